Context: an optimization exercise on an open-source flow, tuned for small area, a short achievable clock period and few clock cycles. The choices shown serve that exercise and are no tape-out recipe.
Where RTL was checked, it was by simulation tests only, not by an equivalence proof against the original.
Order is by start time. A run may have started before the one above it ended, and the first run may already hold edits.
Not every run is shown, and edits may drop behaviour that the tests do not exercise.
Only the layout flow was run in runs 10 and 11; the RTL was not checked for function there.

**flow/config.mk**
```make
export PLATFORM = sky130hd
export DESIGN_NAME = reuleaux
export DESIGN_NICKNAME = reuleaux
export VERILOG_FILES = /design/flow/design.v
export SDC_FILE = /design/flow/constraint.sdc
export NUM_CORES = 4
export LEC_CHECK = 0
export CAP_MARGIN = 20
export CORE_MARGIN = 2
export CORE_UTILIZATION = 40
export SLEW_MARGIN = 20
```
**flow/constraint.sdc**
```tcl
create_clock -name core_clock -period 34.0 [get_ports {clk}]
set_input_delay 6.8000 -clock core_clock [delete_from_list [all_inputs] [get_ports {clk}]]
set_output_delay 6.8000 -clock core_clock [all_outputs]
set_load 0.01 [all_outputs]
```
**flow/design.v**
```verilog
module circle(input logic clk, input logic rst_n, input logic [2:0] colour,
              input logic [7:0] centre_x, input logic [6:0] centre_y, input logic [7:0] radius,
              input logic start, output logic done,
              output logic [7:0] vga_x, output logic [6:0] vga_y,
              output logic [2:0] vga_colour, output logic vga_plot);
logic y_increment, x_increment, crit1_increment, crit2_increment, loop_start, plot;
logic [9:0] offset_x, next_vgax, offset_y, next_vgay, crit;
logic [3:0] state, next_state, which_octant; 
assign vga_colour = colour; 
localparam x_dimension = 159; 
localparam y_dimension = 119;  
localparam RESET = 4'b0000;
localparam START_DRAWING = 4'b0001;
localparam BIG_LOOP = 4'b0010;
localparam OCTANT_1 = 4'b0011;
localparam OCTANT_2 = 4'b0100;
localparam OCTANT_3 = 4'b0101;
localparam OCTANT_4 = 4'b0110;
localparam OCTANT_5 = 4'b0111;
localparam OCTANT_6 = 4'b1000;
localparam OCTANT_7 = 4'b1001;
localparam OCTANT_8 = 4'b1010;
localparam INCREMENT_Y = 4'b1011;
localparam INCREMENT_CRIT1 = 4'b1100;
localparam INCREMENT_CRIT2 = 4'b1101;
localparam DONE_ALL = 4'b1110;
always_ff @(posedge clk or negedge rst_n) begin 
	if(!rst_n) state = RESET; 
	else state = next_state; 
end  
always_comb begin 
	if (plot ==1 && $signed(next_vgax) >= 0 && $signed(next_vgax) <= x_dimension && $signed(next_vgay) >= 0 && $signed(next_vgay) <= y_dimension)
		vga_plot = 1;
	else vga_plot = 0;
end
always_ff @(posedge clk) begin
	if(loop_start == 1) offset_y <= 10'd0; 
	else if (y_increment) offset_y <= offset_y + 10'd1;
	else offset_y <= offset_y;
end
always_ff @ (posedge clk) begin
	if(loop_start == 1) offset_x <= radius;
	else if (x_increment) offset_x <= offset_x - 10'd1;
	else offset_x <= offset_x;
end
always_ff @ (posedge clk) begin
	if(loop_start == 1) crit <= 10'd1 - radius;
	else if (crit1_increment) crit <= crit + (10'd2 * offset_y) + 10'd1; 
	else if (crit2_increment) crit <= crit + (10'd2 * (offset_y - offset_x)) + 10'd1;
	else crit <= crit;
end  
always_ff @(posedge clk) begin 
	if (loop_start == 1) begin
		next_vgax = centre_x + radius;
		next_vgay = centre_y; end
	else
	case(which_octant) 
	4'd1: begin
		next_vgax = centre_x + offset_x;
		next_vgay = centre_y + offset_y; end
	4'd2: begin
		next_vgax = centre_x + offset_y;
		next_vgay = centre_y + offset_x; end
	4'd3: begin
		next_vgax = centre_x - offset_x;
		next_vgay = centre_y + offset_y; end
	4'd4: begin
		next_vgax = centre_x - offset_y;
		next_vgay = centre_y + offset_x; end
	4'd5: begin
		next_vgax = centre_x - offset_x;
		next_vgay = centre_y - offset_y; end
	4'd6: begin
		next_vgax = centre_x - offset_y;
		next_vgay = centre_y - offset_x; end
	4'd7: begin
		next_vgax = centre_x + offset_x;
		next_vgay = centre_y - offset_y; end
	4'd8: begin
		next_vgax = centre_x + offset_y;
		next_vgay = centre_y - offset_x; end
	default:  begin
		next_vgax = next_vgax;
		next_vgay = next_vgay; end
	endcase
end  
assign vga_x = next_vgax[7:0];
assign vga_y = next_vgay[6:0];
always_comb begin
	case(state)
	RESET: begin
		if (start) begin
			next_state = START_DRAWING; 
			end
		else next_state = RESET;
		end
	START_DRAWING: begin 
			next_state = BIG_LOOP; end 
	BIG_LOOP: begin  
			if ($signed(offset_y) <= $signed(offset_x)) next_state = OCTANT_1;  
			else next_state = DONE_ALL; 
		end
	OCTANT_1: next_state = OCTANT_2; 
	OCTANT_2: next_state = OCTANT_3;  
	OCTANT_3: next_state = OCTANT_4; 
	OCTANT_4: next_state = OCTANT_5; 
	OCTANT_5: next_state = OCTANT_6; 
	OCTANT_6: next_state = OCTANT_7;  
	OCTANT_7: next_state = OCTANT_8; 
	OCTANT_8: next_state = INCREMENT_Y; 
	INCREMENT_Y: next_state = INCREMENT_CRIT1; 
	INCREMENT_CRIT1: begin 
		if($signed(crit) <= 0) next_state = BIG_LOOP; 
		else next_state = INCREMENT_CRIT2;  
		end
	INCREMENT_CRIT2: next_state = BIG_LOOP; 
	DONE_ALL: next_state = DONE_ALL;  
	default: next_state = RESET;  
	endcase
end  
always_comb begin
	case(state) 
	RESET: begin
		loop_start = 0;
		which_octant = 0;
		plot = 0;
		x_increment = 0;
		y_increment = 0;
		crit1_increment = 0;
		crit2_increment  = 0;
		done = 0;
		end
	START_DRAWING: begin
		loop_start = 1;
		which_octant = 0;
		plot = 0;
		x_increment = 0;
		y_increment = 0;
		crit1_increment = 0;
		crit2_increment  = 0;
		done = 0;
		end
	BIG_LOOP: begin
		loop_start = 0;
		which_octant = 0;
		plot = 0;
		x_increment = 0;
		y_increment = 0;
		crit1_increment = 0;
		crit2_increment  = 0;
		done = 0;
		end
	OCTANT_1: begin
		loop_start = 0;
		which_octant = 4'd1;
		plot = 1;
		x_increment = 0;
		y_increment = 0;
		crit1_increment = 0;
		crit2_increment  = 0;
		done = 0;
		end
	OCTANT_2: begin
		loop_start = 0;
		which_octant = 4'd2;
		plot = 1;
		x_increment = 0;
		y_increment = 0;
		crit1_increment = 0;
		crit2_increment  = 0;
		done = 0;
		end
	OCTANT_3: begin
		loop_start = 0;
		which_octant = 4'd3;
		plot = 1;
		x_increment = 0;
		y_increment = 0;
		crit1_increment = 0;
		crit2_increment  = 0;
		done = 0;
		end
	OCTANT_4: begin
		loop_start = 0;
		which_octant = 4'd4;
		plot = 1;
		x_increment = 0;
		y_increment = 0;
		crit1_increment = 0;
		crit2_increment  = 0;
		done = 0;
		end
	OCTANT_5: begin
		loop_start = 0;
		which_octant = 4'd5;
		plot = 1;
		x_increment = 0;
		y_increment = 0;
		crit1_increment = 0;
		crit2_increment  = 0;
		done = 0;
		end
	OCTANT_6: begin
		loop_start = 0;
		which_octant = 4'd6;
		plot = 1;
		x_increment = 0;
		y_increment = 0;
		crit1_increment = 0;
		crit2_increment  = 0;
		done = 0;
		end
	OCTANT_7: begin
		loop_start = 0;
		which_octant = 4'd7;
		plot = 1;
		x_increment = 0;
		y_increment = 0;
		crit1_increment = 0;
		crit2_increment  = 0;
		done = 0;
		end
	OCTANT_8: begin
		loop_start = 0;
		which_octant = 4'd8;
		plot = 1;
		x_increment = 0;
		y_increment = 0;
		crit1_increment = 0;
		crit2_increment  = 0;
		done = 0;
		end
	INCREMENT_Y: begin
		loop_start = 0;
		which_octant = 4'd8;
		plot = 1;
		x_increment = 0;
		y_increment = 1;
		crit1_increment = 0;
		crit2_increment  = 0;
		done = 0;
		end
	INCREMENT_CRIT1: begin
		if($signed(crit) <= 0) begin crit1_increment = 1; x_increment = 0; end 
		else begin x_increment = 1; crit1_increment = 0; end  
		loop_start = 0;
		which_octant = 0;
		plot = 0;
		y_increment = 0;
		crit2_increment  = 0;
		done = 0;
		end
	INCREMENT_CRIT2: begin
		loop_start = 0;
		which_octant = 0;
		plot = 0;
		x_increment = 0;
		y_increment = 0;
		crit1_increment = 0;
		crit2_increment  = 1;
		done = 0;
		end
	DONE_ALL: begin
		loop_start = 0;
		which_octant = 0;
		plot = 0;
		x_increment = 0;
		y_increment = 0;
		crit1_increment = 0;
		crit2_increment  = 0;
		done = 1;
		end
	default:  begin
		loop_start = 0;
		which_octant = 0;
		plot = 0;
		x_increment = 0;
		y_increment = 0;
		crit1_increment = 0;
		crit2_increment  = 0;
		done = 0;
		end
	endcase
end  
endmodule
module reuleaux(input logic clk, input logic rst_n, input logic [2:0] colour,
                input logic [7:0] centre_x, input logic [6:0] centre_y, input logic [7:0] diameter,
                input logic start, output logic done,
                output logic [7:0] vga_x, output logic [6:0] vga_y,
                output logic [2:0] vga_colour, output logic vga_plot);
localparam RESET = 4'b0000;
localparam CIRCLE_1 = 4'b0001;
localparam CIRCLE_2 = 4'b0010;
localparam CIRCLE_3 = 4'b0011;
localparam DONE = 4'b0100;
logic [7:0] corner_x1, corner_y1, corner_x2, corner_y2, corner_x3, corner_y3;
logic circle_1_start, circle_2_start, circle_3_start, circle_1_done, circle_2_done, circle_3_done, circle_1_plot, circle_2_plot, circle_3_plot; 
logic [7:0] circle_1_x, circle_2_x, circle_3_x;
logic [6:0] circle_1_y, circle_2_y, circle_3_y;
logic [3:0] state, next_state;
logic [2:0] circle_1_colour_out, circle_2_colour_out, circle_3_colour_out;
assign vga_colour = colour; 
assign corner_x1 = centre_x + (diameter / 2); 
assign corner_y1 = centre_y + (((diameter * 978122)/564719)/6);
assign corner_x2 = centre_x - (diameter / 2);
assign corner_y2 = centre_y + (((diameter * 978122)/564719)/6);
assign corner_x3 = centre_x;
assign corner_y3 = centre_y - (((diameter * 978122)/564719)/3);
circle circle_1(.clk(clk), .rst_n(rst_n),  .colour(colour),
	.centre_x(corner_x1), .centre_y(corner_y1), .radius(diameter),
	 .start(circle_1_start), .done(circle_1_done), .vga_x(circle_1_x), .vga_y(circle_1_y), 
	.vga_colour(circle_1_colour_out), .vga_plot(circle_1_plot) );
circle circle_2(.clk(clk), .rst_n(rst_n),  .colour(colour),
	.centre_x(corner_x2), .centre_y(corner_y2), .radius(diameter),
	 .start(circle_2_start), .done(circle_2_done), .vga_x(circle_2_x), .vga_y(circle_2_y), 
	.vga_colour(circle_2_colour_out), .vga_plot(circle_2_plot) );
circle circle_3(.clk(clk), .rst_n(rst_n),  .colour(colour),
	.centre_x(corner_x3), .centre_y(corner_y3), .radius(diameter),
	 .start(circle_3_start), .done(circle_3_done), .vga_x(circle_3_x), .vga_y(circle_3_y), 
	.vga_colour(circle_3_colour_out), .vga_plot(circle_3_plot) );
always_comb begin 
	if (circle_1_plot ==1 
			&& $signed(circle_1_x) >= $signed(0) 
			&& $signed(circle_1_x) <= $signed(corner_x3) 
			&& (circle_1_y) >= (corner_y3) 
			&& (circle_1_y) <= (corner_y2) 
		) begin
		vga_x = circle_1_x;
		vga_y = circle_1_y;
		vga_plot = circle_1_plot;
		end
	else if (circle_2_plot == 1 
			&& $signed(circle_2_x) >= $signed(corner_x3)
			&& $signed(circle_2_x) <= $signed(corner_x1) 
			&& (circle_2_y) >= (corner_y3) 
			&& (circle_2_y) <= (corner_y1) 
		) begin
		vga_x = circle_2_x;
		vga_y = circle_2_y;
		vga_plot = circle_2_plot;
		end
	else if (circle_3_plot == 1
			&& $signed(circle_3_x) >= $signed(corner_x2)
			&& $signed(circle_3_x) <= $signed(corner_x1)
			&& (circle_3_y) >= (corner_y3) 
			&& (circle_3_y) <= (corner_y1 + diameter) 
			) begin
		vga_x = circle_3_x;
		vga_y = circle_3_y;
		vga_plot = circle_3_plot;
		end
	else begin 
		vga_x = 0;
		vga_y = 0;
		vga_plot = 0;
		end
end
always_ff @(posedge clk or negedge rst_n) begin 
	if(!rst_n) state = RESET; 
	else state = next_state; 
end  
always_comb begin
	case(state)
	RESET: begin
		if (start) next_state = CIRCLE_1;
		else next_state = RESET;
		end
	CIRCLE_1: begin
		if (circle_1_done) next_state = CIRCLE_2;
		else next_state = CIRCLE_1;
		end
	CIRCLE_2: begin
		if (circle_2_done) next_state = CIRCLE_3;
		else next_state = CIRCLE_2;
		end
	CIRCLE_3: begin
		if (circle_3_done) next_state = DONE;
		else next_state = CIRCLE_3;
		end
	DONE: next_state = DONE;
	default: next_state = RESET;
	endcase
end
always_comb begin  
	case(state)
	RESET: begin
		circle_1_start = 0;
		circle_2_start = 0;
		circle_3_start = 0;
		done = 0; end
	CIRCLE_1:  begin
		circle_1_start = 1;
		circle_2_start = 0;
		circle_3_start = 0;
		done = 0; end
	CIRCLE_2: begin
		circle_1_start = 0;
		circle_2_start = 1;
		circle_3_start = 0;
		done = 0; end
	CIRCLE_3: begin
		circle_1_start = 0;
		circle_2_start = 0;
		circle_3_start = 1;
		done = 0; end
	DONE: begin
		circle_1_start = 0;
		circle_2_start = 0;
		circle_3_start = 0;
		done = 1; end
	default:  begin
		circle_1_start = 0;
		circle_2_start = 0;
		circle_3_start = 0;
		done = 0; end
	endcase
end  
endmodule
```
**flow/run.sh**
```bash
#!/bin/bash
# synth_recipe.tcl (not shown) runs the flow's synth.tcl, then flattens the netlist and writes it again
# the make line also repeats each setting of config.mk as NAME=value (left out here)
make -C /OpenROAD-flow-scripts/flow DESIGN_CONFIG=/design/flow/config.mk WORK_HOME=/design/flow/orfs CLKGATE_MAP_FILE= SYNTH_SCRIPT=/design/flow/synth_recipe.tcl finish
```
==> results of run 1 <==
==> flip-flops by register name (all words and copies together) (netlist names) <==
name	flops
circle_1.crit	10
circle_1.next_vgax	10
circle_1.next_vgay	10
circle_1.offset_x	10
circle_1.offset_y	10
circle_1.state	4
circle_2.crit	10
circle_2.next_vgax	10
circle_2.next_vgay	10
circle_2.offset_x	10
circle_2.offset_y	10
circle_2.state	4
circle_3.crit	10
circle_3.next_vgax	10
circle_3.next_vgay	10
circle_3.offset_x	10
circle_3.offset_y	10
circle_3.state	4
state	3
==> stage by stage <==
stage / cell area (um2) / cells
2_1_floorplan: 29300 / 3871
3_3_place_gp: 31200 / 4843
3_5_place_dp: 31200 / 4845
4_1_cts: 31900 / 4878
5_1_grt: 32600 / 4899
6_report: 32600 / 4901
==> cell type report <==
cell class	count	area (um2)	area share, %
antenna	2	5.00	0.0154
clock buffer	18	450	1.38
clock inverter	14	168	0.515
inverter	294	1100	3.39
multi-input combinational	3268	23700	72.8
sequential	165	4430	13.6
tap	959	1200	3.69
timing repair buffer	181	1500	4.60
==> logic make-up after synthesis <==
| kind of cell | after synthesis | synth area share [%] |
|---|---|---|
| buf+inv | 439 | 5.88 |
| mux | 43 | 1.55 |
| xor+xnor | 332 | 9.97 |
| simple gates | 1270 | 20.9 |
| fa+ha+maj | 412 | 19.1 |
| flops | 165 | 15.1 |
| compound gates | 1210 | 27.4 |
==> critical path: cells and delay by family <==
family,cells,cell delay (ps)
multiplexers,2,570
buffers and inverters,12,3040
adder cells (fa/ha/maj),9,3730
AND/OR/NAND/NOR,14,3050
AO/OA/AOI/OAI,38,9030
==> per-layer routing <==
| metal | track usage, % | up-vias | part of all wire (%) |
|---|---|---|---|
| li1 | - | 14092 | - |
| met1 | 35.6 | 13527 | 45 |
| met2 | 42.1 | 1013 | 46 |
| met3 | 2.37 | 146 | 6.3 |
| met4 | 8.98 | 4 | 3.4 |
| met5 | 0 | - | 0.026 |
==> worst max path at each step <==
stage                          end  cells past startpoint
after floorplan           vga_x[0]                     75
after global placement    vga_x[5]                     75
after detailed placement  vga_x[4]                     76
after CTS                 vga_y[2]                     74
after global routing      vga_x[4]                     80
final                     vga_y[2]                     75
==> placed cells by master, fill, tap and decap left out, drive strengths merged, types with 62 or more instances in the layout <==
cell / netlist / final
o21ai: 286 / 286
xor2: 102 / 102
nor3: 87 / 87
nand2b: 67 / 67
edfxtp: 105 / 105
inv: 293 / 302
nand2: 310 / 310
ha: 347 / 347
and2: 62 / 62
xnor2: 230 / 230
nand3: 96 / 96
buf: 31 / 140
a21o: 81 / 81
a21oi: 372 / 372
nor2: 398 / 398
==> timing repair <==
item                                    4_1_cts  5_1_grt
resized for setup                            12       95
setup buffers                                 1       20
hold endpoints to repair                      0        0
pin swaps                                     1       18
cloned                                        0        1
endpoints found under the setup margin       16       16
==> summary.md, run 1 <==
| Metric | Value |
|---|---|
| Worst flop-to-flop path endpoint | `circle_2.next_vgax[9]$_SDFFCE_PP0P_` |
| Slew Viols, Final | `0` |
| R2R depth | `18` |
| Chip height | `275 um` |
| Setup TNS | `0 ps` |
| H-tree lvl count | `4` |
| Fmax | `30.2 MHz` |
| Top-count cell post-synth | `nor2_1` |
| Netlist cell types | `126` |
| Post-Synthesis Cells | `3,871` |
| Final GP Congestion | `0.950` |
| Share of cells above drive strength 1 | `9.11%` |
| Synth Register Bits | `165` |
| Cell area after synthesis | `0.0293 mm2` |
| Row cnt | `99` |
| Worst-Skew Late Latency | `490 ps` |
| 1st-iter DRT viols | `2,894` |
| Final antenna-violating net count | `0` |
| Worst Max-Slew Pin Slew | `1170 ps` |
| Crit path launch | `diameter[3]` |
| Synth cell count leaders | `396 x nor2_1, 367 x a21oi_1, 347 x ha_1, 310 x nand2_1, 292 x inv_1` |
| Num ports | `49` |
| Final setup violating endpoints | `0` |
| Hold path depth | `2` |
| Max-slew headroom | `21.6%` |
| Core ar. | `0.0727 mm2` |
| WHS Endpoint | `circle_1.next_vgay[9]$_SDFFE_PP0P_` |
| Initial Util | `40.3%` |
| Post-route DRC | `0` |
| Die W | `275 um` |
| First-pass GRT wire length | `155,000 um` |
| Synth top area share | `between 10% and 20%` |
| Mapped Nets | `4,308` |
| Syn Area/Cell | `7.57 um2` |
| Worst path required time | `27,200 ps` |
| CTS Buf Count | `17` |
| Area grow syn2layout | `11.1%` |
| Detailed Place HPWL | `a little under 80,000 um` |
| Via density | `5.87` |
| Largest net degree at the start of global routing | `37` |
| Port buffer count | `42` |
| Drt pass-1 iters | `6` |
| Hold Fails Final Rpt | `0` |
| Hold-fix buffers, CTS | `0` |
| Status | `timing/DRC/antenna clean` |
| Routed wire per std cell | `20.2 um` |
| Final worst path period need | `33,090 ps` |
| Die footprint | `about 0.075 mm2` |
| Worst min path class | `flop to flop` |
| R2R Setup Slk | `29,040 ps` |
| Clk_skew | `24.8 ps` |
| Final net count | `4,364` |
| Crit start category | `input pin` |
| Slowest-stage cell, CP | `fa_1` |
| Hold slack | `466 ps` |
| Ys async rst share | `9.09%` |
| Total routed wirelength | `99,200 um` |
| Overall routing resource usage | `25.8%` |
| Tcrit/Tclk final | `97.3%` |
| Initial antenna violation count | `4` |
| CP endpoint kind | `output port` |
| Clk sinks | `between 150 and 200` |
| Final core utilization | `44.8%` |
| Warnings, synthesis | `5` |
| EDFF count, synth | `105` |
| CTS tree | `yes` |
| Top_reg_cell synth | `edfxtp_1` |
| Worst EP arrival | `26,290 ps` |
| Seq/Total Area, Yosys | `about 15%` |
| Hold Crit Start | `circle_1.next_vgay[9]$_SDFFE_PP0P_` |
| Critical path class | `input pin to output port` |
| Root Driver | `clkbuf_16` |
| Dpl ws | `-817 ps` |
| Max-cap violations | `0` |
| Vias in the first global route | `27,050` |
| Slowest stage delay, CP | `600 ps` |
| Reg2reg start | `circle_2.state[2]$_DFF_PN0_` |
| Setup WS post-layout | `approximately 910 ps` |
| Yosys top cell by area | `ha_1` |
| Fillers | `between 7,000 and 8,000` |
| Vias | `approximately 29,000` |
| Register clock-pin slew on the reported worst setup and hold paths | `70 ps` |
| GRT Residual Overflow | `0` |
| Worst-path fanout max | `30` |
| Maximum clock path buffer count | `2` |
| Area contributors post-synth | `ha_1 15%, edfxtp_1 11%, xnor2_1 6.9%, a21oi_1 6.3%, nor2_1 5.1%` |
Testbench counts, summed over its fixed seeds: cycles 415,028.
Power of run 1 is left out: the tool's default activity adds up to more than one toggle a clock period on the data nets, which glitch-free logic cannot reach.
==> run 2: changes to the inputs <==
==> flow/design.v (replaced) <==
module circle_xtest(input logic [7:0] xc, input logic [7:0] off, input logic sub,
                    input logic [7:0] lo, input logic [7:0] hi,
                    output logic [7:0] x, output logic pass);
  logic [9:0] X;
  assign X = sub ? ({2'b00, xc} - {2'b00, off}) : ({2'b00, xc} + {2'b00, off});
  assign x = X[7:0];
  assign pass = ($signed(X) >= 0) && ($signed(X) <= 159) &&
                ($signed(X[7:0]) >= $signed(lo)) && ($signed(X[7:0]) <= $signed(hi));
endmodule
module circle_ytest(input logic [6:0] yc, input logic [7:0] off, input logic sub,
                    input logic [7:0] lo, input logic [7:0] hi,
                    output logic [6:0] y, output logic pass);
  logic [9:0] Y;
  assign Y = sub ? ({3'b000, yc} - {2'b00, off}) : ({3'b000, yc} + {2'b00, off});
  assign y = Y[6:0];
  assign pass = ($signed(Y) >= 0) && ($signed(Y) <= 119) &&
                ({1'b0, Y[6:0]} >= lo) && ({1'b0, Y[6:0]} <= hi);
endmodule
module reuleaux(input logic clk, input logic rst_n, input logic [2:0] colour,
                input logic [7:0] centre_x, input logic [6:0] centre_y, input logic [7:0] diameter,
                input logic start, output logic done,
                output logic [7:0] vga_x, output logic [6:0] vga_y,
                output logic [2:0] vga_colour, output logic vga_plot);
localparam IDLE = 2'd0;
localparam RUN  = 2'd1;
localparam FIN  = 2'd2;
localparam DONE = 2'd3;
logic [1:0] state;
logic [1:0] ci;                  
logic [7:0] cx, d;
logic [6:0] cy;
logic [2:0] col;
logic [7:0] ox, oy;              
logic [9:0] crit;                
logic [2:0] ptr;                 
logic [7:0] px;
logic [6:0] py;
logic plot_r, done_r;
assign vga_x = px;
assign vga_y = py;
assign vga_colour = col;
assign vga_plot = plot_r;
assign done = done_r;
logic [21:0] prod;
logic [7:0] h3, h6;
assign prod = {14'd0, d} * 22'd9459;
assign h3 = prod[21:14];
assign h6 = {1'b0, h3[7:1]};
logic [7:0] x1, x2, x3, y1, y3, y1d;
logic [8:0] x1w, x2w;
assign x1w = {1'b0, cx} + {2'b00, d[7:1]};
assign x2w = {1'b0, cx} - {2'b00, d[7:1]};
assign x1 = x1w[7:0];
assign x2 = x2w[7:0];
assign x3 = cx;
assign y1 = {1'b0, cy} + h6;
assign y3 = {1'b0, cy} - h3;
assign y1d = y1 + d;
logic e1, e2, e3;
assign e1 = x3[7] || (y3 > y1) || (y3 > 8'd119);
assign e2 = ($signed(x3) > $signed(x1)) || (y3 > y1) || (y3 > 8'd119);
assign e3 = ($signed(x2) > $signed(x1)) || (y3 > y1d) || (y3 > 8'd119);
logic nowrap;
assign nowrap = !x1w[8] && !x2w[8];
logic [7:0] xc, xlo, xhi, yhi;
logic [6:0] yc;
always_comb begin
  case (ci)
    2'd0: begin xc = x1; yc = y1[6:0]; xlo = 8'd0; xhi = x3; yhi = y1; end
    2'd1: begin xc = x2; yc = y1[6:0]; xlo = x3;   xhi = x1; yhi = y1; end
    default: begin xc = x3; yc = y3[6:0]; xlo = x2; xhi = x1; yhi = y1d; end
  endcase
end
logic [7:0] xa, xb, xcc, xd;
logic [6:0] ya, yb, ycc, yd;
logic pxa, pxb, pxc, pxd, pya, pyb, pyc, pyd;
circle_xtest tx_a(.xc(xc), .off(ox), .sub(1'b0), .lo(xlo), .hi(xhi), .x(xa),  .pass(pxa));
circle_xtest tx_b(.xc(xc), .off(ox), .sub(1'b1), .lo(xlo), .hi(xhi), .x(xb),  .pass(pxb));
circle_xtest tx_c(.xc(xc), .off(oy), .sub(1'b0), .lo(xlo), .hi(xhi), .x(xcc), .pass(pxc));
circle_xtest tx_d(.xc(xc), .off(oy), .sub(1'b1), .lo(xlo), .hi(xhi), .x(xd),  .pass(pxd));
circle_ytest ty_a(.yc(yc), .off(oy), .sub(1'b0), .lo(y3), .hi(yhi), .y(ya),  .pass(pya));
circle_ytest ty_b(.yc(yc), .off(oy), .sub(1'b1), .lo(y3), .hi(yhi), .y(yb),  .pass(pyb));
circle_ytest ty_c(.yc(yc), .off(ox), .sub(1'b0), .lo(y3), .hi(yhi), .y(ycc), .pass(pyc));
circle_ytest ty_d(.yc(yc), .off(ox), .sub(1'b1), .lo(y3), .hi(yhi), .y(yd),  .pass(pyd));
logic [7:0] mask, avail;
assign mask = {pxc & pyd, pxa & pyb, pxd & pyd, pxb & pyb,
               pxd & pyc, pxb & pya, pxc & pyc, pxa & pya};
assign avail = mask & (8'hFF << ptr);
logic [2:0] sel;
logic any, last;
always_comb begin
  sel = 3'd0;
  for (int i = 7; i >= 0; i--) if (avail[i]) sel = 3'(i);
end
assign any = |avail;
assign last = (avail & ~(8'd1 << sel)) == 8'd0;
logic [7:0] sx;
logic [6:0] sy;
always_comb begin
  case (sel)
    3'd0: begin sx = xa;  sy = ya;  end
    3'd1: begin sx = xcc; sy = ycc; end
    3'd2: begin sx = xb;  sy = ya;  end
    3'd3: begin sx = xd;  sy = ycc; end
    3'd4: begin sx = xb;  sy = yb;  end
    3'd5: begin sx = xd;  sy = yd;  end
    3'd6: begin sx = xa;  sy = yb;  end
    default: begin sx = xcc; sy = yd; end
  endcase
end
logic dec, cont, skip;
logic [8:0] oy_n;
logic [8:0] ox_n;
logic [9:0] crit_n;
assign dec = !crit[9] || (&crit);
assign oy_n = {1'b0, oy} + 9'd1;
assign ox_n = {1'b0, ox} - {8'd0, dec};
assign crit_n = dec ? crit + {oy_n, 1'b0} - {ox_n, 1'b0} + 10'd1
                    : crit + {oy_n, 1'b0} + 10'd1;
always_comb begin
  case (ci)
    2'd0: skip = e1;
    2'd1: skip = e2;
    default: skip = e3;
  endcase
end
assign cont = !skip && ($signed({1'b0, oy_n}) <= $signed({ox_n[8], ox_n})) &&
              !(ci == 2'd2 && nowrap && oy_n > {1'b0, d[7:1]});
logic [1:0] ci_nx;
logic fin_nx;
always_comb begin
  fin_nx = 1'b0;
  ci_nx = 2'd2;
  if (ci == 2'd0 && !e2) ci_nx = 2'd1;
  else if (ci != 2'd2 && !e3) ci_nx = 2'd2;
  else fin_nx = 1'b1;
end
logic adv;
assign adv = skip || !any || last;
always_ff @(posedge clk or negedge rst_n) begin
  if (!rst_n) begin
    state <= IDLE;
    plot_r <= 1'b0;
    done_r <= 1'b0;
  end else begin
    case (state)
      IDLE: if (start) state <= RUN;
      RUN: begin
        plot_r <= any && !skip;
        if (adv && !cont && fin_nx) begin
          if (any && !skip) state <= FIN;
          else begin state <= DONE; done_r <= 1'b1; end
        end
      end
      FIN: begin state <= DONE; plot_r <= 1'b0; done_r <= 1'b1; end
      default: ;
    endcase
  end
end
always_ff @(posedge clk) begin
  if (state == IDLE) begin
    cx <= centre_x;
    cy <= centre_y;
    d <= diameter;
    col <= colour;
    ci <= 2'd0;
    ox <= diameter;
    oy <= 8'd0;
    crit <= {2'b11, ~diameter};
    ptr <= 3'd0;
  end else if (state == RUN) begin
    px <= sx;
    py <= sy;
    if (adv) begin
      ptr <= 3'd0;
      if (cont) begin
        ox <= ox_n[7:0];
        oy <= oy_n[7:0];
        crit <= crit_n;
      end else begin
        ci <= ci_nx;
        ox <= d;
        oy <= 8'd0;
        crit <= {2'b11, ~d};
      end
    end else begin
      ptr <= sel + 3'd1;
    end
  end
end
endmodule
==> run 2 against run 1 <==
Register-to-register slack worse by 7900 ps. Non-clock buffer count is 123 lower. Final cell count is 52% lower. Clock-buffer cell count is 8 lower. First-iteration DRC count is 67% lower. Die area is 47% lower. Via count is 52% lower. Highest routed layer is now met4. Maximum frequency grew to 2.6 times the previous value.
==> summary.md, run 2 <==
| Metric | Value |
|---|---|
| Worst Max-Slew Pin Slew | `1030 ps (-143 ps)` |
| Hold-fix buffers, CTS | `0 (unchanged)` |
| Detailed Place HPWL | `41,300 um (-48%)` |
| CP top delay family | `adder cells` |
| Total routed wirelength | `50,000 um (-50%)` |
| Fillers | `3,765 (-48%)` |
| Setup TNS | `0 ps (unchanged)` |
| Ys async rst share | `5.26% (-3.8 points)` |
| Crit start category | `flop` |
| Synth Register Bits | `76 (-54%)` |
| Initial Util | `40.7% (+0.36 points)` |
| Post-Layout Inst Area | `0.0167 mm2 (-49%)` |
| Max-slew headroom | `31.2% (+9.6 points)` |
| Setup Fix Bufs, Post-CTS | `0 (-1)` |
| Port buffer count | `48 (+14%)` |
| Seq/Total Area, Yosys | `13.8% (-1.4 points)` |
| Hold slack | `533 ps (+67.2 ps)` |
| Post-route DRC | `0 (unchanged)` |
| Worst min path class | `flop to flop` |
| Post-CTS sizing | `0 (-12)` |
| Final antenna-violating net count | `0 (unchanged)` |
| Num ports | `49 (unchanged)` |
| Final GP Congestion | `0.952 (+0.18%)` |
| Yosys top cell by area | `ha_1` |
| Final core utilization | `44.2% (-0.57 points)` |
| Tcrit/Tclk final | `37.9% (-59 points)` |
| Die W | `200 um (-27%)` |
| Warnings, synthesis | `1 (-4)` |
| Vias in the first global route | `13,676 (-49%)` |
| Row cnt | `71 (-28%)` |
| Largest net degree at the start of global routing | `72 (+95%)` |
| Ant. Diodes | `0 (-2)` |
| Hold Fails Final Rpt | `0 (unchanged)` |
| Maximum clock path buffer count | `2 (unchanged)` |
| GRT Residual Overflow | `0 (unchanged)` |
| CTS Buf Count | `9 (-8)` |
| Clk_skew | `14.0 ps (-10.8 ps)` |
| 1st-iter DRT viols | `958 (-67%)` |
| CP dominant cell by count | `a21oi_1` |
| First-pass GRT wire length | `78,900 um (-49%)` |
| Final worst path period need | `12,890 ps (-20,200 ps)` |
| Area contributors post-synth | `ha_1 29%, edfxtp_1 11%, fa_1 4.7%, inv_1 4.3%, a21oi_1 3.9%` |
| Top_reg_cell synth | `edfxtp_1` |
| Most common cell after layout, fill and taps aside | `ha_1` |
| Syn Area/Cell | `8.40 um2 (+11%)` |
| Share of cells above drive strength 1 | `3.29% (-5.8 points)` |
| Slowest stage delay, CP | `800 ps (+200 ps)` |
| EDFF count, synth | `57 (-46%)` |
| Final setup violating endpoints | `0 (unchanged)` |
| Cell area after synthesis | `0.0154 mm2 (-48%)` |
| Die footprint | `0.0400 mm2 (-47%)` |
| Worst-Skew Late Latency | `380 ps (-110 ps)` |
| Core ar. | `0.0378 mm2 (-48%)` |
| Critical path class | `flop to flop` |
| RSZ-0062 raised after global routing | `false` |
| Top-count cell post-synth | `ha_1` |
| Routed wire per std cell | `21.1 um (+4.4%)` |
| Initial antenna violation count | `0 (-4)` |
| Vias | `13,923 (-52%)` |
| Fmax | `77.6 MHz (+160%)` |
| Max-cap violations | `0 (unchanged)` |
| Drt pass-1 iters | `5 (-1)` |
| Area grow syn2layout | `8.67%` |
| Netlist cell types | `92 (-27%)` |
| Overall routing resource usage | `25.9% (+0.13 points)` |
| Worst-path fanout max | `24 (-20%)` |
| Clk sinks | `76 (-54%)` |
| CP bufs+invs | `5 (-7)` |
| Synth cell count leaders | `353 x ha_1, 175 x inv_1, 132 x nor2_1, 120 x a21oi_1, 97 x nand2_1` |
| Via density | `5.88 (+0.16%)` |
| CP endpoint kind | `flop` |
| Most frequent cells in the layout | `352 x ha_1, 175 x inv_1, 132 x nor2_1` |
| Slew Viols, Final | `0 (unchanged)` |
| CTS tree | `yes` |
| Root Driver | `clkbuf_16` |
| Post-Synthesis Cells | `1,829 (-53%)` |
| Number of flip-flops in the largest register | `10` |
| Final net count | `2,269 (-48%)` |
| Worst path required time | `33,960 ps (+6760 ps)` |
| Status | `timing/DRC/antenna clean` |
| Largest Register | `crit` |
| Synth top area share | `28.8% (+14 points)` |
| Mapped Nets | `2,247 (-48%)` |
| Worst EP arrival | `12,850 ps (-13,440 ps)` |
| Register clock-pin slew on the reported worst setup and hold paths | `70 ps (about the same)` |
| Chip height | `200 um (-27%)` |
| H-tree lvl count | `3 (-1)` |
| Slowest-stage cell, CP | `nor4b_1` |
| Cell Area, Placed | `0.0163 mm2 (-48%)` |
run 2: worst paths after layout:
kind,from,endpoint,slack (ps),depth (start not counted)
hold reg to reg,ptr[2]$_SDFFE_PP0P_,ptr[2]$_SDFFE_PP0P_,530,2
max in group asynchronous,rst_n,done_r$_DFFE_PN0P_,27200,1
min in group asynchronous,rst_n,plot_r$_DFFE_PN0P_,6630,1
setup reg to reg,d[5]$_DFFE_PP_,ox[0]$_DFFE_PP_,21110,47
hold / removal,ptr[2]$_SDFFE_PP0P_,ptr[2]$_SDFFE_PP0P_,530,2
setup / recovery,d[5]$_DFFE_PP_,ox[0]$_DFFE_PP_,21110,47
run 2: final cells by class:
class                      count  area [um2]  area share, %
clock inverter                 6        95.1          0.570
clock buffer                  10         229           1.37
multi-input combinational   1528       12400           74.1
tap                          511         639           3.83
sequential                    76        2110           12.7
inverter                     178         668           4.00
timing repair buffer          58         571           3.42
run 2: cells by family after synthesis:
family / Yosys count / synth area share (%)
muxes: 30 / 2.08
DFF: 76 / 13.8
adders and majority gates: 389 / 33.5
xor gates and xnor gates: 109 / 6.27
buffers and inverters: 225 / 5.69
and+or+nand+nor: 486 / 15.9
AOI/OAI and AO/OA: 514 / 22.9
run 2: worst register-to-register path: cells and delay by family, from the launching register on:
kind | cells | cell delay [ps]
buf+inv | 5 | 790
simple gates | 13 | 3500
fa+ha+maj | 9 | 3720
xor+xnor | 3 | 610
compound gates | 17 | 3200
flops | 1 | 670
run 2: through the flow:
step	cells	setup WS, ps
final	2367	21110
after detailed placement	2349	21050
after CTS	2365	20990
after global placement	2349	21560
after global routing	2367	19990
after floorplan	1829	23650
run 2: layer usage:
layer	share of wire, %	GRT usage (%)	wire [um]
met5	0	0	0
met4	2.2	6.34	1110
met3	5.8	3.46	2880
met2	46	43.4	22900
met1	46	35.4	23100
Testbench counts for the RTL of run 2, summed over its fixed seeds: cycles 35,328.
Power of run 2 is not shown: the default activity estimate is doubtful for this run.
==> run 3: changes to the inputs <==
==> flow/design.v (replaced) <==
module radd #(parameter W = 8) (input logic [W-1:0] a, input logic [W-1:0] b, input logic ci,
                               output logic [W-1:0] s, output logic co);
  logic [W:0] c;
  assign c[0] = ci;
  for (genvar i = 0; i < W; i++) begin : g
    assign s[i] = a[i] ^ b[i] ^ c[i];
    assign c[i+1] = (a[i] & b[i]) | (a[i] & c[i]) | (b[i] & c[i]);
  end
  assign co = c[W];
endmodule
module rge #(parameter W = 8) (input logic [W-1:0] a, input logic [W-1:0] b, output logic ge);
  logic [W:0] c;
  assign c[0] = 1'b1;
  for (genvar i = 0; i < W; i++) begin : g
    assign c[i+1] = (a[i] & ~b[i]) | (a[i] & c[i]) | (~b[i] & c[i]);
  end
  assign ge = c[W];
endmodule
module circle_cand(input logic [7:0] xc, input logic [6:0] yc,
                   input logic [7:0] a, input logic [7:0] b, input logic sx, input logic sy,
                   input logic [7:0] xlo, input logic [7:0] xhi,
                   input logic [7:0] ylo, input logic [7:0] yhi,
                   output logic [7:0] x, output logic [6:0] y, output logic pass);
  logic [9:0] X, Y;
  logic cx_, cy_;
  radd #(10) ax(.a({2'b00, xc}), .b({2'b00, a} ^ {10{sx}}), .ci(sx), .s(X), .co(cx_));
  radd #(10) ay(.a({3'b000, yc}), .b({2'b00, b} ^ {10{sy}}), .ci(sy), .s(Y), .co(cy_));
  assign x = X[7:0];
  assign y = Y[6:0];
  logic xge, xle, yge, yle;
  rge #(8) c1(.a({~X[7], X[6:0]}), .b({~xlo[7], xlo[6:0]}), .ge(xge));
  rge #(8) c2(.a({~xhi[7], xhi[6:0]}), .b({~X[7], X[6:0]}), .ge(xle));
  rge #(8) c3(.a(Y[7:0]), .b(ylo), .ge(yge));
  rge #(8) c4(.a(yhi), .b(Y[7:0]), .ge(yle));
  logic xin, yin;
  assign xin = (X[9:8] == 2'b00) && !(X[7] && (X[6:5] != 2'b00)) && !(X[7:5] == 3'b100 && X[4:0] > 5'd31);
  assign yin = (Y[9:7] == 3'b000) && !(Y[6:3] == 4'b1111);
  assign pass = xin && yin && xge && xle && yge && yle;
endmodule
module reuleaux(input logic clk, input logic rst_n, input logic [2:0] colour,
                input logic [7:0] centre_x, input logic [6:0] centre_y, input logic [7:0] diameter,
                input logic start, output logic done,
                output logic [7:0] vga_x, output logic [6:0] vga_y,
                output logic [2:0] vga_colour, output logic vga_plot);
localparam IDLE  = 3'd0;
localparam SETUP = 3'd1;
localparam RUN   = 3'd2;
localparam FIN   = 3'd3;
localparam DONE  = 3'd4;
logic [2:0] state;
logic [2:0] col;
logic [7:0] x3, d, y1, y3;
logic [1:0] ci;                  
logic [1:0] ph;                  
logic qonly;                     
logic [7:0] ox, oy;
logic [9:0] crit;                
logic [7:0] px;
logic [6:0] py;
logic plot_r, done_r;
assign vga_x = px;
assign vga_y = py;
assign vga_colour = col;
assign vga_plot = plot_r;
assign done = done_r;
logic [7:0] t5; logic c5;
radd #(8) m1(.a({2'b00, d[7:2]}), .b(d), .ci(1'b0), .s(t5), .co(c5));
logic [10:0] d5;
assign d5 = {c5, t5, d[1:0]};
logic [8:0] u37; logic c37;
radd #(9) m2(.a({3'b000, d5[10:5]}), .b({1'b0, d}), .ci(1'b0), .s(u37), .co(c37));
logic [13:0] d37;
assign d37 = {u37, d5[4:0]};
logic [8:0] d3s; logic c3s;
radd #(9) m3(.a({1'b0, d}), .b({d, 1'b0}), .ci(1'b0), .s(d3s), .co(c3s));
logic [12:0] d29; logic c29;
radd #(13) m4(.a({d, 5'd0}), .b(~{3'b000, c3s, d3s}), .ci(1'b1), .s(d29), .co(c29));
logic [13:0] r37; logic cr;
radd #(14) m5(.a(d37), .b(~{10'd0, d29[12:9]}), .ci(1'b1), .s(r37), .co(cr));
logic [7:0] h3;
assign h3 = r37[13:6];
logic [7:0] y1s, y3s; logic cy1, cy3;
radd #(8) m6(.a(y1), .b({1'b0, h3[7:1]}), .ci(1'b0), .s(y1s), .co(cy1));
radd #(8) m7(.a(y3), .b(~h3), .ci(1'b1), .s(y3s), .co(cy3));
logic [7:0] x1, x2, y1d; logic cx1, cx2, cyd;
radd #(8) m8(.a(x3), .b({1'b0, d[7:1]}), .ci(1'b0), .s(x1), .co(cx1));
radd #(8) m9(.a(x3), .b(~{1'b0, d[7:1]}), .ci(1'b1), .s(x2), .co(cx2));
radd #(8) m10(.a(y1), .b(d), .ci(1'b0), .s(y1d), .co(cyd));
logic nowrap;
assign nowrap = !cx1 && cx2;
logic ov1, ov2, e1, e2, e3;
assign ov1 = !x3[7] && x1[7];
assign ov2 = x3[7] && !x2[7];
assign e1 = x3[7];
assign e2 = ov1;
assign e3 = ov1 || ov2;
logic norm, norm_s;
assign norm = nowrap && !y1[7] && (d[7:1] != 7'd0);
assign norm_s = nowrap && !y1s[7] && (d[7:1] != 7'd0);
logic [7:0] xc, xlo, xhi, yhi;
logic [6:0] yc;
always_comb begin
  case (ci)
    2'd0: begin xc = x1; yc = y1[6:0]; xlo = 8'd0; xhi = x3; yhi = y1; end
    2'd1: begin xc = x2; yc = y1[6:0]; xlo = x3;   xhi = x1; yhi = y1; end
    default: begin xc = x3; yc = y3[6:0]; xlo = x2; xhi = x1; yhi = y1d; end
  endcase
end
function automatic [1:0] ph_first(input logic [1:0] c, input logic n);
  if (!n) ph_first = 2'd0;
  else case (c)
    2'd0: ph_first = 2'd2;
    2'd1: ph_first = 2'd3;
    default: ph_first = 2'd0;
  endcase
endfunction
logic [1:0] ph_last;
always_comb begin
  if (!norm) ph_last = 2'd3;
  else case (ci)
    2'd0: ph_last = 2'd2;
    2'd1: ph_last = 2'd3;
    default: ph_last = 2'd1;
  endcase
end
logic sx, sy;
assign sx = ph[0] ^ ph[1];
assign sy = ph[1];
logic [7:0] xp, xq;
logic [6:0] yp, yq;
logic okp, okq;
circle_cand cp(.xc(xc), .yc(yc), .a(ox), .b(oy), .sx(sx), .sy(sy), .xlo(xlo), .xhi(xhi),
               .ylo(y3), .yhi(yhi), .x(xp), .y(yp), .pass(okp));
circle_cand cq(.xc(xc), .yc(yc), .a(oy), .b(ox), .sx(sx), .sy(sy), .xlo(xlo), .xhi(xhi),
               .ylo(y3), .yhi(yhi), .x(xq), .y(yq), .pass(okq));
logic oy0;
assign oy0 = (oy == 8'd0);
logic wp, wq;
assign wp = okp && !qonly;
assign wq = okq && !(oy0 && ph == 2'd1);
logic ph_done, it_done;
assign ph_done = !(wp && wq);
assign it_done = ph_done && (ph == ph_last);
logic dec;
assign dec = !crit[9] || (&crit);
logic [7:0] oy_n; logic coy;
radd #(8) m11(.a(oy), .b(8'd0), .ci(1'b1), .s(oy_n), .co(coy));
logic [7:0] ox_n; logic cox;
radd #(8) m12(.a(ox), .b({8{dec}}), .ci(1'b0), .s(ox_n), .co(cox));
logic [9:0] k1, crit_n; logic ck1, ckn;
radd #(10) m13(.a(crit), .b({1'b0, oy_n, 1'b1}), .ci(1'b0), .s(k1), .co(ck1));
radd #(10) m14(.a(k1), .b(dec ? ~{1'b0, ox_n, 1'b0} : 10'd0), .ci(dec), .s(crit_n), .co(ckn));
logic le_n;
rge #(9) m15(.a({1'b0, ox_n}), .b({coy, oy_n}), .ge(le_n));
logic past3;
rge #(8) m16(.a(oy), .b({1'b0, d[7:1]}), .ge(past3));
logic cont;
assign cont = le_n && !(dec && !cox) && !(ci == 2'd2 && nowrap && past3);
logic [1:0] ci_nx;
logic fin_nx;
always_comb begin
  fin_nx = 1'b0;
  ci_nx = 2'd2;
  if (ci == 2'd0 && !e2) ci_nx = 2'd1;
  else if (ci != 2'd2 && !e3) ci_nx = 2'd2;
  else fin_nx = 1'b1;
end
logic [1:0] ci_0;
logic none;
always_comb begin
  none = 1'b0;
  ci_0 = 2'd2;
  if (!e1) ci_0 = 2'd0;
  else if (!e2) ci_0 = 2'd1;
  else if (!e3) ci_0 = 2'd2;
  else none = 1'b1;
end
always_ff @(posedge clk or negedge rst_n) begin
  if (!rst_n) begin
    state <= IDLE;
    plot_r <= 1'b0;
    done_r <= 1'b0;
  end else begin
    case (state)
      IDLE: if (start) state <= SETUP;
      SETUP: if (none) begin state <= DONE; done_r <= 1'b1; end
             else state <= RUN;
      RUN: begin
        plot_r <= wp || wq;
        if (it_done && !cont && fin_nx) begin
          if (wp || wq) state <= FIN;
          else begin state <= DONE; done_r <= 1'b1; end
        end
      end
      FIN: begin state <= DONE; plot_r <= 1'b0; done_r <= 1'b1; end
      default: ;
    endcase
  end
end
always_ff @(posedge clk) begin
  case (state)
    IDLE: begin
      x3 <= centre_x;
      y1 <= {1'b0, centre_y};
      y3 <= {1'b0, centre_y};
      d <= diameter;
      col <= colour;
    end
    SETUP: begin
      y1 <= y1s;
      y3 <= y3s;
      ci <= ci_0;
      ph <= ph_first(ci_0, norm_s);
      qonly <= 1'b0;
      ox <= d;
      oy <= 8'd0;
      crit <= {2'b11, ~d};
    end
    RUN: begin
      px <= wp ? xp : xq;
      py <= wp ? yp : yq;
      qonly <= !ph_done;
      if (ph_done) begin
        if (!it_done) ph <= ph + 2'd1;
        else if (cont) begin
          ph <= ph_first(ci, norm);
          ox <= ox_n;
          oy <= oy_n;
          crit <= crit_n;
        end else begin
          ci <= ci_nx;
          ph <= ph_first(ci_nx, norm);
          ox <= d;
          oy <= 8'd0;
          crit <= {2'b11, ~d};
        end
      end
    end
    default: ;
  endcase
end
endmodule
==> run 3 against run 2 <==
Critical path depth is 12 lower. Highest routed layer unchanged. Synthesized cell count shrank 53%. Clock skew fell by 1.9 ps. Setup slack gained 3600 ps. Sequential share of layout area grew 13 points. Still clean on timing, DRC and antenna. Routed wire length is 53% lower. Hold slack got worse by 47 ps.
==> summary.md, run 3 <==
| Metric | Value |
|---|---|
| Initial antenna violation count | `0 (unchanged)` |
| Hold path depth | `2 (unchanged)` |
| Top_reg_cell synth | `edfxtp_1` |
| CP bufs+invs | `3 (-2)` |
| Top-count cell post-synth | `inv_1` |
| Fmax | `108 MHz (+39%)` |
| Most frequent cells in the layout | `103 x inv_1, 90 x fa_1, 81 x edfxtp_1` |
| Yosys top cell by area | `edfxtp_1` |
| Synth top area share | `27.5% (-1.3 points)` |
| Die W | `153 um (-24%)` |
| CTS tree | `yes` |
| Netlist cell types | `82 (-11%)` |
| Via density | `5.62 (-4.4%)` |
| Final GP Congestion | `0.920 (-3.3%)` |
| Post-route DRC | `0 (unchanged)` |
| Slew Viols, Final | `0 (unchanged)` |
| Ant. Diodes | `0 (unchanged)` |
| Vias | `6,690 (-52%)` |
| Register clock-pin slew on the reported worst setup and hold paths | `70 ps (about the same)` |
| Detailed Place HPWL | `18,100 um (-56%)` |
| Critical path class | `flop to flop` |
| WHS Endpoint | `done_r$_DFFE_PN0P_` |
| Most common cell after layout, fill and taps aside | `inv_1` |
| Root Driver | `clkbuf_16` |
| Max-slew headroom | `39.4% (+8.2 points)` |
| Hold Crit Start | `done_r$_DFFE_PN0P_` |
| Core ar. | `0.0218 mm2 (-42%)` |
| Worst Max-Slew Pin Slew | `909 ps (-117 ps)` |
| 1st-iter DRT viols | `474 (-51%)` |
| Vias in the first global route | `6,741 (-51%)` |
| Clk_skew | `12.1 ps (-1.90 ps)` |
| Routed wire per std cell | `19.6 um (-7.1%)` |
| CTS Buf Count | `9 (unchanged)` |
| Synth Register Bits | `86 (+13%)` |
| R2R depth | `35 (-26%)` |
| Num ports | `49 (unchanged)` |
| Area contributors post-synth | `edfxtp_1 27%, fa_1 20%, ha_1 6.4%, inv_1 4.4%, xnor2_1 3.6%` |
| RSZ-0062 raised after global routing | `false` |
| Final worst path period need | `9260 ps (-3620 ps)` |
| Number of flip-flops in the largest register | `10 (unchanged)` |
| Row cnt | `54 (-24%)` |
| Largest net degree at the start of global routing | `75 (+4.2%)` |
| CP endpoint kind | `flop` |
| Setup TNS | `0 ps (unchanged)` |
| Drt pass-1 iters | `5 (unchanged)` |
| Worst-path fanout max | `13 (-46%)` |
| Area grow syn2layout | `12.2%` |
| Slowest-stage cell, CP | `edfxtp_1` |
| Ys async rst share | `5.81% (+0.55 points)` |
| Maximum clock path buffer count | `2 (unchanged)` |
| Tcrit/Tclk final | `27.2% (-11 points)` |
| Syn Area/Cell | `10.2 um2 (+21%)` |
| Hold-fix buffers, CTS | `0 (unchanged)` |
| Initial Util | `40.7% (about the same)` |
| Synth cell count leaders | `103 x inv_1, 90 x fa_1, 81 x edfxtp_1, 68 x nand2_1, 48 x o21ai_0` |
| Crit start category | `flop` |
| R2R Setup Slk | `24,740 ps (+3620 ps)` |
| Post-CTS sizing | `0 (unchanged)` |
| Cell area after synthesis | `0.00885 mm2 (-42%)` |
| Mapped Nets | `1,032 (-54%)` |
| Worst flop-to-flop path endpoint | `ph[0]$_DFFE_PP_` |
| Worst EP arrival | `9480 ps (-3370 ps)` |
| EDFF count, synth | `81 (+42%)` |
| Chip height | `153 um (-24%)` |
| Final antenna-violating net count | `0 (unchanged)` |
| Final setup violating endpoints | `0 (unchanged)` |
| Post-Synthesis Cells | `868 (-53%)` |
| Worst-Skew Late Latency | `360 ps (-20 ps)` |
| Port buffer count | `48 (unchanged)` |
| Status | `timing/DRC/antenna clean` |
| Fillers | `2,084 (-45%)` |
| CP dominant cell by count | `fa_1` |
| Reg2reg start | `d[1]$_DFFE_PP_` |
| Clk sinks | `86 (+13%)` |
| Max-cap violations | `0 (unchanged)` |
| Die footprint | `0.0233 mm2 (-42%)` |
| Final net count | `1,069 (-53%)` |
| Worst min path class | `flop to flop` |
| Largest Register | `crit` |
| Slowest stage delay, CP | `710 ps (-90 ps)` |
| Hold Fails Final Rpt | `0 (unchanged)` |
| Warnings, synthesis | `1 (unchanged)` |
| Share of cells above drive strength 1 | `6.26% (+3.0 points)` |
| GRT Residual Overflow | `0 (unchanged)` |
| First-pass GRT wire length | `37,400 um (-53%)` |
| Seq/Total Area, Yosys | `28.9% (+15 points)` |
| Overall routing resource usage | `20.5% (-5.4 points)` |
| CP top delay family | `adder cells` |
| H-tree lvl count | `3 (unchanged)` |
| Total routed wirelength | `23,400 um (-53%)` |
| Setup Fix Bufs, Post-CTS | `0 (unchanged)` |
| Worst path required time | `34,210 ps (+250 ps)` |
==> run 3: cell count changes in the layout (fill, tap and decap cells not counted), sizes merged, moves of 31 or more <==
cell	before	now
nand3	40	7
inv	179	107
o21ai	101	55
nor2	133	47
a21oi	120	46
o21a	38	4
xor2	44	13
fa	36	90
ha	353	45
a21o	44	1
nand2b	45	7
==> run 3: layout make-up <==
cell class,count,area [um2],area share (%)
sequential,86,2560,25.8
clock buffer,9,225,2.27
inverter,105,394,3.97
tap,280,350,3.53
multi-input combinational,644,5730,57.7
timing repair buffer,59,571,5.75
clock inverter,7,96.3,0.971
==> run 3: logic make-up after synthesis <==
family                   count (synthesis)  share of synthesized area [%]
AO/OA/AOI/OAI                          187                           14.0
XOR/XNOR                                49                           4.85
adder cells (fa/ha/maj)                152                           28.7
buffers and inverters                  138                           6.39
flip-flops                              86                           28.9
multiplexers                            38                           4.44
AND/OR/NAND/NOR                        218                           12.7
==> run 3: worst max path at each step <==
| stage | cells after the start | endpoint | start | slack [ps] |
|---|---|---|---|---|
| finish | 35 | ph[0]$_DFFE_PP_ | d[1]$_DFFE_PP_ | 24740 |
| global placement | 34 | ph[0]$_DFFE_PP_ | d[3]$_DFFE_PP_ | 24940 |
| detailed placement | 35 | ph[0]$_DFFE_PP_ | d[1]$_DFFE_PP_ | 24740 |
| CTS | 35 | ph[0]$_DFFE_PP_ | d[1]$_DFFE_PP_ | 24720 |
| floorplan | 35 | ph[0]$_DFFE_PP_ | d[1]$_DFFE_PP_ | 25580 |
| global route | 34 | ph[0]$_DFFE_PP_ | d[3]$_DFFE_PP_ | 24050 |
==> run 3: metal layers <==
metal / up-vias / track usage, % / share of wire [%]
li1: 3141 / - / -
met1: 3259 / 28.4 / 45
met2: 247 / 32.5 / 46
met3: 43 / 3.64 / 6.2
met4: 0 / 7.23 / 3.1
met5: - / 0 / 0
==> run 3: worst register-to-register path, delay by kind of cell, from the launching register on <==
| family | cells | cell delay [ps] |
|---|---|---|
| compound gates | 9 | 1130 |
| xor+xnor | 1 | 160 |
| fa+ha+maj | 19 | 6260 |
| buf+inv | 3 | 190 |
| flops | 1 | 710 |
| simple gates | 3 | 650 |
==> run 3: stage by stage <==
step | setup WS [ps] | hold slack, ps | instance area (um2) | instances | utilization [%]
after floorplan | 25580 | 503 | 8850 | 868 | -
after global placement | 24940 | 469 | 9590 | 1173 | 44.1
after detailed placement | 24740 | 485 | 9600 | 1174 | 44.1
after CTS | 24720 | 501 | 9920 | 1190 | 45.6
after global routing | 24050 | 520 | 9920 | 1190 | 45.6
final | 24740 | 486 | 9920 | 1190 | 45.6
Testbench counts for the RTL of run 3, summed over its fixed seeds: cycles 35,214.
Power of run 3 is not shown: the default activity estimate is doubtful for this run.
==> run 4: changes to the inputs <==
--- a/flow/design.v
+++ b/flow/design.v
@@ -43,15 +43,17 @@
                 output logic [7:0] vga_x, output logic [6:0] vga_y,
                 output logic [2:0] vga_colour, output logic vga_plot);
 localparam IDLE  = 3'd0;
-localparam SETUP = 3'd1;
-localparam RUN   = 3'd2;
-localparam FIN   = 3'd3;
-localparam DONE  = 3'd4;
+localparam SET1  = 3'd1;
+localparam SET2  = 3'd2;
+localparam RUN   = 3'd3;
+localparam FIN   = 3'd4;
+localparam DONE  = 3'd5;
 logic [2:0] state;
 logic [2:0] col;
 logic [7:0] x3, d, y1, y3;
 logic [1:0] ci;                  
-logic [1:0] ph;                  
+logic [1:0] pr;                  
+logic [7:0] xc;                  
 logic qonly;                     
 logic [7:0] ox, oy;
 logic [9:0] crit;                
@@ -80,8 +82,8 @@
 logic [7:0] h3;
 assign h3 = r37[13:6];
 logic [7:0] y1s, y3s; logic cy1, cy3;
-radd #(8) m6(.a(y1), .b({1'b0, h3[7:1]}), .ci(1'b0), .s(y1s), .co(cy1));
-radd #(8) m7(.a(y3), .b(~h3), .ci(1'b1), .s(y3s), .co(cy3));
+radd #(8) m6(.a(y1), .b({1'b0, oy[7:1]}), .ci(1'b0), .s(y1s), .co(cy1));
+radd #(8) m7(.a(y3), .b(~oy), .ci(1'b1), .s(y3s), .co(cy3));
 logic [7:0] x1, x2, y1d; logic cx1, cx2, cyd;
 radd #(8) m8(.a(x3), .b({1'b0, d[7:1]}), .ci(1'b0), .s(x1), .co(cx1));
 radd #(8) m9(.a(x3), .b(~{1'b0, d[7:1]}), .ci(1'b1), .s(x2), .co(cx2));
@@ -94,33 +96,35 @@
 assign e1 = x3[7];
 assign e2 = ov1;
 assign e3 = ov1 || ov2;
-logic norm, norm_s;
+logic norm;
 assign norm = nowrap && !y1[7] && (d[7:1] != 7'd0);
-assign norm_s = nowrap && !y1s[7] && (d[7:1] != 7'd0);
-logic [7:0] xc, xlo, xhi, yhi;
+logic [7:0] xlo, xhi, yhi;
 logic [6:0] yc;
 always_comb begin
   case (ci)
-    2'd0: begin xc = x1; yc = y1[6:0]; xlo = 8'd0; xhi = x3; yhi = y1; end
-    2'd1: begin xc = x2; yc = y1[6:0]; xlo = x3;   xhi = x1; yhi = y1; end
-    default: begin xc = x3; yc = y3[6:0]; xlo = x2; xhi = x1; yhi = y1d; end
-  endcase
-end
-function automatic [1:0] ph_first(input logic [1:0] c, input logic n);
-  if (!n) ph_first = 2'd0;
-  else case (c)
-    2'd0: ph_first = 2'd2;
-    2'd1: ph_first = 2'd3;
-    default: ph_first = 2'd0;
+    2'd0: begin yc = y1[6:0]; xlo = 8'd0; xhi = x3; yhi = y1; end
+    2'd1: begin yc = y1[6:0]; xlo = x3;   xhi = x1; yhi = y1; end
+    default: begin yc = y3[6:0]; xlo = x2; xhi = x1; yhi = y1d; end
+  endcase
+end
+function automatic [7:0] centre(input logic [1:0] c, input logic [7:0] a1, input logic [7:0] a2,
+                                input logic [7:0] a3);
+  case (c)
+    2'd0: centre = a1;
+    2'd1: centre = a2;
+    default: centre = a3;
   endcase
 endfunction
-logic [1:0] ph_last;
-always_comb begin
-  if (!norm) ph_last = 2'd3;
-  else case (ci)
-    2'd0: ph_last = 2'd2;
-    2'd1: ph_last = 2'd3;
-    default: ph_last = 2'd1;
+logic [1:0] ph;
+logic pr_last;
+always_comb begin
+  if (!norm) begin
+    ph = pr;
+    pr_last = (pr == 2'd3);
+  end else case (ci)
+    2'd0: begin ph = 2'd2; pr_last = 1'b1; end
+    2'd1: begin ph = 2'd3; pr_last = 1'b1; end
+    default: begin ph = pr; pr_last = pr[0]; end
   endcase
 end
 logic sx, sy;
@@ -140,7 +144,7 @@
 assign wq = okq && !(oy0 && ph == 2'd1);
 logic ph_done, it_done;
 assign ph_done = !(wp && wq);
-assign it_done = ph_done && (ph == ph_last);
+assign it_done = ph_done && pr_last;
 logic dec;
 assign dec = !crit[9] || (&crit);
 logic [7:0] oy_n; logic coy;
@@ -182,9 +186,10 @@
     done_r <= 1'b0;
   end else begin
     case (state)
-      IDLE: if (start) state <= SETUP;
-      SETUP: if (none) begin state <= DONE; done_r <= 1'b1; end
-             else state <= RUN;
+      IDLE: if (start) state <= SET1;
+      SET1: state <= SET2;
+      SET2: if (none) begin state <= DONE; done_r <= 1'b1; end
+            else state <= RUN;
       RUN: begin
         plot_r <= wp || wq;
         if (it_done && !cont && fin_nx) begin
@@ -198,6 +203,8 @@
   end
 end
 always_ff @(posedge clk) begin
+  px <= wp ? xp : xq;
+  py <= wp ? yp : yq;
   case (state)
     IDLE: begin
       x3 <= centre_x;
@@ -206,30 +213,31 @@
       d <= diameter;
       col <= colour;
     end
-    SETUP: begin
+    SET1: oy <= h3;
+    SET2: begin
       y1 <= y1s;
       y3 <= y3s;
       ci <= ci_0;
-      ph <= ph_first(ci_0, norm_s);
+      xc <= centre(ci_0, x1, x2, x3);
+      pr <= 2'd0;
       qonly <= 1'b0;
       ox <= d;
       oy <= 8'd0;
       crit <= {2'b11, ~d};
     end
     RUN: begin
-      px <= wp ? xp : xq;
-      py <= wp ? yp : yq;
       qonly <= !ph_done;
       if (ph_done) begin
-        if (!it_done) ph <= ph + 2'd1;
+        if (!it_done) pr <= pr + 2'd1;
         else if (cont) begin
-          ph <= ph_first(ci, norm);
+          pr <= 2'd0;
           ox <= ox_n;
           oy <= oy_n;
           crit <= crit_n;
         end else begin
           ci <= ci_nx;
-          ph <= ph_first(ci_nx, norm);
+          xc <= centre(ci_nx, x1, x2, x3);
+          pr <= 2'd0;
           ox <= d;
           oy <= 8'd0;
           crit <= {2'b11, ~d};
==> run 4 against run 3 <==
Routed wire length rose by 8.0%. Global-route usage rose by 1.5 points. Synthesized cell count rose by 4.1%. Sequential share of layout area rose by 0.62 points. Sequential cell count rose by 8. Synthesized area rose by 1.9%. Utilization rose by 0.075 points. First-iteration DRC count rose by 25%. Still clean. Critical endpoint is now oy[2]$_DFFE_PP_. Highest routed layer unchanged. Largest cell class unchanged.
==> summary.md, run 4 <==
| Metric | Value |
|---|---|
| Status | `timing/DRC/antenna clean` |
| Share of cells above drive strength 1 | `5.83% (-0.44 points)` |
| H-tree lvl count | `3 (unchanged)` |
| Slowest-stage cell, CP | `ha_1` |
| Ant. Diodes | `0 (unchanged)` |
| Setup WS post-layout | `22,660 ps (-2070 ps)` |
| Worst-Skew Late Latency | `370 ps (about the same)` |
| Initial Util | `41.1% (+0.40 points)` |
| Worst Max-Slew Pin Slew | `924 ps (+15.4 ps)` |
| Tcrit/Tclk final | `33.3% (+6.1 points)` |
| Largest Register | `crit` |
| M1 WL | `11,100 um (+5.9%)` |
| Row cnt | `54 (unchanged)` |
| Warnings, synthesis | `1 (unchanged)` |
| WL met3 | `1660 um (+15%)` |
| Ys async rst share | `5.32% (-0.49 points)` |
| Core ar. | `0.0220 mm2 (+0.93%)` |
| Drt pass-1 iters | `5 (unchanged)` |
| Synth top area share | `24.6% (-2.8 points)` |
| Area contributors post-synth | `edfxtp_1 25%, fa_1 20%, ha_1 6.4%, inv_1 4.0%, nand2_1 3.5%` |
| Seq/Total Area, Yosys | `29.4% (+0.45 points)` |
| CTS Buf Count | `9 (unchanged)` |
| Worst min path class | `flop to flop` |
| Maximum clock path buffer count | `2 (unchanged)` |
| Hold Crit Start | `done_r$_DFFE_PN0P_` |
| Setup Fix Bufs, Post-CTS | `0 (unchanged)` |
| Synth Register Bits | `94 (+9.3%)` |
| Crit start category | `flop` |
| Routed wire per std cell | `20.6 um (+5.0%)` |
| Chip height | `154 um (+0.93%)` |
| Port buffer count | `48 (unchanged)` |
| RSZ-0062 raised after global routing | `false` |
| Top layer in use | `met4` |
| Num ports | `49 (unchanged)` |
| Number of flip-flops in the largest register | `10 (unchanged)` |
| Most frequent cells in the layout | `97 x inv_1, 90 x fa_1, 85 x nand2_1` |
| Clk_skew | `11.3 ps (-0.771 ps)` |
| Met2 wire length | `11,800 um (+9.9%)` |
| Mapped Nets | `1,069 (+3.6%)` |
| Max-slew headroom | `36.8% (-2.6 points)` |
| Slowest stage delay, CP | `880 ps (+170 ps)` |
| Total routed wirelength | `25,200 um (+8.0%)` |
| Vias in the first global route | `7,019 (+4.1%)` |
| Critical path class | `flop to flop` |
| Die footprint | `0.0238 mm2 (+1.9%)` |
| R2R depth | `30 (-14%)` |
| Most common cell after layout, fill and taps aside | `inv_1` |
| Final antenna-violating net count | `0 (unchanged)` |
| CTS tree | `yes` |
| Syn Area/Cell | `9.97 um2 (-2.1%)` |
| Fmax | `88.2 MHz (-18%)` |
| Final net count | `1,104 (+3.3%)` |
| Hold Fails Final Rpt | `0 (unchanged)` |
| Root Driver | `clkbuf_16` |
| Synth cell count leaders | `97 x inv_1, 90 x fa_1, 85 x nand2_1, 74 x edfxtp_1, 57 x nor2_1` |
| Post-Synthesis Cells | `904 (+4.1%)` |
| Register clock-pin slew on the reported worst setup and hold paths | `70 ps (about the same)` |
| 1st-iter DRT viols | `594 (+25%)` |
| Worst flop-to-flop path endpoint | `oy[2]$_DFFE_PP_` |
| EDFF count, synth | `74 (-8.6%)` |
| Max-cap violations | `0 (unchanged)` |
| Final setup violating endpoints | `0 (unchanged)` |
| Hold-fix buffers, CTS | `0 (unchanged)` |
| Top_reg_cell synth | `edfxtp_1` |
| R2R Setup Slk | `22,660 ps (-2070 ps)` |
| Detailed Place HPWL | `19,700 um (+8.3%)` |
| Largest net degree at the start of global routing | `43 (-43%)` |
| Die W | `154 um (+0.93%)` |
| CP dominant cell by count | `fa_1` |
| Clk sinks | `94 (+9.3%)` |
| GRT Residual Overflow | `0 (unchanged)` |
| Slew Viols, Final | `0 (unchanged)` |
| Reg2reg start | `d[1]$_DFFE_PP_` |
| Top-count cell post-synth | `inv_1` |
| First-pass GRT wire length | `40,100 um (+7.4%)` |
| WHS Endpoint | `done_r$_DFFE_PN0P_` |
| Vias | `7,054 (+5.4%)` |
| Fillers | `2,074 (-0.48%)` |
| Netlist cell types | `88 (+7.3%)` |
| Final GP Congestion | `0.956 (+3.9%)` |
| Cell area after synthesis | `0.00902 mm2 (+1.9%)` |
| Yosys top cell by area | `edfxtp_1` |
| Hold path depth | `1 (-1)` |
| Overall routing resource usage | `22.0% (+1.5 points)` |
| Final worst path period need | `11,340 ps (+2070 ps)` |
| Area grow syn2layout | `11.3%` |
| Worst-path fanout max | `27 (+14)` |
| Setup TNS | `0 ps (unchanged)` |
| CP bufs+invs | `3 (unchanged)` |
| Post-route DRC | `0 (unchanged)` |
| Worst path required time | `34,000 ps (-210 ps)` |
| Initial antenna violation count | `0 (unchanged)` |
| Worst EP arrival | `11,340 ps (+1860 ps)` |
| Via density | `5.76 (+2.5%)` |
| Post-CTS sizing | `0 (unchanged)` |
| Dpl ws | `22,340 ps (-2400 ps)` |
| CP endpoint kind | `flop` |
| CP top delay family | `adder cells` |
[run 4: cell count changes after synthesis, sizes merged, moves of 8 or more]
| cell | previous run | this run |
|---|---|---|
| a22oi | 6 | 18 |
| and3 | 10 | 2 |
| dfxtp | 0 | 15 |
| mux2i | 28 | 11 |
| nand2 | 68 | 86 |
| nor2 | 47 | 59 |
[run 4: stage by stage]
stage | std cells | cell area [um2] | util, % | hold WS [ps]
floorplan | 904 | 9020 | - | 506
global placement | 1208 | 9750 | 44.4 | 471
detailed placement | 1208 | 9750 | 44.4 | 500
CTS | 1224 | 10000 | 45.7 | 530
global route | 1224 | 10000 | 45.7 | 536
finish | 1224 | 10000 | 45.7 | 526
[run 4: cell families after synthesis]
logic type / share of synthesized area, %
DFF: 29.4
buffers and inverters: 5.79
muxes: 1.89
adders and majority gates: 27.5
and+or+nand+nor: 13.1
xor gates and xnor gates: 4.57
AOI/OAI and AO/OA: 17.8
[run 4: metal layers]
metal | up-vias | track usage (%)
met5 | - | 0
met4 | 0 | 6.81
met3 | 42 | 4.51
met2 | 289 | 35.3
met1 | 3462 | 30.2
li1 | 3261 | -
[run 4: layout make-up]
cell class,instances,area (um2),area share [%]
clock buffers,10,229,2.28
clock inverters,6,46.3,0.461
inverters,98,368,3.67
multi-input cells,681,5860,58.4
flip-flops and latches,94,2650,26.4
well taps,280,350,3.49
repair buffers,55,533,5.31
[run 4: worst max-delay path by stage]
stage | endpoint | cells past startpoint | slack, ps | startpoint
after floorplan | crit[0]$_DFFE_PP_ | 33 | 23300 | d[1]$_DFFE_PP_
after global placement | oy[4]$_DFFE_PP_ | 30 | 22590 | d[1]$_DFFE_PP_
after detailed placement | oy[7]$_DFFE_PP_ | 30 | 22340 | d[1]$_DFFE_PP_
after CTS | oy[2]$_DFFE_PP_ | 30 | 22320 | d[1]$_DFFE_PP_
after global routing | oy[2]$_DFFE_PP_ | 30 | 22060 | d[1]$_DFFE_PP_
final | oy[2]$_DFFE_PP_ | 30 | 22660 | d[1]$_DFFE_PP_
Testbench counts for the RTL of run 4, summed over its fixed seeds: cycles 35,534.
Power of run 4 is not shown: the default activity estimate is doubtful for this run.
==> run 5: changes to the inputs <==
--- a/flow/design.v
+++ b/flow/design.v
@@ -21,20 +21,20 @@
                    input logic [7:0] xlo, input logic [7:0] xhi,
                    input logic [7:0] ylo, input logic [7:0] yhi,
                    output logic [7:0] x, output logic [6:0] y, output logic pass);
-  logic [9:0] X, Y;
+  logic [7:0] X, Y;
   logic cx_, cy_;
-  radd #(10) ax(.a({2'b00, xc}), .b({2'b00, a} ^ {10{sx}}), .ci(sx), .s(X), .co(cx_));
-  radd #(10) ay(.a({3'b000, yc}), .b({2'b00, b} ^ {10{sy}}), .ci(sy), .s(Y), .co(cy_));
-  assign x = X[7:0];
+  radd #(8) ax(.a(xc), .b(a ^ {8{sx}}), .ci(sx), .s(X), .co(cx_));
+  radd #(8) ay(.a({1'b0, yc}), .b(b ^ {8{sy}}), .ci(sy), .s(Y), .co(cy_));
+  assign x = X;
   assign y = Y[6:0];
   logic xge, xle, yge, yle;
   rge #(8) c1(.a({~X[7], X[6:0]}), .b({~xlo[7], xlo[6:0]}), .ge(xge));
   rge #(8) c2(.a({~xhi[7], xhi[6:0]}), .b({~X[7], X[6:0]}), .ge(xle));
-  rge #(8) c3(.a(Y[7:0]), .b(ylo), .ge(yge));
-  rge #(8) c4(.a(yhi), .b(Y[7:0]), .ge(yle));
+  rge #(8) c3(.a(Y), .b(ylo), .ge(yge));
+  rge #(8) c4(.a(yhi), .b(Y), .ge(yle));
   logic xin, yin;
-  assign xin = (X[9:8] == 2'b00) && !(X[7] && (X[6:5] != 2'b00)) && !(X[7:5] == 3'b100 && X[4:0] > 5'd31);
-  assign yin = (Y[9:7] == 3'b000) && !(Y[6:3] == 4'b1111);
+  assign xin = (cx_ == sx) && !(X[7] && (X[6:5] != 2'b00));
+  assign yin = (cy_ == sy) && !Y[7] && !(Y[6:3] == 4'b1111);
   assign pass = xin && yin && xge && xle && yge && yle;
 endmodule
 module reuleaux(input logic clk, input logic rst_n, input logic [2:0] colour,
@@ -52,7 +52,7 @@
 logic [2:0] col;
 logic [7:0] x3, d, y1, y3;
 logic [1:0] ci;                  
-logic [1:0] pr;                  
+logic sx, sy;                    
 logic [7:0] xc;                  
 logic qonly;                     
 logic [7:0] ox, oy;
@@ -96,8 +96,9 @@
 assign e1 = x3[7];
 assign e2 = ov1;
 assign e3 = ov1 || ov2;
-logic norm;
-assign norm = nowrap && !y1[7] && (d[7:1] != 7'd0);
+logic norm;                      
+logic norm_s;
+assign norm_s = nowrap && !y1s[7] && (d[7:1] != 7'd0);
 logic [7:0] xlo, xhi, yhi;
 logic [6:0] yc;
 always_comb begin
@@ -115,21 +116,23 @@
     default: centre = a3;
   endcase
 endfunction
-logic [1:0] ph;
-logic pr_last;
-always_comb begin
-  if (!norm) begin
-    ph = pr;
-    pr_last = (pr == 2'd3);
-  end else case (ci)
-    2'd0: begin ph = 2'd2; pr_last = 1'b1; end
-    2'd1: begin ph = 2'd3; pr_last = 1'b1; end
-    default: begin ph = pr; pr_last = pr[0]; end
-  endcase
-end
-logic sx, sy;
-assign sx = ph[0] ^ ph[1];
-assign sy = ph[1];
+function automatic [1:0] ph_first(input logic [1:0] c, input logic n);
+  if (!n) ph_first = 2'b00;
+  else case (c)
+    2'd0: ph_first = 2'b11;
+    2'd1: ph_first = 2'b01;
+    default: ph_first = 2'b00;
+  endcase
+endfunction
+logic ph_last;
+always_comb begin
+  if (!norm) ph_last = !sx && sy;
+  else case (ci)
+    2'd0: ph_last = 1'b1;
+    2'd1: ph_last = 1'b1;
+    default: ph_last = sx;
+  endcase
+end
 logic [7:0] xp, xq;
 logic [6:0] yp, yq;
 logic okp, okq;
@@ -141,10 +144,10 @@
 assign oy0 = (oy == 8'd0);
 logic wp, wq;
 assign wp = okp && !qonly;
-assign wq = okq && !(oy0 && ph == 2'd1);
+assign wq = okq && !(oy0 && sx && !sy);
 logic ph_done, it_done;
 assign ph_done = !(wp && wq);
-assign it_done = ph_done && pr_last;
+assign it_done = ph_done && ph_last;
 logic dec;
 assign dec = !crit[9] || (&crit);
 logic [7:0] oy_n; logic coy;
@@ -219,7 +222,8 @@
       y3 <= y3s;
       ci <= ci_0;
       xc <= centre(ci_0, x1, x2, x3);
-      pr <= 2'd0;
+      norm <= norm_s;
+      {sx, sy} <= ph_first(ci_0, norm_s);
       qonly <= 1'b0;
       ox <= d;
       oy <= 8'd0;
@@ -228,16 +232,16 @@
     RUN: begin
       qonly <= !ph_done;
       if (ph_done) begin
-        if (!it_done) pr <= pr + 2'd1;
+        if (!it_done) {sx, sy} <= {!sy, sx};
         else if (cont) begin
-          pr <= 2'd0;
+          {sx, sy} <= ph_first(ci, norm);
           ox <= ox_n;
           oy <= oy_n;
           crit <= crit_n;
         end else begin
           ci <= ci_nx;
           xc <= centre(ci_nx, x1, x2, x3);
-          pr <= 2'd0;
+          {sx, sy} <= ph_first(ci_nx, norm);
           ox <= d;
           oy <= 8'd0;
           crit <= {2'b11, ~d};
==> run 5 against run 4 <==
Setup slack improved by 3300 ps. Cell area is 3.4% lower. Sequential cell count grew 1. Final cell count down 5.8%. Die area decreased by 3.8%. Critical path depth is 29 lower. Routed wire length fell by 9.2%. Synthesized area is 3.9% lower. Utilization is 0.12 points higher. Critical endpoint is now done.
==> summary.md, run 5 <==
| Metric | Value |
|---|---|
| Critical path class | `flop to output port` |
| CP endpoint kind | `output port` |
| Worst flop-to-flop path endpoint | `oy[2]$_DFFE_PP_` |
| Worst path cell trace | `clkdlybuf4s50_1` |
| Setup Fix Bufs, Post-CTS | `0 (unchanged)` |
| Most frequent cells in the layout | `92 x fa_1, 83 x inv_1, 78 x nand2_1` |
| Worst-Skew Late Latency | `370 ps (about the same)` |
| Seq/Total Area, Yosys | `30.9% (+1.5 points)` |
| Detailed Place HPWL | `17,400 um (-11%)` |
| Worst Max-Slew Pin Slew | `879 ps (-45.6 ps)` |
| Largest Register | `crit` |
| Clk sinks | `95 (+1.1%)` |
| Hold Crit Start | `done_r$_DFFE_PN0P_` |
| Ys async rst share | `5.26% (-0.056 points)` |
| DP Cell Count | `1,137 (-5.9%)` |
| Total routed wirelength | `22,900 um (-9.2%)` |
| Post-Layout Inst Area | `0.00969 mm2 (-3.4%)` |
| Final antenna-violating net count | `0 (unchanged)` |
| GRT Residual Overflow | `0 (unchanged)` |
| Max-slew headroom | `41.4% (+4.6 points)` |
| Final core utilization | `45.8% (+0.12 points)` |
| Chip height | `151 um (-1.9%)` |
| Top_reg_cell synth | `edfxtp_1` |
| Port buffer count | `48 (unchanged)` |
| CP bufs+invs | `1 (-2)` |
| CP top delay family | `buffers and inverters` |
| Final net count | `1,034 (-6.3%)` |
| EDFF count, synth | `75 (+1.4%)` |
| Synth cell count leaders | `92 x fa_1, 83 x inv_1, 78 x nand2_1, 75 x edfxtp_1, 58 x o21ai_0` |
| Die W | `151 um (-1.9%)` |
| 1st-iter DRT viols | `497 (-16%)` |
| R2R Setup Slk | `26,940 ps (+4280 ps)` |
| Final GP Congestion | `0.877 (-8.2%)` |
| Share of cells above drive strength 1 | `5.81% (-0.018 points)` |
| Ant. Diodes | `0 (unchanged)` |
| Cell Area, Placed | `0.00941 mm2 (-3.5%)` |
| Hold Fails Final Rpt | `0 (unchanged)` |
| Hold path depth | `2 (+1)` |
| Non-Filler Instances | `1,153 (-5.8%)` |
| Synth Register Bits | `95 (+1.1%)` |
| Worst-path fanout max | `2 (-93%)` |
| Vias in the first global route | `6,525 (-7.0%)` |
| Top-count cell post-synth | `fa_1` |
| H-tree lvl count | `3 (unchanged)` |
| Worst path required time | `27,200 ps (-6800 ps)` |
| WHS Endpoint | `done_r$_DFFE_PN0P_` |
| Most common cell after layout, fill and taps aside | `fa_1` |
| Tcrit/Tclk final | `23.7% (-9.6 points)` |
| Row cnt | `53 (-1.9%)` |
| Cell area after synthesis | `0.00867 mm2 (-3.9%)` |
| Worst EP arrival | `1270 ps (-10,070 ps)` |
| CTS tree | `yes` |
| Area contributors post-synth | `edfxtp_1 26%, fa_1 21%, ha_1 5.8%, xor2_1 3.6%, inv_1 3.6%` |
| Num ports | `49 (unchanged)` |
| Setup TNS | `0 ps (unchanged)` |
| Worst min path class | `flop to flop` |
| Largest net degree at the start of global routing | `53 (+23%)` |
| Reg2reg start | `sx$_DFFE_PP_` |
| Via density | `5.66 (-1.8%)` |
| Crit start category | `flop` |
| Initial antenna violation count | `0 (unchanged)` |
| Final setup violating endpoints | `0 (unchanged)` |
| Post-route DRC | `0 (unchanged)` |
| Final worst path period need | `8070 ps (-3270 ps)` |
| Status | `timing/DRC/antenna clean` |
| Initial Util | `41.0% (-0.082 points)` |
| Syn Area/Cell | `10.4 um2 (+4.2%)` |
| Yosys top cell by area | `edfxtp_1` |
| Netlist cell types | `78 (-11%)` |
| Die footprint | `0.0229 mm2 (-3.8%)` |
| Fmax | `124 MHz (+40%)` |
| Warnings, synthesis | `1 (unchanged)` |
| Vias | `6,528 (-7.5%)` |
| Slew Viols, Final | `0 (unchanged)` |
| Post-CTS sizing | `0 (unchanged)` |
| Area grow syn2layout | `11.8%` |
| Overall routing resource usage | `21.3% (-0.71 points)` |
| Number of flip-flops in the largest register | `10 (unchanged)` |
| Maximum clock path buffer count | `2 (unchanged)` |
| Slowest stage delay, CP | `550 ps (-330 ps)` |
| Register clock-pin slew on the reported worst setup and hold paths | `70 ps (about the same)` |
| Mapped Nets | `995 (-6.9%)` |
| Routed wire per std cell | `19.9 um (-3.6%)` |
| Slowest-stage cell, CP | `clkdlybuf4s50_1` |
| Core ar. | `0.0212 mm2 (-3.7%)` |
| Root Driver | `clkbuf_16` |
| RSZ-0062 raised after global routing | `false` |
| CTS Buf Count | `9 (unchanged)` |
| First-pass GRT wire length | `36,400 um (-9.2%)` |
| Post-Synthesis Cells | `834 (-7.7%)` |
| Max-cap violations | `0 (unchanged)` |
| Synth top area share | `26.0% (+1.3 points)` |
| R2R depth | `17 (-43%)` |
| Clk_skew | `9.69 ps (-1.60 ps)` |
| Hold-fix buffers, CTS | `0 (unchanged)` |
| Drt pass-1 iters | `5 (unchanged)` |
-- run 5: worst max-delay path by stage --
stage	to	slack (ps)	start	depth (start not counted)
6_report	done	25930	done_r$_DFFE_PN0P_	1
3_3_place_gp	state[0]$_DFFE_PN0P_	26290	start	4
3_5_place_dp	state[0]$_DFFE_PN0P_	26280	start	4
5_1_grt	done	25890	done_r$_DFFE_PN0P_	1
4_1_cts	done	25890	done_r$_DFFE_PN0P_	1
2_1_floorplan	state[0]$_DFFE_PN0P_	26750	start	3
-- run 5: cells by family after synthesis --
family / after synthesis / synth area share (%)
muxes: 22 / 2.84
DFF: 95 / 30.9
xor gates and xnor gates: 54 / 5.46
and+or+nand+nor: 190 / 10.2
buffers and inverters: 116 / 5.72
AOI/OAI and AO/OA: 209 / 16.0
adders and majority gates: 148 / 28.9
-- run 5: area by class of cell --
class                           instances  area, um2
Clock buffer                            9        225
Clock inverter                          7       47.5
Fill cell                            1980      11500
Inverter                               85        319
Multi-Input combinational cell        623       5510
Sequential cell                        95       2680
Tap cell                              275        344
Timing Repair Buffer                   59        563
-- run 5: routing by layer --
metal	part of all wire [%]	global-route usage [%]
met1	44	29.4
met4	2.4	7.48
met5	0	0
met2	48	34.0
met3	6.3	3.73
-- run 5: per-stage QoR --
step / setup slack, ps / hold slack (ps)
after global routing: 25890 / 532
after floorplan: 26750 / 507
after detailed placement: 26280 / 500
final: 25930 / 503
after global placement: 26290 / 510
after CTS: 25890 / 518
Testbench counts for the RTL of run 5, summed over its fixed seeds: cycles 35,534.
Power of run 5 is not shown: the default activity estimate is doubtful for this run.
==> run 6: changes to the inputs <==
--- a/flow/design.v
+++ b/flow/design.v
@@ -20,13 +20,13 @@
                    input logic [7:0] a, input logic [7:0] b, input logic sx, input logic sy,
                    input logic [7:0] xlo, input logic [7:0] xhi,
                    input logic [7:0] ylo, input logic [7:0] yhi,
-                   output logic [7:0] x, output logic [6:0] y, output logic pass);
+                   output logic [7:0] x, output logic [7:0] y, output logic pass);
   logic [7:0] X, Y;
   logic cx_, cy_;
   radd #(8) ax(.a(xc), .b(a ^ {8{sx}}), .ci(sx), .s(X), .co(cx_));
   radd #(8) ay(.a({1'b0, yc}), .b(b ^ {8{sy}}), .ci(sy), .s(Y), .co(cy_));
   assign x = X;
-  assign y = Y[6:0];
+  assign y = Y;
   logic xge, xle, yge, yle;
   rge #(8) c1(.a({~X[7], X[6:0]}), .b({~xlo[7], xlo[6:0]}), .ge(xge));
   rge #(8) c2(.a({~xhi[7], xhi[6:0]}), .b({~X[7], X[6:0]}), .ge(xle));
@@ -52,9 +52,8 @@
 logic [2:0] col;
 logic [7:0] x3, d, y1, y3;
 logic [1:0] ci;                  
-logic sx, sy;                    
+logic sx, sy, sw;                
 logic [7:0] xc;                  
-logic qonly;                     
 logic [7:0] ox, oy;
 logic [9:0] crit;                
 logic [7:0] px;
@@ -73,17 +72,24 @@
 radd #(9) m2(.a({3'b000, d5[10:5]}), .b({1'b0, d}), .ci(1'b0), .s(u37), .co(c37));
 logic [13:0] d37;
 assign d37 = {u37, d5[4:0]};
-logic [8:0] d3s; logic c3s;
-radd #(9) m3(.a({1'b0, d}), .b({d, 1'b0}), .ci(1'b0), .s(d3s), .co(c3s));
-logic [12:0] d29; logic c29;
-radd #(13) m4(.a({d, 5'd0}), .b(~{3'b000, c3s, d3s}), .ci(1'b1), .s(d29), .co(c29));
+logic [3:0] cc;
+always_comb begin
+  case (d[7:5])
+    3'd0: cc = 4'd0;
+    3'd1: cc = 4'd2;
+    3'd2: cc = 4'd4;
+    3'd3: cc = 4'd5;
+    3'd4: cc = 4'd7;
+    3'd5: cc = 4'd9;
+    3'd6: cc = 4'd10;
+    default: cc = 4'd12;
+  endcase
+end
 logic [13:0] r37; logic cr;
-radd #(14) m5(.a(d37), .b(~{10'd0, d29[12:9]}), .ci(1'b1), .s(r37), .co(cr));
+radd #(14) m5(.a(d37), .b(~{10'd0, cc}), .ci(1'b1), .s(r37), .co(cr));
 logic [7:0] h3;
 assign h3 = r37[13:6];
-logic [7:0] y1s, y3s; logic cy1, cy3;
-radd #(8) m6(.a(y1), .b({1'b0, oy[7:1]}), .ci(1'b0), .s(y1s), .co(cy1));
-radd #(8) m7(.a(y3), .b(~oy), .ci(1'b1), .s(y3s), .co(cy3));
+logic [7:0] y1s, y3s;
 logic [7:0] x1, x2, y1d; logic cx1, cx2, cyd;
 radd #(8) m8(.a(x3), .b({1'b0, d[7:1]}), .ci(1'b0), .s(x1), .co(cx1));
 radd #(8) m9(.a(x3), .b(~{1'b0, d[7:1]}), .ci(1'b1), .s(x2), .co(cx2));
@@ -96,8 +102,8 @@
 assign e1 = x3[7];
 assign e2 = ov1;
 assign e3 = ov1 || ov2;
-logic norm;                      
-logic norm_s;
+logic norm, norm_s;              
+assign norm = nowrap && !y1[7] && (d[7:1] != 7'd0);
 assign norm_s = nowrap && !y1s[7] && (d[7:1] != 7'd0);
 logic [7:0] xlo, xhi, yhi;
 logic [6:0] yc;
@@ -116,38 +122,37 @@
     default: centre = a3;
   endcase
 endfunction
-function automatic [1:0] ph_first(input logic [1:0] c, input logic n);
-  if (!n) ph_first = 2'b00;
+function automatic [2:0] oct_first(input logic [1:0] c, input logic n);
+  if (!n) oct_first = 3'b000;
   else case (c)
-    2'd0: ph_first = 2'b11;
-    2'd1: ph_first = 2'b01;
-    default: ph_first = 2'b00;
+    2'd0: oct_first = 3'b110;
+    2'd1: oct_first = 3'b010;
+    default: oct_first = 3'b001;
   endcase
 endfunction
-logic ph_last;
-always_comb begin
-  if (!norm) ph_last = !sx && sy;
-  else case (ci)
-    2'd0: ph_last = 1'b1;
-    2'd1: ph_last = 1'b1;
-    default: ph_last = sx;
-  endcase
-end
-logic [7:0] xp, xq;
-logic [6:0] yp, yq;
-logic okp, okq;
-circle_cand cp(.xc(xc), .yc(yc), .a(ox), .b(oy), .sx(sx), .sy(sy), .xlo(xlo), .xhi(xhi),
-               .ylo(y3), .yhi(yhi), .x(xp), .y(yp), .pass(okp));
-circle_cand cq(.xc(xc), .yc(yc), .a(oy), .b(ox), .sx(sx), .sy(sy), .xlo(xlo), .xhi(xhi),
-               .ylo(y3), .yhi(yhi), .x(xq), .y(yq), .pass(okq));
+logic past3;                     
 logic oy0;
 assign oy0 = (oy == 8'd0);
-logic wp, wq;
-assign wp = okp && !qonly;
-assign wq = okq && !(oy0 && sx && !sy);
-logic ph_done, it_done;
-assign ph_done = !(wp && wq);
-assign it_done = ph_done && ph_last;
+logic it_done;
+logic [2:0] oct_nx;
+always_comb begin
+  if (!norm) begin
+    it_done = !sx && sy && sw;
+    oct_nx = sw ? {!sy, sx, 1'b0} : {sx, sy, 1'b1};
+  end else if (ci != 2'd2) begin
+    it_done = sw || !past3;
+    oct_nx = {sx, sy, 1'b1};
+  end else begin
+    it_done = sx || oy0;
+    oct_nx = {1'b1, sy, sw};
+  end
+end
+logic [7:0] xv, yv;
+logic ok;
+circle_cand cand(.xc(xc), .yc(yc), .a(sw ? oy : ox), .b(sw ? ox : oy), .sx(sx), .sy(sy),
+                 .xlo(xlo), .xhi(xhi), .ylo(y3), .yhi(yhi), .x(xv), .y(yv), .pass(ok));
+assign y3s = xv;
+assign y1s = yv;
 logic dec;
 assign dec = !crit[9] || (&crit);
 logic [7:0] oy_n; logic coy;
@@ -159,7 +164,6 @@
 radd #(10) m14(.a(k1), .b(dec ? ~{1'b0, ox_n, 1'b0} : 10'd0), .ci(dec), .s(crit_n), .co(ckn));
 logic le_n;
 rge #(9) m15(.a({1'b0, ox_n}), .b({coy, oy_n}), .ge(le_n));
-logic past3;
 rge #(8) m16(.a(oy), .b({1'b0, d[7:1]}), .ge(past3));
 logic cont;
 assign cont = le_n && !(dec && !cox) && !(ci == 2'd2 && nowrap && past3);
@@ -182,66 +186,67 @@
   else if (!e3) ci_0 = 2'd2;
   else none = 1'b1;
 end
+logic [2:0] state_nx;
+always_comb begin
+  state_nx = state;
+  case (state)
+    IDLE: if (start) state_nx = SET1;
+    SET1: state_nx = SET2;
+    SET2: state_nx = none ? DONE : RUN;
+    RUN: if (it_done && !cont && fin_nx) state_nx = ok ? FIN : DONE;
+    FIN: state_nx = DONE;
+    default: ;
+  endcase
+end
 always_ff @(posedge clk or negedge rst_n) begin
   if (!rst_n) begin
     state <= IDLE;
-    plot_r <= 1'b0;
     done_r <= 1'b0;
   end else begin
-    case (state)
-      IDLE: if (start) state <= SET1;
-      SET1: state <= SET2;
-      SET2: if (none) begin state <= DONE; done_r <= 1'b1; end
-            else state <= RUN;
-      RUN: begin
-        plot_r <= wp || wq;
-        if (it_done && !cont && fin_nx) begin
-          if (wp || wq) state <= FIN;
-          else begin state <= DONE; done_r <= 1'b1; end
-        end
-      end
-      FIN: begin state <= DONE; plot_r <= 1'b0; done_r <= 1'b1; end
-      default: ;
-    endcase
+    state <= state_nx;
+    done_r <= (state_nx == DONE);
   end
 end
 always_ff @(posedge clk) begin
-  px <= wp ? xp : xq;
-  py <= wp ? yp : yq;
+  x3 <= centre_x;
+  d <= diameter;
+  col <= colour;
+  px <= xv;
+  py <= yv[6:0];
+  plot_r <= (state == RUN) && ok;
   case (state)
     IDLE: begin
-      x3 <= centre_x;
+      xc <= {1'b0, centre_y};
       y1 <= {1'b0, centre_y};
       y3 <= {1'b0, centre_y};
-      d <= diameter;
-      col <= colour;
-    end
-    SET1: oy <= h3;
+    end
+    SET1: begin
+      oy <= h3;
+      ox <= {1'b0, h3[7:1]};
+      {sx, sy, sw} <= 3'b101;
+    end
     SET2: begin
       y1 <= y1s;
       y3 <= y3s;
       ci <= ci_0;
       xc <= centre(ci_0, x1, x2, x3);
-      norm <= norm_s;
-      {sx, sy} <= ph_first(ci_0, norm_s);
-      qonly <= 1'b0;
+      {sx, sy, sw} <= oct_first(ci_0, norm_s);
       ox <= d;
       oy <= 8'd0;
       crit <= {2'b11, ~d};
     end
     RUN: begin
-      qonly <= !ph_done;
-      if (ph_done) begin
-        if (!it_done) {sx, sy} <= {!sy, sx};
+      begin
+        if (!it_done) {sx, sy, sw} <= oct_nx;
         else if (cont) begin
-          {sx, sy} <= ph_first(ci, norm);
+          {sx, sy, sw} <= oct_first(ci, norm);
           ox <= ox_n;
           oy <= oy_n;
           crit <= crit_n;
         end else begin
           ci <= ci_nx;
           xc <= centre(ci_nx, x1, x2, x3);
-          {sx, sy} <= ph_first(ci_nx, norm);
+          {sx, sy, sw} <= oct_first(ci_nx, norm);
           ox <= d;
           oy <= 8'd0;
           crit <= {2'b11, ~d};
==> flow/flow/run.sh (new file) <==
#!/bin/bash
# Layout: the standard flow (standard.sh, ORFS synthesis to finish), with
# the port buffers that ORFS inserts on every input and output made
# sky130_fd_sc_hd__buf_2 instead of the default delay-buffer cell, which is
# slow on the port paths. The whole make output goes to standard.log in this
# folder; ORFS also keeps a log of each step under orfs/logs.
set -euo pipefail
export BUFFER_PORTS_ARGS="-buffer_cell sky130_fd_sc_hd__buf_2"
bash standard.sh > standard.log 2>&1
==> flow/standard.sh (new file) <==
#!/bin/bash
# synth_recipe.tcl (not shown) runs the flow's synth.tcl, then flattens the netlist and writes it again
# the make line also repeats each setting of config.mk as NAME=value (left out here)
make -C /OpenROAD-flow-scripts/flow DESIGN_CONFIG=/design/flow/config.mk WORK_HOME=/design/flow/orfs CLKGATE_MAP_FILE= SYNTH_SCRIPT=/design/flow/synth_recipe.tcl "${@:-finish}"
--- a/flow/config.mk
+++ b/flow/config.mk
@@ -7,5 +7,5 @@
 export LEC_CHECK = 0
 export CAP_MARGIN = 20
 export CORE_MARGIN = 2
-export CORE_UTILIZATION = 40
+export CORE_UTILIZATION = 70
 export SLEW_MARGIN = 20
removed: flow/run.sh
==> run 6 against run 5 <==
Synthesized area decreased by 17%. Final cell count decreased by 22%. Sequential share of layout area increased by 4.0 points. Highest routed layer unchanged.
==> summary.md, run 6 <==
| Metric | Value |
|---|---|
| Overall routing resource usage | `35.2% (+14 points)` |
| Worst min path class | `flop to flop` |
| Netlist cell types | `70 (-10%)` |
| Worst-path fanout max | `1 (-1)` |
| Port buffer count | `48 (unchanged)` |
| Number of flip-flops in the largest register | `10 (unchanged)` |
| Detailed Place HPWL | `14,200 um (-19%)` |
| Most common cell after layout, fill and taps aside | `nand2_1` |
| CP bufs+invs | `1 (unchanged)` |
| Initial antenna violation count | `0 (unchanged)` |
| Hold Fails Final Rpt | `0 (unchanged)` |
| Hold-fix buffers, CTS | `0 (unchanged)` |
| Tcrit/Tclk final | `22.6% (-1.2 points)` |
| Worst-Skew Late Latency | `380 ps (about the same)` |
| Final worst path period need | `7680 ps (-395 ps)` |
| Yosys top cell by area | `edfxtp_1` |
| Post-Synthesis Cells | `730 (-12%)` |
| Area grow syn2layout | `7.25%` |
| RSZ-0062 raised after global routing | `false` |
| Initial Util | `71.0% (+30 points)` |
| Clk_skew | `8.83 ps (-0.852 ps)` |
| Top_reg_cell synth | `edfxtp_1` |
| Worst path required time | `27,200 ps (about the same)` |
| Top-count cell post-synth | `nand2_1` |
| CTS tree | `yes` |
| Maximum clock path buffer count | `2 (unchanged)` |
| Root Driver | `clkbuf_8` |
| Final antenna-violating net count | `0 (unchanged)` |
| Status | `timing/DRC/antenna clean` |
| Syn Area/Cell | `9.90 um2 (-4.8%)` |
| DP Cell Count | `889 (-22%)` |
| Via density | `6.40 (+13%)` |
| Core ar. | `0.0102 mm2 (-52%)` |
| Post-CTS sizing | `0 (unchanged)` |
| Cell area after synthesis | `0.00723 mm2 (-17%)` |
| Num ports | `49 (unchanged)` |
| CTS Buf Count | `9 (unchanged)` |
| Area contributors post-synth | `edfxtp_1 23%, fa_1 17%, dfxtp_1 9.7%, ha_1 5.4%, nand2_1 4.2%` |
| Max-cap violations | `0 (unchanged)` |
| Share of cells above drive strength 1 | `11.7% (+5.9 points)` |
| H-tree lvl count | `3 (unchanged)` |
| Largest Register | `crit` |
| CP endpoint kind | `output port` |
| Most frequent cells in the layout | `80 x nand2_1, 77 x inv_1, 62 x fa_1` |
| Row cnt | `37 (-30%)` |
| Synth cell count leaders | `80 x nand2_1, 77 x inv_1, 62 x fa_1, 55 x edfxtp_1, 54 x a21oi_1` |
| Setup TNS | `0 ps (unchanged)` |
| Total routed wirelength | `18,700 um (-18%)` |
| Worst path cell trace | `buf_2` |
| Mapped Nets | `852 (-14%)` |
| Cell Area, Placed | `0.00754 mm2 (-20%)` |
| Slowest-stage cell, CP | `dfrtp_1` |
| Fmax | `130 MHz (+5.1%)` |
| Critical path class | `flop to output port` |
| Non-Filler Instances | `905 (-22%)` |
| Die footprint | `0.0112 mm2 (-51%)` |
| Seq/Total Area, Yosys | `33.9% (+3.0 points)` |
| Synth Register Bits | `94 (-1.1%)` |
| Worst Max-Slew Pin Slew | `970 ps (+91.6 ps)` |
| Register clock-pin slew on the reported worst setup and hold paths | `100 ps (+30 ps)` |
| Final GP Congestion | `0.979 (+12%)` |
| 1st-iter DRT viols | `659 (+33%)` |
| Warnings, synthesis | `1 (unchanged)` |
| Slew Viols, Final | `0 (unchanged)` |
| Ys async rst share | `4.26% (-1.0 points)` |
| Final setup violating endpoints | `0 (unchanged)` |
| Vias in the first global route | `5,717 (-12%)` |
| Vias | `5,788 (-11%)` |
| Dpl ws | `26,470 ps (+192 ps)` |
| Setup Fix Bufs, Post-CTS | `0 (unchanged)` |
| Crit start category | `flop` |
| Max-slew headroom | `35.3% (-6.2 points)` |
| EDFF count, synth | `55 (-27%)` |
| Slowest stage delay, CP | `370 ps (-180 ps)` |
| CP top delay family | `flip-flops` |
| Die W | `106 um (-30%)` |
| GRT Residual Overflow | `0 (unchanged)` |
| Ant. Diodes | `0 (unchanged)` |
| Chip height | `106 um (-30%)` |
| Final net count | `886 (-14%)` |
| Synth top area share | `22.9% (-3.1 points)` |
| Worst EP arrival | `880 ps (-390 ps)` |
| Drt pass-1 iters | `7 (+2)` |
| Post-route DRC | `0 (unchanged)` |
| Post-Layout Inst Area | `0.00775 mm2 (-20%)` |
| First-pass GRT wire length | `29,700 um (-19%)` |
| Setup WS post-layout | `26,320 ps (+395 ps)` |
| Routed wire per std cell | `20.7 um (+4.2%)` |
| Largest net degree at the start of global routing | `42 (-21%)` |
| Clk sinks | `94 (-1.1%)` |
-- run 6: cell count changes in the layout (fill, tap and decap cells not counted), sizes merged, moves of 20 or more --
cell / previous run / this run
buf: 11 / 52
clkdlybuf4s50: 48 / 0
dfxtp: 15 / 35
edfxtp: 75 / 55
a21oi: 31 / 54
fa: 92 / 62
xor2: 36 / 7
-- run 6: cell type report --
class,count,area (um2)
Inverter,81,304
Sequential cell,94,2450
Tap cell,136,170
Timing Repair Buffer,52,270
Multi-Input combinational cell,526,4340
Clock buffer,11,153
Clock inverter,5,62.6
Fill cell,712,2430
-- run 6: path summary, 6_finish.rpt --
kind	start	endpoint	slack, ps	cells after the start
max in group asynchronous	rst_n	state[1]$_DFF_PN0_	27670	1
hold / removal	crit[9]$_SDFFCE_PN1P_	crit[9]$_SDFFCE_PN1P_	690	3
setup / recovery	done_r$_DFF_PN0_	done	26320	1
hold reg to reg	crit[9]$_SDFFCE_PN1P_	crit[9]$_SDFFCE_PN1P_	690	3
min in group asynchronous	rst_n	state[0]$_DFF_PN0_	6210	1
setup reg to reg	crit[7]$_DFFE_PP_	xc[1]$_DFFE_PP_	27550	18
-- run 6: cell families (layout without fill, tap and decap cells) --
kind of cell | count (synthesis) | in the layout | share of synthesized area, %
adder cells (fa/ha/maj) | 105 | 105 | 24.3
AO/OA/AOI/OAI | 185 | 185 | 16.1
XOR/XNOR | 28 | 28 | 3.39
AND/OR/NAND/NOR | 178 | 178 | 12.0
multiplexers | 30 | 30 | 4.24
buffers and inverters | 110 | 149 | 6.02
flip-flops | 94 | 94 | 33.9
-- run 6: through the flow --
stage / hold WS [ps] / utilization (%)
6_report: 694 / 76.1
5_1_grt: 746 / 76.1
4_1_cts: 700 / 76.1
3_5_place_dp: 671 / 74.0
3_3_place_gp: 669 / 74.0
2_1_floorplan: 508 / -
-- run 6: per-layer routing --
layer  track usage, %  part of all wire (%)  vias to the layer above
li1                 -                     -                     2616
met1             47.9                    40                     2771
met2             54.3                    46                      341
met3             5.19                   8.4                       60
met4             20.2                   5.9                        0
met5                0                     0                        -
Testbench counts for the RTL of run 6, summed over its fixed seeds: cycles 36,137.
Power of run 6 is not shown: the default activity estimate is doubtful for this run.
==> run 7: changes to the inputs <==
--- a/flow/config.mk
+++ b/flow/config.mk
@@ -7,5 +7,5 @@
 export LEC_CHECK = 0
 export CAP_MARGIN = 20
 export CORE_MARGIN = 2
-export CORE_UTILIZATION = 70
+export CORE_UTILIZATION = 78
 export SLEW_MARGIN = 20
==> run 7 against run 6 <==
Global-route usage grew 4.0 points. Via count grew 2.4%. Register-to-register slack is essentially flat. Sequential share of layout area grew 0.24 points. Synthesized cell count is the same. Clock-buffer cell count shrank 2. Critical path type unchanged. Highest routed layer unchanged.
==> summary.md, run 7 <==
| Metric | Value |
|---|---|
| Crit start category | `flop` |
| Synth Register Bits | `94 (unchanged)` |
| Worst-path fanout max | `1 (unchanged)` |
| CP endpoint kind | `output port` |
| Slowest stage delay, CP | `370 ps (about the same)` |
| Row cnt | `35 (-5.4%)` |
| Hold Fails Final Rpt | `0 (unchanged)` |
| GRT Residual Overflow | `0 (unchanged)` |
| Clk sinks | `94 (unchanged)` |
| Final worst path period need | `7670 ps (-9.10 ps)` |
| Number of flip-flops in the largest register | `10 (unchanged)` |
| Cell area after synthesis | `0.00723 mm2 (unchanged)` |
| Worst min path class | `flop to flop` |
| Top_reg_cell synth | `edfxtp_1` |
| Area contributors post-synth | `edfxtp_1 23%, fa_1 17%, dfxtp_1 9.7%, ha_1 5.4%, nand2_1 4.2%` |
| Warnings, synthesis | `1 (unchanged)` |
| 1st-iter DRT viols | `568 (-14%)` |
| Ant. Diodes | `0 (unchanged)` |
| Synth cell count leaders | `80 x nand2_1, 77 x inv_1, 62 x fa_1, 55 x edfxtp_1, 54 x a21oi_1` |
| Hold Crit Start | `d[5]$_DFF_P_` |
| Initial antenna violation count | `0 (unchanged)` |
| Slowest-stage cell, CP | `dfrtp_1` |
| Worst path required time | `27,200 ps (about the same)` |
| Max-slew headroom | `32.1% (-3.1 points)` |
| Total routed wirelength | `18,600 um (-0.50%)` |
| R2R depth | `17 (-1)` |
| Setup TNS | `0 ps (unchanged)` |
| CP bufs+invs | `1 (unchanged)` |
| Mapped Nets | `852 (unchanged)` |
| Root Driver | `clkbuf_8` |
| Hold path depth | `1 (-2)` |
| Post-Synthesis Cells | `730 (unchanged)` |
| CP top delay family | `flip-flops` |
| Top-count cell post-synth | `nand2_1` |
| Fmax | `130 MHz (+0.12%)` |
| Register clock-pin slew on the reported worst setup and hold paths | `110 ps (about the same)` |
| Largest net degree at the start of global routing | `42 (unchanged)` |
| Hold-fix buffers, CTS | `0 (unchanged)` |
| Area grow syn2layout | `6.46%` |
| Core ar. | `0.00911 mm2 (-11%)` |
| Final setup violating endpoints | `0 (unchanged)` |
| Post-CTS sizing | `0 (unchanged)` |
| EDFF count, synth | `55 (unchanged)` |
| Yosys top cell by area | `edfxtp_1` |
| Setup Fix Bufs, Post-CTS | `0 (unchanged)` |
| Worst EP arrival | `870 ps (about the same)` |
| Worst flop-to-flop path endpoint | `xc[2]$_DFFE_PP_` |
| Status | `timing/DRC/antenna clean` |
| Clk_skew | `20.7 ps (+11.9 ps)` |
| H-tree lvl count | `3 (unchanged)` |
| Most frequent cells in the layout | `80 x nand2_1, 77 x inv_1, 62 x fa_1` |
| Maximum clock path buffer count | `2 (unchanged)` |
| Die footprint | `0.0101 mm2 (-9.9%)` |
| Chip height | `100 um (-5.1%)` |
| Num ports | `49 (unchanged)` |
| Netlist cell types | `70 (unchanged)` |
| First-pass GRT wire length | `29,700 um (+0.14%)` |
| Syn Area/Cell | `9.90 um2 (unchanged)` |
| Seq/Total Area, Yosys | `33.9% (unchanged)` |
| Critical path class | `flop to output port` |
| Synth top area share | `22.9% (unchanged)` |
| CTS tree | `yes` |
| Post-route DRC | `0 (unchanged)` |
| Max-cap violations | `0 (unchanged)` |
| Detailed Place HPWL | `13,800 um (-2.7%)` |
| CTS Buf Count | `9 (unchanged)` |
| Tcrit/Tclk final | `22.6% (-0.027 points)` |
| Port buffer count | `48 (unchanged)` |
| Drt pass-1 iters | `5 (-2)` |
| Worst Max-Slew Pin Slew | `1020 ps (+46.5 ps)` |
| Final antenna-violating net count | `0 (unchanged)` |
| Slew Viols, Final | `0 (unchanged)` |
| Final net count | `886 (unchanged)` |
| Final GP Congestion | `1.01 (+3.3%)` |
| Ys async rst share | `4.26% (unchanged)` |
| Die W | `100 um (-5.1%)` |
| Vias in the first global route | `5,764 (+0.82%)` |
| Routed wire per std cell | `21.2 um (+2.3%)` |
| Most common cell after layout, fill and taps aside | `nand2_1` |
| Worst path cell trace | `buf_2` |
| WHS Endpoint | `ox[5]$_DFFE_PP_` |
| Vias | `5,925 (+2.4%)` |
| Worst-Skew Late Latency | `380 ps (about the same)` |
| RSZ-0062 raised after global routing | `false` |
| Via density | `6.73 (+5.3%)` |
| Largest Register | `crit` |
| Overall routing resource usage | `39.2% (+4.0 points)` |
| Initial Util | `79.3% (+8.4 points)` |
| R2R Setup Slk | `27,560 ps (about the same)` |
| Share of cells above drive strength 1 | `11.8% (+0.13 points)` |
| Reg2reg start | `crit[8]$_SDFFCE_PN1P_` |
[run 7: layer usage]
layer  share of wire (%)  global-route usage, %  vias up
met3                  11                   10.3       82
li1                    -                      -     2622
met5                   0                      0        -
met4                 4.4                   17.5        0
met2                  48                   62.4      390
met1                  37                   51.0     2831
[run 7: layout make-up]
type | count | area, um2
Tap cell | 111 | 139
Clock buffer | 9 | 124
Sequential cell | 94 | 2450
Timing Repair Buffer | 52 | 270
Clock inverter | 7 | 65.1
Inverter | 81 | 304
Fill cell | 532 | 1420
Multi-Input combinational cell | 526 | 4340
[run 7: stage by stage]
| step | worst slack, ps | hold WS, ps | utilization, % | area [um2] | cells |
|---|---|---|---|---|---|
| 6_report | 26330 | 687 | 84.5 | 7690 | 880 |
| 2_1_floorplan | 26660 | 508 | - | 7230 | 730 |
| 3_5_place_dp | 26470 | 657 | 82.4 | 7500 | 864 |
| 5_1_grt | 26310 | 696 | 84.5 | 7690 | 880 |
| 3_3_place_gp | 26520 | 645 | 82.4 | 7500 | 864 |
| 4_1_cts | 26330 | 679 | 84.5 | 7690 | 880 |
[run 7: cell families (layout without fill, tap and decap cells)]
logic type	after synthesis	count (layout)	share of synthesized area, %
buffers and inverters	110	149	6.02
and+or+nand+nor	178	178	12.0
muxes	30	30	4.24
xor gates and xnor gates	28	28	3.39
adders and majority gates	105	105	24.3
DFF	94	94	33.9
AOI/OAI and AO/OA	185	185	16.1
[run 7: worst max path at each step]
stage	to	depth (start not counted)	from	slack, ps
4_1_cts	done	1	done_r$_DFF_PN0_	26330
2_1_floorplan	xc[0]$_DFFE_PP_	1	centre_y[0]	26660
6_report	done	1	done_r$_DFF_PN0_	26330
3_3_place_gp	state[0]$_DFF_PN0_	5	start	26520
3_5_place_dp	state[0]$_DFF_PN0_	5	start	26470
5_1_grt	done	1	done_r$_DFF_PN0_	26310
Power of run 7 is not shown: the default activity estimate is doubtful for this run.
==> run 8: changes to the inputs <==
==> flow/flow/run.sh (replaced) <==
#!/bin/bash
# Layout: the standard flow (standard.sh, ORFS synthesis to finish), with
# two changes: the port buffers that ORFS inserts on every input and output
# are sky130_fd_sc_hd__buf_2 instead of the default delay-buffer cell, which
# is slow on the port paths, and clock tree synthesis adds no dummy loads.
# The whole make output goes to standard.log in this folder; ORFS also keeps
# a log of each step under orfs/logs.
set -euo pipefail
export BUFFER_PORTS_ARGS="-buffer_cell sky130_fd_sc_hd__buf_2"
export CTS_ARGS="-sink_clustering_enable -repair_clock_nets -dont_use_dummy_load"
bash standard.sh > standard.log 2>&1
--- a/flow/config.mk
+++ b/flow/config.mk
@@ -7,5 +7,5 @@
 export LEC_CHECK = 0
 export CAP_MARGIN = 20
 export CORE_MARGIN = 2
-export CORE_UTILIZATION = 78
+export CORE_UTILIZATION = 70
 export SLEW_MARGIN = 20
==> run 8 against run 7 <==
Largest cell class unchanged. Critical path type unchanged. Sequential share of layout area rose by 0.14 points. Cell area shrank 0.44%. Via count down 2.9%. Critical endpoint unchanged. Maximum frequency hardly changed. Hold slack gained 4.4 ps. Setup slack about the same.
==> summary.md, run 8 <==
| Metric | Value |
|---|---|
| Core ar. | `0.0102 mm2 (+12%)` |
| Largest net degree at the start of global routing | `42 (unchanged)` |
| Status | `timing/DRC/antenna clean` |
| Maximum clock path buffer count | `2 (unchanged)` |
| Largest Register | `crit` |
| Post-Synthesis Cells | `730 (unchanged)` |
| Setup Fix Bufs, Post-CTS | `0 (unchanged)` |
| Fmax | `130 MHz (about the same)` |
| Worst path required time | `27,200 ps (about the same)` |
| Netlist cell types | `70 (unchanged)` |
| Via density | `6.41 (-4.8%)` |
| Num ports | `49 (unchanged)` |
| Routed wire per std cell | `20.8 um (-2.0%)` |
| Vias in the first global route | `5,619 (-2.5%)` |
| Die footprint | `0.0112 mm2 (+11%)` |
| Worst EP arrival | `870 ps (about the same)` |
| Area grow syn2layout | `5.99%` |
| H-tree lvl count | `3 (unchanged)` |
| Vias | `5,754 (-2.9%)` |
| Final setup violating endpoints | `0 (unchanged)` |
| Synth cell count leaders | `80 x nand2_1, 77 x inv_1, 62 x fa_1, 55 x edfxtp_1, 54 x a21oi_1` |
| Final antenna-violating net count | `0 (unchanged)` |
| Yosys top cell by area | `edfxtp_1` |
| Most common cell after layout, fill and taps aside | `nand2_1` |
| RSZ-0062 raised after global routing | `false` |
| Dpl ws | `26,470 ps (+3.20 ps)` |
| Register clock-pin slew on the reported worst setup and hold paths | `80 ps (-30 ps)` |
| Clk sinks | `94 (unchanged)` |
| Synth top area share | `22.9% (unchanged)` |
| First-pass GRT wire length | `29,500 um (-0.86%)` |
| Top_reg_cell synth | `edfxtp_1` |
| Post-route DRC | `0 (unchanged)` |
| Crit start category | `flop` |
| Final GP Congestion | `0.979 (-3.2%)` |
| Hold slack | `692 ps (+4.38 ps)` |
| Worst min path class | `flop to flop` |
| CP top delay family | `flip-flops` |
| 1st-iter DRT viols | `642 (+13%)` |
| Non-Filler Instances | `898 (+2.0%)` |
| Clk_skew | `24.7 ps (+4.00 ps)` |
| Row cnt | `37 (+5.7%)` |
| Detailed Place HPWL | `14,200 um (+2.8%)` |
| DP Cell Count | `889 (+2.9%)` |
| Total routed wirelength | `18,600 um (about the same)` |
| Critical path class | `flop to output port` |
| Fillers | `727 (+37%)` |
| Final worst path period need | `7670 ps (+0.100 ps)` |
| CP bufs+invs | `1 (unchanged)` |
| Hold Fails Final Rpt | `0 (unchanged)` |
| Port buffer count | `48 (unchanged)` |
| Worst Max-Slew Pin Slew | `952 ps (-64.5 ps)` |
| Chip height | `106 um (+5.3%)` |
| Mapped Nets | `852 (unchanged)` |
| Root Driver | `clkbuf_8` |
| Seq/Total Area, Yosys | `33.9% (unchanged)` |
| Share of cells above drive strength 1 | `11.0% (-0.81 points)` |
| Drt pass-1 iters | `5 (unchanged)` |
| Slew Viols, Final | `0 (unchanged)` |
| Tcrit/Tclk final | `22.6% (about the same)` |
| Max-slew headroom | `36.5% (+4.3 points)` |
| Post-CTS sizing | `0 (unchanged)` |
| Hold-fix buffers, CTS | `0 (unchanged)` |
| Most frequent cells in the layout | `80 x nand2_1, 77 x inv_1, 62 x fa_1` |
| CTS Buf Count | `9 (unchanged)` |
| Area contributors post-synth | `edfxtp_1 23%, fa_1 17%, dfxtp_1 9.7%, ha_1 5.4%, nand2_1 4.2%` |
| Worst path cell trace | `buf_2` |
| CP endpoint kind | `output port` |
| Syn Area/Cell | `9.90 um2 (unchanged)` |
| CTS tree | `yes` |
| Warnings, synthesis | `1 (unchanged)` |
| Worst-Skew Late Latency | `380 ps (about the same)` |
| Cell area after synthesis | `0.00723 mm2 (unchanged)` |
| Max-cap violations | `0 (unchanged)` |
| Synth Register Bits | `94 (unchanged)` |
| Setup TNS | `0 ps (unchanged)` |
| Worst-path fanout max | `1 (unchanged)` |
| Slowest stage delay, CP | `370 ps (about the same)` |
| Top-count cell post-synth | `nand2_1` |
| Initial antenna violation count | `0 (unchanged)` |
| GRT Residual Overflow | `0 (unchanged)` |
| Number of flip-flops in the largest register | `10 (unchanged)` |
| Initial Util | `71.0% (-8.4 points)` |
| Die W | `106 um (+5.3%)` |
| Overall routing resource usage | `35.0% (-4.2 points)` |
| Slowest-stage cell, CP | `dfrtp_1` |
| EDFF count, synth | `55 (unchanged)` |
| Setup WS post-layout | `26,330 ps (-0.100 ps)` |
| Ys async rst share | `4.26% (unchanged)` |
| Final net count | `886 (unchanged)` |
| Ant. Diodes | `0 (unchanged)` |
==> run 8: cell type report <==
class	instances	area (um2)	area share, %
Timing Repair Buffer	52	270	3.53
Clock buffer	9	124	1.62
Multi-Input combinational cell	526	4340	56.6
Tap cell	136	170	2.22
Inverter	81	304	3.97
Sequential cell	94	2450	32.0
==> run 8: worst paths after layout <==
kind / from / endpoint / slack (ps) / cells past startpoint
worst max-delay path: done_r$_DFF_PN0_ / done / 26330 / 1
worst min-delay path: crit[9]$_SDFFCE_PN1P_ / crit[9]$_SDFFCE_PN1P_ / 690 / 3
worst max register to register: crit[6]$_DFFE_PP_ / xc[1]$_DFFE_PP_ / 27610 / 18
worst min register to register: crit[9]$_SDFFCE_PN1P_ / crit[9]$_SDFFCE_PN1P_ / 690 / 3
max in group asynchronous: rst_n / state[1]$_DFF_PN0_ / 27670 / 1
min in group asynchronous: rst_n / state[0]$_DFF_PN0_ / 6220 / 1
==> run 8: stage by stage <==
| step | cell area, um2 | util, % |
|---|---|---|
| 6_report | 7660 | 75.2 |
| 5_1_grt | 7660 | 75.2 |
| 4_1_cts | 7660 | 75.2 |
| 3_5_place_dp | 7540 | 74.0 |
| 3_3_place_gp | 7540 | 74.0 |
| 2_1_floorplan | 7230 | - |
==> run 8: metal layers <==
| metal | GRT usage [%] | vias to the layer above | share of wire [%] |
|---|---|---|---|
| met1 | 47.5 | 2737 | 40 |
| met5 | 0 | - | 0 |
| met2 | 54.7 | 357 | 47 |
| met3 | 5.19 | 56 | 8.8 |
| li1 | - | 2604 | - |
| met4 | 19.0 | 0 | 4.9 |
==> run 8: cell families (layout without fill, tap and decap cells) <==
group,after synthesis,after routing,synth area share [%]
multiplexers,30,30,4.24
AO/OA/AOI/OAI,185,185,16.1
adder cells (fa/ha/maj),105,105,24.3
AND/OR/NAND/NOR,178,178,12.0
XOR/XNOR,28,28,3.39
buffers and inverters,110,142,6.02
flip-flops,94,94,33.9
Power of run 8 is not shown: the default activity estimate is doubtful for this run.
==> run 9: changes to the inputs <==
--- a/flow/config.mk
+++ b/flow/config.mk
@@ -7,5 +7,5 @@
 export LEC_CHECK = 0
 export CAP_MARGIN = 20
 export CORE_MARGIN = 2
-export CORE_UTILIZATION = 70
+export CORE_UTILIZATION = 78
 export SLEW_MARGIN = 20
==> run 9 against run 8 <==
Die area shrank 9.9%. Non-clock buffer count is the same. Maximum frequency grew 0.25%. Final cell count shrank 2.8%. Global-route usage grew 3.8 points.
==> summary.md, run 9 <==
| Metric | Value |
|---|---|
| Seq/Total Area, Yosys | `33.9% (unchanged)` |
| Hold-fix buffers, CTS | `0 (unchanged)` |
| Largest Register | `crit` |
| H-tree lvl count | `3 (unchanged)` |
| 1st-iter DRT viols | `537 (-16%)` |
| Ys async rst share | `4.26% (unchanged)` |
| Setup TNS | `0 ps (unchanged)` |
| Top_reg_cell synth | `edfxtp_1` |
| Area grow syn2layout | `5.56%` |
| Post-Synth Simple-Gate Area | `12.0% (unchanged)` |
| Slowest-stage cell, CP | `dfrtp_1` |
| Vias | `5,879 (+2.2%)` |
| Final setup violating endpoints | `0 (unchanged)` |
| Largest net degree at the start of global routing | `42 (unchanged)` |
| Register clock-pin slew on the reported worst setup and hold paths | `90 ps (about the same)` |
| Initial antenna violation count | `0 (unchanged)` |
| Synth Register Bits | `94 (unchanged)` |
| R2R Setup Slk | `27,550 ps (-60 ps)` |
| First-pass GRT wire length | `29,400 um (-0.28%)` |
| Die footprint | `0.0101 mm2 (-9.9%)` |
| WHS Endpoint | `ox[5]$_DFFE_PP_` |
| Yosys top cell by area | `edfxtp_1` |
| Worst flop-to-flop path endpoint | `xc[7]$_DFFE_PP_` |
| Critical path class | `flop to output port` |
| Initial Util | `79.3% (+8.4 points)` |
| Vias in the first global route | `5,726 (+1.9%)` |
| Post-Synthesis Cells | `730 (unchanged)` |
| Post-CTS sizing | `0 (unchanged)` |
| CP endpoint kind | `output port` |
| Final antenna-violating net count | `0 (unchanged)` |
| Top-count cell post-synth | `nand2_1` |
| Core ar. | `0.00911 mm2 (-11%)` |
| Clk sinks | `94 (unchanged)` |
| Status | `timing/DRC/antenna clean` |
| Worst min path class | `flop to flop` |
| Final worst path period need | `7650 ps (-18.9 ps)` |
| Setup Fix Bufs, Post-CTS | `0 (unchanged)` |
| Fmax | `131 MHz (+0.25%)` |
| R2R depth | `17 (-1)` |
| CP bufs+invs | `1 (unchanged)` |
| Tcrit/Tclk final | `22.5% (-0.056 points)` |
| GRT Residual Overflow | `0 (unchanged)` |
| Worst-Skew Late Latency | `370 ps (about the same)` |
| Area contributors post-synth | `edfxtp_1 23%, fa_1 17%, dfxtp_1 9.7%, ha_1 5.4%, nand2_1 4.2%` |
| Final net count | `886 (unchanged)` |
| Post-synthesis compound-gate area fraction | `16.1% (unchanged)` |
| Worst path required time | `27,200 ps (about the same)` |
| Chip height | `100 um (-5.1%)` |
| Hold Crit Start | `d[5]$_DFF_P_` |
| CP top delay family | `flip-flops` |
| Slew Viols, Final | `0 (unchanged)` |
| CTS tree | `yes` |
| Reg2reg start | `crit[8]$_SDFFCE_PN1P_` |
| Num ports | `49 (unchanged)` |
| Synth cell count leaders | `80 x nand2_1, 77 x inv_1, 62 x fa_1, 55 x edfxtp_1, 54 x a21oi_1` |
| Cell area after synthesis | `0.00723 mm2 (unchanged)` |
| Worst path cell trace | `buf_2` |
| Total routed wirelength | `18,400 um (-1.5%)` |
| Slowest stage delay, CP | `360 ps (about the same)` |
| Warnings, synthesis | `1 (unchanged)` |
| Port buffer count | `48 (unchanged)` |
| Maximum clock path buffer count | `2 (unchanged)` |
| Final GP Congestion | `1.01 (+3.3%)` |
| Ant. Diodes | `0 (unchanged)` |
| CTS Buf Count | `9 (unchanged)` |
| Number of flip-flops in the largest register | `10 (unchanged)` |
| Most common cell after layout, fill and taps aside | `nand2_1` |
| Post-route DRC | `0 (unchanged)` |
| Worst-path fanout max | `1 (unchanged)` |
| Largest family of logic cells by synthesized area | `adder cells` |
| Share of cells above drive strength 1 | `11.0% (unchanged)` |
| XOR/XNOR share of the synthesized area | `3.39% (unchanged)` |
| Crit start category | `flop` |
| Worst EP arrival | `850 ps (-20 ps)` |
| Max-slew headroom | `33.4% (-3.1 points)` |
| Syn Area/Cell | `9.90 um2 (unchanged)` |
| Worst Max-Slew Pin Slew | `998 ps (+46.1 ps)` |
| Hold Fails Final Rpt | `0 (unchanged)` |
| Synth top area share | `22.9% (unchanged)` |
| Netlist cell types | `70 (unchanged)` |
| Mapped Nets | `852 (unchanged)` |
| Drt pass-1 iters | `7 (+2)` |
| Detailed Place HPWL | `13,800 um (-2.7%)` |
| Die W | `100 um (-5.1%)` |
| Post-synthesis mux area share | `4.24% (unchanged)` |
| Overall routing resource usage | `38.8% (+3.8 points)` |
| Most frequent cells in the layout | `80 x nand2_1, 77 x inv_1, 62 x fa_1` |
| EDFF count, synth | `55 (unchanged)` |
| Max-cap violations | `0 (unchanged)` |
| RSZ-0062 raised after global routing | `false` |
| Adder-Cell Fraction of Synth Area | `24.3% (unchanged)` |
| Clk_skew | `37.3 ps (+12.6 ps)` |
| Row cnt | `35 (-5.4%)` |
| Hold path depth | `1 (-2)` |
| Routed wire per std cell | `21.0 um (+1.3%)` |
| Root Driver | `clkbuf_8` |
| Via density | `6.73 (+5.1%)` |
## run 9: per-layer routing
| metal | up-vias | part of all wire [%] | track usage (%) |
|---|---|---|---|
| met1 | 2803 | 37 | 51.1 |
| met5 | - | 0 | 0 |
| li1 | 2608 | - | - |
| met4 | 0 | 4.4 | 17.4 |
| met3 | 82 | 11 | 9.26 |
| met2 | 386 | 48 | 61.5 |
## run 9: cells by family after synthesis
family,after synthesis
compound gates,185
simple gates,178
buf+inv,110
fa+ha+maj,105
flops,94
mux,30
xor+xnor,28
## run 9: how the worst max path moves through the flow
stage | from | endpoint | slack (ps) | cells past startpoint
2_1_floorplan | centre_y[0] | xc[0]$_DFFE_PP_ | 26660 | 1
3_3_place_gp | start | state[0]$_DFF_PN0_ | 26520 | 5
3_5_place_dp | start | state[0]$_DFF_PN0_ | 26470 | 5
4_1_cts | done_r$_DFF_PN0_ | done | 26350 | 1
5_1_grt | done_r$_DFF_PN0_ | done | 26330 | 1
6_report | done_r$_DFF_PN0_ | done | 26350 | 1
## run 9: per-stage QoR
step	util (%)	area (um2)	instances	hold WS [ps]	setup slack, ps
after CTS	83.8	7630	873	655	26350
final	83.8	7630	873	683	26350
after detailed placement	82.4	7500	864	657	26470
after floorplan	-	7230	730	508	26660
after global routing	83.8	7630	873	686	26330
after global placement	82.4	7500	864	645	26520
## run 9: area by class of cell
| cell class | instances | area, um2 |
|---|---|---|
| Clock buffer | 9 | 124 |
| Fill cell | 544 | 1480 |
| Tap cell | 111 | 139 |
| Timing Repair Buffer | 52 | 270 |
| Multi-Input combinational cell | 526 | 4340 |
| Sequential cell | 94 | 2450 |
| Inverter | 81 | 304 |
Power of run 9 is not shown: the default activity estimate is doubtful for this run.
==> run 10: changes to the inputs <==
--- a/flow/design.v
+++ b/flow/design.v
@@ -51,7 +51,7 @@
 logic [2:0] state;
 logic [2:0] col;
 logic [7:0] x3, d, y1, y3;
-logic [1:0] ci;                  
+logic [2:0] ci;                  
 logic sx, sy, sw;                
 logic [7:0] xc;                  
 logic [7:0] ox, oy;
@@ -108,27 +108,18 @@
 logic [7:0] xlo, xhi, yhi;
 logic [6:0] yc;
 always_comb begin
-  case (ci)
-    2'd0: begin yc = y1[6:0]; xlo = 8'd0; xhi = x3; yhi = y1; end
-    2'd1: begin yc = y1[6:0]; xlo = x3;   xhi = x1; yhi = y1; end
-    default: begin yc = y3[6:0]; xlo = x2; xhi = x1; yhi = y1d; end
-  endcase
-end
-function automatic [7:0] centre(input logic [1:0] c, input logic [7:0] a1, input logic [7:0] a2,
+  yc = ({7{!ci[2]}} & y1[6:0]) | ({7{ci[2]}} & y3[6:0]);
+  xlo = ({8{ci[1]}} & x3) | ({8{ci[2]}} & x2);
+  xhi = ({8{ci[0]}} & x3) | ({8{!ci[0]}} & x1);
+  yhi = ({8{!ci[2]}} & y1) | ({8{ci[2]}} & y1d);
+end
+function automatic [7:0] centre(input logic [2:0] c, input logic [7:0] a1, input logic [7:0] a2,
                                 input logic [7:0] a3);
-  case (c)
-    2'd0: centre = a1;
-    2'd1: centre = a2;
-    default: centre = a3;
-  endcase
+  centre = ({8{c[0]}} & a1) | ({8{c[1]}} & a2) | ({8{c[2]}} & a3);
 endfunction
-function automatic [2:0] oct_first(input logic [1:0] c, input logic n);
+function automatic [2:0] oct_first(input logic [2:0] c, input logic n);
   if (!n) oct_first = 3'b000;
-  else case (c)
-    2'd0: oct_first = 3'b110;
-    2'd1: oct_first = 3'b010;
-    default: oct_first = 3'b001;
-  endcase
+  else oct_first = {c[0], !c[2], c[2]};
 endfunction
 logic past3;                     
 logic oy0;
@@ -139,7 +130,7 @@
   if (!norm) begin
     it_done = !sx && sy && sw;
     oct_nx = sw ? {!sy, sx, 1'b0} : {sx, sy, 1'b1};
-  end else if (ci != 2'd2) begin
+  end else if (!ci[2]) begin
     it_done = sw || !past3;
     oct_nx = {sx, sy, 1'b1};
   end else begin
@@ -166,24 +157,24 @@
 rge #(9) m15(.a({1'b0, ox_n}), .b({coy, oy_n}), .ge(le_n));
 rge #(8) m16(.a(oy), .b({1'b0, d[7:1]}), .ge(past3));
 logic cont;
-assign cont = le_n && !(dec && !cox) && !(ci == 2'd2 && nowrap && past3);
-logic [1:0] ci_nx;
+assign cont = le_n && !(dec && !cox) && !(ci[2] && nowrap && past3);
+logic [2:0] ci_nx;
 logic fin_nx;
 always_comb begin
   fin_nx = 1'b0;
-  ci_nx = 2'd2;
-  if (ci == 2'd0 && !e2) ci_nx = 2'd1;
-  else if (ci != 2'd2 && !e3) ci_nx = 2'd2;
+  ci_nx = 3'b100;
+  if (ci[0] && !e2) ci_nx = 3'b010;
+  else if (!ci[2] && !e3) ci_nx = 3'b100;
   else fin_nx = 1'b1;
 end
-logic [1:0] ci_0;
+logic [2:0] ci_0;
 logic none;
 always_comb begin
   none = 1'b0;
-  ci_0 = 2'd2;
-  if (!e1) ci_0 = 2'd0;
-  else if (!e2) ci_0 = 2'd1;
-  else if (!e3) ci_0 = 2'd2;
+  ci_0 = 3'b100;
+  if (!e1) ci_0 = 3'b001;
+  else if (!e2) ci_0 = 3'b010;
+  else if (!e3) ci_0 = 3'b100;
   else none = 1'b1;
 end
 logic [2:0] state_nx;
--- a/flow/config.mk
+++ b/flow/config.mk
@@ -7,5 +7,5 @@
 export LEC_CHECK = 0
 export CAP_MARGIN = 20
 export CORE_MARGIN = 2
-export CORE_UTILIZATION = 78
+export CORE_UTILIZATION = 70
 export SLEW_MARGIN = 20
==> run 10 against run 9 <==
Still clean. Synthesized area fell by 0.90%. Via count is 4.8% lower. Clock skew hardly changed. Register-to-register slack worse by 970 ps. Sequential cell count grew 1. Global-route usage decreased by 5.0 points. Cell area shrank 0.33%. Synthesized cell count down 5.6%. Critical path depth unchanged. Critical endpoint unchanged. Highest routed layer unchanged.
==> summary.md, run 10 <==
| Metric | Value |
|---|---|
| Status | `timing/DRC/antenna clean` |
| Largest Register | `crit` |
| Area contributors post-synth | `edfxtp_1 23%, fa_1 17%, dfxtp_1 9.8%, ha_1 5.4%, mux2i_1 5.0%` |
| Die footprint | `0.0111 mm2 (+10%)` |
| Initial antenna violation count | `0 (unchanged)` |
| Top_reg_cell synth | `edfxtp_1` |
| Final setup violating endpoints | `0 (unchanged)` |
| Ys async rst share | `4.21% (-0.045 points)` |
| GRT Residual Overflow | `0 (unchanged)` |
| Total routed wirelength | `17,800 um (-3.1%)` |
| First-pass GRT wire length | `28,400 um (-3.5%)` |
| Final GP Congestion | `0.983 (-2.8%)` |
| Post-Synthesis Cells | `689 (-5.6%)` |
| CTS tree | `yes` |
| Final antenna-violating net count | `0 (unchanged)` |
| Synth top area share | `23.5% (+0.63 points)` |
| Slowest-stage cell, CP | `dfrtp_1` |
| Initial Util | `72.6% (-6.7 points)` |
| Via density | `6.52 (-3.1%)` |
| Worst EP arrival | `880 ps (+30 ps)` |
| Maximum clock path buffer count | `2 (unchanged)` |
| Largest net degree at the start of global routing | `29 (-31%)` |
| Die W | `105 um (+4.9%)` |
| Post-route DRC | `0 (unchanged)` |
| EDFF count, synth | `56 (+1.8%)` |
| Number of flip-flops in the largest register | `10 (unchanged)` |
| Routed wire per std cell | `20.7 um (-1.4%)` |
| Fmax | `130 MHz (-0.36%)` |
| Slowest stage delay, CP | `370 ps (about the same)` |
| CP bufs+invs | `1 (unchanged)` |
| Tcrit/Tclk final | `22.6% (+0.081 points)` |
| H-tree lvl count | `3 (unchanged)` |
| Vias | `5,598 (-4.8%)` |
| Worst-path fanout max | `1 (unchanged)` |
| Netlist cell types | `75 (+7.1%)` |
| Most common cell after layout, fill and taps aside | `inv_1` |
| Hold Fails Final Rpt | `0 (unchanged)` |
| Synth cell count leaders | `88 x inv_1, 62 x fa_1, 56 x edfxtp_1, 54 x nand2_1, 40 x nor2_1` |
| CP endpoint kind | `output port` |
| Port buffer count | `48 (unchanged)` |
| Drt pass-1 iters | `7 (unchanged)` |
| Slew Viols, Final | `0 (unchanged)` |
| Final worst path period need | `7680 ps (+27.4 ps)` |
| Fillers | `684 (+26%)` |
| Hold-fix buffers, CTS | `0 (unchanged)` |
| Clk_skew | `37.8 ps (+0.476 ps)` |
| CP top delay family | `flip-flops` |
| Setup Fix Bufs, Post-CTS | `0 (unchanged)` |
| Row cnt | `36 (+2.9%)` |
| Detailed Place HPWL | `13,700 um (-0.35%)` |
| Register clock-pin slew on the reported worst setup and hold paths | `100 ps (about the same)` |
| Overall routing resource usage | `33.8% (-5.0 points)` |
| RSZ-0062 raised after global routing | `false` |
| Seq/Total Area, Yosys | `34.7% (+0.73 points)` |
| Top-count cell post-synth | `inv_1` |
| Worst path cell trace | `buf_2` |
| Max-cap violations | `0 (unchanged)` |
| Synth Register Bits | `95 (+1.1%)` |
| Cell area after synthesis | `0.00716 mm2 (-0.90%)` |
| Root Driver | `clkbuf_8` |
| Vias in the first global route | `5,572 (-2.7%)` |
| Final net count | `849 (-4.2%)` |
| Syn Area/Cell | `10.4 um2 (+5.0%)` |
| Worst Max-Slew Pin Slew | `1160 ps (+158 ps)` |
| Area grow syn2layout | `6.17%` |
| Max-slew headroom | `22.9% (-10 points)` |
| Share of cells above drive strength 1 | `10.9% (-0.13 points)` |
| Worst-Skew Late Latency | `380 ps (about the same)` |
| Crit start category | `flop` |
| Post-CTS sizing | `0 (unchanged)` |
| Yosys top cell by area | `edfxtp_1` |
| CTS Buf Count | `9 (unchanged)` |
| Critical path class | `flop to output port` |
| 1st-iter DRT viols | `603 (+12%)` |
| Chip height | `105 um (+4.9%)` |
| Mapped Nets | `811 (-4.8%)` |
| Num ports | `49 (unchanged)` |
| Setup TNS | `0 ps (unchanged)` |
| Core ar. | `0.00986 mm2 (+8.3%)` |
| Most frequent cells in the layout | `88 x inv_1, 62 x fa_1, 56 x edfxtp_1` |
| Warnings, synthesis | `1 (unchanged)` |
| Worst path required time | `27,200 ps (about the same)` |
| Ant. Diodes | `0 (unchanged)` |
| Clk sinks | `95 (+1.1%)` |
| Worst min path class | `flop to flop` |
==> run 10: final timing paths <==
path	startpoint	endpoint	slack (ps)	depth (start not counted)
setup reg to reg	crit[5]$_DFFE_PP_	xc[4]$_DFFE_PP_	26580	19
hold / removal	xc[0]$_DFFE_PP_	px[0]$_DFF_P_	610	1
min in group asynchronous	rst_n	done_r$_DFF_PN0_	6210	1
setup / recovery	done_r$_DFF_PN0_	done	26320	1
hold reg to reg	xc[0]$_DFFE_PP_	px[0]$_DFF_P_	610	1
max in group asynchronous	rst_n	state[2]$_DFF_PN0_	27650	1
==> run 10: per-stage QoR <==
step                      cells  utilization (%)  hold WS, ps  cell area, um2  worst slack, ps
after global routing        858             77.1          635            7600            26120
after detailed placement    849             75.8          598            7480            26490
after global placement      849             75.8          587            7480            26520
after CTS                   858             77.1          610            7600            26320
after floorplan             689                -          524            7160            26660
final                       858             77.1          613            7600            26320
==> run 10: cell families (layout without fill, tap and decap cells) <==
kind of cell	after synthesis	in the layout	share of synthesized area [%]
xor+xnor	26	26	3.28
simple gates	147	147	9.52
buf+inv	116	152	6.59
mux	40	40	5.70
fa+ha+maj	105	105	24.4
compound gates	160	160	15.8
flops	95	95	34.7
==> run 10: metal layers <==
layer / GRT usage (%) / share of wire (%) / up-vias
li1: - / - / 2507
met1: 47.8 / 40 / 2680
met2: 51.7 / 46 / 371
met3: 7.24 / 11 / 40
met4: 12.2 / 2.6 / 0
met5: 0 / 0 / -
==> run 10: layout make-up <==
cell class | count | area, um2 | share of cell area (%)
Sequential cell | 95 | 2480 | 32.6
Tap cell | 133 | 166 | 2.19
Clock buffer | 9 | 124 | 1.63
Multi-Input combinational cell | 478 | 4220 | 55.4
Timing Repair Buffer | 53 | 278 | 3.65
Inverter | 90 | 338 | 4.44
Power of run 10 is not shown: the default activity estimate is doubtful for this run.
==> run 11: changes to the inputs <==
--- a/flow/config.mk
+++ b/flow/config.mk
@@ -7,5 +7,5 @@
 export LEC_CHECK = 0
 export CAP_MARGIN = 20
 export CORE_MARGIN = 2
-export CORE_UTILIZATION = 70
+export CORE_UTILIZATION = 78
 export SLEW_MARGIN = 20
==> run 11 against run 10 <==
Via count grew 4.3%. Hold slack gained 27 ps. Setup slack is essentially flat. Critical path type unchanged. Synthesized cell count is the same. Die area shrank 9.9%. Critical endpoint is now vga_x[2]. Largest cell class unchanged. Utilization grew 8.9 points. Clock skew shrank 3.2 ps. Non-clock buffer count shrank 1. Sequential cell count is the same.
==> summary.md, run 11 <==
| Metric | Value |
|---|---|
| Status | `timing/DRC/antenna clean` |
| Slowest stage delay, CP | `350 ps (-20 ps)` |
| Cell area after synthesis | `0.00716 mm2 (unchanged)` |
| Syn Area/Cell | `10.4 um2 (unchanged)` |
| CTS Buf Count | `9 (unchanged)` |
| Maximum clock path buffer count | `2 (unchanged)` |
| Initial antenna violation count | `0 (unchanged)` |
| Hold Fails Final Rpt | `0 (unchanged)` |
| Dpl ws | `26,490 ps (-2.20 ps)` |
| Detailed Place HPWL | `14,800 um (+7.7%)` |
| Worst-Skew Late Latency | `380 ps (about the same)` |
| Post-CTS sizing | `0 (unchanged)` |
| Most frequent cells in the layout | `88 x inv_1, 62 x fa_1, 56 x edfxtp_1` |
| Die W | `99.8 um (-5.1%)` |
| First-pass GRT wire length | `30,100 um (+6.1%)` |
| Mapped Nets | `811 (unchanged)` |
| Top-count cell post-synth | `inv_1` |
| R2R depth | `19 (unchanged)` |
| Overall routing resource usage | `40.1% (+6.4 points)` |
| RSZ-0062 raised after global routing | `false` |
| Most common cell after layout, fill and taps aside | `inv_1` |
| Chip height | `99.8 um (-5.1%)` |
| Number of flip-flops in the largest register | `10 (unchanged)` |
| Worst path required time | `27,200 ps (about the same)` |
| Worst path cell trace | `buf_2` |
| Synth cell count leaders | `88 x inv_1, 62 x fa_1, 56 x edfxtp_1, 54 x nand2_1, 40 x nor2_1` |
| Critical path class | `flop to output port` |
| Ys async rst share | `4.21% (unchanged)` |
| Vias in the first global route | `5,791 (+3.9%)` |
| CTS tree | `yes` |
| Final GP Congestion | `0.971 (-1.2%)` |
| 1st-iter DRT viols | `745 (+24%)` |
| Max-cap violations | `0 (unchanged)` |
| H-tree lvl count | `3 (unchanged)` |
| Fmax | `130 MHz (about the same)` |
| Total routed wirelength | `19,300 um (+8.3%)` |
| Routed wire per std cell | `23.2 um (+12%)` |
| Ant. Diodes | `0 (unchanged)` |
| Final core utilization | `85.9% (+8.9 points)` |
| Post-Layout Inst Area | `0.00757 mm2 (-0.46%)` |
| Slowest-stage cell, CP | `dfxtp_1` |
| Top_reg_cell synth | `edfxtp_1` |
| Final worst path period need | `7680 ps (-0.400 ps)` |
| Slew Viols, Final | `0 (unchanged)` |
| Cell depth of the worst setup path | `1 (unchanged)` |
| Row cnt | `34 (-5.6%)` |
| CP endpoint kind | `output port` |
| GRT Residual Overflow | `0 (unchanged)` |
| Port buffer count | `48 (unchanged)` |
| Largest Register | `crit` |
| Yosys top cell by area | `edfxtp_1` |
| Max-slew headroom | `32.3% (+9.4 points)` |
| Final antenna-violating net count | `0 (unchanged)` |
| Hold-fix buffers, CTS | `0 (unchanged)` |
| Area contributors post-synth | `edfxtp_1 23%, fa_1 17%, dfxtp_1 9.8%, ha_1 5.4%, mux2i_1 5.0%` |
| Setup TNS | `0 ps (unchanged)` |
| Post-Synthesis Cells | `689 (unchanged)` |
| Final setup violating endpoints | `0 (unchanged)` |
| CP bufs+invs | `1 (unchanged)` |
| Synth Register Bits | `95 (unchanged)` |
| Worst EP arrival | `880 ps (about the same)` |
| Root Driver | `clkbuf_8` |
| Vias | `5,838 (+4.3%)` |
| Initial Util | `81.3% (+8.7 points)` |
| Share of cells above drive strength 1 | `11.0% (+0.15 points)` |
| Cell Area, Placed | `0.00744 mm2 (-0.49%)` |
| Setup WS post-layout | `26,320 ps (+0.400 ps)` |
| Hold path depth | `1 (unchanged)` |
| CP top delay family | `flip-flops` |
| Drt pass-1 iters | `8 (+1)` |
| Netlist cell types | `75 (unchanged)` |
| Via density | `7.02 (+7.5%)` |
| Post-route DRC | `0 (unchanged)` |
| Setup Fix Bufs, Post-CTS | `0 (unchanged)` |
| Synth top area share | `23.5% (unchanged)` |
| Clk_skew | `34.6 ps (-3.17 ps)` |
| Worst min path class | `flop to flop` |
| Crit start category | `flop` |
| Final net count | `848 (-0.12%)` |
| Area grow syn2layout | `5.68%` |
| Worst Max-Slew Pin Slew | `1020 ps (-141 ps)` |
| Core ar. | `0.00881 mm2 (-11%)` |
| Warnings, synthesis | `1 (unchanged)` |
| Seq/Total Area, Yosys | `34.7% (unchanged)` |
| Die footprint | `0.00996 mm2 (-9.9%)` |
| Num ports | `49 (unchanged)` |
| Register clock-pin slew on the reported worst setup and hold paths | `110 ps (about the same)` |
| Fillers | `468 (-32%)` |
| Worst-path fanout max | `1 (unchanged)` |
| EDFF count, synth | `56 (unchanged)` |
| Tcrit/Tclk final | `22.6% (about the same)` |
| Clk sinks | `95 (unchanged)` |
| Largest net degree at the start of global routing | `32 (+10%)` |
## run 11: cells by family after synthesis
kind of cell / count (synthesis) / share of synthesized area, %
compound gates: 160 / 15.8
xor+xnor: 26 / 3.28
simple gates: 147 / 9.52
mux: 40 / 5.70
flops: 95 / 34.7
buf+inv: 116 / 6.59
fa+ha+maj: 105 / 24.4
## run 11: worst register-to-register path: cells and delay by family, from the launching register on
| kind | cells | cell delay (ps) |
|---|---|---|
| flip-flops | 1 | 410 |
| AND/OR/NAND/NOR | 2 | 560 |
| AO/OA/AOI/OAI | 7 | 2290 |
| buffers and inverters | 3 | 500 |
| adder cells (fa/ha/maj) | 7 | 2840 |
## run 11: final cells by class
cell class	count	area [um2]	area share, %
Clock buffer	9	124	1.64
Inverter	90	338	4.46
Multi-Input combinational cell	478	4220	55.7
Sequential cell	95	2480	32.8
Tap cell	108	135	1.79
Timing Repair Buffer	52	270	3.57
## run 11: final timing paths
| path | startpoint | slack (ps) | to |
|---|---|---|---|
| setup / recovery | px[2]$_DFF_P_ | 26320 | vga_x[2] |
| hold / removal | xc[0]$_DFFE_PP_ | 640 | px[0]$_DFF_P_ |
| setup reg to reg | crit[4]$_DFFE_PP_ | 27030 | xc[7]$_DFFE_PP_ |
| hold reg to reg | xc[0]$_DFFE_PP_ | 640 | px[0]$_DFF_P_ |
| max in group asynchronous | rst_n | 27650 | state[0]$_DFF_PN0_ |
| min in group asynchronous | rst_n | 6240 | done_r$_DFF_PN0_ |
## run 11: metrics by stage
step / std cells / hold slack (ps)
finish: 832 / 639
CTS: 832 / 625
global placement: 823 / 578
detailed placement: 823 / 593
global route: 832 / 655
floorplan: 689 / 524
## run 11: layer usage
metal	track usage (%)	share of wire, %	up-vias
met2	62.9	46	490
met5	0	0	-
met1	52.1	36	2747
met3	11.2	13	100
met4	19.8	5.2	0
li1	-	-	2501
Power of run 11 is not shown: the default activity estimate is doubtful for this run.
==> run 12: changes to the inputs <==
--- a/flow/design.v
+++ b/flow/design.v
@@ -227,21 +227,19 @@
       crit <= {2'b11, ~d};
     end
     RUN: begin
-      begin
-        if (!it_done) {sx, sy, sw} <= oct_nx;
-        else if (cont) begin
-          {sx, sy, sw} <= oct_first(ci, norm);
-          ox <= ox_n;
-          oy <= oy_n;
-          crit <= crit_n;
-        end else begin
-          ci <= ci_nx;
-          xc <= centre(ci_nx, x1, x2, x3);
-          {sx, sy, sw} <= oct_first(ci_nx, norm);
-          ox <= d;
-          oy <= 8'd0;
-          crit <= {2'b11, ~d};
-        end
+      if (!it_done) {sx, sy, sw} <= oct_nx;
+      else if (cont) begin
+        {sx, sy, sw} <= oct_first(ci, norm);
+        ox <= ox_n;
+        oy <= oy_n;
+        crit <= crit_n;
+      end else begin
+        ci <= ci_nx;
+        xc <= centre(ci_nx, x1, x2, x3);
+        {sx, sy, sw} <= oct_first(ci_nx, norm);
+        ox <= d;
+        oy <= 8'd0;
+        crit <= {2'b11, ~d};
       end
     end
     default: ;
--- a/flow/config.mk
+++ b/flow/config.mk
@@ -7,5 +7,5 @@
 export LEC_CHECK = 0
 export CAP_MARGIN = 20
 export CORE_MARGIN = 2
-export CORE_UTILIZATION = 78
+export CORE_UTILIZATION = 70
 export SLEW_MARGIN = 20
==> run 12 against run 11 <==
Clock-buffer cell count did not move. Sequential share of layout area fell by 0.15 points. Synthesized area did not move. First-iteration DRC count fell by 19%. Global-route usage fell by 6.4 points. Highest routed layer unchanged. Synthesized cell count did not move. Cell area rose by 0.46%. Setup slack barely moved. Sequential cell count did not move. Clock skew rose by 3.2 ps. Largest cell class unchanged.
==> summary.md, run 12 <==
| Metric | Value |
|---|---|
| Status | `timing/DRC/antenna clean` |
| Final setup violating endpoints | `0 (unchanged)` |
| Worst path required time | `27,200 ps (about the same)` |
| Multi-input logic area | `0.00422 mm2 (about the same)` |
| Worst Max-Slew Pin Slew | `1160 ps (+141 ps)` |
| Setup Fix Bufs, Post-CTS | `0 (unchanged)` |
| Maximum clock path buffer count | `2 (unchanged)` |
| Core ar. | `0.00986 mm2 (+12%)` |
| Vias in the first global route | `5,572 (-3.8%)` |
| Hold Fails Final Rpt | `0 (unchanged)` |
| CTS tree | `yes` |
| Vias | `5,598 (-4.1%)` |
| Worst path cell trace | `buf_2` |
| Synth Register Bits | `95 (unchanged)` |
| CP endpoint kind | `output port` |
| Syn Area/Cell | `10.4 um2 (unchanged)` |
| Root Driver | `clkbuf_8` |
| 1st-iter DRT viols | `603 (-19%)` |
| Post-Layout Inst Area | `0.00760 mm2 (+0.46%)` |
| Top-count cell post-synth | `inv_1` |
| Cell Area, Placed | `0.00748 mm2 (+0.49%)` |
| Cell area after synthesis | `0.00716 mm2 (unchanged)` |
| RSZ-0062 raised after global routing | `false` |
| Top_reg_cell synth | `edfxtp_1` |
| Total routed wirelength | `17,800 um (-7.7%)` |
| Final net count | `849 (+0.12%)` |
| H-tree lvl count | `3 (unchanged)` |
| GRT Residual Overflow | `0 (unchanged)` |
| Largest Register | `crit` |
| Die footprint | `0.0111 mm2 (+11%)` |
| Most common cell after layout, fill and taps aside | `inv_1` |
| Fmax | `130 MHz (about the same)` |
| Via density | `6.52 (-7.0%)` |
| Die W | `105 um (+5.3%)` |
| Storage cell area | `0.00248 mm2 (unchanged)` |
| Seq/Total Area, Yosys | `34.7% (unchanged)` |
| Final antenna-violating net count | `0 (unchanged)` |
| Initial antenna violation count | `0 (unchanged)` |
| Routed wire per std cell | `20.7 um (-10%)` |
| Area grow syn2layout | `6.17%` |
| Share of cells above drive strength 1 | `10.9% (-0.15 points)` |
| Register clock-pin slew on the reported worst setup and hold paths | `100 ps (about the same)` |
| Final worst path period need | `7680 ps (+0.400 ps)` |
| Chip height | `105 um (+5.3%)` |
| Yosys top cell by area | `edfxtp_1` |
| Clk_skew | `37.8 ps (+3.17 ps)` |
| Port buffer count | `48 (unchanged)` |
| Mapped Nets | `811 (unchanged)` |
| Ys async rst share | `4.21% (unchanged)` |
| CTS Buf Count | `9 (unchanged)` |
| Worst-path fanout max | `1 (unchanged)` |
| Max-slew headroom | `22.9% (-9.4 points)` |
| Row cnt | `36 (+5.9%)` |
| Worst-Skew Late Latency | `380 ps (about the same)` |
| Netlist cell types | `75 (unchanged)` |
| Clk sinks | `95 (unchanged)` |
| Warnings, synthesis | `1 (unchanged)` |
| CP top delay family | `flip-flops` |
| Non-Filler Instances | `858 (+3.1%)` |
| Number of flip-flops in the largest register | `10 (unchanged)` |
| Initial Util | `72.6% (-8.7 points)` |
| Hold-fix buffers, CTS | `0 (unchanged)` |
| Post-Synthesis Cells | `689 (unchanged)` |
| Final GP Congestion | `0.983 (+1.2%)` |
| Slowest-stage cell, CP | `dfrtp_1` |
| Drt pass-1 iters | `7 (-1)` |
| Detailed Place HPWL | `13,700 um (-7.1%)` |
| Ant. Diodes | `0 (unchanged)` |
| Critical path class | `flop to output port` |
| Fillers | `684 (+46%)` |
| Most frequent cells in the layout | `88 x inv_1, 62 x fa_1, 56 x edfxtp_1` |
| Worst EP arrival | `880 ps (about the same)` |
| Largest net degree at the start of global routing | `29 (-9.4%)` |
| Post-CTS sizing | `0 (unchanged)` |
| Worst min path class | `flop to flop` |
| EDFF count, synth | `56 (unchanged)` |
| Crit start category | `flop` |
| CP bufs+invs | `1 (unchanged)` |
| Synth cell count leaders | `88 x inv_1, 62 x fa_1, 56 x edfxtp_1, 54 x nand2_1, 40 x nor2_1` |
| Post-route DRC | `0 (unchanged)` |
| Setup TNS | `0 ps (unchanged)` |
| Area contributors post-synth | `edfxtp_1 23%, fa_1 17%, dfxtp_1 9.8%, ha_1 5.4%, mux2i_1 5.0%` |
| Max-cap violations | `0 (unchanged)` |
| Tcrit/Tclk final | `22.6% (about the same)` |
| Synth top area share | `23.5% (unchanged)` |
| First-pass GRT wire length | `28,400 um (-5.8%)` |
| Overall routing resource usage | `33.8% (-6.4 points)` |
| Slew Viols, Final | `0 (unchanged)` |
| DP Cell Count | `849 (+3.2%)` |
| Slowest stage delay, CP | `370 ps (+20 ps)` |
| Num ports | `49 (unchanged)` |
| Hold slack | `613 ps (-26.8 ps)` |
-- run 12: layout make-up --
cell class	count	area share [%]
multi-input cells	478	55.4
inverters	90	4.44
flip-flops and latches	95	32.6
repair buffers	53	3.65
well taps	133	2.19
clock buffers	9	1.63
-- run 12: per-stage QoR --
stage | setup WS [ps] | utilization (%)
2_1_floorplan | 26660 | -
3_3_place_gp | 26520 | 75.8
3_5_place_dp | 26490 | 75.8
4_1_cts | 26320 | 77.1
5_1_grt | 26120 | 77.1
6_report | 26320 | 77.1
-- run 12: worst paths after layout --
| kind | slack [ps] | depth (start not counted) | startpoint | to |
|---|---|---|---|---|
| max | 26320 | 1 | done_r$_DFF_PN0_ | done |
| min reg2reg | 610 | 1 | xc[0]$_DFFE_PP_ | px[0]$_DFF_P_ |
| max reg2reg | 26580 | 19 | crit[5]$_DFFE_PP_ | xc[4]$_DFFE_PP_ |
| min | 610 | 1 | xc[0]$_DFFE_PP_ | px[0]$_DFF_P_ |
| max in group asynchronous | 27650 | 1 | rst_n | state[2]$_DFF_PN0_ |
| min in group asynchronous | 6210 | 1 | rst_n | done_r$_DFF_PN0_ |
-- run 12: per-layer routing --
layer  GRT usage [%]  share of wire [%]
met1            47.8                 40
met2            51.7                 46
met3            7.24                 11
met4            12.2                2.6
met5               0                  0
-- run 12: logic make-up after synthesis --
logic type / Yosys count / share of synthesized area [%]
AO/OA/AOI/OAI: 160 / 15.8
AND/OR/NAND/NOR: 147 / 9.52
buffers and inverters: 116 / 6.59
adder cells (fa/ha/maj): 105 / 24.4
flip-flops: 95 / 34.7
multiplexers: 40 / 5.70
XOR/XNOR: 26 / 3.28
Testbench counts for the RTL of run 12, summed over its fixed seeds: cycles 36,137.
Power of run 12 is not shown: the default activity estimate is doubtful for this run.
==> run 13: changes to the inputs <==
==> flow/flow/run.sh (replaced) <==
#!/bin/bash
# Layout: the standard flow (standard.sh, ORFS synthesis to finish), with
# two changes: the buffers that ORFS puts on every port are
# sky130_fd_sc_hd__buf_1 on the inputs and sky130_fd_sc_hd__buf_2 on the
# outputs (flow/ports.tcl) instead of the default delay-buffer cell, which is
# slow on the port paths, and clock tree synthesis adds no dummy loads.
# The whole make output goes to standard.log in this folder; ORFS also keeps
# a log of each step under orfs/logs.
set -euo pipefail
export PRE_GLOBAL_PLACE_TCL="$(pwd)/flow/ports.tcl"
export CTS_ARGS="-sink_clustering_enable -repair_clock_nets -dont_use_dummy_load"
bash standard.sh > standard.log 2>&1
==> flow/flow/ports.tcl (new file) <==
# Sourced before global placement (PRE_GLOBAL_PLACE_TCL): make ORFS's port
# buffering put sky130_fd_sc_hd__buf_1 on the inputs and
# sky130_fd_sc_hd__buf_2 on the outputs.
rename buffer_ports orfs_buffer_ports
proc buffer_ports { args } {
  orfs_buffer_ports -inputs -buffer_cell sky130_fd_sc_hd__buf_1
  orfs_buffer_ports -outputs -buffer_cell sky130_fd_sc_hd__buf_2
}
==> run 13 against run 12 <==
Sequential share of layout area rose by 0.13 points. Sequential cell count did not move. First-iteration DRC count rose by 31%. Largest cell class unchanged. Still clean on timing, DRC and antenna. Global-route usage rose by 1.3 points.
==> summary.md, run 13 <==
| Metric | Value |
|---|---|
| Clk sinks | `95 (unchanged)` |
| R2R Setup Slk | `26,880 ps (+300 ps)` |
| CTS Buf Count | `9 (unchanged)` |
| Setup WS post-layout | `26,340 ps (+13.9 ps)` |
| XOR/XNOR share of the synthesized area | `3.28% (unchanged)` |
| Synth cell count leaders | `88 x inv_1, 62 x fa_1, 56 x edfxtp_1, 54 x nand2_1, 40 x nor2_1` |
| Final net count | `849 (unchanged)` |
| Worst path cell trace | `buf_2` |
| Worst EP arrival | `860 ps (-20 ps)` |
| Register clock-pin slew on the reported worst setup and hold paths | `80 ps (-20 ps)` |
| RSZ-0062 raised after global routing | `false` |
| Port buffer count | `48 (unchanged)` |
| GRT Residual Overflow | `0 (unchanged)` |
| Area grow syn2layout | `5.73%` |
| Tcrit/Tclk final | `22.5% (-0.041 points)` |
| Routed wire per std cell | `21.2 um (+2.2%)` |
| 1st-iter DRT viols | `787 (+31%)` |
| Seq/Total Area, Yosys | `34.7% (unchanged)` |
| Post-CTS sizing | `0 (unchanged)` |
| Share of cells above drive strength 1 | `7.31% (-3.6 points)` |
| Slowest stage delay, CP | `370 ps (about the same)` |
| Post-route DRC | `0 (unchanged)` |
| Via density | `6.53 (about the same)` |
| Detailed Place HPWL | `14,200 um (+3.0%)` |
| Hold Fails Final Rpt | `0 (unchanged)` |
| Max-slew headroom | `29.1% (+6.2 points)` |
| Worst-path fanout max | `1 (unchanged)` |
| Hold-fix buffers, CTS | `0 (unchanged)` |
| CP top delay family | `flip-flops` |
| Yosys top cell by area | `edfxtp_1` |
| Crit start category | `flop` |
| H-tree lvl count | `3 (unchanged)` |
| Warnings, synthesis | `1 (unchanged)` |
| Root Driver | `clkbuf_8` |
| WHS Endpoint | `px[0]$_DFF_P_` |
| Mapped Nets | `811 (unchanged)` |
| Hold path depth | `1 (unchanged)` |
| Top_reg_cell synth | `edfxtp_1` |
| EDFF count, synth | `56 (unchanged)` |
| Top-count cell post-synth | `inv_1` |
| Initial Util | `72.6% (unchanged)` |
| Netlist cell types | `75 (unchanged)` |
| Chip height | `105 um (unchanged)` |
| Setup Fix Bufs, Post-CTS | `0 (unchanged)` |
| Worst flop-to-flop path endpoint | `xc[5]$_DFFE_PP_` |
| Setup TNS | `0 ps (unchanged)` |
| Syn Area/Cell | `10.4 um2 (unchanged)` |
| Die footprint | `0.0111 mm2 (unchanged)` |
| Most frequent cells in the layout | `88 x inv_1, 62 x fa_1, 56 x edfxtp_1` |
| CTS tree | `yes` |
| Post-synthesis compound-gate area fraction | `15.8% (unchanged)` |
| Largest Register | `crit` |
| Final antenna-violating net count | `0 (unchanged)` |
| Worst-Skew Late Latency | `380 ps (about the same)` |
| Reg2reg start | `crit[5]$_DFFE_PP_` |
| Row cnt | `36 (unchanged)` |
| Synth top area share | `23.5% (unchanged)` |
| Total routed wirelength | `18,200 um (+2.2%)` |
| Ys async rst share | `4.21% (unchanged)` |
| First-pass GRT wire length | `29,500 um (+3.9%)` |
| Maximum clock path buffer count | `2 (unchanged)` |
| Final setup violating endpoints | `0 (unchanged)` |
| Slowest-stage cell, CP | `dfrtp_1` |
| Hold slack | `625 ps (+12.5 ps)` |
| Final core utilization | `76.8% (-0.32 points)` |
| Number of flip-flops in the largest register | `10 (unchanged)` |
| R2R depth | `19 (unchanged)` |
| Area contributors post-synth | `edfxtp_1 23%, fa_1 17%, dfxtp_1 9.8%, ha_1 5.4%, mux2i_1 5.0%` |
| Worst min path class | `flop to flop` |
| Slew Viols, Final | `0 (unchanged)` |
| Largest net degree at the start of global routing | `32 (+10%)` |
| Status | `timing/DRC/antenna clean` |
| Drt pass-1 iters | `5 (-2)` |
| Hold Crit Start | `xc[0]$_DFFE_PP_` |
| Post-Synthesis Cells | `689 (unchanged)` |
| Max-cap violations | `0 (unchanged)` |
| Vias | `5,600 (+0.036%)` |
| Clk_skew | `24.7 ps (-13.0 ps)` |
| CP endpoint kind | `output port` |
| Num ports | `49 (unchanged)` |
| Vias in the first global route | `5,564 (-0.14%)` |
| Overall routing resource usage | `35.1% (+1.3 points)` |
| Adder-Cell Fraction of Synth Area | `24.4% (unchanged)` |
| Critical path class | `flop to output port` |
| Synth Register Bits | `95 (unchanged)` |
| Die W | `105 um (unchanged)` |
| Final GP Congestion | `0.912 (-7.2%)` |
| Initial antenna violation count | `0 (unchanged)` |
| Fmax | `131 MHz (+0.18%)` |
| Core ar. | `0.00986 mm2 (unchanged)` |
| Post-synthesis mux area share | `5.70% (unchanged)` |
| Worst Max-Slew Pin Slew | `1040 ps (-120 ps)` |
| Most common cell after layout, fill and taps aside | `inv_1` |
| Final worst path period need | `7660 ps (-13.9 ps)` |
| Worst path required time | `27,200 ps (about the same)` |
| Dpl ws | `26,480 ps (-11.5 ps)` |
| Cell area after synthesis | `0.00716 mm2 (unchanged)` |
| CP bufs+invs | `1 (unchanged)` |
| Post-Synth Simple-Gate Area | `9.52% (unchanged)` |
| Largest family of logic cells by synthesized area | `adder cells` |
| Ant. Diodes | `0 (unchanged)` |
## run 13: routing by layer
metal | global-route usage, % | vias up | wire (um)
li1 | - | 2504 | -
met1 | 48.9 | 2702 | 7260
met2 | 54.5 | 340 | 8520
met3 | 7.24 | 54 | 1830
met4 | 13.3 | 0 | 580
met5 | 0 | - | 0
## run 13: logic make-up after synthesis
group | after synthesis
mux | 40
buf+inv | 116
flops | 95
simple gates | 147
fa+ha+maj | 105
compound gates | 160
xor+xnor | 26
## run 13: cell type report
| cell class | count | area [um2] |
|---|---|---|
| Multi-Input combinational cell | 478 | 4220 |
| Sequential cell | 95 | 2480 |
| Fill cell | 688 | 2290 |
| Inverter | 90 | 338 |
| Timing Repair Buffer | 53 | 243 |
| Tap cell | 133 | 166 |
| Clock buffer | 9 | 124 |
## run 13: stage by stage
stage                     cell area (um2)  cells
after floorplan                      7160    689
after global placement               7450    849
after detailed placement             7450    849
after CTS                            7570    858
after global routing                 7570    858
final                                7570    858
## run 13: worst max path at each step
stage,slack [ps],cells past startpoint,end,startpoint
global placement,26530,2,xc[0]$_DFFE_PP_,centre_y[0]
CTS,26330,1,done,done_r$_DFF_PN0_
global route,26320,1,done,done_r$_DFF_PN0_
floorplan,26660,1,xc[0]$_DFFE_PP_,centre_y[0]
finish,26340,1,done,done_r$_DFF_PN0_
detailed placement,26480,2,xc[0]$_DFFE_PP_,centre_y[0]
Power of run 13 is not shown: the default activity estimate is doubtful for this run.
==> run 14: changes to the inputs <==
--- a/flow/design.v
+++ b/flow/design.v
@@ -168,14 +168,10 @@
   else fin_nx = 1'b1;
 end
 logic [2:0] ci_0;
-logic none;
-always_comb begin
-  none = 1'b0;
+always_comb begin
   ci_0 = 3'b100;
   if (!e1) ci_0 = 3'b001;
   else if (!e2) ci_0 = 3'b010;
-  else if (!e3) ci_0 = 3'b100;
-  else none = 1'b1;
 end
 logic [2:0] state_nx;
 always_comb begin
@@ -183,7 +179,7 @@
   case (state)
     IDLE: if (start) state_nx = SET1;
     SET1: state_nx = SET2;
-    SET2: state_nx = none ? DONE : RUN;
+    SET2: state_nx = RUN;
     RUN: if (it_done && !cont && fin_nx) state_nx = ok ? FIN : DONE;
     FIN: state_nx = DONE;
     default: ;
==> run 14 against run 13 <==
Synthesized cell count down 1.2%. Final cell count down 0.35%. Clock-buffer cell count unchanged. Sequential cell count unchanged. Critical path type unchanged. Largest cell class unchanged.
==> summary.md, run 14 <==
| Metric | Value |
|---|---|
| Core ar. | `0.00977 mm2 (-0.91%)` |
| Crit start category | `flop` |
| Mapped Nets | `803 (-0.99%)` |
| Vias in the first global route | `5,461 (-1.9%)` |
| Setup Fix Bufs, Post-CTS | `0 (unchanged)` |
| H-tree lvl count | `3 (unchanged)` |
| Worst-path fanout max | `1 (unchanged)` |
| Share of cells above drive strength 1 | `7.89% (+0.58 points)` |
| Root Driver | `clkbuf_8` |
| Yosys top cell by area | `edfxtp_1` |
| Worst path cell trace | `buf_2` |
| GRT Residual Overflow | `0 (unchanged)` |
| Synth top area share | `23.8% (+0.33 points)` |
| Hold slack | `627 ps (+1.72 ps)` |
| Post-CTS sizing | `0 (unchanged)` |
| Cell area after synthesis | `0.00706 mm2 (-1.4%)` |
| XOR/XNOR share of the synthesized area | `3.33% (+0.046 points)` |
| Overall routing resource usage | `34.5% (-0.59 points)` |
| CTS Buf Count | `9 (unchanged)` |
| Final net count | `846 (-0.35%)` |
| Max-slew headroom | `32.6% (+3.4 points)` |
| Slowest stage delay, CP | `370 ps (about the same)` |
| Drt pass-1 iters | `5 (unchanged)` |
| RSZ-0062 raised after global routing | `false` |
| Warnings, synthesis | `1 (unchanged)` |
| Hold-fix buffers, CTS | `0 (unchanged)` |
| Initial Util | `72.3% (-0.34 points)` |
| Area contributors post-synth | `edfxtp_1 24%, fa_1 18%, dfxtp_1 9.9%, mux2i_1 5.8%, ha_1 5.5%` |
| Initial antenna violation count | `0 (unchanged)` |
| Final antenna-violating net count | `0 (unchanged)` |
| Die W | `104 um (-0.67%)` |
| Port buffer count | `48 (unchanged)` |
| Final GP Congestion | `0.953 (+4.4%)` |
| Chip height | `104 um (-0.67%)` |
| Worst Max-Slew Pin Slew | `1010 ps (-24.8 ps)` |
| Row cnt | `36 (unchanged)` |
| Worst path required time | `27,200 ps (about the same)` |
| Post-Synth Simple-Gate Area | `10.4% (+0.86 points)` |
| Number of flip-flops in the largest register | `10 (unchanged)` |
| Vias | `5,566 (-0.61%)` |
| Worst min path class | `flop to flop` |
| Worst-Skew Late Latency | `380 ps (about the same)` |
| Synth Register Bits | `95 (unchanged)` |
| Fmax | `130 MHz (-0.13%)` |
| Critical path class | `flop to output port` |
| Max-cap violations | `0 (unchanged)` |
| Largest Register | `crit` |
| EDFF count, synth | `56 (unchanged)` |
| Via density | `6.51 (-0.26%)` |
| Ant. Diodes | `0 (unchanged)` |
| Synth cell count leaders | `75 x inv_1, 75 x nand2_1, 62 x fa_1, 56 x edfxtp_1, 43 x nor2_1` |
| 1st-iter DRT viols | `634 (-19%)` |
| Top_reg_cell synth | `edfxtp_1` |
| Register clock-pin slew on the reported worst setup and hold paths | `80 ps (about the same)` |
| Status | `timing/DRC/antenna clean` |
| Tcrit/Tclk final | `22.6% (+0.031 points)` |
| CP bufs+invs | `1 (unchanged)` |
| Seq/Total Area, Yosys | `35.1% (+0.49 points)` |
| Die footprint | `0.0109 mm2 (-1.3%)` |
| First-pass GRT wire length | `28,700 um (-2.6%)` |
| Post-route DRC | `0 (unchanged)` |
| Syn Area/Cell | `10.4 um2 (-0.22%)` |
| Final setup violating endpoints | `0 (unchanged)` |
| Post-Layout Inst Area | `0.00752 mm2 (-0.73%)` |
| Most frequent cells in the layout | `75 x nand2_1, 75 x inv_1, 62 x fa_1` |
| Clk_skew | `20.1 ps (-4.67 ps)` |
| Cell Area, Placed | `0.00739 mm2 (-0.72%)` |
| Final worst path period need | `7670 ps (+10.4 ps)` |
| CTS tree | `yes` |
| Worst EP arrival | `870 ps (about the same)` |
| Clk sinks | `95 (unchanged)` |
| Fillers | `686 (-0.29%)` |
| Largest net degree at the start of global routing | `32 (unchanged)` |
| CP endpoint kind | `output port` |
| Detailed Place HPWL | `13,700 um (-3.4%)` |
| Netlist cell types | `72 (-4.0%)` |
| Hold Fails Final Rpt | `0 (unchanged)` |
| Maximum clock path buffer count | `2 (unchanged)` |
| Area grow syn2layout | `6.43%` |
| Largest family of logic cells by synthesized area | `adder cells` |
| Final core utilization | `76.9% (+0.14 points)` |
| Routed wire per std cell | `21.1 um (-0.59%)` |
| Slew Viols, Final | `0 (unchanged)` |
| Post-Synthesis Cells | `681 (-1.2%)` |
| Adder-Cell Fraction of Synth Area | `23.8% (-0.63 points)` |
| Total routed wirelength | `18,000 um (-0.93%)` |
| Setup TNS | `0 ps (unchanged)` |
| Ys async rst share | `4.21% (unchanged)` |
| Slowest-stage cell, CP | `dfrtp_1` |
| CP top delay family | `flip-flops` |
| Post-synthesis mux area share | `7.09% (+1.4 points)` |
| Post-synthesis compound-gate area fraction | `14.7% (-1.1 points)` |
| Num ports | `49 (unchanged)` |
-- run 14: cell types whose count changed after synthesis, sizes merged, moves of 4 or more --
cell,change
a221o,-5
o31ai,+4
inv,-12
a21oi,-4
maj3,-7
a221oi,-4
nand2,+22
mux2i,+5
o221ai,-4
o22ai,+4
o21ai,+5
-- run 14: final timing paths --
check                                   start            endpoint  slack [ps]  depth (start not counted)
max                          done_r$_DFF_PN0_                done       26330                          1
min                        state[1]$_DFF_PN0_    done_r$_DFF_PN0_         630                          1
max reg2reg                      sw$_DFFE_PP_    done_r$_DFF_PN0_       27140                         17
min reg2reg                state[1]$_DFF_PN0_    done_r$_DFF_PN0_         630                          1
max in group asynchronous               rst_n    done_r$_DFF_PN0_       27590                          1
min in group asynchronous               rst_n  state[1]$_DFF_PN0_        6240                          1
-- run 14: cells by family (layout without fill, tap and decap cells) --
family / after synthesis / after routing
buffers and inverters: 100 / 141
muxes: 47 / 47
adders and majority gates: 98 / 98
xor gates and xnor gates: 26 / 26
DFF: 95 / 95
and+or+nand+nor: 164 / 164
AOI/OAI and AO/OA: 151 / 151
-- run 14: stage by stage --
step | cells | setup WS, ps
global route | 855 | 26320
finish | 855 | 26330
detailed placement | 846 | 26390
CTS | 855 | 26320
global placement | 846 | 26460
floorplan | 681 | 26600
-- run 14: final cells by class --
cell class / count / area (um2) / share of cell area, %
Inverter: 77 / 289 / 3.84
Sequential cell: 95 / 2480 / 33.0
Tap cell: 133 / 166 / 2.21
Timing Repair Buffer: 55 / 258 / 3.43
Clock buffer: 9 / 124 / 1.65
Multi-Input combinational cell: 486 / 4200 / 55.8
-- run 14: routing by layer --
layer,track usage (%),part of all wire [%],vias up
met1,49.3,40,2701
li1,-,-,2467
met4,13.1,3.1,0
met2,51.7,46,344
met5,0,0,-
met3,7.71,11,54
Testbench counts for the RTL of run 14, summed over its fixed seeds: cycles 36,137.
Power of run 14 is not shown: the default activity estimate is doubtful for this run.
==> run 15: changes to the inputs <==
--- a/flow/config.mk
+++ b/flow/config.mk
@@ -8,4 +8,5 @@
 export CAP_MARGIN = 20
 export CORE_MARGIN = 2
 export CORE_UTILIZATION = 70
+export CTS_BUF_LIST = sky130_fd_sc_hd__clkbuf_4
 export SLEW_MARGIN = 20
==> run 15 against run 14 <==
Clock skew is the same. Maximum frequency stayed put. First-iteration DRC count did not move. Final cell count did not move. Global-route usage unchanged. Sequential cell count unchanged. Setup slack is the same. Routed wire length stayed put. Hold slack stayed put. Non-clock buffer count unchanged. Critical endpoint unchanged. Clock-buffer cell count unchanged.
==> summary.md, run 15 <==
| Metric | Value |
|---|---|
| Setup Fix Bufs, Post-CTS | `0 (unchanged)` |
| Status | `timing/DRC/antenna clean` |
| Total routed wirelength | `18,000 um (unchanged)` |
| Clk sinks | `95 (unchanged)` |
| GRT Residual Overflow | `0 (unchanged)` |
| CTS Buf Count | `9 (unchanged)` |
| Worst EP arrival | `870 ps (about the same)` |
| Worst path required time | `27,200 ps (about the same)` |
| Final net count | `846 (unchanged)` |
| RSZ-0062 raised after global routing | `false` |
| Post-Synthesis Cells | `681 (unchanged)` |
| Netlist cell types | `72 (unchanged)` |
| First-pass GRT wire length | `28,700 um (unchanged)` |
| Setup WS post-layout | `26,330 ps (unchanged)` |
| Yosys top cell by area | `edfxtp_1` |
| Largest Register | `crit` |
| Slowest stage delay, CP | `370 ps (about the same)` |
| WHS Endpoint | `done_r$_DFF_PN0_` |
| Dpl ws | `26,390 ps (unchanged)` |
| Post-route DRC | `0 (unchanged)` |
| Cell area after synthesis | `0.00706 mm2 (unchanged)` |
| Fmax | `130 MHz (unchanged)` |
| Largest net degree at the start of global routing | `32 (unchanged)` |
| Hold path depth | `1 (unchanged)` |
| Worst-Skew Late Latency | `380 ps (about the same)` |
| Port buffer count | `48 (unchanged)` |
| Non-Filler Instances | `855 (unchanged)` |
| Die footprint | `0.0109 mm2 (unchanged)` |
| Hold-fix buffers, CTS | `0 (unchanged)` |
| Final setup violating endpoints | `0 (unchanged)` |
| CP endpoint kind | `output port` |
| CTS tree | `yes` |
| Tcrit/Tclk final | `22.6% (unchanged)` |
| Worst-path fanout max | `1 (unchanged)` |
| Slowest-stage cell, CP | `dfrtp_1` |
| Hold Crit Start | `state[1]$_DFF_PN0_` |
| Core ar. | `0.00977 mm2 (unchanged)` |
| Share of cells above drive strength 1 | `7.89% (unchanged)` |
| Row cnt | `36 (unchanged)` |
| R2R depth | `17 (unchanged)` |
| R2R Setup Slk | `27,140 ps (about the same)` |
| Final antenna-violating net count | `0 (unchanged)` |
| EDFF count, synth | `56 (unchanged)` |
| Top_reg_cell synth | `edfxtp_1` |
| H-tree lvl count | `3 (unchanged)` |
| Syn Area/Cell | `10.4 um2 (unchanged)` |
| Initial antenna violation count | `0 (unchanged)` |
| Area grow syn2layout | `6.43% (unchanged)` |
| Reg2reg start | `sw$_DFFE_PP_` |
| Clk_skew | `20.1 ps (unchanged)` |
| Synth cell count leaders | `75 x inv_1, 75 x nand2_1, 62 x fa_1, 56 x edfxtp_1, 43 x nor2_1` |
| Warnings, synthesis | `1 (unchanged)` |
| Worst min path class | `flop to flop` |
| CP top delay family | `flip-flops` |
| DP Cell Count | `846 (unchanged)` |
| Worst Max-Slew Pin Slew | `1010 ps (unchanged)` |
| Hold Fails Final Rpt | `0 (unchanged)` |
| 1st-iter DRT viols | `634 (unchanged)` |
| Area contributors post-synth | `edfxtp_1 24%, fa_1 18%, dfxtp_1 9.9%, mux2i_1 5.8%, ha_1 5.5%` |
| Worst flop-to-flop path endpoint | `done_r$_DFF_PN0_` |
| Die W | `104 um (unchanged)` |
| Final core utilization | `76.9% (unchanged)` |
| Vias in the first global route | `5,461 (unchanged)` |
| Chip height | `104 um (unchanged)` |
| Final GP Congestion | `0.953 (unchanged)` |
| Initial Util | `72.3% (unchanged)` |
| Synth Register Bits | `95 (unchanged)` |
| Mapped Nets | `803 (unchanged)` |
| Max-slew headroom | `32.6% (unchanged)` |
| Overall routing resource usage | `34.5% (unchanged)` |
| Worst path cell trace | `buf_2` |
| Ys async rst share | `4.21% (unchanged)` |
| Post-CTS sizing | `0 (unchanged)` |
| Drt pass-1 iters | `5 (unchanged)` |
| Slew Viols, Final | `0 (unchanged)` |
| Most frequent cells in the layout | `75 x nand2_1, 75 x inv_1, 62 x fa_1` |
| Vias | `5,566 (unchanged)` |
| Maximum clock path buffer count | `2 (unchanged)` |
| Final worst path period need | `7670 ps (unchanged)` |
| Max-cap violations | `0 (unchanged)` |
| Critical path class | `flop to output port` |
| CP bufs+invs | `1 (unchanged)` |
| Crit start category | `flop` |
| Ant. Diodes | `0 (unchanged)` |
| Root Driver | `clkbuf_8` |
| Detailed Place HPWL | `13,700 um (unchanged)` |
| Synth top area share | `23.8% (unchanged)` |
| Num ports | `49 (unchanged)` |
| Via density | `6.51 (unchanged)` |
| Register clock-pin slew on the reported worst setup and hold paths | `80 ps (about the same)` |
| Seq/Total Area, Yosys | `35.1% (unchanged)` |
| Routed wire per std cell | `21.1 um (unchanged)` |
| Setup TNS | `0 ps (unchanged)` |
| Number of flip-flops in the largest register | `10 (unchanged)` |
[run 15: cell counts after synthesis]
Identical to the previous run, type by type.
[run 15: per-stage QoR]
| step | hold slack, ps | instance area [um2] |
|---|---|---|
| final | 627 | 7520 |
| after global routing | 653 | 7520 |
| after CTS | 620 | 7520 |
| after detailed placement | 599 | 7390 |
| after global placement | 589 | 7390 |
| after floorplan | 511 | 7060 |
[run 15: kinds of logic after synthesis]
| family | share of synthesized area [%] |
|---|---|
| buffers and inverters | 5.56 |
| flip-flops | 35.1 |
| AO/OA/AOI/OAI | 14.7 |
| multiplexers | 7.09 |
| adder cells (fa/ha/maj) | 23.8 |
| AND/OR/NAND/NOR | 10.4 |
| XOR/XNOR | 3.33 |
[run 15: worst max path at each step]
| stage | startpoint | end | slack (ps) | depth (start not counted) |
|---|---|---|---|---|
| after floorplan | centre_y[1] | xc[1]$_DFFE_PP_ | 26600 | 2 |
| after global placement | centre_y[1] | xc[1]$_DFFE_PP_ | 26460 | 3 |
| after detailed placement | centre_y[1] | xc[1]$_DFFE_PP_ | 26390 | 3 |
| after CTS | done_r$_DFF_PN0_ | done | 26320 | 1 |
| after global routing | done_r$_DFF_PN0_ | done | 26320 | 1 |
| final | done_r$_DFF_PN0_ | done | 26330 | 1 |
[run 15: metal layers]
layer | share of wire, % | vias to the layer above | track usage [%]
li1 | - | 2467 | -
met1 | 40 | 2701 | 49.3
met2 | 46 | 344 | 51.7
met3 | 11 | 54 | 7.71
met4 | 3.1 | 0 | 13.1
met5 | 0 | - | 0
[run 15: layout make-up]
class,instances,area [um2]
clock buffer,9,124
fill,686,2260
inverter,77,289
multi-input combinational,486,4200
sequential,95,2480
tap,133,166
timing repair buffer,55,258
Power of run 15 is not shown: the default activity estimate is doubtful for this run.
==> run 16: changes to the inputs <==
--- a/flow/config.mk
+++ b/flow/config.mk
@@ -8,5 +8,5 @@
 export CAP_MARGIN = 20
 export CORE_MARGIN = 2
 export CORE_UTILIZATION = 70
-export CTS_BUF_LIST = sky130_fd_sc_hd__clkbuf_4
+export CTS_BUF_LIST = sky130_fd_sc_hd__clkbuf_4 sky130_fd_sc_hd__clkbuf_8
 export SLEW_MARGIN = 20
==> run 16 against run 15 <==
Still clean on timing, DRC and antenna. Non-clock buffer count unchanged. First-iteration DRC count unchanged. Critical path depth unchanged. Synthesized area unchanged. Die area unchanged. Sequential cell count unchanged. Cell area unchanged. Utilization unchanged. Via count unchanged. Routed wire length unchanged. Maximum frequency unchanged. Highest routed layer unchanged.
==> summary.md, run 16 <==
| Metric | Value |
|---|---|
| Setup WS post-layout | `26,330 ps (unchanged)` |
| Routed wire per std cell | `21.1 um (unchanged)` |
| Setup TNS | `0 ps (unchanged)` |
| Die footprint | `0.0109 mm2 (unchanged)` |
| Via density | `6.51 (unchanged)` |
| Yosys top cell by area | `edfxtp_1` |
| Slowest-stage cell, CP | `dfrtp_1` |
| Share of cells above drive strength 1 | `7.89% (unchanged)` |
| Clk sinks | `95 (unchanged)` |
| Initial antenna violation count | `0 (unchanged)` |
| Cell Area, Placed | `0.00739 mm2 (unchanged)` |
| Post-Layout Inst Area | `0.00752 mm2 (unchanged)` |
| Synth Register Bits | `95 (unchanged)` |
| CTS tree | `yes` |
| Post-route DRC | `0 (unchanged)` |
| CP top delay family | `flip-flops` |
| Worst EP arrival | `870 ps (about the same)` |
| Detailed Place HPWL | `13,700 um (unchanged)` |
| Worst path required time | `27,200 ps (about the same)` |
| RSZ-0062 raised after global routing | `false` |
| Synth cell count leaders | `75 x inv_1, 75 x nand2_1, 62 x fa_1, 56 x edfxtp_1, 43 x nor2_1` |
| Final setup violating endpoints | `0 (unchanged)` |
| Total routed wirelength | `18,000 um (unchanged)` |
| Vias in the first global route | `5,461 (unchanged)` |
| Max-cap violations | `0 (unchanged)` |
| Fmax | `130 MHz (unchanged)` |
| Maximum clock path buffer count | `2 (unchanged)` |
| Num ports | `49 (unchanged)` |
| First-pass GRT wire length | `28,700 um (unchanged)` |
| CP endpoint | `done` |
| Cell depth of the worst setup path | `1 (unchanged)` |
| Most frequent cells in the layout | `75 x nand2_1, 75 x inv_1, 62 x fa_1` |
| Clk_skew | `20.1 ps (unchanged)` |
| R2R depth | `17 (unchanged)` |
| Root Driver | `clkbuf_8` |
| Status | `timing/DRC/antenna clean` |
| Largest Register | `crit` |
| Crit path launch | `done_r$_DFF_PN0_` |
| CTS Buf Count | `9 (unchanged)` |
| Post-Synthesis Cells | `681 (unchanged)` |
| Post-CTS sizing | `0 (unchanged)` |
| Final worst path period need | `7670 ps (unchanged)` |
| Netlist cell types | `72 (unchanged)` |
| Largest net degree at the start of global routing | `32 (unchanged)` |
| Syn Area/Cell | `10.4 um2 (unchanged)` |
| Worst-path fanout max | `1 (unchanged)` |
| Hold Fails Final Rpt | `0 (unchanged)` |
| H-tree lvl count | `3 (unchanged)` |
| Max-slew headroom | `32.6% (unchanged)` |
| Slew Viols, Final | `0 (unchanged)` |
| Setup Fix Bufs, Post-CTS | `0 (unchanged)` |
| Reg2reg start | `sw$_DFFE_PP_` |
| Worst flop-to-flop path endpoint | `done_r$_DFF_PN0_` |
| Final core utilization | `76.9% (unchanged)` |
| Worst path cell trace | `buf_2` |
| 1st-iter DRT viols | `634 (unchanged)` |
| Crit start category | `flop` |
| Ys async rst share | `4.21% (unchanged)` |
| R2R Setup Slk | `27,140 ps (about the same)` |
| Critical path class | `flop to output port` |
| Seq/Total Area, Yosys | `35.1% (unchanged)` |
| Overall routing resource usage | `34.5% (unchanged)` |
| Chip height | `104 um (unchanged)` |
| CP endpoint kind | `output port` |
| Row cnt | `36 (unchanged)` |
| Synth top area share | `23.8% (unchanged)` |
| Top_reg_cell synth | `edfxtp_1` |
| Final antenna-violating net count | `0 (unchanged)` |
| Final GP Congestion | `0.953 (unchanged)` |
| GRT Residual Overflow | `0 (unchanged)` |
| Area contributors post-synth | `edfxtp_1 24%, fa_1 18%, dfxtp_1 9.9%, mux2i_1 5.8%, ha_1 5.5%` |
| Drt pass-1 iters | `5 (unchanged)` |
| Core ar. | `0.00977 mm2 (unchanged)` |
| Cell area after synthesis | `0.00706 mm2 (unchanged)` |
| Initial Util | `72.3% (unchanged)` |
| Vias | `5,566 (unchanged)` |
| Area grow syn2layout | `6.43% (unchanged)` |
| Hold-fix buffers, CTS | `0 (unchanged)` |
| Worst min path class | `flop to flop` |
| Final net count | `846 (unchanged)` |
| Mapped Nets | `803 (unchanged)` |
| Port buffer count | `48 (unchanged)` |
| Worst-Skew Late Latency | `380 ps (about the same)` |
| EDFF count, synth | `56 (unchanged)` |
| CP bufs+invs | `1 (unchanged)` |
| Slowest stage delay, CP | `370 ps (about the same)` |
| Dpl ws | `26,390 ps (unchanged)` |
| Number of flip-flops in the largest register | `10 (unchanged)` |
| Warnings, synthesis | `1 (unchanged)` |
| Worst Max-Slew Pin Slew | `1010 ps (unchanged)` |
| Tcrit/Tclk final | `22.6% (unchanged)` |
| Fillers | `686 (unchanged)` |
| Die W | `104 um (unchanged)` |
| Ant. Diodes | `0 (unchanged)` |
| Register clock-pin slew on the reported worst setup and hold paths | `80 ps (about the same)` |
run 16: cell counts after synthesis:
Identical to the previous run, type by type.
run 16: worst min path at each step:
stage                                  start            endpoint  cells past startpoint
final                     state[1]$_DFF_PN0_    done_r$_DFF_PN0_                      1
after global routing      state[2]$_DFF_PN0_  state[2]$_DFF_PN0_                      1
after CTS                 state[2]$_DFF_PN0_  state[2]$_DFF_PN0_                      1
after detailed placement  state[1]$_DFF_PN0_    done_r$_DFF_PN0_                      1
after global placement    state[1]$_DFF_PN0_    done_r$_DFF_PN0_                      1
after floorplan              xc[0]$_DFFE_PP_       px[0]$_DFF_P_                      1
run 16: final cells by class:
cell class	instances	area (um2)	share of cell area (%)
timing repair buffer	55	258	3.43
tap	133	166	2.21
inverter	77	289	3.84
clock buffer	9	124	1.65
multi-input combinational	486	4200	55.8
sequential	95	2480	33.0
run 16: logic make-up (layout without fill, tap and decap cells):
group                      count (synthesis)  after routing  share of synthesized area [%]
AOI/OAI and AO/OA                        151            151                           14.7
DFF                                       95             95                           35.1
muxes                                     47             47                           7.09
buffers and inverters                    100            141                           5.56
and+or+nand+nor                          164            164                           10.4
adders and majority gates                 98             98                           23.8
xor gates and xnor gates                  26             26                           3.33
run 16: layer usage:
layer | global-route usage (%) | vias to the layer above | share of wire (%)
met5 | 0 | - | 0
met4 | 13.1 | 0 | 3.1
met3 | 7.71 | 54 | 11
met2 | 51.7 | 344 | 46
met1 | 49.3 | 2701 | 40
li1 | - | 2467 | -
run 16: metrics by stage:
stage / hold slack [ps] / cells
3_5_place_dp: 599 / 846
3_3_place_gp: 589 / 846
2_1_floorplan: 511 / 681
6_report: 627 / 855
4_1_cts: 620 / 855
5_1_grt: 653 / 855
Power of run 16 is not shown: the default activity estimate is doubtful for this run.

==> afterwards: timing with drivers on the ports <==
In the flow no input, the clock included, has a driving cell. The finished layouts below were timed again as built, in two steps.
Step 1 (the two cells are an assumption about what drives the block):
set clk [get_ports {clk}]
set_driving_cell -lib_cell sky130_fd_sc_hd__clkbuf_16 $clk
set_driving_cell -lib_cell sky130_fd_sc_hd__buf_2 [delete_from_list [all_inputs] $clk]
Step 2 also shifts input and output timing later by t, the mid clock arrival at the registers, as if the neighbouring blocks saw the same clock.
a / b / c = ideal / step 1 / step 2; a / b = the first two.
run	t, ns	slack for setup (ns)	hold slack, ns	latest minus earliest clock arrival (ns)	pins driven straight from the clock port
run 1	0.525	0.915 / 0.871 / 0.871	0.466 / 0.466 / 0.466	0.029 / 0.028	1
run 2	0.426	21.111 / 21.111 / 21.111	0.533 / 0.533 / 0.533	0.014 / 0.014	1
run 3	0.400	24.736 / 24.736 / 24.736	0.486 / 0.486 / 0.486	0.012 / 0.012	1
run 4	0.410	22.662 / 22.662 / 22.662	0.526 / 0.526 / 0.526	0.011 / 0.012	1
run 5	0.407	25.928 / 25.883 / 26.252	0.503 / 0.503 / 0.503	0.009 / 0.010	1
run 6	0.408	26.323 / 26.286 / 26.445	0.694 / 0.694 / 0.694	0.008 / 0.009	1
run 7	0.402	26.332 / 26.297 / 26.433	0.687 / 0.687 / 0.687	0.021 / 0.021	1
run 8	0.405	26.332 / 26.296 / 26.416	0.692 / 0.692 / 0.692	0.024 / 0.025	1
run 9	0.386	26.351 / 26.316 / 26.438	0.683 / 0.683 / 0.683	0.037 / 0.037	1
run 10	0.391	26.323 / 26.288 / 26.494	0.613 / 0.613 / 0.613	0.038 / 0.037	1
run 11	0.391	26.324 / 26.291 / 26.504	0.639 / 0.639 / 0.639	0.034 / 0.034	1
run 12	0.391	26.323 / 26.288 / 26.494	0.613 / 0.613 / 0.613	0.038 / 0.037	1
run 13	0.403	26.337 / 26.302 / 26.473	0.625 / 0.625 / 0.625	0.025 / 0.025	1
run 14	0.399	26.327 / 26.294 / 26.386	0.627 / 0.627 / 0.627	0.020 / 0.020	1
run 15	0.399	26.327 / 26.294 / 26.386	0.627 / 0.627 / 0.627	0.020 / 0.020	1
run 16	0.399	26.327 / 26.294 / 26.386	0.627 / 0.627 / 0.627	0.020 / 0.020	1
After both steps setup and hold are still met in every run listed. The setup slack of run 1, which loses most, moves by -0.044 ns with the drivers and by -0.044 ns with both steps.
